From an optimization exercise on the open Yosys and OpenROAD flow, aimed at small area; shortcuts taken in it are not production practice. At most, simulation tests tie the RTL to the original design; equivalence was not proved. Runs are listed by start time; runs that overlapped did not see each other's results, and the first one shown may already differ from the original design. Some runs may be left out. An edit can pass the tests and still lose a function that they never use. Function not checked in runs 6 and 7: the RTL went through the layout flow alone. Power and IR drop assume default switching activity.

===== config.mk =====
export PLATFORM = sky130hd
export DESIGN_NAME = ipmb_watchdog
export DESIGN_NICKNAME = ipmb_watchdog
export VERILOG_FILES = /design/flow/design.v
export SDC_FILE = /design/flow/constraint.sdc
export NUM_CORES = 4
export LEC_CHECK = 0
export CAP_MARGIN = 20
export CORE_MARGIN = 2
export CORE_UTILIZATION = 40
export SLEW_MARGIN = 20

===== constraint.sdc =====
create_clock -name core_clock -period 10.0 [get_ports {clk}]
set_input_delay 2.0000 -clock core_clock [delete_from_list [all_inputs] [get_ports {clk}]]
set_output_delay 2.0000 -clock core_clock [all_outputs]
set_load 0.01 [all_outputs]

===== design.v =====
`timescale 1ns / 1ps
module ipmb_watchdog # (
   parameter integer TIMEOUT = 5000
)
(
    input clk,
    input rst,
    output [29:0] gpio_0,
    output [31:0] gpio_1,
    input [1:0] scl_i_in,
    input [1:0] scl_t_in,
    input [1:0] sda_i_in,
    input [1:0] sda_t_in,
    input [1:0] sv_scl_o,
    input [1:0] sv_scl_t,
    input ms_scl_o,
    input ms_scl_t,
    input [1:0] sv_sda_o,
    input [1:0] sv_sda_t,
    input ms_sda_o,
    input ms_sda_t
);
    localparam [12:0] MATCH_MSK = 13'h07fe;
    localparam [12:0] MATCH_VAL = 13'h06be;
    wire [19:0] x = {ms_sda_t, ms_sda_o, sv_sda_t[1], sv_sda_o[1], sv_sda_t[0], sv_sda_o[0],
                     ms_scl_t, ms_scl_o, sv_scl_t[1], sv_scl_o[1], sv_scl_t[0], sv_scl_o[0],
                     sda_t_in[1], sda_i_in[1], sda_t_in[0], sda_i_in[0],
                     scl_t_in[1], scl_i_in[1], scl_t_in[0], scl_i_in[0]};
    reg  [12:0] cnt [0:19];
    reg  [19:0] sflag;      
    wire [19:0] hit;        
    wire [19:0] ev;         
    genvar i;
    generate
        for (i = 0; i < 20; i = i + 1) begin : g_single
            assign hit[i] = (cnt[i] & MATCH_MSK) == MATCH_VAL;
            assign ev[i]  = ~x[i] & hit[i];
            always @(posedge clk) begin
                if (rst | x[i] | hit[i])
                    cnt[i] <= 13'd0;
                else
                    cnt[i] <= {~cnt[i][11:0], cnt[i][12] ^ cnt[i][2]};
                if (rst)
                    sflag[i] <= 1'b1;
                else if (ev[i])
                    sflag[i] <= 1'b0;
            end
        end
    endgenerate
    reg  [9:0] sel;         
    wire [9:0] pev;         
    reg  [9:4] pflag;       
    reg  [7:0] gcnt [0:3];
    generate
        for (i = 0; i < 10; i = i + 1) begin : g_pair
            assign pev[i] = ~x[2*i] & ~x[2*i+1] & (sel[i] ? hit[2*i] : hit[2*i+1]);
            always @(posedge clk) begin
                if (rst)
                    sel[i] <= 1'b1;
                else
                    sel[i] <= x[2*i] | (~x[2*i+1] & sel[i]);
            end
            if (i < 4) begin : g_cnt
                always @(posedge clk) begin
                    if (rst)
                        gcnt[i] <= 8'd0;
                    else if (pev[i] && gcnt[i] != 8'hff)
                        gcnt[i] <= gcnt[i] + 8'd1;
                end
            end else begin : g_flag
                always @(posedge clk) begin
                    if (rst)
                        pflag[i] <= 1'b1;
                    else if (pev[i])
                        pflag[i] <= 1'b0;
                end
            end
        end
    endgenerate
    wire [3:0] cflag;
    assign cflag[0] = ~|gcnt[0];
    assign cflag[1] = ~|gcnt[1];
    assign cflag[2] = ~|gcnt[2];
    assign cflag[3] = ~|gcnt[3];
    assign gpio_0 = {pflag[9:7], sflag[19:14], pflag[6:4], sflag[13:8],
                     cflag[3:2], sflag[7:4], cflag[1:0], sflag[3:0]};
    assign gpio_1 = {gcnt[3], gcnt[2], gcnt[1], gcnt[0]};
endmodule

===== run.sh =====
#!/bin/bash
# synth_recipe.tcl (not shown) runs the flow's synth.tcl, then flattens the netlist and writes it again
# the make line also repeats each setting of config.mk as NAME=value (left out here)
make -C /OpenROAD-flow-scripts/flow DESIGN_CONFIG=/design/flow/config.mk WORK_HOME=/design/flow/orfs CLKGATE_MAP_FILE= SYNTH_SCRIPT=/design/flow/synth_recipe.tcl finish

==> notes.md, run 1 <==
Placement
The sum of net half-perimeters after detailed placement is 12100 um. The number of placed instances, taps included, is 1416. The post-detailed-placement cell area is 0.0114 mm2.

Routability-driven placement finished with a final weighted congestion of 0.718. Buffers placed on the I/O ports in this run total 83.

Final layout
Across the whole layout, storage elements account for 0.00657 mm2. In the final layout, the share of cells above drive strength 1 is 0.0690. The final instance area is 0.0126 mm2. The library cell used most frequently in the layout, excluding fill and tap cells, is sky130_fd_sc_hd__dfxtp_1. The number of nets at the end of the flow is 1152.

The multi-input combinational cell area is 0.00343 mm2. The number of antenna diodes in the final layout is 0. In the layout the commonest cells are 328 x sky130_fd_sc_hd__dfxtp_1, 317 x sky130_fd_sc_hd__nor2_1, 82 x sky130_fd_sc_hd__clkdlybuf4s50_1, 48 x sky130_fd_sc_hd__nand2_1. The filler cells instantiated in the layout total 2342.

Once layout is complete, the cells apart from fillers number 1475. For this run, the share of the core covered by cells in the final layout is 0.500. The layout-stage area growth over the synthesis result is 22.8%.

Die
The row count is 58. The die area is 0.0269 mm2. Pin placement for this block handled 84 I/O pins. Measured along the y axis, the die boundary spans 164 um. The placeable core area is 0.0252 mm2.

The initial core utilization is 0.407. The x dimension of the die is 164 um.

Timing
The number of hold violations in the final report was 0. At the pin with the least slew margin, the transition time is 0.767 ns. Measured against its own limit, the worst slew margin works out to 0.489.

The shortest clock period the worst path allows after layout is 4.52 ns. Setup repair after global routing left no endpoint under its margin. In the final timing run, aggregate negative setup slack is 0 ns. Derived from the worst setup path, the maximum achievable clock frequency is 0.221 GHz. The total count of max-transition violations in the final report was 0. The worst-case hold slack is 0.379 ns.

The setup violation total in the final timing report is 0. The worst-case clock skew is 0.0170 ns. The share of the cycle needed by the critical path after routing is 0.452.

Yosys
The number of flops mapped to enable cells by yosys is 0. In this run, synthesis produced a sequential element count of 328. In this run the cell area of the synthesized design comes to 0.0103 mm2.

The async set-reset flop share out of synthesis is 0. The total of warnings raised by yosys is 3. Dividing the synthesized area by the synthesized cell count gives 9.97 um2. The net count after synthesis is 1059. The dominant synthesized flop cell is sky130_fd_sc_hd__dfxtp_1. The share of the yosys chip area belonging to registers is 0.640. Synthesis handed over a netlist of 1029 instances.

Synthesis instantiated 62 different standard cells from the library.

Setup path
The worst register-to-register path has a depth of 6. The endpoint class of the critical path is an output pin. The worst setup path is launched from a flop.

Data arrives at the worst endpoint at 2.52 ns. The class of the most critical setup path is reg2out. Along the worst path, the maximum fanout reaches 5.

Data on the critical path is required at its endpoint by 8.00 ns.

Power and ir drop
Of the total power, combinational logic draws 0.027. Of the total power, the share spent switching nets is 0.201. The part of the total power dissipated in sequential elements is 0.499. The worst-case IR drop observed on VDD is 0.176 mV.

The power per cell area is 222 mW/mm2. The analysis attributes to net switching a power of 0.000562 W. The share of total power dissipated in the clock network is 0.474.

The analysis attributes to cell leakage a power of 5.28 nW. Internal power comes to 0.00224 W.

Global route
Across every metal layer, demand over resource in global routing totals 0.137. The initial antenna violation count is 0. The number of global-route vias before repair is 6599. After global routing the overflow that remains totals 0.

The first-pass GRT wire length is 30700 um. The largest net degree at the start of global routing is 69.

CTS
The TritonCTS clock tree is built. The clock net sink count is 328. The H-tree was split into 2 levels. The later pin in the worst-skew pair is clocked with a latency of 0.50 ns. In this run the post-CTS setup repair buffer count came out at 0. Hold repair after CTS inserted 0 buffers. Buffers inserted during clock tree synthesis total 34. The number of cells upsized or downsized after cts is 0. The clock slew seen by the registers of the worst setup and hold paths is 0.06 ns. The library cell used as clock root buffer is sky130_fd_sc_hd__clkbuf_16.

The clock passes through at most 3 buffers.

Drt
The first routing iteration left 345 violations. For this run, design rule violations remaining after detail routing come to 0. The first-pass iteration count of the detailed router is 5.

The number of nets with antenna violations after routing is 0. In the final routed layout, each cell accounts on average for 12.3 um. Detailed routing inserted a total of 7009 vias.

The detail-routed via count per cell is 4.75. The final wirelength is 18200 um.

Worst hold path
The number of cells on the worst hold path is 1. The worst hold path belongs to the class reg2reg.

Job
The tool flagged a number of max-cap violations equal to 0.

Status
The flow ran to the end and the layout has no timing, DRC or antenna violations.
-- metal layers --
layer	wire (um)	up-vias	global-route usage
met3	1020	35	0.0404
met5	0	-	0
met4	431	0	0.0506
met2	7820	98	0.211
li1	-	3605	-
met1	8940	3271	0.182
-- logic make-up (layout without fill, tap and decap cells) --
group | count (synthesis) | in the layout | synth area share
simple gates | 502 | 502 | 0.238
flops | 328 | 328 | 0.640
compound gates | 92 | 92 | 0.0585
buf+inv | 67 | 183 | 0.0257
xor+xnor | 27 | 27 | 0.0231
fa+ha+maj | 8 | 8 | 0.00976
mux | 5 | 5 | 0.00512
-- state kept, by name, indices dropped and copies added (netlist names) --
| name | flops |
|---|---|
| pflag | 6 |
| sel | 10 |
| sflag | 20 |
| cnt | 260 |
| gcnt | 32 |
-- through the flow --
step | total power, W | worst slack (ns)
after floorplan | 0.00147 | 6.49
after global placement | 0.00150 | 5.92
after detailed placement | 0.00150 | 5.93
after CTS | 0.00284 | 5.38
after global routing | 0.00291 | 5.32
final | 0.00280 | 5.48
-- critical path, stage by stage (launching register included) --
cell	delay, ns
sky130_fd_sc_hd__dfxtp_1	0.34
sky130_fd_sc_hd__inv_1	0.10
sky130_fd_sc_hd__ha_1	0.15
sky130_fd_sc_hd__or4b_2	0.57
sky130_fd_sc_hd__nor4_1	0.26
sky130_fd_sc_hd__clkdlybuf4s50_1	0.61
-- worst paths after layout --
| check | from | slack, ns | end |
|---|---|---|---|
| min reg2reg | cnt[7][0] | 0.38 | cnt[7][1] |
| max reg2reg | gcnt[3][1] | 8.08 | gcnt[3][5] |
| max | gcnt[2][0] | 5.48 | gpio_0[10] |
| min | cnt[7][0] | 0.38 | cnt[7][1] |
-- Yosys cell counts (5+ instances only) --
cell,number,share of area
sky130_fd_sc_hd__or2_2,5,0.0030
sky130_fd_sc_hd__inv_1,36,0.013
sky130_fd_sc_hd__a21o_1,7,0.0051
sky130_fd_sc_hd__a21oi_1,19,0.0093
sky130_fd_sc_hd__clkbuf_1,27,0.0099
sky130_fd_sc_hd__nor3_1,7,0.0034
sky130_fd_sc_hd__nor4_1,11,0.0067
sky130_fd_sc_hd__and3_1,6,0.0037
sky130_fd_sc_hd__xnor2_1,24,0.020
sky130_fd_sc_hd__nand4_1,21,0.013
sky130_fd_sc_hd__nand4b_1,13,0.011
sky130_fd_sc_hd__nand3_1,14,0.0068
sky130_fd_sc_hd__and4b_1,16,0.016
sky130_fd_sc_hd__dfxtp_1,328,0.64
sky130_fd_sc_hd__nor2_1,317,0.12
sky130_fd_sc_hd__nand2b_1,5,0.0030
sky130_fd_sc_hd__o21ai_0,37,0.018
sky130_fd_sc_hd__nand2_1,48,0.018
sky130_fd_sc_hd__ha_1,8,0.0098
sky130_fd_sc_hd__or3_1,14,0.0085
-- power by group through the flow --
stage,registers (W),logic (W),clock network (W)
after global routing,0.00140,0.0000893,0.00142
after global placement,0.00143,0.0000763,0
after CTS,0.00140,0.0000786,0.00137
after detailed placement,0.00143,0.0000784,0
after floorplan,0.00142,0.0000559,0
final,0.00140,0.0000768,0.00133
-- layout make-up --
class	count	area share
clock inverters	9	0.0135
repair buffers	87	0.0679
clock buffers	50	0.0813
inverters	37	0.0110
multi-input cells	634	0.272
flip-flops and latches	328	0.521
well taps	330	0.0328
==> run 2, diff against run 1 <==
==> flow/run.sh (new file) <==
#!/bin/bash
# Standard ORFS layout, with small port buffers and a lighter clock tree.
set -euo pipefail
export BUFFER_PORTS_ARGS="-buffer_cell sky130_fd_sc_hd__buf_1"
export CTS_ARGS="-sink_clustering_enable -repair_clock_nets -dont_use_dummy_load -buf_list {sky130_fd_sc_hd__clkbuf_4} -root_buf sky130_fd_sc_hd__clkbuf_4"
bash standard.sh finish > flow_make.log 2>&1
==> standard.sh (new file) <==
#!/bin/bash
# synth_recipe.tcl (not shown) runs the flow's synth.tcl, then flattens the netlist and writes it again
# the make line also repeats each setting of config.mk as NAME=value (left out here)
make -C /OpenROAD-flow-scripts/flow DESIGN_CONFIG=/design/flow/config.mk WORK_HOME=/design/flow/orfs CLKGATE_MAP_FILE= SYNTH_SCRIPT=/design/flow/synth_recipe.tcl "${@:-finish}"
--- a/config.mk
+++ b/config.mk
@@ -7,5 +7,6 @@
 export LEC_CHECK = 0
 export CAP_MARGIN = 20
 export CORE_MARGIN = 2
-export CORE_UTILIZATION = 40
+export CORE_UTILIZATION = 70
+export PLACE_DENSITY = 0.8
 export SLEW_MARGIN = 20
removed: run.sh
==> notes.md, run 2 <==
Status
The flow ran to the end and the layout has no timing, DRC or antenna violations.

CTS
The worst-skew pair later-pin latency is 0.64 ns. The number of cells upsized or downsized after cts is 0. TritonCTS built the clock tree. The clock slew seen by the registers of the worst setup and hold paths is 0.07 ns.

In this run the post-CTS setup repair buffer count came out at 0. The clock passes through at most 3 buffers. The number of clock buffers inserted by TritonCTS is 80. The library cell used as clock root buffer is sky130_fd_sc_hd__clkbuf_4. CTS built an H-tree with a depth of 3.

The clock net sink count is 328. In this run, post-CTS hold repair placed 0 buffers.

Die
The initial core utilization is 0.711. The die is 125 um tall. The x dimension of the die is 125 um. The region available for standard cell placement spans 0.0144 mm2. Pin placement for this block handled 84 I/O pins.

In this run the core area contains 44 standard-cell rows. The die area is 0.0156 mm2.

Setup path
The startpoint of the worst register-to-register path is gcnt[3][0]. At the worst endpoint, the arrival time is 2.37 ns. Walking the worst path, the cells encountered are inv_1, ha_1, or4b_2, nor4_1, buf_1. Data on the critical path is required at its endpoint by 8.00 ns. Together, buffers and inverters on the worst path number 2. The critical path startpoint is gcnt[2][1]. STA classifies the critical path startpoint as a flop.

The setup path with the least slack is of type reg2out. The largest individual stage delay along the critical path comes from the cell sky130_fd_sc_hd__or4b_2. The family with the most delay on the worst path is simple AND/OR/NAND/NOR gates. In this run the worst path has a maximum fanout of 6. In this design, the stage delay of the slowest critical-path cell is 0.59 ns. The worst setup path is captured at an output pin.

Drt
The highest metal layer with signal wires is met4. In the final routing, the length of wire on met1 measures 7960 um. Wire segments on met2 add up to 7600 um in the final route. Detailed routing inserted a total of 7153 vias. Dividing the detail-routed via count by the number of cells gives 5.29. The total met3 wirelength after detailed routing is 1070 um.

The average detailed-routed wire length per instance is 12.5 um. The routed design has 16900 um of wire. The post-route DRC violation count is 0. The first-pass iteration count of the detailed router is 5. The detailed router finished its first iteration with 297 violations.

The number of nets with antenna violations after routing is 0.

Power and ir drop
The highest ir drop seen on vdd is 0.149 mV. The leakage power total is 4.83 nW. The power per cell area is 200 mW/mm2.

Final layout
The library cells used most frequently in the layout, excluding fill and tap cells, are 328 x sky130_fd_sc_hd__dfxtp_1, 317 x sky130_fd_sc_hd__nor2_1, 82 x sky130_fd_sc_hd__buf_1, 80 x sky130_fd_sc_hd__clkbuf_4, 48 x sky130_fd_sc_hd__nand2_1. Compared with the post-synthesis result, the final layout area differs by 10.2%. The library cell used most frequently in the layout, excluding fill and tap cells, is sky130_fd_sc_hd__dfxtp_1. Of the cells placed in the final design, the portion with a size suffix greater than 1 is 0.0918. The number of flip-flops in the largest register is 260. Ranked by flip-flop count, first place goes to cnt. The largest registers in the layout are cnt (260), gcnt (32), sflag (20). The final instance area is 0.0113 mm2. In the final design database the tool counted 1197 nets.

Global route
The initial antenna violation count was 1. Entering global routing, the biggest net connects 69 pins. The first-pass GRT wire length is 30200 um. Across every metal layer, demand over resource in global routing totals 0.228. The number of global-route vias before repair came to 7042.

The overflow left after global routing is 0.

Timing
The relative max-transition margin is 0.415. At the pin with the least slew margin, the transition time is 0.877 ns. Setup violations remaining at the end of the flow were counted as 0. The shortest clock period the worst path allows after layout is 4.37 ns. In the final timing run, aggregate negative setup slack is 0 ns. The worst-case clock skew is 0.0567 ns. Setup repair after global routing left no endpoint under its margin.

The upper clock frequency limit is 0.229 GHz. The number of hold violations in the final report was 0. Dividing the final minimum period by the clock period gives 0.437. The total count of max-transition violations in the final report is 0. Across all setup checks in the final design, the least slack found is 5.63 ns.

Placement
The post-detailed-placement cell area is 0.0107 mm2. The minimum setup slack after placement is 6.05 ns. After legalization and detailed placement, the total HPWL measured 11200 um. Routability-driven placement finished with a final weighted congestion of 0.799. The count of buffers added on input and output ports is 83.

Worst hold path
The path class of the tightest hold or removal check is reg2reg. In this run the most critical hold path is launched from cnt[16][0].

Yosys
The area share of the largest cell type after synthesis is 0.640. The library cell occupying the most area in the post-synthesis netlist is sky130_fd_sc_hd__dfxtp_1. Of the total synthesized cell area, the portion taken by XOR and XNOR cells is 0.0231. The cell with the most instances after synthesis is sky130_fd_sc_hd__dfxtp_1. By count the netlist is led by 328 x sky130_fd_sc_hd__dfxtp_1, 317 x sky130_fd_sc_hd__nor2_1, 48 x sky130_fd_sc_hd__nand2_1. The main combinational cell family by area after synthesis is simple AND/OR/NAND/NOR gates. The compound-cell area share of the yosys netlist came to 0.0585. The portion of netlist area occupied by mux cells is 0.00512.

The number of nets in the synthesized netlist is 1059. Each instance of the synthesized netlist takes up on average 9.97 um2. Of the total synthesized cell area, the portion taken by full adders, half adders and majority gates is 0.00976. The cell area after synthesis is 0.0103 mm2.

The cell count after synthesis is 1029. The synthesized design contains 0 enable-type register cells. After synthesis, the cell types taking the most area are sky130_fd_sc_hd__dfxtp_1 64%, sky130_fd_sc_hd__nor2_1 12%, sky130_fd_sc_hd__xnor2_1 2.0%. The number of different library cells used by synthesis comes to 62.

The share of the yosys chip area belonging to registers is 0.640. For this run, asynchronously set or reset flops after synthesis account for 0. The dominant synthesized flop cell is sky130_fd_sc_hd__dfxtp_1. During synthesis, Yosys emitted a total of 3 warnings. The simple logic cell fraction of the synthesized area is 0.238. The count of state elements after synthesis is 328.

Job
Across the run, the number of max-cap violations was 0.
run 2: final timing paths:
kind           endpoint  slack [ns]  depth (start not counted)
min          cnt[16][1]        0.37                          1
max          gpio_0[10]        5.63                          5
max reg2reg  gcnt[3][4]        8.09                          6
min reg2reg  cnt[16][1]        0.37                          1
run 2: cell type report:
| cell class | count | area [um2] |
|---|---|---|
| Antenna cell | 2 | 5.00 |
| Fill cell | 1032 | 3120 |
| Timing Repair Buffer | 86 | 335 |
| Clock buffer | 80 | 601 |
| Tap cell | 184 | 230 |
| Multi-Input combinational cell | 634 | 3430 |
| Sequential cell | 328 | 6570 |
| Inverter | 37 | 139 |
run 2: logic make-up (layout without fill, tap and decap cells):
| logic type | after synthesis | count (layout) |
|---|---|---|
| adders and majority gates | 8 | 8 |
| buffers and inverters | 67 | 203 |
| muxes | 5 | 5 |
| AOI/OAI and AO/OA | 92 | 92 |
| xor gates and xnor gates | 27 | 27 |
| DFF | 328 | 328 |
| other | 0 | 2 |
| and+or+nand+nor | 502 | 502 |
run 2: metal layers:
metal | GRT usage | up-vias
met3 | 0.0834 | 28
met4 | 0.0882 | 0
li1 | - | 3707
met2 | 0.351 | 141
met1 | 0.295 | 3277
met5 | 0 | -
run 2: power breakdown:
part,switching [W],internal (W)
Sequential,0.0000306,0.00137
Clock,0.000422,0.000364
Combinational,0.0000438,0.0000272
Total,0.000497,0.00176
run 2: metrics by stage:
stage	utilization	power, W	hold slack [ns]	instances
floorplan	-	0.00147	0.368	1029
global placement	0.742	0.00149	0.369	1269
detailed placement	0.742	0.00150	0.371	1269
CTS	0.783	0.00229	0.365	1349
global route	0.784	0.00237	0.376	1351
finish	0.784	0.00226	0.369	1351
==> run 3, diff against run 2 <==
--- a/config.mk
+++ b/config.mk
@@ -7,6 +7,6 @@
 export LEC_CHECK = 0
 export CAP_MARGIN = 20
 export CORE_MARGIN = 2
-export CORE_UTILIZATION = 70
-export PLACE_DENSITY = 0.8
+export CORE_UTILIZATION = 55
+export PLACE_DENSITY = 0.65
 export SLEW_MARGIN = 20
==> notes.md, run 3 <==
Status
The flow ran to the end and the layout has no timing, DRC or antenna violations.

Timing
Setup repair after global routing left no endpoint under its margin. The setup violation total in the final timing report is 0. The actual transition at the worst max-transition pin is 0.561 ns. The worst pin sits at a relative slew slack of 0.622.

The upper clock frequency limit is 0.232 GHz. Clock skew on the completed layout was measured at 0.0322 ns. The total count of max-transition violations in the final report came to 0. The number of hold violations in the final report is 0. The sum of negative setup slack is 0 ns. In the finished design, the share of the clock period the worst path needs comes to 0.431. The shortest clock period the worst path allows after layout is 4.31 ns.

Final layout
After the last flow step, the layout net total stands at 1200. In the final layout, the share of cells above drive strength 1 is 0.0942. The library cell used most frequently in the layout, excluding fill and tap cells, is sky130_fd_sc_hd__dfxtp_1. In the final layout, the registers with the most flip-flops are cnt (260), gcnt (32), sflag (20). After routing the design area is 0.0114 mm2. The register with the highest flop count is cnt. For this run, the number of standard cells in the final layout without fillers is 1398. The library cells used most frequently in the layout, excluding fill and tap cells, are 328 x sky130_fd_sc_hd__dfxtp_1, 317 x sky130_fd_sc_hd__nor2_1, 82 x sky130_fd_sc_hd__clkbuf_4, 82 x sky130_fd_sc_hd__buf_1, 48 x sky130_fd_sc_hd__nand2_1.

The number of flip-flops in the largest register is 260. Counting the fill cells in the layout gives 1627. The layout-stage area growth over the synthesis result is 10.9%.

Yosys
The area share of the largest cell type after synthesis is 0.640. Synthesis instantiated 62 different standard cells from the library. The commonest cells after synthesis are 328 x sky130_fd_sc_hd__dfxtp_1, 317 x sky130_fd_sc_hd__nor2_1, 48 x sky130_fd_sc_hd__nand2_1. Averaged over all synthesized cells, the footprint is 9.97 um2. The cell area after synthesis is 0.0103 mm2. The cell count after synthesis is 1029. The count of state elements after synthesis is 328. In the post-synthesis netlist, the biggest area contributors are sky130_fd_sc_hd__dfxtp_1 64%, sky130_fd_sc_hd__nor2_1 12%, sky130_fd_sc_hd__xnor2_1 2.0%. The library cell occupying the most area in the post-synthesis netlist is sky130_fd_sc_hd__dfxtp_1. The share of the yosys chip area belonging to registers is 0.640. The net count after synthesis is 1059. The cell with the most instances after synthesis is sky130_fd_sc_hd__dfxtp_1.

The total of warnings raised by yosys is 3. The synthesized design contains 0 enable-type register cells. After synthesis, the share of flip-flops with an asynchronous set or reset is 0. The dominant synthesized flop cell is sky130_fd_sc_hd__dfxtp_1.

Setup path
The nature of the critical path startpoint is a flop. Grouping stages by cell kind, the critical path spends the most delay in simple AND/OR/NAND/NOR gates. Together, buffers and inverters on the worst path number 2. For the worst flop-to-flop path, the logic depth is 6. The class of the most critical setup path is reg2out. Walking the worst path, the cells encountered are inv_1, ha_1, or4b_2, nor4_1, buf_1. For the worst setup path, the data arrival time is 2.31 ns.

Among all stages on the critical path, the largest delay is contributed by sky130_fd_sc_hd__or4b_2. The critical register-to-register path endpoint is gcnt[3][4]. The highest cell delay on the worst timing path is 0.57 ns. Data on the critical path is required at its endpoint by 8.00 ns. In this run the critical register-to-register path is launched from gcnt[3][0]. The endpoint class of the critical path is an output pin. The maximum fanout count along the critical path is 5.

The setup slack of the worst register-to-register path is 8.07 ns.

Power and ir drop
The worst-case IR drop observed on VDD is 0.138 mV. Summed over all cells, the static leakage comes to 4.85 nW. Dividing total power by cell area gives a power density of 199 mW/mm2.

Placement
The sum of net half-perimeters after detailed placement is 11600 um. The instance count after placement with tap cells included is 1315. The routability congestion estimate from global placement is 0.724. The port buffer count is 83. The post-detailed-placement cell area is 0.0108 mm2.

Die
The die boundary height is 141 um. The x dimension of the die is 141 um. The initial utilization of the core area, before any placement, comes to 0.565. The row count is 49.

The floorplan step defined a core boundary enclosing 0.0181 mm2. 84 I/O pins were placed. The die area is 0.0198 mm2.

Global route
Entering global routing, the biggest net connects 47 pins. The first global-routing pass estimated 30100 um of wire. The number of global-route vias before repair is 6775. For this run the aggregate overflow at the end of global routing stands at 0.

Across every metal layer, demand over resource in global routing totals 0.181. The initial antenna violation count is 1.

CTS
After clock tree synthesis, the repair step resized 0 gates. The number of clock buffers inserted by TritonCTS is 82. The library cell used as clock root buffer is sky130_fd_sc_hd__clkbuf_4. TritonCTS built the clock tree. For this design, the sink count on the clock tree is 328. The H-tree was split into 3 levels. The hold buffer count at CTS is 0. The post-CTS setup repair buffer count is 0. At the later pin of the worst-skew pair, clock insertion delay measures 0.63 ns.

After clock tree synthesis, the clock-pin slew on the worst setup and hold paths is 0.06 ns. The longest clock path from root to sink contains 3 buffers.

Worst hold path
The number of cells on the worst hold path is 1. The worst hold path terminates at cnt[13][12]. The hold path startpoint is cnt[13][11].

In this run the worst hold path is classified as reg2reg.

Drt
The final wirelength is 17300 um. Using the TritonRoute via totals, the vias-per-cell ratio works out to 5.08. The first detailed-routing pass took 4 iterations. The detailed router finished its first iteration with 271 violations. For this block, the via count after detailed routing is 7101. Once detail routing completed, the nets flagged for antenna violations numbered 0. In the final routed layout, each cell accounts on average for 12.4 um. The post-route DRC violation count is 0.

Job
Max-cap violations in this run came to 0.
[run 3: metrics by stage]
| stage | hold slack (ns) | setup slack [ns] | power (W) | util |
|---|---|---|---|---|
| after CTS | 0.355 | 5.63 | 0.00231 | 0.627 |
| after global placement | 0.368 | 6.33 | 0.00150 | 0.593 |
| after detailed placement | 0.372 | 6.33 | 0.00150 | 0.593 |
| after global routing | 0.379 | 5.59 | 0.00239 | 0.627 |
| after floorplan | 0.368 | 6.49 | 0.00147 | - |
| final | 0.352 | 5.69 | 0.00226 | 0.627 |
[run 3: routing by layer]
metal | up-vias | global-route usage | share of wire
li1 | 3710 | - | -
met1 | 3229 | 0.246 | 0.50
met2 | 137 | 0.263 | 0.42
met3 | 25 | 0.0601 | 0.057
met4 | 0 | 0.0879 | 0.017
met5 | - | 0 | 0
[run 3: worst max path at each step]
stage          startpoint         end  slack (ns)  cells after the start
2_1_floorplan  gcnt[2][0]  gpio_0[10]        6.49                      4
3_3_place_gp          rst   cnt[9][0]        6.33                      4
3_5_place_dp          rst  cnt[2][11]        6.33                      5
4_1_cts        gcnt[2][0]  gpio_0[10]        5.63                      5
5_1_grt        gcnt[2][0]  gpio_0[10]        5.59                      5
6_report       gcnt[2][0]  gpio_0[10]        5.69                      5
[run 3: kinds of logic after synthesis]
logic type / synth area share
xor+xnor: 0.0231
mux: 0.00512
flops: 0.640
buf+inv: 0.0257
simple gates: 0.238
compound gates: 0.0585
fa+ha+maj: 0.00976
[run 3: area by class of cell]
class                           count  area, um2  share of cell area
Tap cell                          229        287              0.0252
Multi-Input combinational cell    634       3430               0.301
Sequential cell                   328       6570               0.577
Inverter                           37        139              0.0122
Clock buffer                       82        616              0.0541
Timing Repair Buffer               87        343              0.0301
Antenna cell                        1       2.50            0.000220
[run 3: power breakdown]
part / switching, W / internal, W / leakage [nW]
combinational: 0.0000444 / 0.0000274 / 1.76
sequential: 0.0000297 / 0.00137 / 2.70
clock: 0.000420 / 0.000372 / 0.377
==> run 4, diff against run 3 <==
==> flow/run.sh (replaced) <==
#!/bin/bash
# Standard ORFS layout, with small port buffers and a lighter clock tree.
set -euo pipefail
export BUFFER_PORTS_ARGS="-buffer_cell sky130_fd_sc_hd__buf_1"
export CTS_ARGS="-sink_clustering_enable -repair_clock_nets -dont_use_dummy_load -buf_list {sky130_fd_sc_hd__clkbuf_4} -root_buf sky130_fd_sc_hd__clkbuf_8 -sink_clustering_size 11 -sink_clustering_max_diameter 35"
bash standard.sh finish > flow_make.log 2>&1
--- a/config.mk
+++ b/config.mk
@@ -7,6 +7,6 @@
 export LEC_CHECK = 0
 export CAP_MARGIN = 20
 export CORE_MARGIN = 2
-export CORE_UTILIZATION = 55
-export PLACE_DENSITY = 0.65
+export CORE_UTILIZATION = 70
+export PLACE_DENSITY = 0.8
 export SLEW_MARGIN = 20
==> notes.md, run 4 <==
Status
The run finished with no timing, DRC or antenna violations.

Global route
In the global route stage, overall resource usage came out at 0.217. The initial antenna violation count is 0. Entering global routing, the biggest net connects 69 pins. The overflow left after global routing is 0.

The first global-routing pass estimated 29100 um of wire. The number of global-route vias before repair is 6656.

Yosys
Among all cell types in the netlist, the one instantiated most often is sky130_fd_sc_hd__dfxtp_1. Yosys attributes the largest share of cell area to sky130_fd_sc_hd__dfxtp_1 64%, sky130_fd_sc_hd__nor2_1 12%, sky130_fd_sc_hd__xnor2_1 2.0%. The area share of the largest cell type after synthesis is 0.640. Counting instances in the post-synthesis netlist gives the leading cell types as 328 x sky130_fd_sc_hd__dfxtp_1, 317 x sky130_fd_sc_hd__nor2_1, 48 x sky130_fd_sc_hd__nand2_1. The net count after synthesis is 1059. The mean post-synth cell area is 9.97 um2. The number of flops mapped to enable cells by yosys is 0. The mapped netlist covers 0.0103 mm2. sky130_fd_sc_hd__dfxtp_1 takes more of the synthesized area than any other cell. Among all flip-flop cells after synthesis, the most frequent one is sky130_fd_sc_hd__dfxtp_1. After synthesis, the share of flip-flops with an asynchronous set or reset is 0. The number of different library cells used by synthesis comes to 62. The share of the yosys chip area belonging to registers is 0.640. The total of warnings raised by yosys is 3. Synthesis produced 1029 cells. The count of state elements after synthesis is 328.

Final layout
The sequential cells in the finished layout cover a total of 0.00657 mm2. The multi-input combinational cell area is 0.00343 mm2. The finished cells cover 0.0110 mm2. The final layout contains 1158 nets. The antenna diode instance count is 0. Leaving out fill and tap cells, the most frequent cells in the layout are 328 x sky130_fd_sc_hd__dfxtp_1, 317 x sky130_fd_sc_hd__nor2_1, 82 x sky130_fd_sc_hd__buf_1, 48 x sky130_fd_sc_hd__nand2_1, 37 x sky130_fd_sc_hd__o21ai_0. After filler insertion, the fill cell instance count of the layout stands at 1060. In the final layout, the registers with the most flip-flops are cnt (260), gcnt (32), sflag (20). The layout-stage area growth over the synthesis result is 7.60%. Leaving out fill and tap cells, the most frequent cell in the layout is sky130_fd_sc_hd__dfxtp_1. In the final layout, the share of cells above drive strength 1 is 0.0604. The register with the most flip-flops in the layout has 260 of them.

Counting flops per register, the top entry is cnt.

Die
For this configuration, the core starts out at a cell density of 0.711. The placeable core area is 0.0144 mm2. The x dimension of the die is 125 um. The die covers 0.0156 mm2.

The die is 125 um tall. The I/O pin count is 84. The initialized floorplan defines 44 standard-cell rows.

Setup path
The required time of the critical path is 8.00 ns. The setup slack of the worst register-to-register path is 8.06 ns. STA classifies the critical path endpoint as an output pin.

The data arrival time at the worst-slack endpoint is 2.27 ns. In this run the worst path has a maximum fanout of 5. The highest cell delay on the worst timing path is 0.59 ns. The endpoint identified for the worst register-to-register timing path is gcnt[3][4].

The cell with the largest stage delay on the worst path is sky130_fd_sc_hd__or4b_2. The startpoint of the worst register-to-register path is gcnt[3][0]. The depth of the worst register-to-register path is 6. Traced cell by cell, the critical path runs through inv_1, ha_1, or4b_2, nor4_1, buf_1. The critical path starts at gcnt[2][0]. The capturing instance or port of the critical path is gpio_0[10]. The class of the most critical setup path is reg2out. The worst setup path is launched from a flop.

Timing
The sum of negative setup slack is 0 ns. The worst-case clock skew is 0.0522 ns. At the pin with the least slew margin, the transition time is 0.907 ns. The relative max-transition margin is 0.394.

The number of hold violations in the final report is 0. The total count of max-transition violations in the final report came to 0. Setup repair after global routing left no endpoint under its margin.

The smallest clock period supported by the final layout is computed as 4.27 ns. Derived from the worst setup path, the maximum achievable clock frequency is 0.234 GHz. Setup violations remaining at the end of the flow were counted as 0. Hold is met by 0.369 ns. The share of the cycle needed by the critical path after routing is 0.427. Setup slack on the critical path of the routed design comes to 5.73 ns.

CTS
The worst-skew pair later-pin latency is 0.54 ns. The clock passes through at most 3 buffers. The number of cells upsized or downsized after cts is 0. CTS placed an instance of sky130_fd_sc_hd__clkbuf_8 at the clock tree root. The post-CTS setup repair buffer count is 0. The hold buffer count at CTS is 0. TritonCTS built the clock tree.

The number of clock buffers inserted by TritonCTS is 41. For this design, the sink count on the clock tree is 328. The H-tree depth is 2. The clock slew seen by the registers of the worst setup and hold paths is 0.11 ns.

Drt
The total vias in the final route is 6962. The number of design-rule violations left by the first detailed-router iteration is 332. The number of nets with antenna violations after routing is 0.

The post-route DRC violation count is 0. The final wirelength is 16400 um. The detail-routed via count per cell is 5.31. The average detailed-routed wire length per instance is 12.5 um. The first-pass iteration count of the detailed router is 5.

Power and ir drop
The highest ir drop seen on vdd is 0.135 mV. The analysis attributes to cell leakage a power of 4.66 nW. In this run the power density over the cells is 186 mW/mm2.

Worst hold path
Counting instances, the worst hold path has a depth of 1. The min-delay analysis places its worst path in the category reg2reg.

Placement
At the end of routability-driven placement, the weighted congestion stood at 0.799. The HPWL after detailed placement is 11200 um. The minimum setup slack after placement is 6.05 ns.

Input and output buffers added on the ports amount to 83. Once placement finished, the instance area stood at 0.0107 mm2.

Job
The tool flagged a number of max-cap violations equal to 0.
run 4: kinds of logic after synthesis:
group | count (synthesis) | synth area share
simple gates | 502 | 0.238
flops | 328 | 0.640
mux | 5 | 0.00512
xor+xnor | 27 | 0.0231
buf+inv | 67 | 0.0257
compound gates | 92 | 0.0585
fa+ha+maj | 8 | 0.00976
run 4: how the worst min path moves through the flow:
stage | slack [ns] | from | endpoint
2_1_floorplan | 0.37 | cnt[0][11] | cnt[0][12]
3_3_place_gp | 0.37 | cnt[15][0] | cnt[15][1]
3_5_place_dp | 0.37 | cnt[7][11] | cnt[7][12]
4_1_cts | 0.36 | cnt[4][0] | cnt[4][1]
5_1_grt | 0.39 | cnt[5][0] | cnt[5][1]
6_report | 0.37 | cnt[5][0] | cnt[5][1]
run 4: report_power, final:
group	leakage (nW)	internal, W	switching (W)
Clock	0.202	0.000213	0.000375
Sequential	2.70	0.00137	0.0000304
Combinational	1.76	0.0000272	0.0000437
run 4: layer usage:
layer | global-route usage | wire, um | vias up
met5 | 0 | 0 | -
met4 | 0.0837 | 282 | 0
met3 | 0.0603 | 887 | 26
met2 | 0.340 | 7260 | 100
met1 | 0.290 | 7980 | 3215
li1 | - | - | 3621
run 4: area by class of cell:
class / count / share of cell area
Inverter: 37 / 0.0126
Sequential cell: 328 / 0.595
Clock buffer: 41 / 0.0307
Timing Repair Buffer: 86 / 0.0304
Multi-Input combinational cell: 634 / 0.311
Tap cell: 184 / 0.0209
run 4: worst max-delay path, delay by kind of cell, from the launching register on:
kind,cells,cell delay (ns)
adders and majority gates,1,0.14
buffers and inverters,2,0.31
DFF,1,0.36
and+or+nand+nor,2,0.95
run 4: stage by stage:
step                power (W)  std cells  utilization
floorplan             0.00147       1029            -
global route          0.00215       1310        0.765
global placement      0.00149       1269        0.742
CTS                   0.00208       1310        0.765
finish                0.00206       1310        0.765
detailed placement    0.00150       1269        0.742
==> run 5, diff against run 4 <==
==> flow/run.sh (replaced) <==
#!/bin/bash
# Standard ORFS layout, with small port buffers and a lighter clock tree.
set -euo pipefail
export BUFFER_PORTS_ARGS="-buffer_cell sky130_fd_sc_hd__buf_1"
export CTS_ARGS="-sink_clustering_enable -repair_clock_nets -dont_use_dummy_load -buf_list {sky130_fd_sc_hd__clkbuf_8} -root_buf sky130_fd_sc_hd__clkbuf_8 -sink_clustering_size 18 -sink_clustering_max_diameter 45"
bash standard.sh finish > flow_make.log 2>&1
==> notes.md, run 5 <==
Global route
The first-pass GRT wire length is 28900 um. The largest net degree at the start of global routing is 69. The overflow left after global routing is 0. In the global route stage, overall resource usage came out at 0.213. The initial antenna violation count is 0.

The number of global-route vias before repair is 6587.

Yosys
The synthesized design contains 328 register bits. The number of nets handed over by synthesis was 1059. The mean post-synth cell area is 9.97 um2. The total of warnings raised by yosys is 3. The share of the yosys chip area belonging to registers is 0.640. The dominant synthesized flop cell is sky130_fd_sc_hd__dfxtp_1. The number of distinct library cells after synthesis is 62.

The cell area after synthesis is 0.0103 mm2. The number of flops mapped to enable cells by yosys is 0. The cell count after synthesis came out at 1029.

Yosys instantiated no cell more often than sky130_fd_sc_hd__dfxtp_1. The area share of the largest cell type after synthesis is 0.640. The library cell occupying the most area in the post-synthesis netlist is sky130_fd_sc_hd__dfxtp_1. Yosys attributes the largest share of cell area to sky130_fd_sc_hd__dfxtp_1 64%, sky130_fd_sc_hd__nor2_1 12%, sky130_fd_sc_hd__xnor2_1 2.0%. After synthesis, the most frequently instantiated cells are 328 x sky130_fd_sc_hd__dfxtp_1, 317 x sky130_fd_sc_hd__nor2_1, 48 x sky130_fd_sc_hd__nand2_1. The async set-reset flop share out of synthesis is 0.

Power and ir drop
Of the total power, the share spent switching nets is 0.212. The portion of total power attributed to combinational logic is 0.034. The part of the total power dissipated in sequential elements is 0.663. The leakage power total is 4.68 nW.

VDD sags by at most 0.155 mV. For this design the total switching power over the nets is 0.000448 W. For this design the ratio of total power to cell area is 190 mW/mm2. The internal power of the cells is 0.00166 W. Of the total power, the clock network draws 0.303.

Worst hold path
The class of the tightest hold or removal check is reg2reg. Counting instances, the worst hold path has a depth of 1. The hold path startpoint is cnt[18][0].

The end point of the most critical hold path is cnt[18][1].

Die
The x dimension of the die is 125 um. The initial utilization of the core area, before any placement, comes to 0.711. The I/O pin count is 84.

The die boundary height is 125 um. After floorplanning, the core was sized to cover 0.0144 mm2. The die covers 0.0156 mm2. The row count is 44.

Drt
The post-route DRC violation count is 0. The total vias in the final route is 6913. The first detailed-routing pass took 4 iterations. The detail-routed via count per cell is 5.32. After detailed routing, the total wire length is 16400 um. The average detailed-routed wire length per instance is 12.6 um. For this block, the initial DRC count from the detailed router was 329.

The count of nets left with antenna violations once routing finished came out at 0.

Setup path
The worst setup path is launched from a flop. The class of the most critical setup path is reg2out. The critical path startpoint is gcnt[2][0].

The worst register-to-register path ends at gcnt[3][4]. The startpoint of the worst register-to-register path is gcnt[3][0]. The required time of the critical path is 8.00 ns. The worst register-to-register path has a depth of 6. The setup slack of the worst register-to-register path is 8.07 ns. STA classifies the critical path endpoint as an output pin. Along the worst path, the maximum fanout reaches 5. The data arrival time at the worst-slack endpoint is 2.26 ns.

Timing
The number of hold violations in the final report is 0. At the pin with the least slew margin, the transition time is 0.908 ns. The clock arrives with 0.0516 ns of skew. The setup violation total in the final timing report is 0.

Summed over all failing endpoints, the final setup total negative slack is 0 ns. The share of the cycle needed by the critical path after routing is 0.426. Timing would allow up to 0.235 GHz. The worst-case hold slack is 0.351 ns. Setup repair after global routing left no endpoint under its margin. The total count of max-transition violations in the final report is 0.

Counting I/O delays and the setup requirement, the final critical path takes 4.26 ns. Measured against its own limit, the worst slew margin works out to 0.394.

CTS
The worst-skew pair later-pin latency is 0.56 ns. The deepest clock path buffer count is 3. Post-CTS timing repair inserted 0 buffers for setup. Buffers inserted during clock tree synthesis total 30. The clock net sink count is 328.

Gates resized during post-CTS repair numbered 0. The H-tree depth is 1. The TritonCTS clock tree is built. The hold buffer count at CTS is 0. The tree is rooted in a sky130_fd_sc_hd__clkbuf_8. After clock tree synthesis, the clock-pin slew on the worst setup and hold paths is 0.10 ns.

Job
The number of max-cap violations is 0.

Final layout
The antenna diode instance count is 0. The number of inserted filler cells in the final layout is 1027. The final instance area is 0.0111 mm2.

The top cell types in the final layout, fill and taps aside, are 328 x sky130_fd_sc_hd__dfxtp_1, 317 x sky130_fd_sc_hd__nor2_1, 82 x sky130_fd_sc_hd__buf_1, 48 x sky130_fd_sc_hd__nand2_1, 37 x sky130_fd_sc_hd__o21ai_0. The layout-stage area growth over the synthesis result is 8.32%. The number of nets at the end of the flow is 1147. The register with the most flip-flops in the layout has 260 of them. Counting flops per register, the top entry is cnt.

The commonest non-fill, non-tap cell in the layout is sky130_fd_sc_hd__dfxtp_1. The share of cells above drive strength 1 is 0.0511. Once layout is complete, the utilization of the core stands at 0.770. The finished layout holds 1299 standard cells, fillers aside. The largest registers in the layout are cnt (260), gcnt (32), sflag (20).

Placement
The port buffer count is 83. The routability congestion estimate from global placement is 0.799. The instance count after placement with tap cells included is 1269.

After detailed placement, the total cell area comes to 0.0107 mm2. Detailed placement ended at an HPWL of 11200 um.

Status
The run finished with no timing, DRC or antenna violations.
==> run 5: power by group through the flow <==
| stage | sequential, W | clock, W | combinational (W) |
|---|---|---|---|
| final | 0.00140 | 0.000639 | 0.0000711 |
| after global routing | 0.00140 | 0.000709 | 0.0000830 |
| after CTS | 0.00140 | 0.000661 | 0.0000722 |
| after detailed placement | 0.00143 | 0 | 0.0000723 |
| after global placement | 0.00143 | 0 | 0.0000691 |
| after floorplan | 0.00142 | 0 | 0.0000559 |
==> run 5: per-layer routing <==
layer  global-route usage  share of wire  wire [um]  vias to the layer above
met2                0.347           0.45       7320                      105
li1                     -              -          -                     3577
met4               0.0542          0.015        247                        0
met3               0.0458          0.051        835                       24
met5                    0              0          0                        -
met1                0.293           0.49       7990                     3207
==> run 5: area by class of cell <==
type	count	area [um2]	share of cell area
Timing Repair Buffer	86	335	0.0302
Clock buffer	30	413	0.0372
Inverter	37	139	0.0125
Sequential cell	328	6570	0.591
Tap cell	184	230	0.0207
Multi-Input combinational cell	634	3430	0.309
==> run 5: per-stage QoR <==
step	power, W	worst slack [ns]
finish	0.00211	5.74
global route	0.00220	5.64
CTS	0.00213	5.71
detailed placement	0.00150	6.05
global placement	0.00149	6.04
floorplan	0.00147	6.49
==> run 5: cells by family (layout without fill, tap and decap cells) <==
family          count (synthesis)  in the layout  synth area share
buf+inv                        67            153            0.0257
simple gates                  502            502             0.238
mux                             5              5           0.00512
compound gates                 92             92            0.0585
flops                         328            328             0.640
xor+xnor                       27             27            0.0231
fa+ha+maj                       8              8           0.00976
==> run 5: worst max-delay path, stage by stage, from the launching register on <==
cell	delay [ns]
sky130_fd_sc_hd__dfxtp_1	0.34
sky130_fd_sc_hd__inv_1	0.10
sky130_fd_sc_hd__ha_1	0.14
sky130_fd_sc_hd__or4b_2	0.59
sky130_fd_sc_hd__nor4_1	0.36
sky130_fd_sc_hd__buf_1	0.21
==> run 5: how the worst max path moves through the flow <==
stage                  to  cells after the start
2_1_floorplan  gpio_0[10]                      4
3_3_place_gp   gcnt[3][2]                      6
3_5_place_dp   gcnt[3][2]                      6
4_1_cts        gpio_0[10]                      5
6_report       gpio_0[10]                      5
5_1_grt        gpio_0[10]                      5
==> run 6, diff against run 5 <==
--- a/design.v
+++ b/design.v
@@ -30,7 +30,7 @@
     reg  [19:0] sflag;      
     wire [19:0] hit;        
     wire [19:0] ev;         
-    genvar i;
+    genvar i, j;
     generate
         for (i = 0; i < 20; i = i + 1) begin : g_single
             assign hit[i] = (cnt[i] & MATCH_MSK) == MATCH_VAL;
@@ -61,11 +61,16 @@
                     sel[i] <= x[2*i] | (~x[2*i+1] & sel[i]);
             end
             if (i < 4) begin : g_cnt
+                wire [8:0] k;
+                assign k[0] = pev[i];
+                for (j = 0; j < 8; j = j + 1) begin : g_k
+                    assign k[j+1] = k[j] & gcnt[i][j];
+                end
                 always @(posedge clk) begin
                     if (rst)
                         gcnt[i] <= 8'd0;
-                    else if (pev[i] && gcnt[i] != 8'hff)
-                        gcnt[i] <= gcnt[i] + 8'd1;
+                    else if (!k[8])
+                        gcnt[i] <= gcnt[i] ^ k[7:0];
                 end
             end else begin : g_flag
                 always @(posedge clk) begin
==> flow/run.sh (replaced) <==
#!/bin/bash
# Standard ORFS layout, with small port buffers and a lighter clock tree.
set -euo pipefail
export BUFFER_PORTS_ARGS="-buffer_cell sky130_fd_sc_hd__buf_1"
export CTS_ARGS="-sink_clustering_enable -repair_clock_nets -dont_use_dummy_load -buf_list {sky130_fd_sc_hd__clkbuf_4} -root_buf sky130_fd_sc_hd__clkbuf_8 -sink_clustering_size 11 -sink_clustering_max_diameter 35"
bash standard.sh finish > flow_make.log 2>&1
--- a/config.mk
+++ b/config.mk
@@ -7,6 +7,6 @@
 export LEC_CHECK = 0
 export CAP_MARGIN = 20
 export CORE_MARGIN = 2
-export CORE_UTILIZATION = 70
-export PLACE_DENSITY = 0.8
+export CORE_UTILIZATION = 85
+export PLACE_DENSITY = 0.92
 export SLEW_MARGIN = 20
==> notes.md, run 6 <==
Status
The flow ran to the end and the layout has no timing, DRC or antenna violations.

CTS
The clock drives 328 sinks. The deepest clock path buffer count is 3. The number of clock buffers inserted by TritonCTS is 37. Post-CTS repair changed the size of 0 cells. The later pin in the worst-skew pair is clocked with a latency of 0.52 ns. The H-tree was split into 2 levels.

The hold buffer count at CTS is 0. The clock slew seen by the registers of the worst setup and hold paths is 0.12 ns. The library cell used as clock root buffer is sky130_fd_sc_hd__clkbuf_8. The TritonCTS clock tree is built.

In this run the post-CTS setup repair buffer count came out at 0.

Placement
After detailed placement, the total cell area comes to 0.0103 mm2. The sum of net half-perimeters after detailed placement is 13300 um. The count of buffers added on input and output ports is 83.

Routability-driven placement finished with a final weighted congestion of 0.784. Including well taps, the total number of placed cells is 1135.

Timing
The worst pin sits at a relative slew slack of 0.470. The smallest clock period supported by the final layout is computed as 4.36 ns. The number of hold violations in the final report is 0. Setup repair after global routing left no endpoint under its margin. The worst-case clock skew is 0.0615 ns. The setup violation total in the final timing report is 0. The total count of max-transition violations in the final report came to 0.

At the pin with the least slew margin, the transition time is 0.795 ns. Timing would allow up to 0.229 GHz. Setup total negative slack on the finished layout was measured at 0 ns. Of the available clock period, the critical path in the final layout requires 0.436.

Drt
In the routed layout, each cell is associated on average with a via count of 5.86. The number of design-rule violations left by the first detailed-router iteration is 382. The final layout contains routed wiring with a total length of 20000 um. The average detailed-routed wire length per instance is 17.0 um. The post-route DRC violation count is 0. Across all layers, the routed design uses 6873 vias.

The first-pass iteration count of the detailed router is 6. The detail route stage leaves a number of antenna-violating nets equal to 0.

Die
The die area is 0.0127 mm2. Row generation in the floorplan step produced 39 rows. In this run the horizontal extent of the chip is 113 um. The floorplan step defined a core boundary enclosing 0.0115 mm2. The I/O pin count is 84. The die boundary height is 113 um. For this configuration, the core starts out at a cell density of 0.873.

Yosys
In the synthesized netlist, the cells that appear most often are 328 x sky130_fd_sc_hd__dfxtp_1, 306 x sky130_fd_sc_hd__nor2_1, 33 x sky130_fd_sc_hd__mux2i_1. Yosys instantiated no cell more often than sky130_fd_sc_hd__dfxtp_1. Of the synthesized area, sequential elements account for 0.656. The cell count after synthesis is 941. Of the post-synthesis cell area, the part taken by muxes is 0.0330. The cell area after synthesis is 0.0100 mm2. Of the total synthesized cell area, the portion taken by AND, OR, NAND and NOR gates is 0.207. sky130_fd_sc_hd__dfxtp_1 takes more of the synthesized area than any other cell. Counting flops with a built-in enable in the synthesized netlist gives 0. The dominant synthesized flop cell is sky130_fd_sc_hd__dfxtp_1. The async set-reset flop share out of synthesis is 0. The main combinational cell family by area after synthesis is simple AND/OR/NAND/NOR gates. In this run the mean area of a mapped cell was 10.6 um2. The count of state elements after synthesis is 328.

The share of synthesized area in the top cell type comes to 0.656. The number of distinct library cells after synthesis is 32. The synthesized-area fraction occupied by adder cells is 0.0400.

By area the synthesized netlist is led by sky130_fd_sc_hd__dfxtp_1 66%, sky130_fd_sc_hd__nor2_1 11%, sky130_fd_sc_hd__ha_1 4.0%. For this run, the number of Yosys warnings is 3. The post-synthesis xor/xnor area fraction is 0.0175.

The net count after synthesis is 995. The compound-cell area share of the yosys netlist is 0.0268.

Setup path
The endpoint class of the critical path is a flop. The worst setup path is launched from an input pin. The endpoint identified for the worst register-to-register timing path is gcnt[2][3].

The class of the most critical setup path is in2reg. The required time of the critical path is 10.37 ns. In this run the critical register-to-register path is launched from cnt[5][2]. STA puts the critical path data arrival time at 4.73 ns. The depth of the worst register-to-register path is 14. For flop-to-flop paths, the worst setup slack is 6.46 ns.

Along the worst path, the maximum fanout reaches 8.

Final layout
Counting the fill cells in the layout gives 394. The largest registers in the layout are cnt (260), gcnt (32), sflag (20). The sequential cells in the finished layout cover a total of 0.00657 mm2. The share of cells above drive strength 1 is 0.0496. The finished cells cover 0.0107 mm2.

The register with the highest flop count is cnt. Leaving out fill and tap cells, the most frequent cell in the layout is sky130_fd_sc_hd__dfxtp_1. In the layout the commonest cells are 328 x sky130_fd_sc_hd__dfxtp_1, 306 x sky130_fd_sc_hd__nor2_1, 82 x sky130_fd_sc_hd__buf_1, 33 x sky130_fd_sc_hd__mux2i_1. From synthesis to final layout, the design area changed by 6.46%. The multi-input combinational cell area is 0.00324 mm2. The finished layout holds 1172 standard cells, fillers aside.

The antenna diode instance count is 0. The register with the most flip-flops in the layout has 260 of them. At the end of the flow, the number of nets in the layout was 1085.

Power and ir drop
The highest ir drop seen on vdd is 0.165 mV. The power per cell area is 193 mW/mm2. The leakage power total is 4.61 nW. Overall power consumption after layout is estimated at 0.00205 W.

Worst hold path
In this run the most critical hold path is launched from cnt[16][4]. Counting instances, the worst hold path has a depth of 1. For hold timing, the worst endpoint is cnt[16][5].

The min-delay analysis places its worst path in the category reg2reg.

Job
The number of max-cap violations is 0.

Global route
In the global route stage, overall resource usage came out at 0.320. The busiest layer in global routing is met2. The initial antenna violation count is 0. The global-route track usage on met1 is 0.362. The overflow left after global routing is 0. The global-route track usage on met3 is 0.0556. The number of global-route vias before repair came to 7227.

The first-pass GRT wire length is 32900 um. The met2 usage is 0.594. Entering global routing, the biggest net connects 46 pins.
## run 6: changes by cell type in the layout (fill, tap and decap cells not counted), sizes merged, moves of 14 or more
cell,delta
a21oi,-15
inv,-27
nand2b,+24
ha,+24
o21ai,-20
nand3,-14
nand2,-33
mux2i,+30
## run 6: stage by stage
step	setup WS, ns	utilization	hold WS [ns]
after floorplan	5.73	-	0.368
after global placement	5.54	0.902	0.369
after detailed placement	5.21	0.902	0.372
after CTS	5.69	0.929	0.374
after global routing	5.52	0.929	0.394
final	5.64	0.929	0.378
## run 6: metal layers
layer / routed length [um] / share of wire
met1: 7810 / 0.39
met2: 10500 / 0.52
met3: 981 / 0.049
met4: 691 / 0.035
met5: 0 / 0
## run 6: worst max path at each step
stage	slack [ns]	endpoint	from
after floorplan	5.73	gcnt[0][0]	scl_t_in[0]
after detailed placement	5.21	gcnt[2][3]	sda_t_in[0]
after global placement	5.54	gcnt[2][3]	sda_t_in[0]
after CTS	5.69	gcnt[2][3]	sda_t_in[0]
after global routing	5.52	gcnt[2][3]	sda_t_in[0]
final	5.64	gcnt[2][3]	sda_t_in[0]
## run 6: cells by family after synthesis
family / count (synthesis)
mux: 33
compound gates: 41
xor+xnor: 20
simple gates: 444
flops: 328
fa+ha+maj: 32
buf+inv: 43
## run 6: area by class of cell
cell class / count / area share
Inverter: 10 / 0.00352
Timing Repair Buffer: 84 / 0.0301
Sequential cell: 328 / 0.616
Multi-Input combinational cell: 570 / 0.304
Clock buffer: 37 / 0.0290
Tap cell: 143 / 0.0168
## run 6: critical path, stage by stage
cell and delay (ns):
sky130_fd_sc_hd__buf_1 0.10, sky130_fd_sc_hd__nand2b_1 0.17, sky130_fd_sc_hd__a221oi_1 0.39, sky130_fd_sc_hd__ha_1 0.23, sky130_fd_sc_hd__ha_1 0.18, sky130_fd_sc_hd__ha_1 0.16
sky130_fd_sc_hd__ha_1 0.16, sky130_fd_sc_hd__ha_1 0.17, sky130_fd_sc_hd__ha_1 0.15, sky130_fd_sc_hd__ha_1 0.15, sky130_fd_sc_hd__ha_1 0.46, sky130_fd_sc_hd__mux2i_1 0.33
sky130_fd_sc_hd__nor2_1 0.08
## run 6: report_power, final
part	leakage [nW]	switching [W]	internal, W
combinational	1.72	0.0000482	0.0000276
clock	0.183	0.000379	0.000195
sequential	2.70	0.0000353	0.00137
==> run 7, diff against run 6 <==
--- a/config.mk
+++ b/config.mk
@@ -7,6 +7,6 @@
 export LEC_CHECK = 0
 export CAP_MARGIN = 20
 export CORE_MARGIN = 2
-export CORE_UTILIZATION = 85
-export PLACE_DENSITY = 0.92
+export CORE_UTILIZATION = 70
+export PLACE_DENSITY = 0.8
 export SLEW_MARGIN = 20
==> notes.md, run 7 <==
Die
In this run the count of I/O pins placed on the die edge is 84. Row generation in the floorplan step produced 43 rows. The initial utilization of the core area, before any placement, comes to 0.718. The die area is 0.0153 mm2. The placeable core area is 0.0139 mm2. The x dimension of the die is 124 um.

The die is 124 um tall.

Yosys
The total of warnings raised by yosys is 3. The share of the Yosys chip area taken by registers is 0.656. Yosys attributes the largest share of cell area to sky130_fd_sc_hd__dfxtp_1 66%, sky130_fd_sc_hd__nor2_1 11%, sky130_fd_sc_hd__ha_1 4.0%. Of the total synthesized cell area, the portion taken by AND, OR, NAND and NOR gates is 0.207. The async set-reset flop share out of synthesis is 0. The portion of netlist area occupied by mux cells is 0.0330. The synthesized-area fraction occupied by adder cells is 0.0400. Yosys mapped a number of flops with a built-in enable equal to 0. The post-synthesis xor/xnor area fraction is 0.0175. The main combinational cell family by area after synthesis is simple AND/OR/NAND/NOR gates.

After synthesis, the most frequently instantiated cells are 328 x sky130_fd_sc_hd__dfxtp_1, 306 x sky130_fd_sc_hd__nor2_1, 33 x sky130_fd_sc_hd__mux2i_1. The number of nets in the synthesized netlist is 995. The compound-cell area share of the yosys netlist is 0.0268. For this run, the leading register cell type out of synthesis is sky130_fd_sc_hd__dfxtp_1.

Averaged over all synthesized cells, the footprint is 10.6 um2. Synthesis produced 941 cells. The library cell occupying the most area in the post-synthesis netlist is sky130_fd_sc_hd__dfxtp_1.

Summing every instance area after synthesis gives 0.0100 mm2. The cell with the most instances after synthesis is sky130_fd_sc_hd__dfxtp_1. Synthesis instantiated 32 different standard cells from the library. The share of synthesized area in the top cell type comes to 0.656. The count of state elements after synthesis is 328.

Placement
Once detailed placement completed, the half-perimeter wirelength came to 10000 um. The congestion estimate from routability-driven global placement came to 0.749. The post-detailed-placement cell area is 0.0104 mm2. The instance count after placement with tap cells included is 1172. The port buffer count is 83.

Final layout
With fillers left out, the area of the finished cells amounts to 0.0107 mm2. The number of inserted filler cells in the final layout is 999. In the final layout, the registers with the most flip-flops are cnt (260), gcnt (32), sflag (20). Of the cells placed in the final design, the portion with a size suffix greater than 1 is 0.0523. The final instance count without filler cells is 1212. The commonest non-fill, non-tap cell in the layout is sky130_fd_sc_hd__dfxtp_1.

0 antenna diodes ended up in the layout. The library cells used most frequently in the layout, excluding fill and tap cells, are 328 x sky130_fd_sc_hd__dfxtp_1, 306 x sky130_fd_sc_hd__nor2_1, 82 x sky130_fd_sc_hd__buf_1, 35 x sky130_fd_sc_hd__clkbuf_4, 33 x sky130_fd_sc_hd__mux2i_1. In the final design database the tool counted 1088 nets.

The number of flip-flops in the largest register is 260. Measured on the finished design, the core utilization comes to 0.770. The register with the most flip-flops in the final layout is cnt. The layout-stage area growth over the synthesis result is 7.15%.

Power and ir drop
Cell internal power was estimated by the tool at 0.00160 W. The leakage power total is 4.62 nW. The clock network fraction of design power is 0.283. The share of total power dissipated in sequential elements is 0.684.

The power per cell area is 191 mW/mm2. The portion of total power attributed to combinational logic is 0.034. VDD sags by at most 0.145 mV.

For this design the total switching power over the nets is 0.000440 W. Of the total power, the share spent switching nets is 0.215.

Timing
Final hold analysis gives a worst-case slack of 0.363 ns. Based on the critical path, the design can be clocked at up to 0.241 GHz. The total count of max-transition violations in the final report was 0. At the pin with the least slew margin, the transition time is 0.834 ns. The relative max-transition margin is 0.444. The number of hold violations in the final report is 0.

The worst-case clock skew is 0.0494 ns. Setup repair after global routing left no endpoint under its margin. Setup violations remaining at the end of the flow were counted as 0. After routing, the total negative slack on setup checks comes to 0 ns. The shortest clock period the worst path allows after layout is 4.15 ns. In the finished design, the share of the clock period the worst path needs comes to 0.415.

Drt
The detail-routed via count per cell is 5.21. After detailed routing, the average wire length per cell comes to 12.1 um. The first detailed-routing pass ran for 4 iterations. The final wirelength is 14600 um. For this run, design rule violations remaining after detail routing come to 0.

In this run the remaining antenna-violating nets after routing total 0. The total vias in the final route is 6318. The number of design-rule violations left by the first detailed-router iteration is 183.

Setup path
The setup slack of the worst register-to-register path is 6.67 ns. The maximum fanout count along the critical path is 8. STA classifies the critical path startpoint as an input pin. The cell repeated most along the worst path is sky130_fd_sc_hd__ha_1. The worst setup path is captured at a flop. The startpoint of the worst register-to-register path is cnt[5][2].

In this run the critical register-to-register path is captured at gcnt[2][7]. For the worst setup path, the data required time is 10.34 ns. In this design, the stage delay of the slowest critical-path cell is 0.45 ns.

STA puts the critical path data arrival time at 4.49 ns. In this run the worst setup path begins at sda_t_in[0]. The class of the most critical setup path is in2reg. The capturing instance or port of the critical path is gcnt[2][7]. For this design, the slowest cell found on the critical path is sky130_fd_sc_hd__a221oi_1.

The worst register-to-register path has a depth of 14. The signal on the critical path passes through buf_1, nand2b_1, a221oi_1, ha_1, ha_1, ha_1, ha_1, ha_1, ha_1, ha_1, ha_1, mux2i_1, nor2_1.

Worst hold path
The tightest min-delay check is of the reg2reg type.

Global route
The overflow left after global routing is 0. The first-pass GRT wire length is 25300 um. For this run, the total global-route usage over all layers was measured as 0.204. The initial antenna violation count came to 0. Entering global routing, the biggest net connects 86 pins. The number of global-route vias before repair is 5941.

CTS
Clock-pin slew was measured on the worst setup and hold paths at 0.10 ns. The worst-skew pair later-pin latency is 0.52 ns. The number of setup buffers added after CTS is 0.

Once the clock tree was built, the resizer swapped 0 gates to a different size. The TritonCTS clock tree is built. The clock net in this run drives a total of 328 sinks. The number of hold buffers added after CTS was 0. Counting the buffers created by CTS gives 40. The root buffer cell chosen for the clock tree is sky130_fd_sc_hd__clkbuf_8. The longest clock path from root to sink contains 3 buffers.

The H-tree depth is 2.

Job
The number of max-cap violations is 0.

Status
The flow ran to the end and the layout has no timing, DRC or antenna violations.
-- run 7: cell count changes in the layout (fill, tap and decap cells not counted), sizes merged --
| cell | change |
|---|---|
| clkbuf | +2 |
| buf | +1 |
-- run 7: power by group through the flow --
| stage | clock (W) | sequential (W) | combinational (W) |
|---|---|---|---|
| floorplan | 0 | 0.00142 | 0.0000562 |
| global placement | 0 | 0.00143 | 0.0000667 |
| detailed placement | 0 | 0.00143 | 0.0000701 |
| CTS | 0.000606 | 0.00140 | 0.0000703 |
| global route | 0.000653 | 0.00141 | 0.0000807 |
| finish | 0.000578 | 0.00140 | 0.0000685 |
-- run 7: worst min path at each step --
stage               depth (start not counted)        start           to
floorplan                                   1   cnt[0][11]   cnt[0][12]
global placement                            1    cnt[3][0]    cnt[3][1]
detailed placement                          1  cnt[12][11]  cnt[12][12]
CTS                                         1   cnt[8][11]   cnt[8][12]
global route                                1   cnt[0][11]   cnt[0][12]
finish                                      1   cnt[8][11]   cnt[8][12]
-- run 7: cells by family (layout without fill, tap and decap cells) --
| kind of cell | count (synthesis) | count (layout) |
|---|---|---|
| adder cells (fa/ha/maj) | 32 | 32 |
| multiplexers | 33 | 33 |
| flip-flops | 328 | 328 |
| buffers and inverters | 43 | 134 |
| AND/OR/NAND/NOR | 444 | 444 |
| AO/OA/AOI/OAI | 41 | 41 |
| XOR/XNOR | 20 | 20 |
-- run 7: area by class of cell --
class                   count  area [um2]  share of cell area
multi-input cells         570        3240               0.302
flip-flops and latches    328        6570               0.612
clock buffers              40         332              0.0309
inverters                  10        37.5             0.00350
repair buffers             84         320              0.0299
well taps                 180         225              0.0210
-- run 7: routing by layer --
layer  global-route usage  share of wire  vias up
li1                     -              -     3284
met1                0.268           0.49     2913
met2                0.326           0.45      101
met3               0.0485          0.048       20
met4               0.0817          0.018        0
met5                    0              0        -
-- run 7: worst max-delay path: cells and delay by family --
family	cells	cell delay (ns)
buf+inv	1	0.08
fa+ha+maj	8	1.50
simple gates	2	0.20
compound gates	1	0.45
mux	1	0.25
-- run 7: metrics by stage --
| step | power, W | setup WS [ns] |
|---|---|---|
| floorplan | 0.00148 | 5.73 |
| global placement | 0.00149 | 5.43 |
| detailed placement | 0.00150 | 5.36 |
| CTS | 0.00207 | 5.89 |
| global route | 0.00214 | 5.68 |
| finish | 0.00204 | 5.85 |
==> run 8, diff against run 7 <==
--- a/design.v
+++ b/design.v
@@ -62,14 +62,14 @@
             end
             if (i < 4) begin : g_cnt
                 wire [8:0] k;
-                assign k[0] = pev[i];
+                assign k[0] = pev[i] & ~&gcnt[i];
                 for (j = 0; j < 8; j = j + 1) begin : g_k
                     assign k[j+1] = k[j] & gcnt[i][j];
                 end
                 always @(posedge clk) begin
                     if (rst)
                         gcnt[i] <= 8'd0;
-                    else if (!k[8])
+                    else
                         gcnt[i] <= gcnt[i] ^ k[7:0];
                 end
             end else begin : g_flag
==> flow/run.sh (replaced) <==
#!/bin/bash
# Standard ORFS layout, with small port buffers, a lighter clock tree, and
# synthesis cells brought to their smallest drive strength before floorplanning.
set -euo pipefail
here=$(pwd)
export PRE_FLOORPLAN_TCL="$here/flow/downsize.tcl"
export BUFFER_PORTS_ARGS="-buffer_cell sky130_fd_sc_hd__buf_1"
export CTS_ARGS="-sink_clustering_enable -repair_clock_nets -dont_use_dummy_load -buf_list {sky130_fd_sc_hd__clkbuf_4} -root_buf sky130_fd_sc_hd__clkbuf_8 -sink_clustering_size 11 -sink_clustering_max_diameter 35"
bash standard.sh finish > flow_make.log 2>&1
==> flow/downsize.tcl (new file) <==
set_dont_use $::env(DONT_USE_CELLS)
# Give every combinational cell the smallest drive strength of its function
# (timing has several ns of slack; repair_design re-buffers any net that needs it).
set n 0
set saved 0.0
foreach inst [get_cells *] {
  set master [get_property $inst ref_name]
  if { ![regexp {^(sky130_fd_sc_hd__[a-z0-9]+)_([0-9]+)$} $master -> base drv] } { continue }
  if { [string match "*__df*" $base] || [string match "*__sdf*" $base] || [string match "*__edf*" $base] } { continue }
  if { [string match "*__conb*" $base] || [string match "*tap*" $base] || [string match "*__clk*" $base] } { continue }
  set best ""
  set best_area [get_property [get_lib_cells */$master] area]
  foreach d {0 1 2} {
    if { $d >= $drv } { break }
    set cand [get_lib_cells -quiet */${base}_$d]
    if { [llength $cand] == 0 } { continue }
    if { [get_property $cand dont_use] } { continue }
    set a [get_property $cand area]
    if { $a < $best_area } { set best ${base}_$d; set best_area $a }
  }
  if { $best ne "" } {
    set saved [expr { $saved + [get_property [get_lib_cells */$master] area] - $best_area }]
    replace_cell $inst [get_lib_cells */$best]
    incr n
  }
}
puts "downsize: resized $n cells, saving [format %.1f $saved] um2"
remove_buffers
--- a/config.mk
+++ b/config.mk
@@ -7,6 +7,6 @@
 export LEC_CHECK = 0
 export CAP_MARGIN = 20
 export CORE_MARGIN = 2
-export CORE_UTILIZATION = 70
-export PLACE_DENSITY = 0.8
+export CORE_UTILIZATION = 85
+export PLACE_DENSITY = 0.92
 export SLEW_MARGIN = 20
==> notes.md, run 8 <==
Status
The run finished with no timing, DRC or antenna violations.

Die
The placeable core area is 0.0113 mm2. The die boundary height is 111 um. The x dimension of the die is 111 um.

The die area is 0.0123 mm2. The initialized floorplan defines 39 standard-cell rows. The I/O pin count is 84. For this configuration, the core starts out at a cell density of 0.860.

Final layout
Of the cells placed in the final design, the portion with a size suffix greater than 1 is 0.0440. In the layout the commonest cells are 328 x sky130_fd_sc_hd__dfxtp_1, 287 x sky130_fd_sc_hd__nor2_1, 82 x sky130_fd_sc_hd__buf_1, 34 x sky130_fd_sc_hd__clkbuf_4, 30 x sky130_fd_sc_hd__nand2b_1. The register with the highest flop count is cnt. The register with the most flip-flops in the layout has 260 of them. The layout has 363 filler cells. In the final layout, the multi-input gates occupy 0.00307 mm2. The antenna diode instance count is 0.

The sequential cell area is 0.00657 mm2. The final cell utilization of the core is 0.934. The layout-stage area growth over the synthesis result is 8.57%. At the end of the flow, the number of nets in the layout was 1075. The largest registers in the layout are cnt (260), gcnt (32), sflag (20). The commonest non-fill, non-tap cell in the layout is sky130_fd_sc_hd__dfxtp_1.

Setup path
The class of the most critical setup path is reg2out. At the worst endpoint, the required time is 8.00 ns. The nature of the critical path startpoint is a flop. The maximum fanout count along the critical path is 4. STA classifies the critical path endpoint as an output pin. At the worst endpoint, the arrival time is 1.78 ns.

Drt
The first detailed-routing pass took 5 iterations. The number of design-rule violations left by the first detailed-router iteration is 575. The count of nets left with antenna violations once routing finished came out at 0. Across all layers, the routed design uses 6914 vias. In the final routed layout, each cell accounts on average for 17.8 um. The final wirelength is 20800 um. For this run, design rule violations remaining after detail routing come to 0.

The detail-routed via count per cell is 5.93.

CTS
For this design, the CTS-stage hold fixing added 0 buffers. Buffers added to address setup during post-CTS repair amount to 0. The longest clock path from root to sink contains 3 buffers.

The tree is rooted in a sky130_fd_sc_hd__clkbuf_8. The H-tree generated during clock tree synthesis spans 2 levels. The clock reaches the later pin of the worst-skew pair after 0.52 ns. TritonCTS built the clock tree.

The number of clock buffers inserted by TritonCTS is 39. In this run, post-CTS repair resized a total of 0 instances. The clock net sink count is 328. Clock-pin slew was measured on the worst setup and hold paths at 0.11 ns.

Job
The number of max-cap violations is 0.

Timing
The total count of max-transition violations in the final report is 0. Setup violations remaining at the end of the flow were counted as 0. Measured against its own limit, the worst slew margin works out to 0.446.

The worst-case hold slack is 0.357 ns. For the pin with the worst max-slew slack, the measured transition is 0.831 ns. Setup repair after global routing left no endpoint under its margin. Clock skew on the completed layout was measured at 0.0421 ns. The shortest clock period the worst path allows after layout is 3.78 ns. The number of hold violations in the final report is 0. Setup slack closes at 6.22 ns. The share of the cycle needed by the critical path after routing is 0.378. Static timing analysis puts the maximum clock frequency at 0.265 GHz. The sum of negative setup slack is 0 ns.

Global route
The largest net degree at the start of global routing is 80. The number of global-route vias before repair is 7206. The initial antenna violation count is 0.

The first-pass GRT wire length is 34300 um. In the global route stage, overall resource usage came out at 0.344. The overflow left after global routing is 0.

Power and ir drop
The internal power of the cells is 0.00160 W. The highest ir drop seen on vdd is 0.156 mV. In this run the power spent charging and discharging nets is 0.000466 W. Of the total power, combinational logic draws 0.036. The power per cell area is 196 mW/mm2. The switching part of the total is 0.226. The leakage power total is 4.58 nW.

The clock network fraction of design power is 0.284. The share of total power dissipated in sequential elements is 0.680.

Placement
After legalization and detailed placement, the total HPWL measured 13000 um. Prior to clock tree synthesis, the placed netlist has a worst setup slack of 6.09 ns. Routability-driven placement finished with a final weighted congestion of 0.808. Buffers placed on the I/O ports in this run total 83.

Yosys
The average instance in the mapped netlist occupies 10.8 um2. Synthesis produced a netlist whose cell count is 899. The net count after synthesis is 949. The cell area that synthesis handed to floorplanning was 0.00970 mm2. The total of warnings raised by yosys is 3.

Worst hold path
The class of the tightest hold or removal check is reg2reg.
-- run 8: cell type report --
type / count / area share
inverters: 17 / 0.00606
clock buffers: 39 / 0.0308
flip-flops and latches: 328 / 0.624
multi-input cells: 554 / 0.291
repair buffers: 85 / 0.0311
well taps: 143 / 0.0170
-- run 8: final timing paths --
path,from,to,slack [ns],cells past startpoint
worst max-delay path,gcnt[0][3],gpio_0[4],6.22,3
worst max register to register,cnt[1][2],gcnt[0][7],6.88,13
worst min-delay path,cnt[7][0],cnt[7][1],0.36,1
worst min register to register,cnt[7][0],cnt[7][1],0.36,1
-- run 8: through the flow --
stage               power [W]  area [um2]  instances
floorplan             0.00147        9700        899
global placement      0.00149       10200       1127
detailed placement    0.00150       10200       1127
CTS                   0.00206       10500       1166
global route          0.00213       10500       1166
finish                0.00206       10500       1166
-- run 8: layer usage --
layer / global-route usage / up-vias / wire (um) / part of all wire
met5: 0 / - / 0 / 0
met1: 0.390 / 3309 / 7980 / 0.38
met3: 0.0590 / 77 / 1130 / 0.054
li1: - / 3242 / - / -
met2: 0.639 / 286 / 11000 / 0.53
met4: 0.147 / 0 / 751 / 0.036
-- run 8: worst max-delay path: stages (launching register included) --
cell and delay, ns:
sky130_fd_sc_hd__dfxtp_1 0.36, sky130_fd_sc_hd__or4_1 0.55, sky130_fd_sc_hd__nor2_1 0.12, sky130_fd_sc_hd__buf_1 0.22
-- run 8: power by group through the flow --
stage / combinational (W) / sequential [W] / clock, W
3_5_place_dp: 0.0000710 / 0.00143 / 0
6_report: 0.0000749 / 0.00140 / 0.000585
2_1_floorplan: 0.0000470 / 0.00142 / 0
4_1_cts: 0.0000747 / 0.00140 / 0.000587
5_1_grt: 0.0000836 / 0.00141 / 0.000633
3_3_place_gp: 0.0000625 / 0.00142 / 0
==> run 9, diff against run 8 <==
--- a/config.mk
+++ b/config.mk
@@ -7,6 +7,6 @@
 export LEC_CHECK = 0
 export CAP_MARGIN = 20
 export CORE_MARGIN = 2
-export CORE_UTILIZATION = 85
-export PLACE_DENSITY = 0.92
+export CORE_UTILIZATION = 70
+export PLACE_DENSITY = 0.8
 export SLEW_MARGIN = 20
==> notes.md, run 9 <==
Die
The core region is 0.0137 mm2. The row count is 43. In this run the count of I/O pins placed on the die edge is 84. The initial core utilization is 0.707. The die covers 0.0148 mm2.

The x dimension of the die is 122 um. The die boundary height is 122 um.

Timing
The clock arrives with 0.0536 ns of skew. Setup repair after global routing left no endpoint under its margin. The setup violation total in the final timing report is 0. The total count of max-transition violations in the final report came to 0. The tightest hold path in the finished design has a slack of 0.336 ns. Timing would allow up to 0.272 GHz. After routing, the total negative slack on setup checks comes to 0 ns. The relative max-transition margin is 0.495. The number of hold violations in the final report is 0.

The shortest clock period the worst path allows after layout is 3.68 ns. In the post-route analysis, the smallest setup slack over all paths is 6.32 ns. The actual transition at the worst max-transition pin is 0.757 ns. The share of the cycle needed by the critical path after routing is 0.368.

CTS
The number of cells upsized or downsized after cts is 0. CTS built an H-tree with a depth of 2. TritonCTS created 42 clock buffers. The post-CTS setup repair buffer count is 0. In this run the deepest clock path goes through 3 buffers. The hold buffer count at CTS is 0.

For this design, the sink count on the clock tree is 328. After clock tree synthesis, the clock-pin slew on the worst setup and hold paths is 0.11 ns. The clock reaches the later pin of the worst-skew pair after 0.53 ns. The library cell used as clock root buffer is sky130_fd_sc_hd__clkbuf_8. TritonCTS built the clock tree.

Power and ir drop
The part of the total power dissipated in sequential elements is 0.680. Summed over all nets, the switching power comes to 0.000442 W. The internal power of the cells is 0.00161 W. The share of total power dissipated in the clock network is 0.288. For this design the ratio of total power to cell area is 194 mW/mm2. The highest ir drop seen on vdd is 0.120 mV. The switching part of the total is 0.215.

The portion of total power attributed to combinational logic is 0.033. The analysis attributes to cell leakage a power of 4.59 nW.

Global route
After global routing the overflow that remains totals 0. The largest net degree at the start of global routing is 48. The initial antenna violation count is 0.

The first global-routing pass estimated 24800 um of wire. The number of global-route vias before repair is 5840. In the global route stage, overall resource usage came out at 0.203.

Yosys
For this run, the number of Yosys warnings is 3. Summing every instance area after synthesis gives 0.00970 mm2. The cell count after synthesis is 899. The net count after synthesis is 949. After synthesis, the mean cell area works out to 10.8 um2.

Final layout
The number of nets at the end of the flow is 1078. The antenna diode instance count is 0. The commonest non-fill, non-tap cell in the layout is sky130_fd_sc_hd__dfxtp_1. The number of flip-flops in the largest register is 260. The number of inserted filler cells in the final layout is 959. The largest registers in the layout are cnt (260), gcnt (32), sflag (20). The share of cells above drive strength 1 is 0.0468.

The layout-stage area growth over the synthesis result is 9.28%. The register with the highest flop count is cnt. Leaving out fill and tap cells, the most frequent cells in the layout are 328 x sky130_fd_sc_hd__dfxtp_1, 287 x sky130_fd_sc_hd__nor2_1, 82 x sky130_fd_sc_hd__buf_1, 37 x sky130_fd_sc_hd__clkbuf_4, 30 x sky130_fd_sc_hd__nand2b_1.

Setup path
Traced cell by cell, the critical path runs through or4_1, nor2_1, buf_1. For the worst setup path, the data required time is 8.00 ns. STA classifies the critical path endpoint as an output pin.

In this design, the stage delay of the slowest critical-path cell is 0.55 ns. The slowest stage of the critical path belongs to the cell sky130_fd_sc_hd__or4_1. The number of buffer and inverter instances along the worst setup path is 1.

The class of the most critical setup path is reg2out. The maximum fanout count along the critical path is 4. The family with the most delay on the worst path is simple AND/OR/NAND/NOR gates. For the worst setup path, the data arrival time is 1.68 ns. The nature of the critical path startpoint is a flop.

Worst hold path
The path class of the tightest hold or removal check is reg2reg.

Placement
The port buffer count is 83. The minimum setup slack after placement is 6.14 ns. The sum of net half-perimeters after detailed placement is 9820 um. The routability congestion estimate from global placement is 0.720.

Drt
The count of nets left with antenna violations once routing finished came out at 0. For this run, design rule violations remaining after detail routing come to 0. The number of design-rule violations left by the first detailed-router iteration is 249. The first-pass iteration count of the detailed router is 4.

Dividing the detail-routed via count by the number of cells gives 5.11. The detailed router placed 6168 vias in this run. After detailed routing, the total wire length is 14400 um. The average detailed-routed wire length per instance is 11.9 um.

Status
The run finished with no timing, DRC or antenna violations.

Job
The number of max-cap violations is 0.
## run 9: cell type report
type	count	area, um2	share of cell area
flip-flops and latches	328	6570	0.620
inverters	17	63.8	0.00602
repair buffers	85	328	0.0309
multi-input cells	554	3070	0.289
clock buffers	42	347	0.0327
well taps	180	225	0.0213
## run 9: per-stage QoR
step	cells	total power, W	cell area [um2]	util
after floorplan	899	0.00147	9700	-
after global placement	1164	0.00149	10200	0.747
after detailed placement	1164	0.00149	10200	0.747
after CTS	1206	0.00208	10600	0.772
after global routing	1206	0.00215	10600	0.772
final	1206	0.00205	10600	0.772
## run 9: routing by layer
metal / vias up / global-route usage / routed length, um / share of wire
met2: 91 / 0.323 / 6390 / 0.44
met1: 2820 / 0.274 / 7230 / 0.50
met3: 22 / 0.0435 / 536 / 0.037
li1: 3235 / - / - / -
met4: 0 / 0.0805 / 246 / 0.017
met5: - / 0 / 0 / 0
## run 9: power groups by stage
stage / Clock (W) / Sequential (W) / Combinational [W]
detailed placement: 0 / 0.00143 / 0.0000680
global placement: 0 / 0.00142 / 0.0000648
CTS: 0.000612 / 0.00140 / 0.0000683
global route: 0.000663 / 0.00140 / 0.0000784
floorplan: 0 / 0.00142 / 0.0000470
finish: 0.000590 / 0.00140 / 0.0000670
## run 9: worst paths after layout
path / from / depth (start not counted) / to / slack (ns)
setup / recovery: gcnt[3][1] / 3 / gpio_0[11] / 6.32
hold / removal: cnt[12][0] / 1 / cnt[12][1] / 0.34
setup reg to reg: cnt[3][9] / 12 / gcnt[1][6] / 7.24
hold reg to reg: cnt[12][0] / 1 / cnt[12][1] / 0.34
## run 9: worst register-to-register path, cell delays in order (launching register included)
cell,delay (ns)
sky130_fd_sc_hd__dfxtp_1,0.35
sky130_fd_sc_hd__nand4b_1,0.11
sky130_fd_sc_hd__nor4_1,0.49
sky130_fd_sc_hd__mux2i_1,0.15
sky130_fd_sc_hd__nor4_1,0.25
sky130_fd_sc_hd__ha_1,0.19
sky130_fd_sc_hd__ha_1,0.14
sky130_fd_sc_hd__ha_1,0.14
sky130_fd_sc_hd__ha_1,0.14
sky130_fd_sc_hd__ha_1,0.15
sky130_fd_sc_hd__ha_1,0.15
sky130_fd_sc_hd__ha_1,0.22
sky130_fd_sc_hd__nor2b_1,0.13
==> run 10, diff against run 9 <==
==> flow/run.sh (replaced) <==
#!/bin/bash
# Standard ORFS layout, with small port buffers, a lighter clock tree, and
# synthesis cells brought to their smallest drive strength before floorplanning.
set -euo pipefail
here=$(pwd)
export PRE_FLOORPLAN_TCL="$here/flow/downsize.tcl"
export BUFFER_PORTS_ARGS="-buffer_cell sky130_fd_sc_hd__buf_1"
export CTS_ARGS="-sink_clustering_enable -repair_clock_nets -dont_use_dummy_load -buf_list {sky130_fd_sc_hd__clkbuf_4} -root_buf sky130_fd_sc_hd__clkbuf_4 -sink_clustering_size 12 -sink_clustering_max_diameter 60"
bash standard.sh finish > flow_make.log 2>&1
--- a/flow/downsize.tcl
+++ b/flow/downsize.tcl
@@ -1,4 +1,16 @@
+# Run before floorplanning, on the standard synthesis netlist. Registers are
+# left as they are; only the combinational cells change.
 set_dont_use $::env(DONT_USE_CELLS)
+
+# drop synthesis buffers, then re-map the combinational logic for area
+remove_buffers
+file mkdir $::env(OBJECTS_DIR)/rmp
+restructure -liberty_file [lindex $::env(LIB_FILES) 0] -target area \
+  -tielo_port [join $::env(TIELO_CELL_AND_PORT) /] \
+  -tiehi_port [join $::env(TIEHI_CELL_AND_PORT) /] \
+  -work_dir $::env(OBJECTS_DIR)/rmp
+report_design_area
+
 # Give every combinational cell the smallest drive strength of its function
 # (timing has several ns of slack; repair_design re-buffers any net that needs it).
 set n 0
@@ -25,4 +37,4 @@
   }
 }
 puts "downsize: resized $n cells, saving [format %.1f $saved] um2"
-remove_buffers
+report_design_area
==> notes.md, run 10 <==
Status
The flow ran to the end and the layout has no timing, DRC or antenna violations.

Global route
The total routing resource utilization after global routing is 0.215. The overflow left after global routing is 0. The first global-routing pass estimated 26300 um of wire. The initial antenna violation count is 0. Entering global routing, the biggest net connects 53 pins. The number of global-route vias before repair came to 6019.

Drt
Summing over every cut layer, the via total after detailed routing is 6567. The pre-antenna-repair detailed-routing pass consisted of 4 iterations. In this run the remaining antenna-violating nets after routing total 0. The number of design-rule violations left by the first detailed-router iteration is 329.

The detail-routed via count per cell is 5.25. Dividing the detail-routed wire length by the instance count gives 12.4 um. The final wirelength is 15500 um. The post-route DRC violation count is 0.

Setup path
Of all nets on the critical path, the largest fanout is 3. In this run the critical register-to-register path is launched from cnt[1][2]. The setup slack of the worst register-to-register path is 6.79 ns. The critical path ends at gpio_0[4]. The critical path is of the reg2out type. For the worst setup path, the data arrival time is 1.95 ns. The number of cells on the worst reg-to-reg path is 17.

The nature of the critical path startpoint is a flop. The critical register-to-register path endpoint is gcnt[0][6]. The endpoint class of the critical path is an output pin. The required time of the critical path is 8.00 ns. The critical path starts at gcnt[0][6].

Worst hold path
The worst hold path belongs to the class reg2reg. The hold path startpoint is cnt[16][5].

Die
From bottom edge to top edge, the die measures 121 um. The initial utilization of the core area, before any placement, comes to 0.718. During I/O placement, the number of pins put on the boundary was 84.

From left edge to right edge, the die measures 121 um. The floorplan step defined a die boundary enclosing 0.0146 mm2. The total area inside the core boundary comes to 0.0133 mm2. The floorplan has 42 rows.

Timing
Setup violations remaining at the end of the flow were counted as 0. The number of hold violations in the final report is 0. Adding up every negative setup slack in the final design gives 0 ns. The share of the cycle needed by the critical path after routing is 0.395.

The upper clock frequency limit is 0.253 GHz. The worst-case clock skew is 0.0554 ns. Setup repair after global routing left no endpoint under its margin.

The total count of max-transition violations in the final report is 0. The relative max-transition margin is 0.488. The actual transition at the worst max-transition pin is 0.757 ns. The worst-case hold slack is 0.356 ns. The shortest clock period the worst path allows after layout is 3.95 ns.

Power and ir drop
The power per cell area is 190 mW/mm2. Across the VDD grid, the largest voltage drop is 0.175 mV. The clock network fraction of design power is 0.253. The switching power is 0.000430 W. The share of total power dissipated in combinational logic is 0.034.

Summed over all cells, the static leakage comes to 4.10 nW. The internal power of the cells totals 0.00153 W. Of the total power, the share spent switching nets is 0.219. The part of the total power dissipated in sequential elements is 0.713.

Placement
The instance count after placement with tap cells included is 1219. The post-detailed-placement cell area is 0.0101 mm2. The sum of net half-perimeters after detailed placement is 10400 um. Port buffering added 83 buffers. The routability congestion estimate from global placement is 0.768.

Yosys
In this run the mean area of a mapped cell was 9.95 um2. The total of warnings raised by yosys is 3. The net count after synthesis is 981. The mapped netlist covers 0.00955 mm2. Counting every instance in the synthesized netlist gives 959.

Final layout
In the layout the commonest cells are 328 x sky130_fd_sc_hd__dfxtp_1, 310 x sky130_fd_sc_hd__nor2_1, 85 x sky130_fd_sc_hd__clkinv_1, 82 x sky130_fd_sc_hd__buf_1, 41 x sky130_fd_sc_hd__a211oi_1. The final cell utilization of the core is 0.776. The largest registers in the layout are cnt (260), gcnt (32), sflag (20). The repair_antennas step left the layout with diodes totalling 0.

The finished cells cover 0.0103 mm2. The register with the most flip-flops in the layout has 260 of them. The layout-stage area growth over the synthesis result is 8.10%.

In the final layout, the share of cells above drive strength 1 is 0.0317. The number of nets at the end of the flow is 1098. The register with the highest flop count is cnt. The final instance count without filler cells is 1250.

Leaving out fill and tap cells, the most frequent cell in the layout is sky130_fd_sc_hd__dfxtp_1.

CTS
At the later pin of the worst-skew pair, clock insertion delay measures 0.65 ns. TritonCTS built the clock tree. In this run the post-CTS setup repair buffer count came out at 0.

The clock net sink count is 328. Hold repair after CTS inserted 0 buffers. In this run the number of H-tree levels came out at 1.

The number of clock buffers inserted by TritonCTS is 31. Clock-pin slew was measured on the worst setup and hold paths at 0.12 ns. The deepest clock path buffer count is 3. The number of cells upsized or downsized after cts is 0.

The library cell used as clock root buffer is sky130_fd_sc_hd__clkbuf_4.

Job
The number of max-cap violations is 0.
==> run 10: cell count changes in the layout (fill, tap and decap cells not counted), moves of 12 or more <==
| cell | before | now |
|---|---|---|
| sky130_fd_sc_hd__inv_1 | 17 | 0 |
| sky130_fd_sc_hd__o21ai_0 | 18 | 30 |
| sky130_fd_sc_hd__nand2b_1 | 30 | 0 |
| sky130_fd_sc_hd__nor3_1 | 9 | 23 |
| sky130_fd_sc_hd__nor2_1 | 287 | 310 |
| sky130_fd_sc_hd__a211oi_1 | 0 | 41 |
| sky130_fd_sc_hd__nor4b_1 | 0 | 13 |
| sky130_fd_sc_hd__nor2b_1 | 28 | 9 |
| sky130_fd_sc_hd__ha_1 | 28 | 0 |
| sky130_fd_sc_hd__xnor2_1 | 24 | 0 |
| sky130_fd_sc_hd__and4b_1 | 12 | 0 |
| sky130_fd_sc_hd__clkinv_1 | 0 | 85 |
==> run 10: power groups by stage <==
stage	sequential (W)	combinational (W)	clock, W
final	0.00140	0.0000669	0.000497
after global routing	0.00141	0.0000781	0.000570
after CTS	0.00140	0.0000676	0.000516
after detailed placement	0.00143	0.0000678	0
after global placement	0.00143	0.0000641	0
after floorplan	0.00142	0.0000451	0
==> run 10: worst min-delay path by stage <==
stage	slack [ns]	depth (start not counted)	end
final	0.36	1	cnt[16][6]
after global routing	0.36	1	cnt[16][6]
after CTS	0.36	1	cnt[16][6]
after detailed placement	0.37	1	cnt[7][12]
after global placement	0.37	1	cnt[3][1]
after floorplan	0.37	1	cnt[0][12]
==> run 10: cell type report <==
cell class                      instances  area (um2)
Multi-Input combinational cell        545        2660
Sequential cell                       328        6570
Clock buffer                           31         233
Inverter                               86         323
Tap cell                              176         220
Timing Repair Buffer                   84         320
Fill cell                             951        2980
==> run 10: routing by layer <==
layer	vias to the layer above	GRT usage	routed length (um)
met1	3024	0.302	7770
met2	111	0.349	6870
li1	3410	-	-
met3	22	0.0396	596
met4	0	0.0509	211
met5	-	0	0
==> run 10: metrics by stage <==
step                      worst slack (ns)  total power, W
after floorplan                       6.05         0.00147
after global placement                5.74         0.00149
after detailed placement              5.65         0.00150
after CTS                             5.96         0.00198
after global routing                  5.88         0.00206
final                                 6.05         0.00196
==> run 10: worst max-delay path: stages (launching register included) <==
cell                      delay [ns]
sky130_fd_sc_hd__dfxtp_1        0.36
sky130_fd_sc_hd__or3_1          0.38
sky130_fd_sc_hd__nor4_1         0.28
sky130_fd_sc_hd__buf_1          0.27
==> run 11, diff against run 10 <==
==> flow/run.sh (replaced) <==
#!/bin/bash
# Standard ORFS layout, with small port buffers, a lighter clock tree, and
# synthesis cells brought to their smallest drive strength before floorplanning.
set -euo pipefail
here=$(pwd)
export PRE_FLOORPLAN_TCL="$here/flow/downsize.tcl"
export BUFFER_PORTS_ARGS="-buffer_cell sky130_fd_sc_hd__buf_1"
export CTS_ARGS="-sink_clustering_enable -repair_clock_nets -dont_use_dummy_load -buf_list {sky130_fd_sc_hd__clkbuf_4} -root_buf sky130_fd_sc_hd__clkbuf_8 -sink_clustering_size 11 -sink_clustering_max_diameter 35"
bash standard.sh finish > flow_make.log 2>&1
==> notes.md, run 11 <==
Worst hold path
The class of the tightest hold or removal check is reg2reg.

Final layout
In the final layout, the share of cells above drive strength 1 is 0.0388. 0 antenna diodes ended up in the layout. The register with the most flip-flops in the layout has 260 of them. Leaving out fill and tap cells, the most frequent cell in the layout is sky130_fd_sc_hd__dfxtp_1. In the layout the commonest cells are 328 x sky130_fd_sc_hd__dfxtp_1, 310 x sky130_fd_sc_hd__nor2_1, 85 x sky130_fd_sc_hd__clkinv_1, 82 x sky130_fd_sc_hd__buf_1, 41 x sky130_fd_sc_hd__a211oi_1. In the final design database the tool counted 1106 nets. From synthesis to final layout, the design area changed by 9.06%.

The largest registers in the layout are cnt (260), gcnt (32), sflag (20). cnt holds more flip-flops than any other register.

CTS
The deepest clock path buffer count is 3. TritonCTS built the clock tree. Post-CTS repair changed the size of 0 cells.

The post-CTS setup repair buffer count is 0. The number of clock buffers inserted by TritonCTS is 39. At the later pin of the worst-skew pair, clock insertion delay measures 0.53 ns.

The hold buffer count at CTS is 0. The H-tree generated during clock tree synthesis spans 2 levels. The clock slew seen by the registers of the worst setup and hold paths is 0.10 ns. The root buffer cell chosen for the clock tree is sky130_fd_sc_hd__clkbuf_8. The tree built by TritonCTS fans out to 328 sinks.

Die
For this configuration, the core starts out at a cell density of 0.718. The floorplan step set the die height to 121 um. The die area is 0.0146 mm2. Row generation in the floorplan step produced 42 rows.

The floorplan step defined a core boundary enclosing 0.0133 mm2. The x dimension of the die is 121 um. The I/O pin count is 84.

Timing
The total count of max-transition violations in the final report is 0. The number of hold violations in the final report is 0. The least setup slack across all paths after layout is 6.13 ns. The worst-case clock skew is 0.0455 ns.

The sum of negative setup slack is 0 ns. The share of the cycle needed by the critical path after routing is 0.387. The actual transition at the worst max-transition pin is 0.731 ns. Setup violations remaining at the end of the flow were counted as 0. The upper clock frequency limit is 0.259 GHz. The relative max-transition margin is 0.506. Setup repair after global routing left no endpoint under its margin. The shortest clock period the worst path allows after layout is 3.87 ns.

Yosys
Synthesis produced 959 cells. The mapped netlist covers 0.00955 mm2. The number of nets in the synthesized netlist is 981. For this run, the number of Yosys warnings is 3. The mean post-synth cell area is 9.95 um2.

Drt
The highest metal layer with signal wires is met4. The number of nets with antenna violations after routing is 0. The total vias in the final route is 6631. For this block, the initial DRC count from the detailed router was 305. In the routed design, unresolved DRC markers number 0. The first detailed-routing pass took 4 iterations. The detailed router put a total of 7640 um of wire on met1. The routed design uses 654 um of met3 wire. Summed over all layers, the routed wires come to 15600 um. In the final routed layout, each cell accounts on average for 12.4 um. The detail-routed via count per cell is 5.27. Wire segments on met2 add up to 7050 um in the final route.

Global route
The overflow left after global routing is 0. The first global-routing pass estimated 26700 um of wire. The largest net degree at the start of global routing is 53. The number of global-route vias before repair was 6128.

The initial antenna violation count came to 0. For this run, the total global-route usage over all layers was measured as 0.222.

Placement
The port buffer count is 83. The routability congestion estimate from global placement is 0.768. OpenSTA, run right after detailed placement, puts the worst setup slack at 5.65 ns. The HPWL after detailed placement is 10400 um.

Setup path
The maximum fanout count along the critical path is 3. Data arrives at the worst endpoint at 4.21 ns. The critical path is of the in2reg type. The worst setup path is launched from an input pin. The endpoint class of the critical path is a flop.

The required time of the critical path is 10.34 ns.

Power and ir drop
The worst-case IR drop observed on VDD is 0.131 mV. The design draws 0.00204 W. The leakage power total is 4.15 nW. Dividing total power by cell area gives a power density of 196 mW/mm2.

Job
The number of max-cap violations is 0.

Status
The run finished with no timing, DRC or antenna violations.
[run 11: layout make-up]
type,instances,area [um2]
Clock buffer,39,324
Fill cell,958,2890
Inverter,86,323
Multi-Input combinational cell,545,2660
Sequential cell,328,6570
Tap cell,176,220
Timing Repair Buffer,84,320
[run 11: final timing paths]
path               startpoint    endpoint  slack, ns  cells after the start
setup / recovery  sda_i_in[0]  gcnt[2][6]       6.13                     17
hold / removal     cnt[15][0]  cnt[15][1]       0.36                      1
setup reg to reg    cnt[1][8]  gcnt[0][6]       6.77                     17
hold reg to reg    cnt[15][0]  cnt[15][1]       0.36                      1
[run 11: report_power, final]
| group | total, W | switching [W] | internal (W) |
|---|---|---|---|
| sequential | 0.00140 | 0.0000318 | 0.00137 |
| combinational | 0.0000669 | 0.0000435 | 0.0000235 |
| clock | 0.000570 | 0.000366 | 0.000204 |
| total | 0.00204 | 0.000442 | 0.00159 |
[run 11: through the flow]
stage,util,hold slack [ns],std cells,cell area [um2]
after global placement,0.759,0.368,1219,10100
after detailed placement,0.759,0.371,1219,10100
after global routing,0.783,0.358,1258,10400
after floorplan,-,0.368,959,9550
final,0.783,0.357,1258,10400
after CTS,0.783,0.357,1258,10400
[run 11: layer usage]
layer	vias up	GRT usage
met4	0	0.0799
met3	24	0.0519
met5	-	0
li1	3432	-
met1	3059	0.300
met2	116	0.351
[run 11: worst max-delay path, cell delays in order]
cell	delay, ns
sky130_fd_sc_hd__buf_1	0.09
sky130_fd_sc_hd__a311oi_1	0.24
sky130_fd_sc_hd__o221ai_1	0.18
sky130_fd_sc_hd__nor2_1	0.17
sky130_fd_sc_hd__clkinv_1	0.10
sky130_fd_sc_hd__nor2_1	0.14
sky130_fd_sc_hd__clkinv_1	0.10
sky130_fd_sc_hd__nor2_1	0.14
sky130_fd_sc_hd__clkinv_1	0.10
sky130_fd_sc_hd__nor2_1	0.13
sky130_fd_sc_hd__clkinv_1	0.10
sky130_fd_sc_hd__nor2_1	0.14
sky130_fd_sc_hd__clkinv_1	0.10
sky130_fd_sc_hd__nor2_1	0.16
sky130_fd_sc_hd__clkinv_1	0.11
sky130_fd_sc_hd__nor2_1	0.13
sky130_fd_sc_hd__a211oi_1	0.06
==> run 12, diff against run 11 <==
==> flow/run.sh (replaced) <==
#!/bin/bash
# Standard ORFS layout, with small port buffers, a lighter clock tree, and
# synthesis cells brought to their smallest drive strength before floorplanning.
set -euo pipefail
here=$(pwd)
export PRE_FLOORPLAN_TCL="$here/flow/downsize.tcl"
export BUFFER_PORTS_ARGS="-buffer_cell sky130_fd_sc_hd__buf_1"
export CTS_ARGS="-sink_clustering_enable -repair_clock_nets -dont_use_dummy_load -buf_list {sky130_fd_sc_hd__clkbuf_4} -root_buf sky130_fd_sc_hd__clkbuf_4 -sink_clustering_size 12 -sink_clustering_max_diameter 45"
bash standard.sh finish > flow_make.log 2>&1
--- a/config.mk
+++ b/config.mk
@@ -5,6 +5,7 @@
 export SDC_FILE = /design/flow/constraint.sdc
 export NUM_CORES = 4
 export LEC_CHECK = 0
+export ABC_AREA = 1
 export CAP_MARGIN = 20
 export CORE_MARGIN = 2
 export CORE_UTILIZATION = 70
==> notes.md, run 12 <==
Timing
For the final routed database, the setup TNS stands at 0 ns. The relative max-transition margin is 0.600. Setup violations remaining at the end of the flow were counted as 0. The clock arrives with 0.0490 ns of skew.

The total count of max-transition violations in the final report is 0. The number of hold violations in the final report is 0. The share of the cycle needed by the critical path after routing is 0.398.

The upper clock frequency limit is 0.251 GHz. For the pin with the worst max-slew slack, the measured transition is 0.600 ns. After layout, the minimum clock period comes to 3.98 ns. Setup repair after global routing left no endpoint under its margin.

Power and ir drop
Of the total power, the clock network draws 0.252. IR analysis of the VDD net gives a maximum drop of 0.117 mV. Summing internal, switching and leakage power gives 0.00196 W. The leakage power total is 4.06 nW. The portion of total power attributed to combinational logic is 0.033. The analysis attributes to net switching a power of 0.000424 W. Dividing total power by cell area gives a power density of 190 mW/mm2.

Cell internal power was estimated by the tool at 0.00153 W. The part of the total power dissipated in sequential elements is 0.715. Of the total power, the share spent switching nets is 0.217.

Worst hold path
The min-delay analysis places its worst path in the category reg2reg. Counting instances, the worst hold path has a depth of 1. The hold path startpoint is cnt[13][11]. The end point of the most critical hold path is cnt[13][12].

CTS
The number of cells upsized or downsized after cts is 0. The post-CTS setup repair buffer count is 0. CTS built an H-tree with a depth of 1. The clock reaches the later pin of the worst-skew pair after 0.67 ns.

The library cell used as clock root buffer is sky130_fd_sc_hd__clkbuf_4. The deepest clock path buffer count is 3. The TritonCTS clock tree is built. The tree built by TritonCTS fans out to 328 sinks. The hold buffer count at CTS is 0. TritonCTS created 31 clock buffers. Clock-pin slew was measured on the worst setup and hold paths at 0.11 ns.

Setup path
The class of the most critical setup path is reg2out. The data arrival time at the worst-slack endpoint is 1.98 ns. In this run the critical register-to-register path is launched from cnt[4][2]. Along the worst path, the maximum fanout reaches 4. The worst register-to-register path has a setup slack of 6.98 ns. The nature of the critical path startpoint is a flop. Counting cells, the worst reg-to-reg path comes to 17.

The endpoint class of the critical path is an output pin. The critical register-to-register path endpoint is gcnt[2][6]. The required time of the critical path is 8.00 ns.

Final layout
The number of flip-flops in the largest register is 260. The largest registers in the layout are cnt (260), gcnt (32), sflag (20). The filler cells instantiated in the layout total 984. The top cell types in the final layout, fill and taps aside, are 328 x sky130_fd_sc_hd__dfxtp_1, 305 x sky130_fd_sc_hd__nor2_1, 92 x sky130_fd_sc_hd__clkinv_1, 82 x sky130_fd_sc_hd__buf_1, 47 x sky130_fd_sc_hd__a211oi_1. Of the cells placed in the final design, the portion with a size suffix greater than 1 is 0.0318.

The commonest non-fill, non-tap cell in the layout is sky130_fd_sc_hd__dfxtp_1. The final instance count without filler cells is 1245. The area growth from synthesis to layout is 8.47%.

The final instance area is 0.0103 mm2. Ranked by flip-flop count, first place goes to cnt. The net count of the finished layout is 1092.

Global route
The largest net degree at the start of global routing is 55. The initial antenna violation count is 1. The overflow left after global routing is 0. The number of global-route vias before repair is 6086. The first global-routing pass estimated 26300 um of wire. The total routing resource utilization after global routing is 0.215.

Die
The I/O pin count is 84. Measured along the y axis, the die boundary spans 120 um. In this run the core area contains 42 standard-cell rows. The placeable core area is 0.0132 mm2. The initial core utilization is 0.716. The die area is 0.0145 mm2. The x dimension of the die is 120 um.

Drt
The first TritonRoute pass finished after 6 iterations. The detail-routed via count per cell is 5.18. The average detailed-routed wire length per instance is 12.1 um. The post-route DRC violation count is 0. The routed layout has 6450 vias. The number of design-rule violations left by the first detailed-router iteration is 295.

The number of nets with antenna violations after routing is 0. The final wirelength is 15100 um.

Yosys
The Yosys step of the flow raised 3 warnings. The cell area after synthesis is 0.00948 mm2. The cell count after synthesis is 952. A synthesized cell averages 9.96 um2. The number of nets handed over by synthesis was 974.

Placement
Buffers placed on the I/O ports in this run total 83. The instance count after placement with tap cells included is 1212. The routability congestion estimate from global placement is 0.787. Summing all placed instances gives a cell area of 0.0100 mm2. Summed over all nets, the half-perimeter wirelength after detailed placement is 10200 um.

Status
The flow ran to the end and the layout has no timing, DRC or antenna violations.

Job
The number of max-cap violations is 0.
## run 12: layout make-up
type	instances	area [um2]	share of cell area
diodes	1	2.50	0.000243
clock buffers	31	233	0.0226
inverters	92	345	0.0336
multi-input cells	532	2570	0.250
flip-flops and latches	328	6570	0.638
well taps	176	220	0.0214
repair buffers	85	348	0.0338
## run 12: worst max-delay path by stage
stage               depth (start not counted)          to   startpoint
finish                                      3   gpio_0[5]   gcnt[1][7]
global route                               17  gcnt[2][6]  sda_i_in[0]
CTS                                         3   gpio_0[5]   gcnt[1][7]
detailed placement                         17  gcnt[2][6]  sda_i_in[0]
global placement                           17  gcnt[2][6]  sda_i_in[0]
floorplan                                  16  gcnt[0][6]  scl_i_in[0]
## run 12: power groups by stage
| stage | Combinational [W] | Sequential (W) | Clock [W] |
|---|---|---|---|
| after floorplan | 0.0000435 | 0.00142 | 0 |
| after global placement | 0.0000622 | 0.00143 | 0 |
| after detailed placement | 0.0000653 | 0.00143 | 0 |
| after CTS | 0.0000651 | 0.00140 | 0.000514 |
| after global routing | 0.0000771 | 0.00141 | 0.000565 |
| final | 0.0000654 | 0.00140 | 0.000493 |
## run 12: layer usage
| metal | GRT usage | vias up | part of all wire |
|---|---|---|---|
| li1 | - | 3391 | - |
| met1 | 0.295 | 2928 | 0.49 |
| met2 | 0.352 | 111 | 0.45 |
| met3 | 0.0415 | 20 | 0.049 |
| met4 | 0.0574 | 0 | 0.014 |
| met5 | 0 | - | 0 |
## run 12: through the flow
step / util / worst slack (ns) / hold slack [ns]
2_1_floorplan: - / 6.05 / 0.368
3_3_place_gp: 0.757 / 5.76 / 0.369
3_5_place_dp: 0.757 / 5.61 / 0.371
4_1_cts: 0.774 / 5.94 / 0.330
5_1_grt: 0.777 / 5.84 / 0.335
6_report: 0.777 / 6.02 / 0.335
## run 12: critical path, stage by stage, from the launching register on
cell,delay [ns]
sky130_fd_sc_hd__dfxtp_1,0.36
sky130_fd_sc_hd__or3_1,0.37
sky130_fd_sc_hd__nor4_1,0.44
sky130_fd_sc_hd__buf_1,0.20
==> run 13, diff against run 12 <==
==> flow/run.sh (replaced) <==
#!/bin/bash
# Standard ORFS layout, with small port buffers, a lighter clock tree, and
# synthesis cells brought to their smallest drive strength before floorplanning.
set -euo pipefail
here=$(pwd)
export PRE_FLOORPLAN_TCL="$here/flow/downsize.tcl"
export BUFFER_PORTS_ARGS="-buffer_cell sky130_fd_sc_hd__buf_1"
export CTS_ARGS="-sink_clustering_enable -repair_clock_nets -dont_use_dummy_load -buf_list {sky130_fd_sc_hd__clkbuf_4} -root_buf sky130_fd_sc_hd__clkbuf_4 -sink_clustering_size 11 -sink_clustering_max_diameter 60"
bash standard.sh finish > flow_make.log 2>&1
==> notes.md, run 13 <==
Die
The I/O pin count is 84. The die is 120 um wide. The floorplan has 42 rows. The die covers 0.0145 mm2. The initial utilization of the core area, before any placement, comes to 0.716. In this run the vertical extent of the chip is 120 um. The core region is 0.0132 mm2.

Setup path
In this run the worst path has a maximum fanout of 4. The highest cell delay on the worst timing path is 0.44 ns. The setup slack of the worst register-to-register path is 6.94 ns.

The nature of the critical path startpoint is a flop. The signal on the critical path passes through or3_1, nor4_1, buf_1. The number of buffers and inverters on the critical path is 1. The data arrival time at the worst-slack endpoint is 1.96 ns. The worst setup path is captured at an output pin. The cell family contributing the most delay on the critical path is simple AND/OR/NAND/NOR gates. The critical register-to-register path endpoint is gcnt[2][6].

In this run the critical register-to-register path is launched from cnt[4][2]. The depth of the worst register-to-register path is 17. At the worst endpoint, the required time is 8.00 ns. Among all stages on the critical path, the largest delay is contributed by sky130_fd_sc_hd__nor4_1. The class of the most critical setup path is reg2out.

Global route
The first global-routing pass estimated 26700 um of wire. For this run, global-route usage on met1 was measured as 0.299. For this run the aggregate overflow at the end of global routing stands at 0. The largest net degree at the start of global routing is 55. The busiest layer in global routing is met2. The number of global-route vias before repair was 6143. For met2 alone, demand over resource in global routing was 0.354. The initial antenna violation count was 1. The global-route track usage on met3 is 0.0580. The total routing resource utilization after global routing is 0.221.

Yosys
The total of warnings raised by yosys is 3. In the synthesized netlist, the number of instances is 952. The net count after synthesis is 974. The cell area after synthesis is 0.00948 mm2. The mean post-synth cell area is 9.96 um2.

Timing
Setup violations remaining at the end of the flow were counted as 0. The number of hold violations in the final report is 0. The upper clock frequency limit is 0.252 GHz. Across the routed clock network, the largest skew measured is 0.0232 ns. For the final routed database, the setup TNS stands at 0 ns. In this run the tightest slew margin relative to its limit is 0.599. The total count of max-transition violations in the final report is 0. The actual transition at the worst max-transition pin is 0.602 ns.

The share of the cycle needed by the critical path after routing is 0.396. The least setup slack across all paths after layout is 6.04 ns. Counting I/O delays and the setup requirement, the final critical path takes 3.96 ns. Setup repair after global routing left no endpoint under its margin.

Drt
The average detailed-routed wire length per instance is 12.2 um. Wires add up to 15200 um. The detail-routed via count per cell is 5.21. After detailed routing, the number of remaining DRC violations is 0. The first-pass iteration count of the detailed router is 7.

The number of design-rule violations left by the first detailed-router iteration is 274. Across all layers, the routed design uses 6503 vias. The number of nets with antenna violations after routing is 0.

Final layout
The largest registers in the layout are cnt (260), gcnt (32), sflag (20). The number of flip-flops in the largest register is 260. The commonest non-fill, non-tap cell in the layout is sky130_fd_sc_hd__dfxtp_1. The number of nets at the end of the flow is 1096. In the layout the commonest cells are 328 x sky130_fd_sc_hd__dfxtp_1, 305 x sky130_fd_sc_hd__nor2_1, 92 x sky130_fd_sc_hd__clkinv_1, 82 x sky130_fd_sc_hd__buf_1, 47 x sky130_fd_sc_hd__a211oi_1. The register with the most flip-flops in the final layout is cnt. The layout-stage area growth over the synthesis result is 8.79%. The share of cells above drive strength 1 is 0.0354.

Status
The run finished with no timing, DRC or antenna violations.

Worst hold path
The min-delay analysis places its worst path in the category reg2reg. The path with the worst hold slack has its endpoint at cnt[12][12]. The hold path startpoint is cnt[12][11]. The number of cells on the worst hold path is 1.

Job
Across the run, the number of max-cap violations was 0.

Power and ir drop
The highest ir drop seen on vdd is 0.145 mV. The power per cell area is 193 mW/mm2. The leakage power total is 4.08 nW.

CTS
The hold buffer count at CTS is 0. The deepest clock path buffer count is 3. Clock-pin slew was measured on the worst setup and hold paths at 0.11 ns. Once the clock tree was built, the resizer swapped 0 gates to a different size. The H-tree was split into 2 levels.

The TritonCTS clock tree is built. The clock reaches the later pin of the worst-skew pair after 0.61 ns. The clock drives 328 sinks.

The library cell used as clock root buffer is sky130_fd_sc_hd__clkbuf_4. The post-CTS setup repair buffer count is 0. The number of clock buffers inserted by TritonCTS is 35.

Placement
Detailed placement ended at an HPWL of 10200 um. In this run the tool buffered the top-level ports with 83 buffer cells. At the end of routability-driven placement, the weighted congestion stood at 0.787. Timing analysis after detailed placement gives a worst setup slack of 5.61 ns.
## run 13: worst reg2reg max path, delay by kind of cell, from the launching register on
kind | cells | cell delay (ns)
AOI/OAI and AO/OA | 2 | 0.29
buffers and inverters | 6 | 0.61
DFF | 1 | 0.40
and+or+nand+nor | 9 | 1.63
## run 13: layout make-up
class | count | area (um2)
Timing Repair Buffer | 85 | 348
Multi-Input combinational cell | 532 | 2570
Clock buffer | 35 | 263
Inverter | 92 | 345
Fill cell | 969 | 2930
Tap cell | 176 | 220
Antenna cell | 1 | 2.50
Sequential cell | 328 | 6570
## run 13: worst max path at each step
stage	from	endpoint	slack [ns]	cells past startpoint
detailed placement	sda_i_in[0]	gcnt[2][6]	5.61	17
CTS	gcnt[1][7]	gpio_0[5]	5.97	3
global placement	sda_i_in[0]	gcnt[2][6]	5.76	17
global route	sda_i_in[0]	gcnt[2][6]	5.80	17
floorplan	scl_i_in[0]	gcnt[0][6]	6.05	16
finish	gcnt[1][7]	gpio_0[5]	6.04	3
## run 13: stage by stage
step / hold WS [ns] / cell area (um2) / util / std cells / total power (W)
finish: 0.373 / 10300 / 0.779 / 1249 / 0.00199
detailed placement: 0.371 / 10000 / 0.757 / 1212 / 0.00149
floorplan: 0.368 / 9480 / - / 952 / 0.00146
global route: 0.384 / 10300 / 0.779 / 1249 / 0.00209
CTS: 0.374 / 10300 / 0.777 / 1247 / 0.00201
global placement: 0.369 / 10000 / 0.757 / 1212 / 0.00149
## run 13: power by group
group | total, W | internal, W | switching [W]
clock network | 0.000526 | 0.000163 | 0.000363
logic | 0.0000654 | 0.0000232 | 0.0000423
registers | 0.00140 | 0.00137 | 0.0000319
total | 0.00199 | 0.00155 | 0.000437
## run 13: per-layer routing
metal	wire length, um	share of wire
met5	0	0
met4	209	0.014
met3	807	0.053
met2	6740	0.44
met1	7480	0.49
==> run 14, diff against run 13 <==
==> flow/run.sh (replaced) <==
#!/bin/bash
# Standard ORFS layout, with small port buffers, a lighter clock tree, and
# synthesis cells brought to their smallest drive strength before floorplanning.
set -euo pipefail
here=$(pwd)
export PRE_FLOORPLAN_TCL="$here/flow/downsize.tcl"
export BUFFER_PORTS_ARGS="-buffer_cell sky130_fd_sc_hd__buf_1"
export CTS_ARGS="-sink_clustering_enable -repair_clock_nets -dont_use_dummy_load -buf_list {sky130_fd_sc_hd__clkbuf_8} -root_buf sky130_fd_sc_hd__clkbuf_8 -sink_clustering_size 20 -sink_clustering_max_diameter 60"
bash standard.sh finish > flow_make.log 2>&1
==> notes.md, run 14 <==
Global route
In the global route stage, overall resource usage came out at 0.216. The initial antenna violation count was 0. The total overflow left after global routing is 0. The first global-routing pass estimated 26400 um of wire.

The largest net degree at the start of global routing is 55. The number of global-route vias before repair came to 6026.

CTS
The clock net sink count is 328. The clock reaches the later pin of the worst-skew pair after 0.52 ns. Once the clock tree was built, the resizer swapped 0 gates to a different size. The post-CTS setup repair buffer count is 0. Buffers inserted during clock tree synthesis total 20.

Clock tree synthesis selected as its root buffer the cell sky130_fd_sc_hd__clkbuf_8. Clock-pin slew was measured on the worst setup and hold paths at 0.11 ns. Buffers inserted to repair hold after CTS numbered 0. The H-tree depth is 1. TritonCTS built the clock tree. Counting along the longest clock path gives a buffer depth of 3.

Yosys
Synthesis produced 952 cells. The net count after synthesis is 974. In this run the cell area of the synthesized design comes to 0.00948 mm2. The total of warnings raised by yosys is 3. The mean post-synth cell area is 9.96 um2.

Die
Measured along the y axis, the die boundary spans 120 um. The initialized floorplan defines 42 standard-cell rows. In this run the standard cell core region covers 0.0132 mm2. The initial utilization of the core area, before any placement, comes to 0.716. The x dimension of the die is 120 um.

The floorplan step defined a die boundary enclosing 0.0145 mm2. Pin placement for this block handled 84 I/O pins.

Timing
The relative max-transition margin is 0.595. At the pin with the least slew margin, the transition time is 0.599 ns. Counting I/O delays and the setup requirement, the final critical path takes 3.90 ns. The least setup slack across all paths after layout is 6.10 ns. Dividing the final minimum period by the clock period gives 0.390. The total count of max-transition violations in the final report is 0. Setup violations remaining at the end of the flow were counted as 0. The number of hold violations in the final report is 0. Across the routed clock network, the largest skew measured is 0.0462 ns. Setup repair after global routing left no endpoint under its margin.

The sum of negative setup slack is 0 ns. Derived from the worst setup path, the maximum achievable clock frequency is 0.257 GHz.

Final layout
The number of nets at the end of the flow is 1081. In the final layout, the registers with the most flip-flops are cnt (260), gcnt (32), sflag (20). The layout-stage area growth over the synthesis result is 8.89%. The top cell types in the final layout, fill and taps aside, are 328 x sky130_fd_sc_hd__dfxtp_1, 305 x sky130_fd_sc_hd__nor2_1, 92 x sky130_fd_sc_hd__clkinv_1, 82 x sky130_fd_sc_hd__buf_1, 47 x sky130_fd_sc_hd__a211oi_1. 0 antenna diodes ended up in the layout.

The register with the highest flop count is cnt. The register with the most flip-flops in the layout has 260 of them. The library cell used most frequently in the layout, excluding fill and tap cells, is sky130_fd_sc_hd__dfxtp_1.

In the final layout, the share of cells above drive strength 1 is 0.0218.

Power and ir drop
The share of total power dissipated in the clock network is 0.267. The share of total power dissipated in sequential elements is 0.700. The internal power of the cells is 0.00157 W. Summed over all nets, the switching power comes to 0.000428 W. Summed over all cells, the static leakage comes to 4.07 nW. Power comes to 0.00200 W. In this run the power density over the cells is 194 mW/mm2. Of the total power, the share spent switching nets is 0.214.

Of the total power, combinational logic draws 0.033. The highest ir drop seen on vdd is 0.155 mV.

Status
The run finished with no timing, DRC or antenna violations.

Setup path
The nature of the critical path startpoint is a flop. The data arrival time at the worst-slack endpoint is 1.90 ns. The maximum fanout count along the critical path is 4. STA classifies the critical path endpoint as an output pin. The class of the most critical setup path is reg2out.

STA puts the critical path data required time at 8.00 ns.

Drt
For this block, the via count after detailed routing is 6399. In the routed layout, each cell is associated on average with a via count of 5.19. The average detailed-routed wire length per instance is 12.3 um. Before antenna repair, the detailed router went through 4 iterations. For this block, the routed nets add up to 15200 um of wire. The number of design-rule violations left by the first detailed-router iteration is 293. The post-route DRC violation count is 0. In this run the remaining antenna-violating nets after routing total 0.

Placement
At the end of routability-driven placement, the weighted congestion stood at 0.787. The minimum setup slack after placement is 5.61 ns. The sum of net half-perimeters after detailed placement is 10200 um. In this run the tool buffered the top-level ports with 83 buffer cells.

Job
The number of max-cap violations is 0.

Worst hold path
The class of the tightest hold or removal check is reg2reg.
run 14: area by class of cell:
cell class	count	area, um2
clock buffers	20	275
repair buffers	85	348
flip-flops and latches	328	6570
well taps	176	220
inverters	92	345
multi-input cells	532	2570
fillers	957	2920
run 14: final timing paths:
check                           slack [ns]    endpoint        from  depth (start not counted)
worst min-delay path                  0.35  cnt[12][4]  cnt[12][3]                          1
worst max register to register        6.99  gcnt[2][6]   cnt[4][2]                         17
worst max-delay path                  6.10   gpio_0[5]  gcnt[1][7]                          3
worst min register to register        0.35  cnt[12][4]  cnt[12][3]                          1
run 14: layer usage:
metal  part of all wire  vias up  track usage  wire length, um
met3              0.045       21       0.0392              679
met1               0.49     2915        0.294             7510
li1                   -     3367            -                -
met4              0.015        0       0.0538              224
met5                  0        -            0                0
met2               0.45       96        0.361             6780
run 14: critical path, cell delays in order, from the launching register on:
cell and delay, ns:
sky130_fd_sc_hd__dfxtp_1 0.36, sky130_fd_sc_hd__or3_1 0.37, sky130_fd_sc_hd__nor4_1 0.44, sky130_fd_sc_hd__buf_1 0.20
run 14: through the flow:
step	instances	cell area [um2]	hold WS, ns	util
6_report	1233	10300	0.347	0.780
5_1_grt	1233	10300	0.343	0.780
4_1_cts	1232	10300	0.353	0.778
3_5_place_dp	1212	10000	0.371	0.757
3_3_place_gp	1212	10000	0.369	0.757
2_1_floorplan	952	9480	0.368	-
run 14: power by group through the flow:
stage	clock [W]	combinational [W]	sequential [W]
floorplan	0	0.0000435	0.00142
global placement	0	0.0000622	0.00143
detailed placement	0	0.0000653	0.00143
CTS	0.000553	0.0000654	0.00140
global route	0.000598	0.0000771	0.00141
finish	0.000535	0.0000658	0.00140
==> run 15, diff against run 14 <==
==> flow/run.sh (replaced) <==
#!/bin/bash
# Standard ORFS layout, with small port buffers, a lighter clock tree, and
# synthesis cells brought to their smallest drive strength before floorplanning.
set -euo pipefail
here=$(pwd)
export PRE_FLOORPLAN_TCL="$here/flow/downsize.tcl"
export BUFFER_PORTS_ARGS="-buffer_cell sky130_fd_sc_hd__buf_1"
export CTS_ARGS="-sink_clustering_enable -repair_clock_nets -dont_use_dummy_load -buf_list {sky130_fd_sc_hd__clkbuf_4} -root_buf sky130_fd_sc_hd__clkbuf_4 -sink_clustering_size 12 -sink_clustering_max_diameter 45"
bash standard.sh finish > flow_make.log 2>&1
--- a/config.mk
+++ b/config.mk
@@ -6,8 +6,8 @@
 export NUM_CORES = 4
 export LEC_CHECK = 0
 export ABC_AREA = 1
-export CAP_MARGIN = 20
+export CAP_MARGIN = 0
 export CORE_MARGIN = 2
 export CORE_UTILIZATION = 70
 export PLACE_DENSITY = 0.8
-export SLEW_MARGIN = 20
+export SLEW_MARGIN = 0
==> notes.md, run 15 <==
Timing
Clock skew on the completed layout was measured at 0.0509 ns. Setup repair after global routing left no endpoint under its margin. The upper clock frequency limit is 0.251 GHz. The number of hold violations in the final report is 0. The share of the cycle needed by the critical path after routing is 0.398.

The setup violation total in the final timing report is 0. The relative max-transition margin is 0.299. Summed over all failing endpoints, the final setup total negative slack is 0 ns. The total count of max-transition violations in the final report is 0.

The actual transition at the worst max-transition pin is 1.04 ns. Subtracting the final worst setup slack from the clock period gives 3.98 ns.

Placement
Detailed placement finished with a half-perimeter wire length of 10200 um. In this run the cell area measured after placement is 0.0100 mm2. The routability congestion estimate from global placement is 0.787. The instance count after placement with tap cells included is 1212. The port buffer count is 83.

Die
The initial utilization of the core area, before any placement, comes to 0.716. The placeable core area is 0.0132 mm2. The x dimension of the die is 120 um. The die boundary height is 120 um. The die area is 0.0145 mm2. For this design the top-level I/O count stands at 84. The row count is 42.

Drt
The highest metal layer with signal wires is met4. The routed metal-1 wirelength is 7370 um. In the detailed route, the total length drawn on met2 is 6570 um. The total vias in the final route is 6431. The post-route DRC violation count is 0.

The detail-routed via count per cell is 5.17. Summed over all layers, the routed wires come to 14900 um. In the final routed layout, each cell accounts on average for 12.0 um. The total met3 wirelength after detailed routing is 741 um. The first-pass iteration count of the detailed router is 5. The number of design-rule violations left by the first detailed-router iteration is 342. The number of nets with antenna violations after routing is 0.

Global route
The initial antenna violation count is 1. The overflow left after global routing is 0. The total routing resource utilization after global routing is 0.215. The largest net degree at the start of global routing is 55. The first global-routing pass estimated 26300 um of wire. The number of global-route vias before repair is 6086.

Setup path
The maximum fanout count along the critical path is 4. Data on the critical path arrives at its endpoint at 1.98 ns. The class of the most critical setup path is reg2out. At the worst endpoint, the required time is 8.00 ns.

The worst setup path is captured at an output pin. The nature of the critical path startpoint is a flop.

Yosys
Synthesis handed over a netlist of 952 instances. Counting every net in the synthesized netlist gives 974. A synthesized cell averages 9.96 um2. The cell area after synthesis is 0.00948 mm2.

Yosys printed 3 warnings.

CTS
In this run the post-CTS setup repair buffer count came out at 0. In this run the number of H-tree levels came out at 1. Clock-pin slew was measured on the worst setup and hold paths at 0.11 ns. Hold repair after CTS inserted 0 buffers. The number of cells upsized or downsized after cts is 0.

The cell sitting at the root of the clock tree is a sky130_fd_sc_hd__clkbuf_4. The deepest clock path buffer count is 3. For the worst-skew pair, the clock arrives at the later sink with an insertion delay of 0.67 ns. The clock net sink count is 328. TritonCTS built the clock tree.

Buffers inserted during clock tree synthesis total 31.

Power and ir drop
In this run the static leakage power is 4.05 nW. Dividing total power by cell area gives a power density of 191 mW/mm2. The worst-case IR drop observed on VDD is 0.118 mV.

The power consumption is 0.00196 W.

Worst hold path
The path class of the tightest hold or removal check is reg2reg.

Final layout
The register with the most flip-flops in the layout has 260 of them. The largest registers in the layout are cnt (260), gcnt (32), sflag (20). The library cells used most frequently in the layout, excluding fill and tap cells, are 328 x sky130_fd_sc_hd__dfxtp_1, 305 x sky130_fd_sc_hd__nor2_1, 92 x sky130_fd_sc_hd__clkinv_1, 82 x sky130_fd_sc_hd__buf_1, 47 x sky130_fd_sc_hd__a211oi_1. Of the cells placed in the final design, the portion with a size suffix greater than 1 is 0.0309. The layout-stage area growth over the synthesis result is 8.18%. At the end of the flow, the number of nets in the layout was 1091. The final instance count without filler cells is 1244. The register with the highest flop count is cnt.

Leaving out fill and tap cells, the most frequent cell in the layout is sky130_fd_sc_hd__dfxtp_1. The final instance area is 0.0103 mm2.

Job
The tool flagged a number of max-cap violations equal to 0.

Status
The run finished with no timing, DRC or antenna violations.
## run 15: through the flow
step | setup WS, ns | utilization | hold slack, ns
floorplan | 6.05 | - | 0.368
global placement | 5.76 | 0.757 | 0.369
detailed placement | 5.61 | 0.757 | 0.371
CTS | 5.94 | 0.774 | 0.330
global route | 5.84 | 0.775 | 0.335
finish | 6.02 | 0.775 | 0.334
## run 15: area by class of cell
class / count / area (um2)
sequential: 328 / 6570
fill: 990 / 2980
multi-input combinational: 532 / 2570
inverter: 92 / 345
timing repair buffer: 84 / 320
clock buffer: 31 / 233
tap: 176 / 220
antenna: 1 / 2.50
## run 15: power breakdown
| group | internal [W] | leakage, nW | switching, W | total, W |
|---|---|---|---|---|
| clock | 0.000143 | 0.143 | 0.000350 | 0.000493 |
| sequential | 0.00137 | 2.71 | 0.0000317 | 0.00140 |
| combinational | 0.0000221 | 1.20 | 0.0000418 | 0.0000639 |
| total | 0.00153 | 4.05 | 0.000424 | 0.00196 |
## run 15: final timing paths
path,cells after the start,to,slack (ns),startpoint
setup / recovery,3,gpio_0[5],6.02,gcnt[1][7]
setup reg to reg,17,gcnt[2][6],6.98,cnt[4][2]
hold reg to reg,1,cnt[13][12],0.33,cnt[13][11]
hold / removal,1,cnt[13][12],0.33,cnt[13][11]
## run 15: routing by layer
metal  up-vias  track usage
met1      2906        0.295
met3        20       0.0415
li1       3392            -
met2       113        0.352
met4         0       0.0574
met5         -            0
## run 15: worst max-delay path, cell delays in order, from the launching register on
cell	delay, ns
sky130_fd_sc_hd__dfxtp_1	0.36
sky130_fd_sc_hd__or3_1	0.37
sky130_fd_sc_hd__nor4_1	0.44
sky130_fd_sc_hd__buf_1	0.20
==> run 16, diff against run 15 <==
--- a/config.mk
+++ b/config.mk
@@ -9,5 +9,7 @@
 export CAP_MARGIN = 0
 export CORE_MARGIN = 2
 export CORE_UTILIZATION = 70
+export GPL_ROUTABILITY_DRIVEN = 0
+export GPL_TIMING_DRIVEN = 0
 export PLACE_DENSITY = 0.8
 export SLEW_MARGIN = 0
==> notes.md, run 16 <==
Final layout
Relative to the synthesized area, the layout overhead comes to 8.31%. The share of cells above drive strength 1 is 0.0309. The register with the highest flop count is cnt. The final cell utilization of the core is 0.776. The largest registers in the layout are cnt (260), gcnt (32), sflag (20).

The number of flip-flops in the largest register is 260. The number of nets at the end of the flow is 1091. The final instance area is 0.0103 mm2. The commonest non-fill, non-tap cell in the layout is sky130_fd_sc_hd__dfxtp_1. The final instance count without filler cells is 1244. The top cell types in the final layout, fill and taps aside, are 328 x sky130_fd_sc_hd__dfxtp_1, 305 x sky130_fd_sc_hd__nor2_1, 92 x sky130_fd_sc_hd__clkinv_1, 82 x sky130_fd_sc_hd__buf_1, 47 x sky130_fd_sc_hd__a211oi_1.

Setup path
The nature of the critical path startpoint is a flop. STA puts the critical path data required time at 8.00 ns. The data arrival time at the worst-slack endpoint is 2.02 ns. The class of the most critical setup path is reg2out. In this run the worst path has a maximum fanout of 3. The endpoint class of the critical path is an output pin.

Drt
The number of nets with antenna violations after routing is 0. In this run, the number of DRC markers left after iteration 0 of detailed routing was 381. The total vias in the final route is 6505. The final wirelength is 15300 um. The post-route DRC violation count is 0. The first TritonRoute pass finished after 6 iterations. Using the TritonRoute via totals, the vias-per-cell ratio works out to 5.23. The average detailed-routed wire length per instance is 12.3 um.

CTS
The clock slew seen by the registers of the worst setup and hold paths is 0.12 ns. The clock passes through at most 3 buffers. The number of clock buffers inserted by TritonCTS is 31. At the later pin of the worst-skew pair, clock insertion delay measures 0.68 ns.

The TritonCTS clock tree is built. The number of hold buffers added after CTS was 0. In this run the number of H-tree levels came out at 1. Gates resized during post-CTS repair numbered 0. The tree is rooted in a sky130_fd_sc_hd__clkbuf_4.

Clock tree synthesis found a total of 328 sinks. Buffers added to address setup during post-CTS repair amount to 0.

Timing
The share of the cycle needed by the critical path after routing is 0.402. The relative max-transition margin is 0.287. The sum of negative setup slack is 0 ns. The total count of max-transition violations in the final report is 0. The setup violation total in the final timing report is 0.

At the pin with the least slew margin, the transition time is 1.06 ns. The shortest clock period the worst path allows after layout is 4.02 ns. Based on the critical path, the design can be clocked at up to 0.249 GHz. Setup repair after global routing left no endpoint under its margin. The number of hold violations in the final report was 0. Clock skew on the completed layout was measured at 0.0335 ns.

Die
The placeable core area is 0.0132 mm2. The initial core utilization is 0.716. The floorplan step defined a die boundary enclosing 0.0145 mm2. The row count is 42. 84 I/O pins were placed. The x dimension of the die is 120 um. The die boundary height is 120 um.

Global route
The first-pass GRT wire length is 26400 um. The largest net degree at the start of global routing is 31. Summed over all layers, the global routing overflow is 0. The initial antenna violation count was 1. The number of global-route vias before repair is 6052. The total routing resource utilization after global routing is 0.217.

Yosys
Synthesis produced a netlist with a net count of 974. In this run the mean area of a mapped cell was 9.96 um2. The total of warnings raised by yosys is 3. The cell area after synthesis is 0.00948 mm2. The cell count after synthesis is 952.

Power and ir drop
The internal power of the cells is 0.00153 W. The share of total power dissipated in combinational logic is 0.033. The clock network fraction of design power is 0.254. In this run the power spent charging and discharging nets is 0.000431 W. The switching part of the total is 0.219. The leakage power total is 4.06 nW. The power per cell area is 191 mW/mm2.

The highest ir drop seen on vdd is 0.143 mV. The part of the total power dissipated in sequential elements is 0.713.

Job
Across the run, the number of max-cap violations was 0.

Placement
The HPWL after detailed placement is 10500 um. The port buffer count is 83. The number of placed instances, taps included, is 1212.

The post-detailed-placement cell area is 0.0100 mm2.

Worst hold path
The path class of the tightest hold or removal check is reg2reg.

Status
The flow ran to the end and the layout has no timing, DRC or antenna violations.
## run 16: cell type report
type	instances	area, um2
diodes	1	2.50
inverters	92	345
multi-input cells	532	2570
repair buffers	84	333
clock buffers	31	233
fillers	951	2970
well taps	176	220
flip-flops and latches	328	6570
## run 16: final timing paths
check	startpoint	endpoint	slack (ns)	cells past startpoint
worst max-delay path	gcnt[1][6]	gpio_0[5]	5.98	3
worst min-delay path	cnt[5][3]	cnt[5][4]	0.38	1
worst max register to register	cnt[0][2]	gcnt[0][6]	6.97	17
worst min register to register	cnt[5][3]	cnt[5][4]	0.38	1
## run 16: routing by layer
metal	global-route usage	share of wire	wire length (um)	vias up
met5	0	0	0	-
met4	0.0603	0.017	264	0
met3	0.0439	0.044	667	22
met2	0.356	0.45	6940	102
met1	0.294	0.48	7380	2978
li1	-	-	-	3403
## run 16: power by group through the flow
stage	sequential, W	clock [W]	combinational, W
6_report	0.00140	0.000499	0.0000655
5_1_grt	0.00141	0.000571	0.0000767
4_1_cts	0.00140	0.000518	0.0000663
3_5_place_dp	0.00143	0	0.0000664
3_3_place_gp	0.00143	0	0.0000621
2_1_floorplan	0.00142	0	0.0000435
## run 16: worst max-delay path, cell delays in order, from the launching register on
cell	delay [ns]
sky130_fd_sc_hd__dfxtp_1	0.37
sky130_fd_sc_hd__or3_1	0.38
sky130_fd_sc_hd__nor4_1	0.40
sky130_fd_sc_hd__buf_1	0.19
## run 16: per-stage QoR
stage	total power [W]	hold WS [ns]	setup slack [ns]
6_report	0.00196	0.376	5.98
5_1_grt	0.00206	0.387	5.89
4_1_cts	0.00198	0.376	5.96
3_5_place_dp	0.00149	0.372	5.56
3_3_place_gp	0.00149	0.368	3.83
2_1_floorplan	0.00146	0.368	6.05
==> run 17, diff against run 16 <==
--- a/config.mk
+++ b/config.mk
@@ -9,7 +9,5 @@
 export CAP_MARGIN = 0
 export CORE_MARGIN = 2
 export CORE_UTILIZATION = 70
-export GPL_ROUTABILITY_DRIVEN = 0
-export GPL_TIMING_DRIVEN = 0
-export PLACE_DENSITY = 0.8
+export PLACE_DENSITY = 0.9
 export SLEW_MARGIN = 0
==> notes.md, run 17 <==
Final layout
From synthesis to final layout, the design area changed by 8.15%. Ranked by flip-flop count, first place goes to cnt. The largest registers in the layout are cnt (260), gcnt (32), sflag (20). The number of nets at the end of the flow is 1091. The antenna diode instance count is 0. Leaving out fill and tap cells, the most frequent cells in the layout are 328 x sky130_fd_sc_hd__dfxtp_1, 305 x sky130_fd_sc_hd__nor2_1, 92 x sky130_fd_sc_hd__clkinv_1, 82 x sky130_fd_sc_hd__buf_1, 47 x sky130_fd_sc_hd__a211oi_1.

The register with the most flip-flops in the layout has 260 of them. The commonest non-fill, non-tap cell in the layout is sky130_fd_sc_hd__dfxtp_1. The share of cells above drive strength 1 is 0.0309.

Status
The flow ran to the end and the layout has no timing, DRC or antenna violations.

Global route
The number of global-route vias before repair is 6390. Global routing finished with a remaining overflow of 0. The largest net degree at the start of global routing is 55.

The first global-routing pass estimated 27700 um of wire. The total routing resource utilization after global routing is 0.229. The initial antenna violation count was 0.

CTS
The library cell used as clock root buffer is sky130_fd_sc_hd__clkbuf_4. In this run, CTS created clock tree buffers numbering 31. The longest clock path from root to sink contains 3 buffers.

Once the clock tree was built, the resizer swapped 0 gates to a different size. The clock net sink count is 328. The clock slew seen by the registers of the worst setup and hold paths is 0.11 ns. The TritonCTS clock tree is built. After clock tree synthesis, the setup repair step added 0 buffers. CTS built an H-tree with a depth of 1. Clock latency on the worst-skew pair, taken at its later pin, is 0.65 ns.

Hold repair after CTS inserted 0 buffers.

Die
From bottom edge to top edge, the die measures 120 um. The row count is 42. The initial core utilization is 0.716. During I/O placement, the number of pins put on the boundary was 84.

The die area is 0.0145 mm2. The x dimension of the die is 120 um. The placeable core area is 0.0132 mm2.

Timing
The number of hold violations in the final report came to 0. The share of the cycle needed by the critical path after routing is 0.387. The total count of max-transition violations in the final report came to 0.

For the finished layout, the period the worst path requires is 3.87 ns. The worst-case hold slack is 0.346 ns. In this run the tightest slew margin relative to its limit is 0.321. Setup repair after global routing left no endpoint under its margin.

The worst-case clock skew is 0.0311 ns. Static timing analysis puts the maximum clock frequency at 0.258 GHz. At the pin with the least slew margin, the transition time is 1.01 ns. Setup violations remaining at the end of the flow were counted as 0. The sum of negative setup slack is 0 ns.

Drt
The final wirelength is 16100 um. The average detailed-routed wire length per instance is 12.9 um. The detail-routed via count per cell is 5.34. The count of nets left with antenna violations once routing finished came out at 0. The first-pass iteration count of the detailed router is 4. The post-route DRC violation count is 0.

The routed layout has 6634 vias. For this block, the initial DRC count from the detailed router was 267.

Power and ir drop
The worst-case IR drop observed on VDD is 0.129 mV. Of the total power, the clock network draws 0.253. The analysis attributes to cell leakage a power of 4.05 nW. In this run the power density over the cells is 191 mW/mm2. The part of the total power dissipated in sequential elements is 0.714. The portion of total power attributed to combinational logic is 0.033. The switching power is 0.000430 W. Of the total power, the share spent switching nets is 0.219. The internal power of the cells is 0.00153 W. The power consumption is 0.00196 W.

Setup path
The highest cell delay on the worst timing path is 0.31 ns. The cell with the largest stage delay on the worst path is sky130_fd_sc_hd__a311oi_1. The data arrival time at the worst-slack endpoint is 4.39 ns. In this run the worst path has a maximum fanout of 3. The endpoint class of the critical path is a flop. Grouping stages by cell kind, the critical path spends the most delay in simple AND/OR/NAND/NOR gates.

The cell repeated most along the worst path is sky130_fd_sc_hd__nor2_1. STA classifies the critical path startpoint as an input pin. The class of the most critical setup path is in2reg.

The number of buffers and inverters on the critical path is 7. Traced cell by cell, the critical path runs through buf_1, a311oi_1, o221ai_1, nor2_1, clkinv_1, nor2_1, clkinv_1, nor2_1, clkinv_1, nor2_1, clkinv_1, nor2_1, clkinv_1, nor2_1, clkinv_1, nor2_1, a211oi_1. STA puts the critical path data required time at 10.52 ns.

Placement
The sum of net half-perimeters after detailed placement is 11200 um. The port buffer count is 83. At the end of routability-driven placement, the weighted congestion stood at 0.785.

Yosys
The average instance in the mapped netlist occupies 9.96 um2. For this run, the number of Yosys warnings is 3. After synthesis the cells add up to 0.00948 mm2. The cell count after synthesis is 952. When the netlist entered floorplanning its net count stood at 974.

Worst hold path
The class of the tightest hold or removal check is reg2reg.

Job
The number of max-cap violations is 0.
==> run 17: layout make-up <==
type | count | area (um2)
sequential | 328 | 6570
fill | 904 | 2990
multi-input combinational | 532 | 2570
inverter | 92 | 345
timing repair buffer | 84 | 320
clock buffer | 31 | 233
tap | 176 | 220
==> run 17: stage by stage <==
stage / utilization / instances / setup WS (ns) / cell area [um2]
floorplan: - / 952 / 6.05 / 9480
global placement: 0.757 / 1212 / 5.75 / 10000
detailed placement: 0.757 / 1212 / 5.57 / 10000
CTS: 0.774 / 1243 / 6.07 / 10300
global route: 0.774 / 1243 / 5.86 / 10300
finish: 0.774 / 1243 / 6.13 / 10300
==> run 17: worst paths after layout <==
kind               startpoint          end  slack (ns)  depth (start not counted)
hold / removal    cnt[13][11]  cnt[13][12]        0.35                          1
hold reg to reg   cnt[13][11]  cnt[13][12]        0.35                          1
setup / recovery  sda_i_in[1]   gcnt[3][6]        6.13                         17
setup reg to reg    cnt[2][8]   gcnt[1][6]        6.92                         16
==> run 17: routing by layer <==
layer	share of wire	wire length [um]	GRT usage	vias up
met3	0.049	783	0.0458	27
met4	0.017	278	0.0581	0
met5	0	0	0	-
li1	-	-	-	3400
met1	0.46	7430	0.299	3071
met2	0.47	7570	0.394	136
==> run 17: worst reg2reg max path, stage by stage, from the launching register on <==
cell	delay, ns
sky130_fd_sc_hd__dfxtp_1	0.32
sky130_fd_sc_hd__nand4b_1	0.19
sky130_fd_sc_hd__nor4b_1	0.56
sky130_fd_sc_hd__o22a_1	0.22
sky130_fd_sc_hd__o2111ai_1	0.16
sky130_fd_sc_hd__nor2_1	0.18
sky130_fd_sc_hd__clkinv_1	0.10
sky130_fd_sc_hd__nor2_1	0.14
sky130_fd_sc_hd__clkinv_1	0.10
sky130_fd_sc_hd__nor2_1	0.16
sky130_fd_sc_hd__nand2_1	0.11
sky130_fd_sc_hd__nor2_1	0.14
sky130_fd_sc_hd__clkinv_1	0.11
sky130_fd_sc_hd__nor2_1	0.16
sky130_fd_sc_hd__clkinv_1	0.11
sky130_fd_sc_hd__nor2_1	0.14
sky130_fd_sc_hd__a211oi_1	0.07
==> run 17: power groups by stage <==
stage          Clock (W)  Sequential, W  Combinational [W]
6_report        0.000496        0.00140          0.0000656
5_1_grt         0.000567        0.00141          0.0000768
4_1_cts         0.000514        0.00140          0.0000664
3_5_place_dp           0        0.00143          0.0000665
3_3_place_gp           0        0.00143          0.0000614
2_1_floorplan          0        0.00142          0.0000435
==> run 18, diff against run 17 <==
==> flow/run.sh (replaced) <==
#!/bin/bash
# Standard ORFS layout, with small port buffers, a lighter clock tree, and
# synthesis cells brought to their smallest drive strength before floorplanning.
set -euo pipefail
here=$(pwd)
export PRE_FLOORPLAN_TCL="$here/flow/downsize.tcl"
export BUFFER_PORTS_ARGS="-buffer_cell sky130_fd_sc_hd__buf_1"
export CTS_ARGS="-sink_clustering_enable -repair_clock_nets -dont_use_dummy_load -buf_list {sky130_fd_sc_hd__clkbuf_16} -root_buf sky130_fd_sc_hd__clkbuf_16 -sink_clustering_size 30 -sink_clustering_max_diameter 60"
bash standard.sh finish > flow_make.log 2>&1
--- a/config.mk
+++ b/config.mk
@@ -9,5 +9,5 @@
 export CAP_MARGIN = 0
 export CORE_MARGIN = 2
 export CORE_UTILIZATION = 70
-export PLACE_DENSITY = 0.9
+export PLACE_DENSITY = 0.8
 export SLEW_MARGIN = 0
==> notes.md, run 18 <==
Status
The flow ran to the end and the layout has no timing, DRC or antenna violations.

CTS
CTS built an H-tree with a depth of 1. Clock tree synthesis selected as its root buffer the cell sky130_fd_sc_hd__clkbuf_16. The deepest clock path buffer count is 3. TritonCTS built the clock tree. CTS saw 328 sinks.

The worst-skew pair later-pin latency is 0.49 ns. Once the clock tree was built, the setup fixing pass inserted 0 buffers. Buffers inserted during clock tree synthesis total 15.

The number of gates resized after CTS was 0. For this design, the CTS-stage hold fixing added 0 buffers. The clock slew seen by the registers of the worst setup and hold paths is 0.10 ns.

Setup path
In this run the critical register-to-register path is launched from cnt[6][8]. Counting cells, the worst reg-to-reg path comes to 17. At the worst endpoint, the arrival time is 4.30 ns. In this run the worst path has a maximum fanout of 3. The critical path is of the in2reg type. The critical register-to-register path endpoint is gcnt[3][6]. Data on the critical path is required at its endpoint by 10.30 ns. The worst setup path is launched from an input pin.

The critical path startpoint is scl_i_in[0]. For flop-to-flop paths, the worst setup slack is 6.99 ns. The endpoint class of the critical path is a flop.

Final layout
Leaving out fill and tap cells, the most frequent cells in the layout are 328 x sky130_fd_sc_hd__dfxtp_1, 305 x sky130_fd_sc_hd__nor2_1, 92 x sky130_fd_sc_hd__clkinv_1, 82 x sky130_fd_sc_hd__buf_1, 47 x sky130_fd_sc_hd__a211oi_1. From synthesis to final layout, the design area changed by 9.66%. After filler insertion, the fill cell instance count of the layout stands at 932. The register with the most flip-flops in the final layout is cnt. 0 antenna diodes ended up in the layout. The largest registers in the layout are cnt (260), gcnt (32), sflag (20). At the end of the flow the core is filled with cells to 0.785. Of the cells placed in the final design, the portion with a size suffix greater than 1 is 0.0162. The final layout contains 1075 nets. The number of flip-flops in the largest register is 260.

The commonest non-fill, non-tap cell in the layout is sky130_fd_sc_hd__dfxtp_1.

Timing
The number of hold violations in the final report is 0. The shortest clock period the worst path allows after layout is 4.00 ns. In the post-route analysis, the smallest setup slack over all paths is 6.00 ns. The total count of max-transition violations in the final report is 0. Setup violations remaining at the end of the flow were counted as 0. The relative max-transition margin is 0.274. Dividing the final minimum period by the clock period gives 0.400. Between clock sinks in the finished design, the worst skew comes to 0.0543 ns. Setup repair after global routing left no endpoint under its margin.

The sum of negative setup slack is 0 ns. For the pin with the worst max-slew slack, the measured transition is 1.08 ns. Derived from the worst setup path, the maximum achievable clock frequency is 0.250 GHz.

Die
The initial utilization of the core area, before any placement, comes to 0.716. In this run the core area contains 42 standard-cell rows. The core region is 0.0132 mm2.

The die boundary height is 120 um. The die covers 0.0145 mm2. 84 I/O pins were placed. The floorplan step set the die width to 120 um.

Worst hold path
The startpoint identified for the worst hold timing path is cnt[4][11]. Along the worst hold path, the cell count comes to 1. For hold timing, the worst endpoint is cnt[4][12]. The class of the tightest hold or removal check is reg2reg.

Global route
In the global route stage, overall resource usage came out at 0.215. The initial antenna violation count is 0. The number of global-route vias before repair is 5933. The first global-routing pass estimated 26300 um of wire. The overflow left after global routing is 0. The largest net degree at the start of global routing is 55.

Yosys
The cell count after synthesis is 952. The mean post-synth cell area is 9.96 um2. Synthesis produced a netlist with a net count of 974.

The total of warnings raised by yosys is 3. The cell area that synthesis handed to floorplanning was 0.00948 mm2.

Placement
The port buffer count is 83. OpenSTA, run right after detailed placement, puts the worst setup slack at 5.61 ns. The sum of net half-perimeters after detailed placement is 10200 um.

The congestion estimate from routability-driven global placement came to 0.787.

Drt
Dividing the detail-routed wire length by the instance count gives 12.4 um. In the routed design, unresolved DRC markers number 0. The first-pass iteration count of the detailed router is 4. The number of nets with antenna violations after routing is 0. The routed layout has 6344 vias. Using the TritonRoute via totals, the vias-per-cell ratio works out to 5.17.

The number of design-rule violations left by the first detailed-router iteration is 280. The final wirelength is 15200 um.

Power and ir drop
Summed over all cells, the static leakage comes to 4.09 nW. VDD sags by at most 0.163 mV. Dividing total power by cell area gives a power density of 201 mW/mm2.

Job
The number of max-cap violations is 0.
-- run 18: worst max-delay path by stage --
stage | to | slack [ns]
after floorplan | gcnt[0][6] | 6.05
after global routing | gcnt[0][6] | 5.60
after CTS | gcnt[0][6] | 6.06
after global placement | gcnt[2][6] | 5.76
after detailed placement | gcnt[2][6] | 5.61
final | gcnt[0][6] | 6.00
-- run 18: critical path, cell delays in order --
cell and delay, ns:
sky130_fd_sc_hd__buf_1 0.10, sky130_fd_sc_hd__a311oi_1 0.29, sky130_fd_sc_hd__o221ai_1 0.19, sky130_fd_sc_hd__nor2_1 0.16, sky130_fd_sc_hd__clkinv_1 0.10, sky130_fd_sc_hd__nor2_1 0.13, sky130_fd_sc_hd__clkinv_1 0.10, sky130_fd_sc_hd__nor2_1 0.14
sky130_fd_sc_hd__clkinv_1 0.10, sky130_fd_sc_hd__nor2_1 0.14, sky130_fd_sc_hd__clkinv_1 0.10, sky130_fd_sc_hd__nor2_1 0.13, sky130_fd_sc_hd__clkinv_1 0.10, sky130_fd_sc_hd__nor2_1 0.17, sky130_fd_sc_hd__clkinv_1 0.13, sky130_fd_sc_hd__nor2_1 0.14
sky130_fd_sc_hd__a211oi_1 0.06
-- run 18: power by group --
part           switching, W  internal, W
registers         0.0000322      0.00137
clock network      0.000360     0.000271
logic             0.0000425    0.0000221
-- run 18: layout make-up --
| type | instances | area [um2] | share of cell area |
|---|---|---|---|
| multi-input cells | 532 | 2570 | 0.247 |
| clock buffers | 15 | 375 | 0.0361 |
| well taps | 176 | 220 | 0.0212 |
| repair buffers | 84 | 320 | 0.0308 |
| inverters | 92 | 345 | 0.0332 |
| flip-flops and latches | 328 | 6570 | 0.631 |
-- run 18: layer usage --
metal	part of all wire	vias to the layer above	track usage
met1	0.49	2869	0.296
met5	0	-	0
met4	0.017	0	0.0392
met3	0.046	17	0.0358
met2	0.45	108	0.366
li1	-	3350	-
-- run 18: stage by stage --
step                std cells  instance area [um2]  hold WS, ns  total power, W
global placement         1212                10000        0.369         0.00149
detailed placement       1212                10000        0.371         0.00149
floorplan                 952                 9480        0.368         0.00146
finish                   1227                10400        0.361         0.00210
CTS                      1227                10400        0.367         0.00211
global route             1227                10400        0.371         0.00217
==> run 19, diff against run 18 <==
==> flow/run.sh (replaced) <==
#!/bin/bash
# Standard ORFS layout, with small port buffers, a lighter clock tree, and
# synthesis cells brought to their smallest drive strength before floorplanning.
set -euo pipefail
here=$(pwd)
export PRE_FLOORPLAN_TCL="$here/flow/downsize.tcl"
export BUFFER_PORTS_ARGS="-buffer_cell sky130_fd_sc_hd__buf_1"
export CTS_ARGS="-sink_clustering_enable -repair_clock_nets -dont_use_dummy_load -buf_list {sky130_fd_sc_hd__clkbuf_4} -root_buf sky130_fd_sc_hd__clkbuf_4 -sink_clustering_size 12 -sink_clustering_max_diameter 45"
bash standard.sh finish > flow_make.log 2>&1
--- a/flow/downsize.tcl
+++ b/flow/downsize.tcl
@@ -5,10 +5,13 @@
 # drop synthesis buffers, then re-map the combinational logic for area
 remove_buffers
 file mkdir $::env(OBJECTS_DIR)/rmp
-restructure -liberty_file [lindex $::env(LIB_FILES) 0] -target area \
-  -tielo_port [join $::env(TIELO_CELL_AND_PORT) /] \
-  -tiehi_port [join $::env(TIEHI_CELL_AND_PORT) /] \
-  -work_dir $::env(OBJECTS_DIR)/rmp
+# two passes: the second one still finds some area to recover
+foreach pass {1 2} {
+  restructure -liberty_file [lindex $::env(LIB_FILES) 0] -target area \
+    -tielo_port [join $::env(TIELO_CELL_AND_PORT) /] \
+    -tiehi_port [join $::env(TIEHI_CELL_AND_PORT) /] \
+    -work_dir $::env(OBJECTS_DIR)/rmp
+}
 report_design_area
 
 # Give every combinational cell the smallest drive strength of its function
==> notes.md, run 19 <==
Job
Max-cap violations in this run came to 0.

CTS
The post-CTS setup repair buffer count is 0. The number of cells upsized or downsized after cts is 0. After clock tree synthesis, the flow added hold-fix buffers numbering 0. The library cell used as clock root buffer is sky130_fd_sc_hd__clkbuf_4.

TritonCTS created 31 clock buffers. The clock passes through at most 3 buffers. After clock tree synthesis, the clock-pin slew on the worst setup and hold paths is 0.11 ns.

The TritonCTS clock tree is built. The worst-skew pair later-pin latency is 0.67 ns. CTS built an H-tree with a depth of 1. The tree built by TritonCTS fans out to 328 sinks.

Final layout
The largest registers in the layout are cnt (260), gcnt (32), sflag (20). The layout-stage area growth over the synthesis result is 8.22%. The final instance area is 0.0102 mm2. The register with the most flip-flops in the layout has 260 of them.

The library cells used most frequently in the layout, excluding fill and tap cells, are 328 x sky130_fd_sc_hd__dfxtp_1, 302 x sky130_fd_sc_hd__nor2_1, 82 x sky130_fd_sc_hd__buf_1, 70 x sky130_fd_sc_hd__clkinv_1, 39 x sky130_fd_sc_hd__nand4_1. The count of cells in the finished layout, fillers not included, comes to 1237. At the end of the flow, the number of nets in the layout was 1084. Counting flops per register, the top entry is cnt. The final cell utilization of the core is 0.774. The share of cells above drive strength 1 is 0.0311.

The library cell used most frequently in the layout, excluding fill and tap cells, is sky130_fd_sc_hd__dfxtp_1.

Timing
The number of hold violations in the final report is 0. Setup violations remaining at the end of the flow were counted as 0. The actual transition at the worst max-transition pin is 0.977 ns.

The worst-case clock skew is 0.0490 ns. The total count of max-transition violations in the final report was 0. In this run the tightest slew margin relative to its limit is 0.344. The sum of negative setup slack is 0 ns.

Setup repair after global routing left no endpoint under its margin. The worst-case hold slack is 0.371 ns. The clock period could shrink to 3.85 ns. Of the available clock period, the critical path in the final layout requires 0.385. The upper clock frequency limit is 0.260 GHz.

Placement
The post-detailed-placement cell area is 0.00997 mm2. The port buffer count is 83. The instance count after placement with tap cells included is 1205.

The sum of net half-perimeters after detailed placement is 10200 um. At the end of routability-driven placement, the weighted congestion stood at 0.771.

Die
During I/O placement, the number of pins put on the boundary was 84. After floorplanning, the core was divided into 42 placement rows. The x dimension of the die is 120 um. The die area is 0.0144 mm2. The initial core utilization is 0.715.

In this run the vertical extent of the chip is 120 um. The placeable core area is 0.0132 mm2.

Setup path
At the worst endpoint, the required time is 10.52 ns. STA classifies the critical path startpoint as an input pin. The cell repeated most along the worst path is sky130_fd_sc_hd__nor2_1. The number of buffer and inverter instances along the worst setup path is 7. The critical path goes through buf_1, a311oi_1, o221ai_1, nor2_1, clkinv_1, nor2_1, clkinv_1, nor2_1, clkinv_1, nor2_1, clkinv_1, nor2_1, clkinv_1, nor2_1, clkinv_1, nor2_1, a211oi_1.

The family with the most delay on the worst path is simple AND/OR/NAND/NOR gates. On the worst path, the slowest cell contributes a delay of 0.28 ns. For the worst setup path, the data arrival time is 4.37 ns. The cell with the largest stage delay on the worst path is sky130_fd_sc_hd__a311oi_1.

In this run the worst path has a maximum fanout of 3. The endpoint class of the critical path is a flop. The worst setup path is of the in2reg kind.

Worst hold path
The worst hold path belongs to the class reg2reg.

Power and ir drop
The leakage power total is 4.11 nW. The worst-case IR drop observed on VDD is 0.135 mV. The power per cell area is 192 mW/mm2.

Yosys
The total of warnings raised by yosys is 3. Each instance of the synthesized netlist takes up on average 9.98 um2. Counting every net in the synthesized netlist gives 967. In this run the cell area of the synthesized design comes to 0.00943 mm2. After technology mapping, the gate count stands at 945.

Drt
Across all layers, the routed design uses 6506 vias. The final wirelength is 15100 um. The average detailed-routed wire length per instance is 12.2 um.

After detailed routing, the number of remaining DRC violations is 0. The count of nets left with antenna violations once routing finished came out at 0. The detailed router finished its first iteration with 349 violations. Dividing the detail-routed via count by the number of cells gives 5.26.

The first detailed-routing pass ran for 5 iterations.

Global route
Global routing finished with a remaining overflow of 0. The total routing resource utilization after global routing is 0.217. The number of global-route vias before repair is 6140.

Entering global routing, the biggest net connects 57 pins. The initial antenna violation count came to 1. The first global-routing pass estimated 26300 um of wire.

Status
The run finished with no timing, DRC or antenna violations.
[run 19: power breakdown]
group          internal, W  switching, W
registers          0.00137     0.0000323
logic            0.0000221     0.0000425
clock network     0.000142      0.000355
total              0.00153      0.000429
[run 19: final timing paths]
path,slack [ns],depth (start not counted),end,startpoint
worst max register to register,6.84,17,gcnt[0][6],cnt[0][2]
worst max-delay path,6.15,17,gcnt[0][6],scl_i_in[0]
worst min register to register,0.37,1,cnt[15][12],cnt[15][11]
worst min-delay path,0.37,1,cnt[15][12],cnt[15][11]
[run 19: worst reg2reg max path: cells and delay by family (launching register included)]
kind	cells	cell delay, ns
buffers and inverters	6	0.64
AOI/OAI and AO/OA	2	0.28
and+or+nand+nor	9	1.69
DFF	1	0.40
[run 19: per-layer routing]
layer  share of wire  up-vias  global-route usage  wire [um]
met1            0.49     2993               0.294       7340
met4           0.017        0              0.0662        256
met3           0.043       25              0.0428        647
li1                -     3385                   -          -
met5               0        -                   0          0
met2            0.45      103               0.355       6810
[run 19: area by class of cell]
type	count	area, um2
diodes	1	2.50
clock buffers	31	233
fillers	926	2980
inverters	70	263
multi-input cells	547	2610
flip-flops and latches	328	6570
well taps	176	220
repair buffers	84	320
[run 19: per-stage QoR]
step	power [W]	worst slack [ns]
final	0.00196	6.15
after global routing	0.00206	5.83
after CTS	0.00199	6.11
after detailed placement	0.00150	5.58
after global placement	0.00149	5.77
after floorplan	0.00146	6.05
==> run 20, diff against run 19 <==
==> flow/run.sh (replaced) <==
#!/bin/bash
# Standard ORFS layout, with small port buffers, a lighter clock tree, and
# synthesis cells brought to their smallest drive strength before floorplanning.
set -euo pipefail
here=$(pwd)
export PRE_FLOORPLAN_TCL="$here/flow/downsize.tcl"
export BUFFER_PORTS_ARGS="-buffer_cell sky130_fd_sc_hd__buf_1"
export CTS_ARGS="-sink_clustering_enable -repair_clock_nets -dont_use_dummy_load -buf_list {sky130_fd_sc_hd__clkbuf_4} -root_buf sky130_fd_sc_hd__clkbuf_4 -sink_clustering_size 11 -sink_clustering_max_diameter 45"
bash standard.sh finish > flow_make.log 2>&1
==> notes.md, run 20 <==
Status
The flow ran to the end and the layout has no timing, DRC or antenna violations.

CTS
Once the clock tree was built, the setup fixing pass inserted 0 buffers. In this run, CTS created clock tree buffers numbering 36. In this run, post-CTS hold repair placed 0 buffers. The worst-skew pair later-pin latency is 0.61 ns. CTS built an H-tree with a depth of 2. Clock-pin slew was measured on the worst setup and hold paths at 0.10 ns. The TritonCTS clock tree is built. The number of cells upsized or downsized after cts is 0. Clock tree synthesis selected as its root buffer the cell sky130_fd_sc_hd__clkbuf_4. The deepest clock path buffer count is 3.

Counting every sink on the clock net gives 328.

Yosys
The Yosys step of the flow raised 3 warnings. After synthesis, the mean cell area works out to 9.98 um2. Synthesis handed over a netlist of 945 instances. The cell area after synthesis is 0.00943 mm2.

The number of nets in the synthesized netlist is 967.

Power and ir drop
Across the VDD grid, the largest voltage drop is 0.154 mV. The power per cell area is 195 mW/mm2. The leakage power total is 4.13 nW.

Timing
The number of hold violations in the final report is 0. The actual transition at the worst max-transition pin is 0.980 ns. For the finished layout, the period the worst path requires is 3.83 ns. The worst-case clock skew is 0.0603 ns.

Setup repair after global routing left no endpoint under its margin. Setup violations remaining at the end of the flow were counted as 0. The share of the cycle needed by the critical path after routing is 0.383. Summed over all failing endpoints, the final setup total negative slack is 0 ns.

For this run, the top clock speed supported by timing is 0.261 GHz. The total count of max-transition violations in the final report came to 0. In the post-route analysis, the smallest setup slack over all paths is 6.17 ns. The relative max-transition margin is 0.343.

Setup path
The worst setup path is captured at a flop. In this run the worst path has a maximum fanout of 3. The critical path is of the in2reg type. In this run the critical register-to-register path is captured at gcnt[0][6].

Data on the critical path is required at its endpoint by 10.45 ns. Walking the worst path, the cells encountered are buf_1, a311oi_1, o221ai_1, nor2_1, clkinv_1, nor2_1, clkinv_1, nor2_1, clkinv_1, nor2_1, clkinv_1, nor2_1, clkinv_1, nor2_1, clkinv_1, nor2_1, a211oi_1. STA classifies the critical path startpoint as an input pin. Across all register-to-register paths, the minimum setup slack is 6.91 ns. In this design, the stage delay of the slowest critical-path cell is 0.28 ns.

The cell with the largest stage delay on the worst path is sky130_fd_sc_hd__a311oi_1. The cell repeated most along the worst path is sky130_fd_sc_hd__nor2_1. Data arrives at the worst endpoint at 4.28 ns. Measured in cells, the most critical reg-to-reg path has a length of 17. The startpoint of the worst register-to-register path is cnt[0][2].

Final layout
In the final layout, the multi-input gates occupy 0.00261 mm2. In the final layout, the share of cells above drive strength 1 is 0.0357. After the last flow step, the layout net total stands at 1089. The largest registers in the layout are cnt (260), gcnt (32), sflag (20). Ranked by flip-flop count, first place goes to cnt.

The number of inserted filler cells in the final layout is 922. The layout-stage area growth over the synthesis result is 8.62%. For this run, the number of standard cells in the final layout without fillers is 1242.

Registers take 0.00657 mm2. The commonest non-fill, non-tap cell in the layout is sky130_fd_sc_hd__dfxtp_1. In the layout the commonest cells are 328 x sky130_fd_sc_hd__dfxtp_1, 302 x sky130_fd_sc_hd__nor2_1, 82 x sky130_fd_sc_hd__buf_1, 70 x sky130_fd_sc_hd__clkinv_1, 39 x sky130_fd_sc_hd__nand4_1.

The number of flip-flops in the largest register is 260.

Die
From left edge to right edge, the die measures 120 um. In this run the core area contains 42 standard-cell rows. The die covers 0.0144 mm2.

The core region is 0.0132 mm2. The I/O pin count is 84. The floorplan step set the die height to 120 um. The initial core utilization is 0.715.

Global route
The largest net degree at the start of global routing is 57. The initial antenna violation count is 1. The overflow left after global routing is 0.

Across every metal layer, demand over resource in global routing totals 0.224. The number of global-route vias before repair is 6195. The first-pass GRT wire length is 26700 um.

Drt
The detail-routed via count per cell is 5.27. Once detail routing completed, the nets flagged for antenna violations numbered 0. The average detailed-routed wire length per instance is 12.4 um.

The first-pass iteration count of the detailed router is 4. The final layout contains routed wiring with a total length of 15400 um. The post-route DRC violation count is 0.

The number of design-rule violations left by the first detailed-router iteration is 297. The total vias in the final route is 6543.

Placement
Once placement completed, the tool counted placed cells totaling 1205. Timing analysis after detailed placement gives a worst setup slack of 5.58 ns. The count of buffers added on input and output ports is 83.

The routability congestion estimate from global placement is 0.771. Detailed placement finished with a half-perimeter wire length of 10200 um.

Worst hold path
The end point of the most critical hold path is cnt[12][2]. Along the worst hold path, the cell count comes to 1. The worst hold path belongs to the class reg2reg. The hold path startpoint is cnt[12][1].

Job
The number of max-cap violations is 0.
run 20: where the power goes:
group | total, W | switching [W] | internal (W)
registers | 0.00140 | 0.0000328 | 0.00137
clock network | 0.000531 | 0.000364 | 0.000167
logic | 0.0000651 | 0.0000429 | 0.0000221
total | 0.00200 | 0.000440 | 0.00156
run 20: metrics by stage:
step                 util  total power [W]  instance area, um2  hold WS (ns)
global placement    0.756          0.00149                9970         0.369
CTS                 0.777          0.00202               10200         0.350
global route        0.777          0.00209               10200         0.355
floorplan               -          0.00146                9430         0.368
detailed placement  0.756          0.00150                9970         0.372
finish              0.777          0.00200               10200         0.344
run 20: critical path, delay by kind of cell:
kind	cells	cell delay [ns]
AOI/OAI and AO/OA	3	0.54
buffers and inverters	7	0.70
and+or+nand+nor	7	1.03
run 20: per-layer routing:
layer	wire, um	part of all wire	GRT usage
met5	0	0	0
met4	278	0.018	0.0824
met3	558	0.036	0.0437
met2	7080	0.46	0.365
met1	7500	0.49	0.297
run 20: worst max-delay path by stage:
stage                start         end  slack [ns]  depth (start not counted)
2_1_floorplan  scl_i_in[0]  gcnt[0][6]        6.05                         15
3_3_place_gp   scl_i_in[0]  gcnt[0][6]        5.77                         17
3_5_place_dp   scl_i_in[0]  gcnt[0][6]        5.58                         17
4_1_cts         gcnt[3][4]  gpio_0[11]        6.20                          3
5_1_grt        scl_i_in[0]  gcnt[0][6]        5.80                         17
6_report       scl_i_in[0]  gcnt[0][6]        6.17                         17
run 20: final cells by class:
cell class,instances,share of cell area
diodes,1,0.000244
clock buffers,36,0.0264
inverters,70,0.0256
multi-input cells,547,0.254
flip-flops and latches,328,0.641
well taps,176,0.0215
repair buffers,84,0.0313

-- port drivers added, routing unchanged --
The flow's constraints put no driver on any port. The routed layouts listed below were extracted and timed again, unchanged, in two steps. Step 1 assumes that a clkbuf_16 drives the clock port and a buf_2 every other input. Step 2 adds t to the input delays and takes it off the output delays; t is the mean of the earliest and latest rising clock arrival at the registers after step 1. Input paths then give back, and output paths get back, about the clock's delay inside the block. a / b / c = no drivers / after step 1 / after step 2; a / b = the first two.
run	t, ns	setup WS [ns]	hold slack, ns	slew at the worst register clock pin (ns)	pins driven straight from the clock port
run 1	0.538	5.476 / 5.430 / 5.968	0.379 / 0.379 / 0.379	0.06 / 0.06	1
run 2	0.658	5.632 / 5.593 / 6.083	0.369 / 0.369 / 0.369	0.07 / 0.07	1
run 3	0.655	5.691 / 5.649 / 6.304	0.352 / 0.352 / 0.352	0.07 / 0.07	1
run 4	0.549	5.729 / 5.690 / 6.054	0.369 / 0.369 / 0.369	0.11 / 0.11	1
run 5	0.572	5.738 / 5.700 / 6.055	0.351 / 0.351 / 0.351	0.10 / 0.10	1
run 6	0.526	5.639 / 5.657 / 5.131	0.378 / 0.378 / 0.378	0.12 / 0.12	1
run 7	0.533	5.850 / 5.869 / 5.336	0.363 / 0.363 / 0.363	0.11 / 0.11	1
run 8	0.537	6.221 / 6.186 / 6.004	0.357 / 0.357 / 0.357	0.12 / 0.12	1
run 9	0.544	6.322 / 6.284 / 6.111	0.336 / 0.336 / 0.336	0.11 / 0.11	1
run 10	0.658	6.048 / 6.012 / 5.628	0.356 / 0.356 / 0.356	0.12 / 0.12	1
run 11	0.540	6.134 / 6.143 / 5.602	0.357 / 0.357 / 0.357	0.11 / 0.11	1
run 12	0.661	6.016 / 5.979 / 5.585	0.335 / 0.335 / 0.335	0.12 / 0.12	1
run 13	0.632	6.038 / 6.002 / 5.571	0.373 / 0.373 / 0.373	0.11 / 0.11	1
run 14	0.534	6.104 / 6.067 / 5.612	0.347 / 0.347 / 0.347	0.12 / 0.12	1
run 15	0.662	6.020 / 5.984 / 5.585	0.334 / 0.334 / 0.334	0.12 / 0.12	1
run 16	0.698	5.984 / 5.946 / 5.537	0.376 / 0.376 / 0.376	0.12 / 0.12	1
run 17	0.672	6.130 / 6.100 / 5.466	0.346 / 0.346 / 0.346	0.12 / 0.12	1
run 18	0.505	6.003 / 6.020 / 5.515	0.361 / 0.361 / 0.361	0.10 / 0.10	1
run 19	0.684	6.150 / 6.136 / 5.476	0.371 / 0.371 / 0.371	0.12 / 0.12	1
run 20	0.617	6.170 / 6.183 / 5.567	0.344 / 0.344 / 0.344	0.12 / 0.12	1
After both steps every run listed still meets setup and hold. For run 19, which loses most, drivers alone change the setup slack by -0.014 ns; drivers and shift together by -0.674 ns.
